Source: an optimization exercise on an open RTL-to-GDS flow (aim: small area and few clock cycles). Production flows keep margins and buffers that such runs may drop.
At most, simulation tests tie the RTL to the original design; equivalence was not proved.
Order is by start time. A run may have started before the one above it ended, and the first run may already hold edits.
Some runs may be left out. An edit can pass the tests and still lose a function that they never use.
Function not checked in runs 3 to 6: the RTL went through the layout flow alone.

--- flow/run.sh ---
#!/bin/bash
# synth_recipe.tcl (not shown) runs the flow's synth.tcl, then flattens the netlist and writes it again
# the make line also repeats each setting of config.mk as NAME=value (left out here)
make -C /OpenROAD-flow-scripts/flow DESIGN_CONFIG=/design/flow/config.mk WORK_HOME=/design/flow/orfs CLKGATE_MAP_FILE= SYNTH_SCRIPT=/design/flow/synth_recipe.tcl finish
--- flow/config.mk ---
export PLATFORM = sky130hd
export DESIGN_NAME = huffman
export DESIGN_NICKNAME = huffman
export VERILOG_FILES = /design/flow/design.v
export SDC_FILE = /design/flow/constraint.sdc
export NUM_CORES = 4
export LEC_CHECK = 0
export CAP_MARGIN = 20
export CORE_MARGIN = 2
export CORE_UTILIZATION = 40
export SLEW_MARGIN = 20
--- flow/constraint.sdc ---
create_clock -name core_clock -period 12.0 [get_ports {clk}]
set_input_delay 2.4000 -clock core_clock [delete_from_list [all_inputs] [get_ports {clk}]]
set_output_delay 2.4000 -clock core_clock [all_outputs]
set_load 0.01 [all_outputs]
--- flow/design.v ---
module huffman(
  clk, 
  rst_n, 
  in_valid, 
  gray_data, 
  CNT_valid, 
  CNT1, 
  CNT2, 
  CNT3, 
  CNT4, 
  CNT5, 
  CNT6,
  code_valid, 
  HC1, 
  HC2, 
  HC3, 
  HC4, 
  HC5, 
  HC6, 
  M1, 
  M2, 
  M3, 
  M4, 
  M5, 
  M6
);
input clk;
input rst_n;
input in_valid;
input [7:0] gray_data;
output logic CNT_valid;
output logic [7:0] CNT1, CNT2, CNT3, CNT4, CNT5, CNT6;
output logic code_valid;
output logic [7:0] HC1, HC2, HC3, HC4, HC5, HC6;
output logic [7:0] M1, M2, M3, M4, M5, M6;
logic [14:0] Huf1,Huf2,Huf3,Huf4,Huf5,Huf6;
logic [14:0] Huf1_sort,Huf2_sort,Huf3_sort,Huf4_sort,Huf5_sort,Huf6_sort;
logic [14:0] Huf1_ns,Huf2_ns,Huf3_ns,Huf4_ns,Huf5_ns,Huf6_ns;
logic [6:0] CNT1_temp,CNT2_temp,CNT3_temp,CNT4_temp,CNT5_temp,CNT6_temp;
logic [6:0] CNT1_temp_ns,CNT2_temp_ns,CNT3_temp_ns,CNT4_temp_ns,CNT5_temp_ns,CNT6_temp_ns;
logic [4:0] HC1_temp, HC2_temp, HC3_temp, HC4_temp, HC5_temp, HC6_temp;
logic [4:0] HC1_temp_ns, HC2_temp_ns, HC3_temp_ns, HC4_temp_ns, HC5_temp_ns, HC6_temp_ns;
logic [4:0] M1_temp, M2_temp, M3_temp, M4_temp, M5_temp, M6_temp;
logic [4:0] M1_temp_ns, M2_temp_ns, M3_temp_ns, M4_temp_ns, M5_temp_ns, M6_temp_ns;
logic [1:0] current_state,next;
logic round1,round1_ns,round2,round2_ns;
parameter
IDLE      = 2'b00,
COUNT_PRO = 2'b01,
HUFFMAN   = 2'b11;
parameter
C0 = 2'b00,
C1 = 2'b01,
C2 = 2'b10,
C3 = 2'b11;
CN SORT (Huf6_sort,Huf5_sort,Huf4_sort,Huf3_sort,Huf2_sort,Huf1_sort,Huf6_ns,Huf5_ns,Huf4_ns,Huf3_ns,Huf2_ns,Huf1_ns);
always_comb begin
  CNT_valid = 0;
  code_valid = 0;
  CNT1 = 0; 
  CNT2 = 0;
  CNT3 = 0;
  CNT4 = 0;
  CNT5 = 0;
  CNT6 = 0;
  HC1 = 0;
  HC2 = 0;
  HC3 = 0;
  HC4 = 0;
  HC5 = 0;
  HC6 = 0;
  M1 = 0;
  M2 = 0;
  M3 = 0;
  M4 = 0;
  M5 = 0;
  M6 = 0;
  CNT1_temp_ns = CNT1_temp;
  CNT2_temp_ns = CNT2_temp;
  CNT3_temp_ns = CNT3_temp;
  CNT4_temp_ns = CNT4_temp;
  CNT5_temp_ns = CNT5_temp;
  CNT6_temp_ns = CNT6_temp;
  HC1_temp_ns = HC1_temp;
  HC2_temp_ns = HC2_temp;
  HC3_temp_ns = HC3_temp;
  HC4_temp_ns = HC4_temp;
  HC5_temp_ns = HC5_temp;
  HC6_temp_ns = HC6_temp;
  M1_temp_ns = M1_temp;
  M2_temp_ns = M2_temp;
  M3_temp_ns = M3_temp;
  M4_temp_ns = M4_temp;
  M5_temp_ns = M5_temp;
  M6_temp_ns = M6_temp;
  Huf1_sort = {CNT1_temp,C3,6'b10_0000};
  Huf2_sort = {CNT2_temp,C3,6'b01_0000};
  Huf3_sort = {CNT3_temp,C3,6'b00_1000};
  Huf4_sort = {CNT4_temp,C3,6'b00_0100};
  Huf5_sort = {CNT5_temp,C3,6'b00_0010};
  Huf6_sort = {CNT6_temp,C3,6'b00_0001};
  round1_ns = 0;
  round2_ns = 0;
  next = IDLE;
  if (gray_data[2]) begin
    if (gray_data[1]) begin 
      CNT6_temp_ns = CNT6_temp + 1;
    end
    else begin
      if (gray_data[0]) begin 
        CNT5_temp_ns = CNT5_temp + 1; 
      end
      else begin 
        CNT4_temp_ns = CNT4_temp + 1;
      end
    end
  end
  else begin
    if (gray_data[1]) begin
      if (gray_data[0]) begin 
        CNT3_temp_ns = CNT3_temp + 1; 
      end
      else begin 
        CNT2_temp_ns = CNT2_temp + 1;
      end
    end
    else begin
      if (gray_data[0]) begin 
        CNT1_temp_ns = CNT1_temp + 1; 
      end
    end
  end
  case (current_state)
    IDLE : begin 
      HC1_temp_ns = 0;
      HC2_temp_ns = 0;
      HC3_temp_ns = 0;
      HC4_temp_ns = 0;
      HC5_temp_ns = 0;
      HC6_temp_ns = 0;
      M1_temp_ns = 0;
      M2_temp_ns = 0;
      M3_temp_ns = 0;
      M4_temp_ns = 0;
      M5_temp_ns = 0;
      M6_temp_ns = 0;
      if (in_valid) next = COUNT_PRO;
      else begin
        CNT1_temp_ns = 0;
        CNT2_temp_ns = 0;
        CNT3_temp_ns = 0;
        CNT4_temp_ns = 0;
        CNT5_temp_ns = 0;
        CNT6_temp_ns = 0;
      end
    end
    COUNT_PRO : begin
      next = current_state;
      if (!in_valid) next = HUFFMAN;
    end
    HUFFMAN : begin
      next = current_state;
      round1_ns = 1;
      round2_ns = round1;
      Huf6_sort = ~(Huf6 & 0);
      Huf5_sort = Huf6;
      Huf4_sort = Huf5;
      Huf3_sort = Huf4;
      Huf2_sort = Huf3;
      Huf1_sort[14:8] = Huf1[14:8] + Huf2[14:8];
      Huf1_sort[5:0] = Huf1[5:0] + Huf2[5:0];
      Huf1_sort[7:6] = C2;
      if (round1) Huf1_sort[7:6] = C1;
      else begin
        CNT_valid = 1;
        CNT1 = {1'b0,CNT1_temp};
        CNT2 = {1'b0,CNT2_temp};
        CNT3 = {1'b0,CNT3_temp};
        CNT4 = {1'b0,CNT4_temp};
        CNT5 = {1'b0,CNT5_temp};
        CNT6 = {1'b0,CNT6_temp};
      end
      if (round2) Huf1_sort[7:6] = C0;
      if (Huf1[5]) begin 
        if (M1_temp[3]) HC1_temp_ns[4] = 1;
        else if (M1_temp[2]) HC1_temp_ns[3] = 1;
        else if (M1_temp[1]) HC1_temp_ns[2] = 1;
        else if (M1_temp[0]) HC1_temp_ns[1] = 1;
        else HC1_temp_ns[0] = 1;
      end
      if (Huf1[4]) begin 
        if (M2_temp[3]) HC2_temp_ns[4] = 1;
        else if (M2_temp[2]) HC2_temp_ns[3] = 1;
        else if (M2_temp[1]) HC2_temp_ns[2] = 1;
        else if (M2_temp[0]) HC2_temp_ns[1] = 1;
        else HC2_temp_ns[0] = 1; 
      end      
      if (Huf1[3]) begin 
        if (M3_temp[3]) HC3_temp_ns[4] = 1;
        else if (M3_temp[2]) HC3_temp_ns[3] = 1;
        else if (M3_temp[1]) HC3_temp_ns[2] = 1;
        else if (M3_temp[0]) HC3_temp_ns[1] = 1;
        else HC3_temp_ns[0] = 1; 
      end
      if (Huf1[2]) begin 
        if (M4_temp[3]) HC4_temp_ns[4] = 1;
        else if (M4_temp[2]) HC4_temp_ns[3] = 1;
        else if (M4_temp[1]) HC4_temp_ns[2] = 1;
        else if (M4_temp[0]) HC4_temp_ns[1] = 1;
        else HC4_temp_ns[0] = 1;  
      end
      if (Huf1[1]) begin 
        if (M5_temp[3]) HC5_temp_ns[4] = 1;
        else if (M5_temp[2]) HC5_temp_ns[3] = 1;
        else if (M5_temp[1]) HC5_temp_ns[2] = 1;
        else if (M5_temp[0]) HC5_temp_ns[1] = 1;
        else HC5_temp_ns[0] = 1;  
      end
      if (Huf1[0]) begin 
        if (M6_temp[3]) HC6_temp_ns[4] = 1;
        else if (M6_temp[2]) HC6_temp_ns[3] = 1;
        else if (M6_temp[1]) HC6_temp_ns[2] = 1;
        else if (M6_temp[0]) HC6_temp_ns[1] = 1;
        else HC6_temp_ns[0] = 1;  
      end
      if (Huf1[5] | Huf2[5]) begin 
        if (M1_temp[3]) M1_temp_ns[4] = 1;
        else if (M1_temp[2]) M1_temp_ns[3] = 1;
        else if (M1_temp[1]) M1_temp_ns[2] = 1;
        else if (M1_temp[0]) M1_temp_ns[1] = 1;
        else M1_temp_ns[0] = 1;
      end
      if (Huf1[4] | Huf2[4]) begin 
        if (M2_temp[3]) M2_temp_ns[4] = 1;
        else if (M2_temp[2]) M2_temp_ns[3] = 1;
        else if (M2_temp[1]) M2_temp_ns[2] = 1;
        else if (M2_temp[0]) M2_temp_ns[1] = 1;
        else M2_temp_ns[0] = 1; 
      end      
      if (Huf1[3] | Huf2[3]) begin 
        if (M3_temp[3]) M3_temp_ns[4] = 1;
        else if (M3_temp[2]) M3_temp_ns[3] = 1;
        else if (M3_temp[1]) M3_temp_ns[2] = 1;
        else if (M3_temp[0]) M3_temp_ns[1] = 1;
        else M3_temp_ns[0] = 1; 
      end
      if (Huf1[2] | Huf2[2]) begin 
        if (M4_temp[3]) M4_temp_ns[4] = 1;
        else if (M4_temp[2]) M4_temp_ns[3] = 1;
        else if (M4_temp[1]) M4_temp_ns[2] = 1;
        else if (M4_temp[0]) M4_temp_ns[1] = 1;
        else M4_temp_ns[0] = 1;  
      end
      if (Huf1[1] | Huf2[1]) begin 
        if (M5_temp[3]) M5_temp_ns[4] = 1;
        else if (M5_temp[2]) M5_temp_ns[3] = 1;
        else if (M5_temp[1]) M5_temp_ns[2] = 1;
        else if (M5_temp[0]) M5_temp_ns[1] = 1;
        else M5_temp_ns[0] = 1;  
      end
      if (Huf1[0] | Huf2[0]) begin 
        if (M6_temp[3]) M6_temp_ns[4] = 1;
        else if (M6_temp[2]) M6_temp_ns[3] = 1;
        else if (M6_temp[1]) M6_temp_ns[2] = 1;
        else if (M6_temp[0]) M6_temp_ns[1] = 1;
        else M6_temp_ns[0] = 1;  
      end
      if (Huf1_sort[14] & Huf1_sort[13] & Huf1_sort[10]) begin
      next = IDLE;
      code_valid = 1;
      M1[4:0] = M1_temp_ns;
      M2[4:0] = M2_temp_ns;
      M3[4:0] = M3_temp_ns;
      M4[4:0] = M4_temp_ns;
      M5[4:0] = M5_temp_ns;
      M6[4:0] = M6_temp_ns;
      HC1[4:0] = HC1_temp_ns;
      HC2[4:0] = HC2_temp_ns;
      HC3[4:0] = HC3_temp_ns;
      HC4[4:0] = HC4_temp_ns;
      HC5[4:0] = HC5_temp_ns;
      HC6[4:0] = HC6_temp_ns;
      end
    end
  endcase 
end
always_ff @(posedge clk) begin
    Huf6 <= Huf6_ns;
    Huf5 <= Huf5_ns;
    Huf4 <= Huf4_ns;
    Huf3 <= Huf3_ns;
    Huf2 <= Huf2_ns;
    Huf1 <= Huf1_ns;
end
always_ff @(posedge clk) begin
    round1 <= round1_ns;
    round2 <= round2_ns;
end
always_ff @(posedge clk) begin
    CNT1_temp <= CNT1_temp_ns;
    CNT2_temp <= CNT2_temp_ns;
    CNT3_temp <= CNT3_temp_ns;
    CNT4_temp <= CNT4_temp_ns;
    CNT5_temp <= CNT5_temp_ns;
    CNT6_temp <= CNT6_temp_ns;
end
always_ff @(posedge clk) begin
    HC1_temp <= HC1_temp_ns;
    HC2_temp <= HC2_temp_ns;
    HC3_temp <= HC3_temp_ns;
    HC4_temp <= HC4_temp_ns;
    HC5_temp <= HC5_temp_ns;
    HC6_temp <= HC6_temp_ns;
end
always_ff @(posedge clk) begin
    M1_temp <= M1_temp_ns;
    M2_temp <= M2_temp_ns;
    M3_temp <= M3_temp_ns;
    M4_temp <= M4_temp_ns;
    M5_temp <= M5_temp_ns;
    M6_temp <= M6_temp_ns;
end
always_ff @(posedge clk,negedge rst_n) begin
  if (!rst_n) current_state <= IDLE;
  else current_state <= next;
end
endmodule
module CN(number1,number2,number3,number4,number5,number6,s_number6,s_number5,s_number4,s_number3,s_number2,s_number1);
	input [14:0] number1, number2, number3, number4, number5, number6;
	output logic [14:0] s_number1, s_number2, s_number3, s_number4, s_number5, s_number6;
	logic [14:0] w1,w2,w3,w4,w5,w6,w7,w8,w9,w10;
	always_comb begin
		if(number1 > number2) begin
            w1 = (number2 > number3) ? number3 : number2;
            w2 = (number2 > number3) ? number2 : number3;
            w3 = number1;
		end 
        else begin
            w1 = (number1 > number3) ? number3 : number1;
            w2 = (number1 > number3) ? number1 : number3;
            w3 = number2;
		end
	end
	always_comb begin
		if(number5 > number6) begin
            w4 = (number4 > number6) ? number6 : number4;
            w5 = (number4 > number6) ? number4 : number6;
            w6 = number5;
		end 
        else begin
            w4 = (number4 > number5) ? number5 : number4;
            w5 = (number4 > number5) ? number4 : number5;
            w6 = number6;
		end
	end
    assign s_number3 = (w2 > w3) ? w2 : w3;
    assign w7 = (w2 > w3) ? w3 : w2;
    assign s_number4 = (w5 > w6) ? w5 : w6;
    assign w8 = (w5 > w6) ? w6 : w5;
    assign w9 = (w1 > w4) ? w1 : w4;
    assign s_number1 = (w1 > w4) ? w4 : w1;
    assign s_number5 = (w7 > w8) ? w7 : w8;
    assign w10 = (w7 > w8) ? w8 : w7;
    assign s_number6 = (w9 > w10) ? w9 : w10;
    assign s_number2 = (w9 > w10) ? w10 : w9;
endmodule
==> impl_metrics.tcl, run 1 <==
set metrics [dict create \
    status "timing/DRC/antenna clean" \
    synth_ff_type "dfxtp_1" \
    syn-cell-area_sq_um 15700 \
    drive_gt1_frac 0.0892 \
    hp-start "CNT6_temp[1]$_DFF_P_" \
    portBuffers 109 \
    end_kind "flip-flop" \
    slowest_stage "or4_1" \
    htreeDepth 4 \
    clock_skew_ps 12.3 \
    holdWs_ps 516 \
    syn_inst 1944 \
    fin_crit_sh 0.960 \
    synth_edf_count 60 \
    synth_top_family_by_area "simple AND/OR/NAND/NOR gates" \
    critPathMaxStageDelay_ps 530 \
    synth_warnings 2 \
    synth_compound_area_frac 0.181 \
    ctsLongestPathBuffers 2 \
    hp-class "reg2reg" \
    cp_num_buf_inv 6 \
    avgViaCountPerCell 5.48 \
    hold_violations 0 \
    cp_top_family "compound AO/OA/AOI/OAI gates" \
    rsz0062_at_grt "false" \
    drc 0 \
    die_height_microns 202 \
    clock-sinks 192 \
    ant_nets 0 \
    synth.distinct_cells 84 \
    die_x_microns 202 \
    arrival_ps 11880 \
    fin_nets 2231 \
    dr.pass1.iters 6 \
    syn_avg_cell_area_sq_um 8.07 \
    critPathKind "reg2reg" \
    io_pins 157 \
    synth_top_area_frac 0.166 \
    clkTransAtPathRegs_ps 80 \
    dieArea_sq_um 40800 \
    drv_cap 0 \
    crit_required_ps 12350 \
    wl_per_cell_microns 17.7 \
    grt_overflow 0 \
    clk_latency_ps 460 \
    root_buffer "clkbuf_16" \
    synth_fa_ha_area_frac 0.137 \
    drt-initial-drc-count 1321 \
    muxShareOfSynthArea 0.104 \
    clock.fmax_ghz 0.0868 \
    fp.coreArea_sq_um 38600 \
    place_inst 2542 \
    dpl.hpwl_microns 35900 \
    area_delta_synth_final_pct 15.4 \
    synth_area_leader_cell "dfxtp_1" \
    antenna_found_initial 1 \
    relSlewSlack 0.455 \
    antennaDiodeCount 0 \
    reg2reg_from "Huf1[8]$_DFF_P_" \
    synth-xor-area-share 0.0257 \
    grtUsageTotal 0.221 \
    vias 14100 \
    netlist_top_cells_area "dfxtp_1 (17%), ha_1 (13%), edfxtp_1 (11%), mux2i_1 (7.6%), nor2_1 (7.2%)" \
    rows 72 \
    tightest_slew_ps 815 \
    cts_tree "built" \
    wl_microns 45800 \
    first_global_vias 13500 \
    initial_core_util 0.406 \
    setup_tns_ps 0 \
    grt_max_degree 65 \
    crit_fanout 30 \
    maxSlewViolCount 0 \
    crit_top_cell "a21o_1" \
    cts_made_buffers 17 \
    async_flop_share 0.0104 \
    layout_min_cycle_time_ps 11520 \
    yosys-top-cells-count "nor2_1 (302), ha_1 (168), a21oi_1 (146)" \
    synth_seq_cells 192 \
    crit_start "Huf1[8]$_DFF_P_" \
    yosysMostFrequentCell "nor2_1" \
    yosysSeqAreaShare 0.284 \
    finalSetupViolCount 0 \
    fin_cells 2581 \
    cp-start-kind "flip-flop" \
    gp_congestion 0.909 \
    yosys.area_share.simple 0.189 \
    grt_pass1_wl_microns 72000 \
]
[sequential cells by signal, summed over array words and instances (netlist names), 13 cells and up]
register and flops:
Huf1 13, Huf2 13, Huf3 15, Huf4 15, Huf5 15, Huf6 15
[timing repair]
item / CTS / global route
endpoints found under the setup margin: 0 / 26
hold buffers: 0 / 0
buffers inserted: 0 / 7
resized for setup: 0 / 12
[layout by cell type, fill, tap and decap left out, types with 21 or more instances in the layout]
cell type	n
a211oi_1	21
edfxtp_1	60
a21oi_1	144
clkdlybuf4s50_1	109
inv_1	144
dfxtp_1	130
nand4_1	21
a31oi_1	22
mux2_2	36
nor3_1	23
nor2_1	299
nand3_1	29
and3_1	50
xnor2_1	27
mux2i_1	118
ha_1	167
conb_1	42
nand2_1	142
o21ai_0	109
a21o_1	45
buf_4	68
[path summary, 6_finish.rpt]
check / endpoint / slack [ps] / depth (start not counted)
min in group asynchronous: current_state[0]$_DFFE_PN0P_ / 2100 / 1
min: CNT6_temp[1]$_DFF_P_ / 520 / 2
max reg2reg: Huf6[0]$_DFF_P_ / 480 / 51
max in group asynchronous: current_state[1]$_DFFE_PN0P_ / 9780 / 1
min reg2reg: CNT6_temp[1]$_DFF_P_ / 520 / 2
max: Huf6[0]$_DFF_P_ / 480 / 51
[layer usage]
metal | up-vias | wire [microns] | global-route usage
met1 | 6722 | 21600 | 0.306
met4 | 0 | 1130 | 0.0704
met2 | 380 | 20900 | 0.355
li1 | 6969 | - | -
met5 | - | 0 | 0
met3 | 62 | 2220 | 0.0335
[final cells by class]
cell class / count / area, sq um
Timing Repair Buffer: 180 / 1650
Fill cell: 3849 / 20500
Clock buffer: 17 / 425
Clock inverter: 15 / 133
Multi-Input combinational cell: 1514 / 10200
Sequential cell: 192 / 4450
Inverter: 145 / 544
Tap cell: 518 / 648
[cells by family after synthesis]
kind of cell,Yosys count
adder cells (fa/ha/maj),170
other,1
AND/OR/NAND/NOR,648
buffers and inverters,279
XOR/XNOR,46
flip-flops,192
multiplexers,158
AO/OA/AOI/OAI,450
[stage by stage]
step                worst slack (ps)  cell area (sq um)   util
finish                           476              18100  0.468
global route                    50.8              18100  0.468
CTS                              319              18000  0.466
detailed placement               476              17400  0.451
global placement                 540              17400  0.451
floorplan                        855              15800      -
[worst register-to-register path: cells and delay by family (launching register included)]
kind                     cells  cell delay [ps]
AND/OR/NAND/NOR              6             1330
flip-flops                   1              310
XOR/XNOR                     1              220
multiplexers                 4             1130
AO/OA/AOI/OAI               28             5680
adder cells (fa/ha/maj)      6             1750
buffers and inverters        6             1010
Testbench counts, summed over its fixed seeds: cycles 20,536.
Power of run 1 is not shown: default switching activity piles up to over one toggle a cycle in this logic, so the estimate is an artifact.
==> run 2, diff against run 1 <==
==> flow/design.v (replaced) <==
module huffman(
  input  logic       clk,
  input  logic       rst_n,
  input  logic       in_valid,
  input  logic [7:0] gray_data,
  output logic       CNT_valid,
  output logic [7:0] CNT1, CNT2, CNT3, CNT4, CNT5, CNT6,
  output logic       code_valid,
  output logic [7:0] HC1, HC2, HC3, HC4, HC5, HC6,
  output logic [7:0] M1, M2, M3, M4, M5, M6
);
  logic [1:0] st;
  logic [6:0] cnt [6];
  logic [1:0] tag [6];
  logic [2:0] ptr [6];
  logic [4:0] val [6];
  logic counting, merge1, merging, clr;
  assign counting = in_valid;
  assign merge1   = (st == 2'b01) & ~in_valid;
  assign merging  = merge1 | st[1];
  assign clr      = (st == 2'b00) & ~in_valid;
  logic [5:0] pix;
  always_comb begin
    pix[5] = in_valid &  gray_data[2] &  gray_data[1];
    pix[4] = in_valid &  gray_data[2] & ~gray_data[1] &  gray_data[0];
    pix[3] = in_valid &  gray_data[2] & ~gray_data[1] & ~gray_data[0];
    pix[2] = in_valid & ~gray_data[2] &  gray_data[1] &  gray_data[0];
    pix[1] = in_valid & ~gray_data[2] &  gray_data[1] & ~gray_data[0];
    pix[0] = in_valid & ~gray_data[2] & ~gray_data[1] &  gray_data[0];
  end
  logic jb [6][6];
  always_comb begin
    for (int i = 0; i < 6; i++)
      for (int j = 0; j < 6; j++)
        jb[i][j] = 1'b0;
    for (int i = 0; i < 6; i++)
      for (int j = i + 1; j < 6; j++)
        jb[i][j] = {cnt[j], tag[j]} <= {cnt[i], tag[i]};
  end
  logic [5:0] a, b, sa, sb, r, d;
  always_comb begin
    for (int x = 0; x < 6; x++) begin
      a[x] = 1'b1;
      for (int y = 0; y < 6; y++)
        if (y < x) a[x] = a[x] & jb[y][x];
        else if (y > x) a[x] = a[x] & ~jb[x][y];
    end
    for (int x = 0; x < 6; x++) begin
      b[x] = ~a[x];
      for (int y = 0; y < 6; y++)
        if (y < x) b[x] = b[x] & (jb[y][x] | a[y]);
        else if (y > x) b[x] = b[x] & (~jb[x][y] | a[y]);
    end
    sa = merging ? a : pix;
    sb = merging ? b : 6'b0;
    for (int x = 0; x < 6; x++) begin
      r[x] = sa[x] | sb[x];
      for (int y = 0; y < x; y++) r[x] = r[x] & ~(sa[y] | sb[y]);
    end
    d = merging ? ((a | b) & ~r) : 6'b0;
  end
  logic [6:0] ca, cb, sum;
  always_comb begin
    ca = '0;
    cb = '0;
    for (int x = 0; x < 6; x++) begin
      ca = ca | (cnt[x] & {7{sa[x]}});
      cb = cb | (cnt[x] & {7{sb[x]}});
    end
    sum = ca + cb + {6'b0, ~merging};
  end
  logic last;
  assign last = merging & sum[6] & sum[5] & sum[2];
  logic [1:0] newtag;
  assign newtag = merge1 ? 2'b10 : (st == 2'b10) ? 2'b01 : 2'b00;
  logic [2:0] ridx;
  always_comb begin
    ridx = 3'd0;
    for (int x = 0; x < 6; x++) if (r[x]) ridx = ridx | 3'(x);
  end
  logic [5:0] ina, inb;
  always_comb begin
    for (int s = 0; s < 6; s++) begin
      ina[s] = a[ptr[s]];
      inb[s] = b[ptr[s]];
    end
  end
  logic [4:0] above [6];
  logic [4:0] lead [6];
  logic [4:0] vnext [6];
  always_comb begin
    for (int s = 0; s < 6; s++) begin
      above[s][4] = 1'b0;
      for (int j = 3; j >= 0; j--) above[s][j] = above[s][j + 1] | val[s][j + 1];
      lead[s] = val[s] & ~above[s];
      vnext[s] = (val[s] & ~lead[s]) | (lead[s] & {5{ina[s]}}) | {lead[s][3:0], 1'b0};
    end
  end
  always_ff @(posedge clk) begin
    for (int x = 0; x < 6; x++) begin
      if (clr) cnt[x] <= 7'd0;
      else if (d[x]) cnt[x] <= 7'd127;
      else if (r[x]) cnt[x] <= sum;
    end
    for (int x = 0; x < 6; x++) begin
      if (!merging) tag[x] <= 2'b11;
      else if (r[x]) tag[x] <= newtag;
    end
    for (int s = 0; s < 6; s++) begin
      if (!merging) begin
        ptr[s] <= 3'(s);
        val[s] <= 5'b00001;
      end else if (ina[s] | inb[s]) begin
        ptr[s] <= ridx;
        val[s] <= vnext[s];
      end
    end
  end
  always_ff @(posedge clk or negedge rst_n) begin
    if (!rst_n) st <= 2'b00;
    else begin
      case (st)
        2'b00: st <= in_valid ? 2'b01 : 2'b00;
        2'b01: st <= in_valid ? 2'b01 : 2'b10;
        2'b10: st <= 2'b11;
        default: st <= last ? 2'b00 : 2'b11;
      endcase
    end
  end
  logic [4:0] hc [6];
  logic [4:0] mk [6];
  always_comb begin
    for (int s = 0; s < 6; s++) begin
      hc[s] = {5{last}} & val[s] & (above[s] | {5{ina[s]}});
      mk[s] = {5{last}} & (above[s] | val[s]);
    end
  end
  assign CNT_valid  = merge1;
  assign code_valid = last;
  assign CNT1 = {1'b0, cnt[0] & {7{merge1}}};
  assign CNT2 = {1'b0, cnt[1] & {7{merge1}}};
  assign CNT3 = {1'b0, cnt[2] & {7{merge1}}};
  assign CNT4 = {1'b0, cnt[3] & {7{merge1}}};
  assign CNT5 = {1'b0, cnt[4] & {7{merge1}}};
  assign CNT6 = {1'b0, cnt[5] & {7{merge1}}};
  assign HC1 = {3'b0, hc[0]};
  assign HC2 = {3'b0, hc[1]};
  assign HC3 = {3'b0, hc[2]};
  assign HC4 = {3'b0, hc[3]};
  assign HC5 = {3'b0, hc[4]};
  assign HC6 = {3'b0, hc[5]};
  assign M1 = {3'b0, mk[0]};
  assign M2 = {3'b0, mk[1]};
  assign M3 = {3'b0, mk[2]};
  assign M4 = {3'b0, mk[3]};
  assign M5 = {3'b0, mk[4]};
  assign M6 = {3'b0, mk[5]};
endmodule
==> impl_metrics.tcl, run 2 <==
set metrics [dict create \
    grt_max_degree 43 \
    synth_seq_cells 104 \
    rsz0062_at_grt "false" \
    dr.pass1.iters 6 \
    regMostFlops "cnt" \
    grt_overflow 0 \
    die_height_microns 167 \
    worstRegToRegCells 22 \
    fin_nets 1577 \
    cp_top_family "simple AND/OR/NAND/NOR gates" \
    syn_inst 1352 \
    post-route-cell-area_sq_um 12100 \
    synth_warnings 11 \
    relSlewSlack 0.335 \
    yosysSeqAreaShare 0.197 \
    clkTransAtPathRegs_ps 70 \
    first_global_vias 10300 \
    hp-class "reg2reg" \
    rows 59 \
    cp.depth 21 \
    hold_violations 0 \
    mostFrequentLayoutCell "nor2_1" \
    syn-cell-area_sq_um 10600 \
    yosysMostFrequentCell "nor2_1" \
    avgViaCountPerCell 6.28 \
    area_delta_synth_final_pct 14.4 \
    htreeDepth 3 \
    cp_num_buf_inv 5 \
    crit_required_ps 9600 \
    wl_per_cell_microns 21.6 \
    grtUsageTotal 0.267 \
    synth.distinct_cells 96 \
    largest_registers "cnt: 42 flops, val: 24 flops, ptr: 18 flops" \
    finalSetupViolCount 0 \
    clock.fmax_ghz 0.0881 \
    crit_top_cell "clkdlybuf4s50_1" \
    synth_ff_type "dfxtp_1" \
    drc 0 \
    cp-start-kind "input pin" \
    netlist_top_cells_area "dfxtp_1 (19%), ha_1 (17%), nor2_1 (5.3%), a21oi_1 (3.7%), o21ai_0 (3.6%)" \
    end_kind "output pin" \
    post_cts_resized 0 \
    clock_skew_ps 11.4 \
    cts_made_buffers 9 \
    worstHoldPathCells 2 \
    drive_gt1_frac 0.0623 \
    status "timing/DRC/antenna clean" \
    gp_congestion 0.964 \
    wl_microns 38200 \
    critPathMaxStageDelay_ps 860 \
    synth_top_area_frac 0.192 \
    maxSlewViolCount 0 \
    fp.coreArea_sq_um 26100 \
    grt_pass1_wl_microns 58800 \
    ctsLongestPathBuffers 2 \
    tightest_slew_ps 994 \
    io_pins 157 \
    synth_edf_count 0 \
    n_fill_cell 2619 \
    drt-initial-drc-count 1184 \
    clk_latency_ps 360 \
    largest_reg_flops 42 \
    yosys-top-cells-count "nor2_1 (150), ha_1 (140), dfxtp_1 (102)" \
    final_cell_mix "nor2_1 (149), ha_1 (140), clkdlybuf4s50_1 (109)" \
    worstPathCellList "clkdlybuf4s50_1 > nor2_1 > nand2_1 > inv_1 > nor2_4 > buf_4 > nor4_1 > a22oi_1 > o211a_1 > fa_1 > nor2b_1 > o21ai_0 > nand2b_1 > a21o_1 > a21oi_1 > xnor2_1 > and3_1 > o21ai_4 > inv_2 > o311a_1 > clkdlybuf4s50_1" \
    layout_min_cycle_time_ps 11350 \
    vias 11100 \
    fin_crit_sh 0.946 \
    portBuffers 109 \
    slowest_stage "nor4_1" \
    dpl.hpwl_microns 28300 \
    initial_core_util 0.407 \
    clock-sinks 104 \
    crit_fanout 29 \
    die_x_microns 167 \
    async_flop_share 0.0192 \
    root_buffer "clkbuf_16" \
    cts_tree "built" \
    synth_area_leader_cell "dfxtp_1" \
    dieArea_sq_um 27900 \
    hold_buffers 0 \
    syn_avg_cell_area_sq_um 7.85 \
    antenna_found_initial 1 \
    cts_setup_buffers 0 \
    setup_tns_ps 0 \
    arrival_ps 8950 \
    critPathKind "in2out" \
    ant_nets 0 \
    drv_cap 0 \
    dpl_cell_area_sq_um 11800 \
]
run 2: changes by cell type after synthesis, sizes merged, moves of 26 or more:
cell / delta
dfxtp: -28
and3: -34
o21ai: -27
a21o: -26
edfxtp: -60
inv: -73
a21oi: -69
mux2i: -89
mux2: -39
nor2: -152
ha: -28
nand2: -43
run 2: stage by stage:
| step | util | hold WS (ps) | setup slack, ps | cells |
|---|---|---|---|---|
| 2_1_floorplan | - | 439 | 2800 | 1393 |
| 3_3_place_gp | 0.455 | 451 | 937 | 1748 |
| 3_5_place_dp | 0.455 | 487 | 818 | 1748 |
| 4_1_cts | 0.466 | 502 | 860 | 1764 |
| 5_1_grt | 0.466 | 539 | 379 | 1765 |
| 6_report | 0.466 | 497 | 651 | 1765 |
run 2: path summary, 6_finish.rpt:
kind                                         from                      to  slack (ps)
min in group asynchronous                   rst_n         st[0]$_DFF_PN0_        2190
max in group asynchronous                   rst_n         st[0]$_DFF_PN0_        9700
min                        tag[0][1]$_SDFFE_PP1P_  tag[0][1]$_SDFFE_PP1P_         500
max                                      in_valid                  HC4[0]         650
max reg2reg                cnt[4][5]$_SDFFE_PP0P_         st[1]$_DFF_PN0_        4260
min reg2reg                tag[0][1]$_SDFFE_PP1P_  tag[0][1]$_SDFFE_PP1P_         500
run 2: cells by family (layout without fill, tap and decap cells):
logic type,count (synthesis),after routing,synth area share
AOI/OAI and AO/OA,404,404,0.281
adders and majority gates,142,142,0.169
muxes,36,36,0.0410
DFF,104,104,0.197
xor gates and xnor gates,8,8,0.00660
other,1,43,0.000353
buffers and inverters,179,215,0.0816
and+or+nand+nor,478,478,0.224
run 2: final cells by class:
type                    count  area, sq um  share of cell area
flip-flops and latches    104         2090               0.172
inverters                  72          270              0.0222
repair buffers            127         1230               0.101
clock buffers               9          225              0.0185
well taps                 335          419              0.0345
clock inverters             7         72.6             0.00597
diodes                      1         2.50            0.000206
multi-input cells        1110         7840               0.645
run 2: worst min-delay path, cell delays in order (launching register included):
cell	delay, ps
dfxtp_1	340
a21oi_1	60
o21ai_0	70
run 2: routing by layer:
metal / part of all wire / global-route usage
met2: 0.42 / 0.396
met5: 0 / 0
met1: 0.44 / 0.378
met3: 0.10 / 0.0520
met4: 0.040 / 0.109
Testbench counts for the RTL of run 2, summed over its fixed seeds: cycles 20,344.
Power of run 2 is left out for the same reason.
==> run 3, diff against run 2 <==
--- a/flow/design.v
+++ b/flow/design.v
@@ -11,12 +11,16 @@
 );
-  logic [1:0] st;
+  localparam logic [2:0] IDLE = 3'd0, COUNT = 3'd1, MG2 = 3'd2, MG3 = 3'd3,
+                         MG4 = 3'd4, MG5 = 3'd5;
+  logic [2:0] st;
   logic [6:0] cnt [6];
-  logic [1:0] tag [6];
+  logic [5:0] z;           
+  assign z[5] = 1'b0;      
+  logic       rel [6][6];  
   logic [2:0] ptr [6];
   logic [4:0] val [6];
-  logic counting, merge1, merging, clr;
-  assign counting = in_valid;
-  assign merge1   = (st == 2'b01) & ~in_valid;
-  assign merging  = merge1 | st[1];
-  assign clr      = (st == 2'b00) & ~in_valid;
+  logic merge1, merging, late, clr;
+  assign merge1  = (st == COUNT) & ~in_valid;
+  assign merging = merge1 | (st >= MG2);
+  assign late    = (st >= MG3);
+  assign clr     = (st == IDLE) & ~in_valid;
   logic [5:0] pix;
@@ -30,12 +34,3 @@
   end
-  logic jb [6][6];
-  always_comb begin
-    for (int i = 0; i < 6; i++)
-      for (int j = 0; j < 6; j++)
-        jb[i][j] = 1'b0;
-    for (int i = 0; i < 6; i++)
-      for (int j = i + 1; j < 6; j++)
-        jb[i][j] = {cnt[j], tag[j]} <= {cnt[i], tag[i]};
-  end
-  logic [5:0] a, b, sa, sb, r, d;
+  logic [5:0] a, b, sa, sb, r, d, gt;
   always_comb begin
@@ -43,5 +38,6 @@
       a[x] = 1'b1;
+      b[x] = 1'b1;
       for (int y = 0; y < 6; y++)
-        if (y < x) a[x] = a[x] & jb[y][x];
-        else if (y > x) a[x] = a[x] & ~jb[x][y];
+        if (y < x) a[x] = a[x] & rel[y][x];
+        else if (y > x) a[x] = a[x] & ~rel[x][y];
     end
@@ -50,4 +46,4 @@
       for (int y = 0; y < 6; y++)
-        if (y < x) b[x] = b[x] & (jb[y][x] | a[y]);
-        else if (y > x) b[x] = b[x] & (~jb[x][y] | a[y]);
+        if (y < x) b[x] = b[x] & (rel[y][x] | a[y]);
+        else if (y > x) b[x] = b[x] & (~rel[x][y] | a[y]);
     end
@@ -59,3 +55,7 @@
     end
-    d = merging ? ((a | b) & ~r) : 6'b0;
+    d = (sa | sb) & ~r;
+    for (int j = 0; j < 6; j++) begin
+      gt[j] = 1'b0;
+      for (int x = j + 1; x < 6; x++) gt[j] = gt[j] | r[x];
+    end
   end
@@ -69,14 +69,16 @@
     end
-    sum = ca + cb + {6'b0, ~merging};
+    sum = ca + cb + {6'b0, in_valid};
   end
-  logic last;
-  assign last = merging & sum[6] & sum[5] & sum[2];
-  logic [1:0] newtag;
-  assign newtag = merge1 ? 2'b10 : (st == 2'b10) ? 2'b01 : 2'b00;
-  logic [2:0] ridx;
+  logic [5:0] xb;
   always_comb begin
-    ridx = 3'd0;
-    for (int x = 0; x < 6; x++) if (r[x]) ridx = ridx | 3'(x);
+    for (int j = 0; j < 6; j++) begin
+      logic t;
+      t = merging & ~(late & z[j]) | gt[j];
+      for (int k = 0; k < 7; k++)
+        t = (~sum[k] & cnt[j][k]) | (~(sum[k] ^ cnt[j][k]) & t);
+      xb[j] = t;
+    end
   end
   logic [5:0] ina, inb;
+  logic [2:0] ridx;
   always_comb begin
@@ -86,2 +88,4 @@
     end
+    ridx = 3'd0;
+    for (int x = 0; x < 6; x++) if (r[x]) ridx = ridx | 3'(x);
   end
@@ -100,10 +104,17 @@
     for (int x = 0; x < 6; x++) begin
-      if (clr) cnt[x] <= 7'd0;
-      else if (d[x]) cnt[x] <= 7'd127;
-      else if (r[x]) cnt[x] <= sum;
+      if (r[x] | clr) cnt[x] <= sum;
+      else if (d[x]) cnt[x] <= cnt[x] | 7'b1110000;
     end
-    for (int x = 0; x < 6; x++) begin
-      if (!merging) tag[x] <= 2'b11;
-      else if (r[x]) tag[x] <= newtag;
+    for (int x = 0; x < 5; x++) begin
+      if (clr) z[x] <= 1'b0;
+      else if (r[x] & late) z[x] <= 1'b1;
     end
+    for (int i = 0; i < 6; i++)
+      for (int j = i + 1; j < 6; j++) begin
+        if (clr) rel[i][j] <= 1'b1;
+        else if (d[j]) rel[i][j] <= 1'b0;
+        else if (d[i]) rel[i][j] <= 1'b1;
+        else if (r[i]) rel[i][j] <= ~xb[j];
+        else if (r[j]) rel[i][j] <= xb[i];
+      end
     for (int s = 0; s < 6; s++) begin
@@ -119,9 +130,11 @@
   always_ff @(posedge clk or negedge rst_n) begin
-    if (!rst_n) st <= 2'b00;
+    if (!rst_n) st <= IDLE;
     else begin
       case (st)
-        2'b00: st <= in_valid ? 2'b01 : 2'b00;
-        2'b01: st <= in_valid ? 2'b01 : 2'b10;
-        2'b10: st <= 2'b11;
-        default: st <= last ? 2'b00 : 2'b11;
+        IDLE:    st <= in_valid ? COUNT : IDLE;
+        COUNT:   st <= in_valid ? COUNT : MG2;
+        MG2:     st <= MG3;
+        MG3:     st <= MG4;
+        MG4:     st <= MG5;
+        default: st <= IDLE;
       endcase
@@ -129,2 +142,4 @@
   end
+  logic last;
+  assign last = (st == MG5);
   logic [4:0] hc [6];
--- a/flow/config.mk
+++ b/flow/config.mk
@@ -7,5 +7,7 @@
 export LEC_CHECK = 0
+export ABC_AREA = 1
+export ABC_CLOCK_PERIOD_IN_PS = 12000
 export CAP_MARGIN = 20
 export CORE_MARGIN = 2
-export CORE_UTILIZATION = 40
+export CORE_UTILIZATION = 65
 export SLEW_MARGIN = 20
==> impl_metrics.tcl, run 3 <==
set metrics [dict create \
    synth-xor-area-share 0.00409 \
    synth_ff_type "dfxtp_1" \
    yosys-top-cells-count "nand2_1 (306), inv_1 (237), nor2_1 (164)" \
    ctsLongestPathBuffers 2 \
    critPathKind "in2reg" \
    hp-start "z[4]$_SDFFE_PP0P_" \
    io_pins 157 \
    cts_made_buffers 17 \
    hp-class "reg2reg" \
    synth_edf_count 42 \
    layout_min_cycle_time_ps 8710 \
    yosysMostFrequentCell "nand2_1" \
    grt_overflow 0 \
    netlist_top_cells_area "dfxtp_1 (16%), edfxtp_1 (15%), nand2_1 (13%), inv_1 (10%), nor2_1 (7.2%)" \
    clock-sinks 113 \
    ant_nets 0 \
    relSlewSlack 0.308 \
    dpl.hpwl_microns 18100 \
    drive_gt1_frac 0.0548 \
    yosysSeqAreaShare 0.315 \
    antenna_found_initial 0 \
    r2r_slack_ps 5500 \
    crit_start "in_valid" \
    grt_max_degree 46 \
    avgViaCountPerCell 5.81 \
    synth_area_leader_cell "dfxtp_1" \
    hold_violations 0 \
    fp.coreArea_sq_um 12700 \
    largest_reg_flops 42 \
    htreeDepth 4 \
    critPathMaxStageDelay_ps 820 \
    dr.pass1.iters 7 \
    clock_skew_ps 8.78 \
    mostFrequentLayoutCell "nand2_1" \
    crit_required_ps 12370 \
    cp-endpoint "rel[17]$_SDFFE_PP1P_" \
    muxShareOfSynthArea 0 \
    post_cts_resized 0 \
    fin_crit_sh 0.726 \
    drc 0 \
    end_kind "flip-flop" \
    gp_congestion 0.966 \
    reg2reg_from "st[2]$_DFF_PN0_" \
    die_x_microns 119 \
    crit_top_cell "nand2_1" \
    root_buffer "clkbuf_16" \
    finalSetupViolCount 0 \
    worstPathCellList "clkdlybuf4s50_1 > nor2_8 > nand2_8 > nand2_8 > inv_2 > nor3_1 > inv_1 > o22ai_1 > a2111oi_0 > fa_1 > inv_1 > fa_1 > a21oi_1 > o21ai_0 > a21o_1 > a21oi_1 > xnor2_1 > xnor2_1 > ha_1 > nand2_1 > nand2_1 > a211oi_1 > nand2_1 > nand2_1" \
    synth_seq_cells 113 \
    worstRegToRegCells 25 \
    syn-cell-area_sq_um 8560 \
    status "timing/DRC/antenna clean" \
    first_global_vias 8270 \
    wl_per_cell_microns 16.0 \
    yosys.area_share.simple 0.289 \
    clk_latency_ps 430 \
    synth.distinct_cells 47 \
    async_flop_share 0.0265 \
    antennaDiodeCount 0 \
    synth_warnings 10 \
    r2r_end "rel[17]$_SDFFE_PP1P_" \
    setup_tns_ps 0 \
    drt-initial-drc-count 965 \
    clkTransAtPathRegs_ps 50 \
    die_height_microns 119 \
    wl_microns 25500 \
    synth_compound_area_frac 0.186 \
    grt_pass1_wl_microns 40200 \
    cts_setup_buffers 0 \
    n_fill_cell 959 \
    synth_top_area_frac 0.159 \
    crit_fanout 45 \
    hold_buffers 0 \
    cts_tree "built" \
    fin_nets 1453 \
    dieArea_sq_um 14100 \
    area_delta_synth_final_pct 19.5 \
    syn_inst 1304 \
    tightest_slew_ps 1030 \
    synth_top_family_by_area "simple AND/OR/NAND/NOR gates" \
    syn_avg_cell_area_sq_um 6.56 \
    portBuffers 109 \
    arrival_ps 9080 \
    initial_core_util 0.673 \
    cp-start-kind "input pin" \
    synth_fa_ha_area_frac 0.0471 \
    clock.fmax_ghz 0.115 \
    final_cell_mix "nand2_1 (306), inv_1 (237), nor2_1 (164)" \
    ff_latch_area_sq_um 2700 \
    rows 41 \
    maxSlewViolCount 0 \
    slowest_stage "xnor2_1" \
    multi_input_comb_area_sq_um 4660 \
    rsz0062_at_grt "false" \
    regMostFlops "cnt" \
    drv_cap 0 \
    grtUsageTotal 0.355 \
    largest_registers "cnt: 42 flops, val: 24 flops, ptr: 18 flops" \
    vias 9272 \
]
## run 3: changes by cell type in the layout (fill, tap and decap cells not counted), sizes merged, moves of 32 or more
cell	delta
inv	+170
nor3	-32
ha	-111
edfxtp	+42
nand3	+52
dfxtp	-34
nand2	+221
## run 3: worst max-delay path, delay by kind of cell
kind | cells | cell delay, ps
adders and majority gates | 3 | 1140
AOI/OAI and AO/OA | 7 | 1740
and+or+nand+nor | 8 | 1150
xor gates and xnor gates | 2 | 960
buffers and inverters | 4 | 1680
## run 3: cells by family after synthesis
group	after synthesis
xor+xnor	4
simple gates	580
other cells	1
flops	113
fa+ha+maj	31
buf+inv	315
compound gates	260
## run 3: layer usage
metal / up-vias / global-route usage / share of wire
met4: 0 / 0.183 / 0.045
met1: 4180 / 0.448 / 0.38
met5: - / 0 / 0
li1: 4359 / - / -
met2: 603 / 0.584 / 0.47
met3: 130 / 0.0594 / 0.10
## run 3: cell type report
type | count | share of cell area
Clock buffer | 23 | 0.0488
Tap cell | 172 | 0.0210
Sequential cell | 113 | 0.264
Inverter | 249 | 0.0914
Timing Repair Buffer | 113 | 0.110
Multi-Input combinational cell | 917 | 0.455
Clock inverter | 9 | 0.00991
## run 3: stage by stage
step	setup slack (ps)	utilization	std cells	area [sq um]	hold slack (ps)
after floorplan	5620	-	1345	8710	430
after global placement	3230	0.757	1564	9630	439
after detailed placement	3150	0.757	1564	9630	446
after CTS	3510	0.804	1596	10200	453
after global routing	2950	0.804	1596	10200	482
final	3290	0.804	1596	10200	452
## run 3: how the worst min path moves through the flow
stage | end | slack [ps] | depth (start not counted)
floorplan | z[2]$_SDFFE_PP0P_ | 430 | 2
global placement | z[4]$_SDFFE_PP0P_ | 440 | 2
detailed placement | z[1]$_SDFFE_PP0P_ | 450 | 2
CTS | z[4]$_SDFFE_PP0P_ | 450 | 2
global route | z[0]$_SDFFE_PP0P_ | 480 | 2
finish | z[4]$_SDFFE_PP0P_ | 450 | 2
Power of run 3 is left out for the same reason.
==> run 4, diff against run 3 <==
--- a/flow/config.mk
+++ b/flow/config.mk
@@ -11,3 +11,3 @@
 export CORE_MARGIN = 2
-export CORE_UTILIZATION = 65
+export CORE_UTILIZATION = 40
 export SLEW_MARGIN = 20
==> impl_metrics.tcl, run 4 <==
set metrics [dict create \
    drt-initial-drc-count 643 \
    worst_slack_ps 3580 \
    largest_registers "cnt: 42 flops, val: 24 flops, ptr: 18 flops" \
    yosysSeqAreaShare 0.315 \
    clock_skew_ps 11.4 \
    die_x_microns 150 \
    dpl_cell_area_sq_um 9750 \
    hp-start "z[1]$_SDFFE_PP0P_" \
    rsz0062_at_grt "false" \
    relSlewSlack 0.379 \
    final_cell_mix "nand2_1 (306), inv_1 (237), nor2_1 (164)" \
    dieArea_sq_um 22600 \
    synth.distinct_cells 47 \
    crit_required_ps 12370 \
    vias 8657 \
    clk_latency_ps 430 \
    die_height_microns 150 \
    post-route-cell-area_sq_um 10400 \
    synth_fa_ha_area_frac 0.0471 \
    muxShareOfSynthArea 0 \
    portBuffers 109 \
    r2r_slack_ps 5770 \
    hp-class "reg2reg" \
    first_global_vias 7852 \
    worstRegToRegCells 25 \
    dpl.hpwl_microns 19200 \
    regMostFlops "cnt" \
    layout_min_cycle_time_ps 8420 \
    critPathKind "in2reg" \
    end_kind "flip-flop" \
    hold_violations 0 \
    pre_cts_slack_ps 2900 \
    wl_per_cell_microns 15.5 \
    synth_area_leader_cell "dfxtp_1" \
    drive_gt1_frac 0.0555 \
    clock.fmax_ghz 0.119 \
    drv_cap 0 \
    synth_warnings 10 \
    dr.pass1.iters 5 \
    worstHoldPathCells 2 \
    netlist_top_cells_area "dfxtp_1 (16%), edfxtp_1 (15%), nand2_1 (13%), inv_1 (10%), nor2_1 (7.2%)" \
    finalSetupViolCount 0 \
    synth_top_area_frac 0.159 \
    arrival_ps 8790 \
    drc 0 \
    synth_seq_cells 113 \
    root_buffer "clkbuf_16" \
    synth_edf_count 42 \
    fin_crit_sh 0.702 \
    syn_avg_cell_area_sq_um 6.56 \
    async_flop_share 0.0265 \
    r2r_end "rel[17]$_SDFFE_PP1P_" \
    synth_ff_type "dfxtp_1" \
    setup_tns_ps 0 \
    synth_compound_area_frac 0.186 \
    syn-cell-area_sq_um 8560 \
    area_delta_synth_final_pct 21.2 \
    clkTransAtPathRegs_ps 60 \
    synth_top_family_by_area "simple AND/OR/NAND/NOR gates" \
    cts_setup_buffers 0 \
    largest_reg_flops 42 \
    cts_tree "built" \
    yosys-top-cells-count "nand2_1 (306), inv_1 (237), nor2_1 (164)" \
    clock-sinks 113 \
    antennaDiodeCount 0 \
    grt_overflow 0 \
    crit_fanout 45 \
    yosys.area_share.simple 0.289 \
    io_pins 157 \
    grtUsageTotal 0.237 \
    maxSlewViolCount 0 \
    htreeDepth 4 \
    yosysMostFrequentCell "nand2_1" \
    holdPathEnd "z[1]$_SDFFE_PP0P_" \
    ant_nets 0 \
    status "timing/DRC/antenna clean" \
    antenna_found_initial 0 \
    fp.coreArea_sq_um 21000 \
    ctsLongestPathBuffers 2 \
    synth-xor-area-share 0.00409 \
    cts_made_buffers 17 \
    wl_microns 26300 \
    rows 53 \
    hold_buffers 0 \
    initial_core_util 0.407 \
    tightest_slew_ps 930 \
    reg2reg_from "st[2]$_DFF_PN0_" \
    cp-start-kind "input pin" \
    fin_nets 1452 \
    grt_pass1_wl_microns 41500 \
    grt_max_degree 46 \
    mostFrequentLayoutCell "nand2_1" \
    avgViaCountPerCell 5.10 \
    post_cts_resized 0 \
    gp_congestion 0.920 \
    syn_inst 1304 \
]
-- run 4: per-layer routing --
metal,part of all wire,vias to the layer above,GRT usage
met1,0.45,3961,0.315
li1,-,4361,-
met4,0.028,0,0.0967
met5,0,-,0
met2,0.47,284,0.389
met3,0.057,51,0.0355
-- run 4: critical path, cell delays in order --
cell,delay [ps]
clkdlybuf4s50_1,750
nor2_8,90
nand2_8,240
nand2_8,260
inv_2,560
nor3_1,140
inv_1,310
o22ai_1,120
a2111oi_0,610
fa_1,310
inv_1,70
fa_1,460
a21oi_1,140
o21ai_0,200
a21o_1,220
a21oi_1,260
xnor2_1,170
xnor2_2,500
ha_1,340
nand2_1,80
nand2_1,130
a211oi_1,240
nand2_1,90
nand2_1,70
-- run 4: stage by stage --
| stage | hold WS (ps) | utilization | instances |
|---|---|---|---|
| global route | 462 | 0.493 | 1698 |
| global placement | 440 | 0.464 | 1666 |
| detailed placement | 445 | 0.464 | 1666 |
| CTS | 453 | 0.493 | 1698 |
| floorplan | 430 | - | 1345 |
| finish | 455 | 0.493 | 1698 |
-- run 4: cell type report --
| class | count | area [sq um] |
|---|---|---|
| Clock buffer | 18 | 450 |
| Tap cell | 275 | 344 |
| Multi-Input combinational cell | 917 | 4670 |
| Fill cell | 2162 | 10600 |
| Inverter | 249 | 935 |
| Clock inverter | 14 | 160 |
| Timing Repair Buffer | 112 | 1110 |
| Sequential cell | 113 | 2700 |
-- run 4: how the worst max path moves through the flow --
stage / from / slack (ps) / to
CTS: in_valid / 3320 / rel[17]$_SDFFE_PP1P_
detailed placement: in_valid / 2900 / rel[29]$_SDFFE_PP1P_
floorplan: in_valid / 5620 / rel[29]$_SDFFE_PP1P_
global route: in_valid / 3120 / rel[29]$_SDFFE_PP1P_
global placement: in_valid / 2940 / rel[29]$_SDFFE_PP1P_
finish: in_valid / 3580 / rel[17]$_SDFFE_PP1P_
-- run 4: kinds of logic after synthesis --
logic type / count (synthesis)
AND/OR/NAND/NOR: 580
other: 1
flip-flops: 113
XOR/XNOR: 4
buffers and inverters: 315
AO/OA/AOI/OAI: 260
adder cells (fa/ha/maj): 31
Power of run 4 is left out for the same reason.
==> run 5, diff against run 4 <==
--- a/flow/design.v
+++ b/flow/design.v
@@ -19,2 +19,3 @@
   logic [2:0] ptr [6];
+  localparam logic [17:0] PMASK = {3'b111, 3'b111, 3'b011, 3'b011, 3'b001, 3'b000};
   logic [4:0] val [6];
@@ -124,3 +125,3 @@
       end else if (ina[s] | inb[s]) begin
-        ptr[s] <= ridx;
+        ptr[s] <= ridx & PMASK[3*s +: 3];   
         val[s] <= vnext[s];
==> flow/flow/run.sh (new file) <==
#!/bin/bash
# Own layout flow: the standard synthesis, then its combinational logic
# re-mapped for area (every flip-flop kept as the standard synthesis made
# it, same instance name and cell), then the standard layout steps with
# small port buffers. Each tool's output goes to a log file here.
set -euo pipefail
here=$(pwd)
res=$here/orfs/results/$FLOW_PLATFORM/huffman/base
lib=$FLOW_HOME/platforms/$FLOW_PLATFORM/lib/sky130_fd_sc_hd__tt_025C_1v80.lib
yosys_bin=${YOSYS_EXE:-$FLOW_HOME/../tools/install/yosys/bin/yosys}

# 1. standard synthesis, netlist only
bash standard.sh "$res/1_2_yosys.v" > "$here/flow_synth.log" 2>&1
cp "$res/1_2_yosys.v" "$here/standard_synth.v"

# 2. re-map the combinational logic for area
grep -o 'cell *( *"\?sky130_fd_sc_hd__[a-z0-9_]*' "$lib" | sed 's/.*(\s*"\?//' \
  | grep -E "__(df|edf|sdf|sedf|dl|conb|lpflow|probe)" | tr '\n' ' ' > "$here/keep_cells.txt"
REOPT_LIB=$lib REOPT_KEEP=$here/keep_cells.txt REOPT_IN=$here/standard_synth.v \
  REOPT_OUT=$here/reopt.v REOPT_SCRIPT=$here/flow/area.abc \
  "$yosys_bin" -c "$here/flow/reopt.tcl" > "$here/flow_reopt.log" 2>&1
cp "$here/reopt.v" "$res/1_2_yosys.v"
rm -f "$res/1_synth.odb" "$res/1_synth.sdc"

# 3. the standard layout from there, ports buffered with the smallest buffer
bash standard.sh "BUFFER_PORTS_ARGS=-buffer_cell sky130_fd_sc_hd__buf_1" finish \
  > "$here/flow_layout.log" 2>&1
==> flow/flow/area.abc (new file) <==
strash; dch; map -a; topo
==> flow/flow/reopt.tcl (new file) <==
yosys -import
# Re-map the combinational logic of a mapped netlist for area, keeping
# every flip-flop (and its instance name) as it is.
set lib $::env(REOPT_LIB)
set keep [read [open $::env(REOPT_KEEP)]]
read_liberty -ignore_miss_func $lib
foreach c $keep { catch { blackbox $c } }
read_verilog $::env(REOPT_IN)
hierarchy -top huffman
flatten
opt_clean -purge
set du {}
foreach c $keep { if {[string match *lpflow* $c] || [string match *probe* $c]} { lappend du -dont_use $c } }
abc -liberty $lib {*}$du -script $::env(REOPT_SCRIPT)
opt_clean -purge
hilomap -singleton -hicell sky130_fd_sc_hd__conb_1 HI -locell sky130_fd_sc_hd__conb_1 LO
splitnets
opt_clean -purge
stat -liberty $lib
write_verilog -noattr -nohex -nodec $::env(REOPT_OUT)
==> flow/standard.sh (new file) <==
#!/bin/bash
# synth_recipe.tcl (not shown) runs the flow's synth.tcl, then flattens the netlist and writes it again
# the make line also repeats each setting of config.mk as NAME=value (left out here)
make -C /OpenROAD-flow-scripts/flow DESIGN_CONFIG=/design/flow/config.mk WORK_HOME=/design/flow/orfs CLKGATE_MAP_FILE= SYNTH_SCRIPT=/design/flow/synth_recipe.tcl "${@:-finish}"
--- a/flow/config.mk
+++ b/flow/config.mk
@@ -11,3 +11,3 @@
 export CORE_MARGIN = 2
-export CORE_UTILIZATION = 40
+export CORE_UTILIZATION = 50
 export SLEW_MARGIN = 20
removed: flow/run.sh
==> impl_metrics.tcl, run 5 <==
set metrics [dict create \
    status "timing/DRC/antenna clean" \
    fin_nets 1191 \
    cts_setup_buffers 0 \
    regMostFlops "cnt" \
    worst_slack_ps 3830 \
    antenna_found_initial 0 \
    syn_avg_cell_area_sq_um 6.72 \
    die_x_microns 120 \
    mostFrequentLayoutCell "nor2_1" \
    wl_microns 21700 \
    clock-sinks 106 \
    cts_made_buffers 9 \
    vias 7685 \
    rows 42 \
    synth_warnings 10 \
    drc 0 \
    worstRegToRegCells 23 \
    arrival_ps 8420 \
    area_delta_synth_final_pct 17.4 \
    hold_buffers 0 \
    relSlewSlack 0.407 \
    fp.coreArea_sq_um 13200 \
    antennaDiodeCount 0 \
    end_kind "flip-flop" \
    multi_input_comb_area_sq_um 3700 \
    grtUsageTotal 0.298 \
    tightest_slew_ps 883 \
    cp_top_family "compound AO/OA/AOI/OAI gates" \
    largest_reg_flops 42 \
    dpl.hpwl_microns 16500 \
    cp.depth 27 \
    critPathKind "in2reg" \
    hp-class "reg2reg" \
    maxSlewViolCount 0 \
    root_buffer "clkbuf_16" \
    portBuffers 109 \
    final_cell_mix "nor2_1 (232), clkinv_1 (177), nand2_1 (118)" \
    drv_cap 0 \
    cp_num_buf_inv 5 \
    worstHoldPathCells 2 \
    gp_congestion 0.960 \
    drive_gt1_frac 0.0312 \
    ctsLongestPathBuffers 2 \
    setup_tns_ps 0 \
    dr.pass1.iters 6 \
    holdWs_ps 447 \
    clock.fmax_ghz 0.122 \
    avgViaCountPerCell 5.65 \
    clock_skew_ps 11.7 \
    critPathMaxStageDelay_ps 640 \
    pre_cts_slack_ps 3580 \
    fin_crit_sh 0.681 \
    post_cts_resized 0 \
    holdPathEnd "z[2]$_SDFFE_PP0P_" \
    die_height_microns 120 \
    io_pins 157 \
    crit_top_cell "nand2_1" \
    r2r_slack_ps 5220 \
    first_global_vias 6515 \
    clk_latency_ps 360 \
    clkTransAtPathRegs_ps 80 \
    htreeDepth 3 \
    cts_tree "built" \
    finalSetupViolCount 0 \
    grt_max_degree 51 \
    ant_nets 0 \
    slowest_stage "clkinv_1" \
    syn_inst 1006 \
    rsz0062_at_grt "false" \
    cp-start-kind "input pin" \
    fin_cells 1361 \
    reg2reg_from "rel[8]$_SDFFE_PP1P_" \
    place_inst 1345 \
    syn-cell-area_sq_um 6770 \
    crit_fanout 50 \
    hp-start "z[2]$_SDFFE_PP0P_" \
    grt_overflow 0 \
    largest_registers "cnt: 42 flops, val: 24 flops, rel: 15 flops" \
    r2r_end "rel[1]$_SDFFE_PP1P_" \
    drt-initial-drc-count 762 \
    grt_pass1_wl_microns 34000 \
    dieArea_sq_um 14500 \
    layout_min_cycle_time_ps 8170 \
    wl_per_cell_microns 16.0 \
    initial_core_util 0.511 \
    ff_latch_area_sq_um 2560 \
    crit_required_ps 12240 \
    hold_violations 0 \
    n_fill_cell 1369 \
]
==> run 5: worst max path at each step <==
stage          startpoint              endpoint
2_1_floorplan    in_valid   rel[1]$_SDFFE_PP1P_
3_3_place_gp     in_valid  rel[17]$_SDFFE_PP1P_
3_5_place_dp     in_valid  rel[17]$_SDFFE_PP1P_
4_1_cts          in_valid  rel[17]$_SDFFE_PP1P_
5_1_grt          in_valid  rel[23]$_SDFFE_PP1P_
6_report         in_valid  rel[17]$_SDFFE_PP1P_
==> run 5: area by class of cell <==
type / count / share of cell area
tap: 176 / 0.0277
timing repair buffer: 122 / 0.0638
multi-input combinational: 763 / 0.466
clock inverter: 5 / 0.00441
inverter: 178 / 0.0841
clock buffer: 11 / 0.0320
sequential: 106 / 0.322
==> run 5: per-layer routing <==
metal | global-route usage | wire length, microns
met4 | 0.0945 | 418
met1 | 0.454 | 9940
met5 | 0 | 0
met2 | 0.428 | 8960
met3 | 0.0514 | 2400
==> run 5: through the flow <==
stage / area (sq um) / utilization
after floorplan: 6920 / -
after global routing: 7940 / 0.600
after global placement: 7650 / 0.578
after CTS: 7940 / 0.600
after detailed placement: 7650 / 0.578
final: 7940 / 0.600
==> run 5: tightest hold or removal path, cell delays in order (launching register included) <==
cell and delay, ps:
dfxtp_1 300, clkinv_1 50, a21oi_1 50
Power of run 5 is not shown: the default activity estimate is doubtful for this run.
==> run 6, diff against run 5 <==
==> flow/run.sh (new file) <==
#!/bin/bash
# synth_recipe.tcl (not shown) runs the flow's synth.tcl, then flattens the netlist and writes it again
# the make line also repeats each setting of config.mk as NAME=value (left out here)
make -C /OpenROAD-flow-scripts/flow DESIGN_CONFIG=/design/flow/config.mk WORK_HOME=/design/flow/orfs CLKGATE_MAP_FILE= SYNTH_SCRIPT=/design/flow/synth_recipe.tcl finish
--- a/flow/config.mk
+++ b/flow/config.mk
@@ -12,2 +12,3 @@
 export CORE_UTILIZATION = 50
+export CTS_BUF_LIST = sky130_fd_sc_hd__clkbuf_8
 export SLEW_MARGIN = 20
removed: flow/flow/run.sh
removed: flow/flow/area.abc
removed: flow/flow/reopt.tcl
removed: flow/standard.sh
==> impl_metrics.tcl, run 6 <==
set metrics [dict create \
    status "timing/DRC/antenna clean" \
    root_buffer "clkbuf_8" \
    rows 46 \
    fin_nets 1340 \
    dieArea_sq_um 17400 \
    crit_fanout 33 \
    cp-start-kind "input pin" \
    wl_microns 23800 \
    worstPathCellList "clkdlybuf4s50_1 > o21ai_4 > buf_4 > nand2_1 > nand2_2 > o22ai_1 > nor3_1 > fa_1 > inv_1 > fa_1 > a21oi_1 > o21ai_0 > a21o_1 > a21oi_1 > xnor2_1 > xnor2_1 > ha_1 > nand2_1 > nand2_1 > o21ai_0 > inv_1 > nand2_1 > nand2_1 > nand2_1" \
    wl_per_cell_microns 15.7 \
    synth_ff_type "dfxtp_1" \
    syn_inst 1196 \
    die_height_microns 132 \
    async_flop_share 0.0283 \
    fp.coreArea_sq_um 15900 \
    grt_pass1_wl_microns 37500 \
    end_kind "flip-flop" \
    drc 0 \
    initial_core_util 0.513 \
    synth_warnings 10 \
    cp_top_family "compound AO/OA/AOI/OAI gates" \
    fin_crit_sh 0.632 \
    antenna_found_initial 0 \
    crit_top_cell "nand2_1" \
    synth_seq_cells 106 \
    yosysMostFrequentCell "nand2_1" \
    yosys-top-cells-count "nand2_1 (248), inv_1 (212), nor2_1 (159)" \
    largest_registers "cnt: 42 flops, val: 24 flops, rel: 15 flops" \
    synth_area_leader_cell "edfxtp_1" \
    worstHoldPathCells 2 \
    grtUsageTotal 0.269 \
    cts_tree "built" \
    final_cell_mix "nand2_1 (248), inv_1 (213), nor2_1 (159)" \
    dr.pass1.iters 5 \
    rsz0062_at_grt "false" \
    relSlewSlack 0.300 \
    holdWs_ps 461 \
    portBuffers 109 \
    worstRegToRegCells 28 \
    grt_max_degree 44 \
    hp-class "reg2reg" \
    clock.fmax_ghz 0.132 \
    first_global_vias 7155 \
    synth_edf_count 42 \
    mostFrequentLayoutCell "nand2_1" \
    dpl.hpwl_microns 17800 \
    synth.distinct_cells 50 \
    die_x_microns 132 \
    crit_required_ps 12350 \
    tightest_slew_ps 1040 \
    drt-initial-drc-count 629 \
    clk_latency_ps 400 \
    htreeDepth 3 \
    critPathKind "in2reg" \
    antennaDiodeCount 0 \
    hold_buffers 0 \
    setup_tns_ps 0 \
    layout_min_cycle_time_ps 7590 \
    hp-start "z[2]$_SDFFE_PP0P_" \
    syn-cell-area_sq_um 8180 \
    r2r_slack_ps 6530 \
    post_cts_resized 0 \
    ctsLongestPathBuffers 2 \
    clkTransAtPathRegs_ps 110 \
    syn_avg_cell_area_sq_um 6.84 \
    clock-sinks 106 \
    cts_made_buffers 9 \
    maxSlewViolCount 0 \
    io_pins 157 \
    gp_congestion 0.868 \
    finalSetupViolCount 0 \
    arrival_ps 7940 \
    cp_num_buf_inv 4 \
    pre_cts_slack_ps 4070 \
    avgViaCountPerCell 5.26 \
    cts_setup_buffers 0 \
    netlist_top_cells_area "edfxtp_1 (15%), dfxtp_1 (15%), nand2_1 (11%), inv_1 (9.7%), nor2_1 (7.3%)" \
    ant_nets 0 \
    regMostFlops "cnt" \
    worst_slack_ps 4410 \
    area_delta_synth_final_pct 16.7 \
    r2r_end "rel[23]$_SDFFE_PP1P_" \
    hold_violations 0 \
    largest_reg_flops 42 \
    holdPathEnd "z[2]$_SDFFE_PP0P_" \
    grt_overflow 0 \
    vias 7997 \
    reg2reg_from "rel[4]$_SDFFE_PP1P_" \
    synth_top_area_frac 0.154 \
    critPathMaxStageDelay_ps 820 \
    drive_gt1_frac 0.0752 \
    clock_skew_ps 12.8 \
    yosysSeqAreaShare 0.313 \
    drv_cap 0 \
    slowest_stage "xnor2_1" \
]
[run 6: metal layers]
metal | GRT usage | vias up | share of wire
met1 | 0.356 | 3682 | 0.44
met3 | 0.0334 | 30 | 0.060
met5 | 0 | - | 0
met4 | 0.0773 | 0 | 0.019
li1 | - | 4009 | -
met2 | 0.463 | 276 | 0.49
[run 6: cell type report]
type	count	area (sq um)
Clock buffer	11	151
Clock inverter	5	77.6
Fill cell	1594	6390
Inverter	226	851
Multi-Input combinational cell	840	4510
Sequential cell	106	2560
Tap cell	216	270
Timing Repair Buffer	115	1140
[run 6: logic make-up after synthesis]
family	synth area share
other	0.000458
AOI/OAI and AO/OA	0.184
and+or+nand+nor	0.293
buffers and inverters	0.156
adders and majority gates	0.0492
xor gates and xnor gates	0.00428
DFF	0.313
[run 6: how the worst max path moves through the flow]
stage	cells past startpoint	end	from
3_5_place_dp	24	rel[23]$_SDFFE_PP1P_	in_valid
2_1_floorplan	24	rel[23]$_SDFFE_PP1P_	in_valid
6_report	24	rel[23]$_SDFFE_PP1P_	in_valid
3_3_place_gp	24	rel[23]$_SDFFE_PP1P_	in_valid
5_1_grt	23	rel[23]$_SDFFE_PP1P_	in_valid
4_1_cts	24	rel[23]$_SDFFE_PP1P_	in_valid
[run 6: metrics by stage]
step | instance area, sq um | cells | util
after global routing | 9550 | 1519 | 0.599
final | 9550 | 1519 | 0.599
after detailed placement | 9320 | 1503 | 0.585
after floorplan | 8340 | 1237 | -
after CTS | 9550 | 1519 | 0.599
after global placement | 9320 | 1503 | 0.585
[run 6: worst min-delay path, cell delays in order, from the launching register on]
cell and delay [ps]:
dfxtp_1 320, inv_1 50, a21oi_1 50
Power of run 6 is not shown: default switching activity piles up to over one toggle a cycle in this logic, so the estimate is an artifact.
==> run 7, diff against run 6 <==
--- a/flow/design.v
+++ b/flow/design.v
@@ -93,3 +93,2 @@
   logic [4:0] above [6];
-  logic [4:0] lead [6];
   logic [4:0] vnext [6];
@@ -99,4 +98,6 @@
       for (int j = 3; j >= 0; j--) above[s][j] = above[s][j + 1] | val[s][j + 1];
-      lead[s] = val[s] & ~above[s];
-      vnext[s] = (val[s] & ~lead[s]) | (lead[s] & {5{ina[s]}}) | {lead[s][3:0], 1'b0};
+      for (int j = 0; j < 5; j++)
+        vnext[s][j] = above[s][j] ? val[s][j] :
+                      val[s][j]   ? ~inb[s] :
+                      (j > 0) & (ina[s] | inb[s]) & val[s][(j > 0) ? j - 1 : 0];
     end
@@ -124,4 +125,4 @@
         val[s] <= 5'b00001;
-      end else if (ina[s] | inb[s]) begin
-        ptr[s] <= ridx & PMASK[3*s +: 3];   
+      end else begin
+        if (ina[s] | inb[s]) ptr[s] <= ridx & PMASK[3*s +: 3];   
         val[s] <= vnext[s];
@@ -150,3 +151,3 @@
       hc[s] = {5{last}} & val[s] & (above[s] | {5{ina[s]}});
-      mk[s] = {5{last}} & (above[s] | val[s]);
+      mk[s] = {{4{last}} & (above[s][4:1] | val[s][4:1]), last};
     end
==> flow/flow/run.sh (new file) <==
#!/bin/bash
# Own layout flow: the standard synthesis, then its combinational logic
# re-mapped for area (every flip-flop kept as the standard synthesis made
# it, same instance name and cell), then the standard layout steps with
# small port buffers. Each tool's output goes to a log file here.
set -euo pipefail
here=$(pwd)
res=$here/orfs/results/$FLOW_PLATFORM/huffman/base
lib=$FLOW_HOME/platforms/$FLOW_PLATFORM/lib/sky130_fd_sc_hd__tt_025C_1v80.lib
yosys_bin=${YOSYS_EXE:-$FLOW_HOME/../tools/install/yosys/bin/yosys}

# 1. standard synthesis, netlist only
bash standard.sh "$res/1_2_yosys.v" > "$here/flow_synth.log" 2>&1
cp "$res/1_2_yosys.v" "$here/standard_synth.v"

# 2. re-map the combinational logic for area
grep -o 'cell *( *"\?sky130_fd_sc_hd__[a-z0-9_]*' "$lib" | sed 's/.*(\s*"\?//' \
  | grep -E "__(df|edf|sdf|sedf|dl|conb|lpflow|probe)" | tr '\n' ' ' > "$here/keep_cells.txt"
REOPT_LIB=$lib REOPT_KEEP=$here/keep_cells.txt REOPT_IN=$here/standard_synth.v \
  REOPT_OUT=$here/reopt.v REOPT_SCRIPT=$here/flow/area.abc \
  "$yosys_bin" -c "$here/flow/reopt.tcl" > "$here/flow_reopt.log" 2>&1
cp "$here/reopt.v" "$res/1_2_yosys.v"
rm -f "$res/1_synth.odb" "$res/1_synth.sdc"

# 3. the standard layout from there, ports buffered with the smallest buffer
bash standard.sh "BUFFER_PORTS_ARGS=-buffer_cell sky130_fd_sc_hd__buf_1" finish \
  > "$here/flow_layout.log" 2>&1
==> flow/flow/area.abc (new file) <==
strash; dch; map -a; topo
==> flow/flow/reopt.tcl (new file) <==
yosys -import
# Re-map the combinational logic of a mapped netlist for area, keeping
# every flip-flop (and its instance name) as it is.
set lib $::env(REOPT_LIB)
set keep [read [open $::env(REOPT_KEEP)]]
read_liberty -ignore_miss_func $lib
foreach c $keep { catch { blackbox $c } }
read_verilog $::env(REOPT_IN)
hierarchy -top huffman
flatten
opt_clean -purge
set du {}
foreach c $keep { if {[string match *lpflow* $c] || [string match *probe* $c]} { lappend du -dont_use $c } }
abc -liberty $lib {*}$du -script $::env(REOPT_SCRIPT)
opt_clean -purge
hilomap -singleton -hicell sky130_fd_sc_hd__conb_1 HI -locell sky130_fd_sc_hd__conb_1 LO
splitnets
opt_clean -purge
stat -liberty $lib
write_verilog -noattr -nohex -nodec $::env(REOPT_OUT)
==> flow/standard.sh (new file) <==
#!/bin/bash
# synth_recipe.tcl (not shown) runs the flow's synth.tcl, then flattens the netlist and writes it again
# the make line also repeats each setting of config.mk as NAME=value (left out here)
make -C /OpenROAD-flow-scripts/flow DESIGN_CONFIG=/design/flow/config.mk WORK_HOME=/design/flow/orfs CLKGATE_MAP_FILE= SYNTH_SCRIPT=/design/flow/synth_recipe.tcl "${@:-finish}"
--- a/flow/config.mk
+++ b/flow/config.mk
@@ -12,3 +12,2 @@
 export CORE_UTILIZATION = 50
-export CTS_BUF_LIST = sky130_fd_sc_hd__clkbuf_8
 export SLEW_MARGIN = 20
removed: flow/run.sh
==> impl_metrics.tcl, run 7 <==
set metrics [dict create \
    status "timing/DRC/antenna clean" \
    dr.pass1.iters 5 \
    clock-sinks 106 \
    crit_top_cell "nor2_1" \
    fp.coreArea_sq_um 13100 \
    final_cell_mix "nor2_1 (236), clkinv_1 (170), nand2_1 (121)" \
    clock_skew_ps 9.30 \
    grt_pass1_wl_microns 33500 \
    area_delta_synth_final_pct 16.9 \
    cts_tree "built" \
    rows 42 \
    drv_cap 0 \
    fin_crit_sh 0.719 \
    rsz0062_at_grt "false" \
    hp-class "reg2reg" \
    die_height_microns 120 \
    fin_nets 1173 \
    root_buffer "clkbuf_16" \
    tightest_slew_ps 1030 \
    clock.fmax_ghz 0.116 \
    wl_per_cell_microns 15.8 \
    clk_latency_ps 360 \
    cts_made_buffers 9 \
    syn-cell-area_sq_um 6680 \
    dpl.hpwl_microns 16200 \
    regMostFlops "cnt" \
    end_kind "flip-flop" \
    grt_overflow 0 \
    die_x_microns 120 \
    hold_buffers 0 \
    initial_core_util 0.508 \
    avgViaCountPerCell 5.64 \
    cp-start-kind "input pin" \
    vias 7573 \
    post-route-util 0.594 \
    arrival_ps 8910 \
    wl_microns 21200 \
    ant_nets 0 \
    relSlewSlack 0.304 \
    antenna_found_initial 0 \
    dieArea_sq_um 14300 \
    drt-initial-drc-count 683 \
    place_inst 1327 \
    syn_inst 992 \
    largest_reg_flops 42 \
    drc 0 \
    io_pins 157 \
    slowest_stage "o21ai_0" \
    n_fill_cell 1334 \
    clkTransAtPathRegs_ps 70 \
    crit_fanout 50 \
    setup_tns_ps 0 \
    htreeDepth 3 \
    finalSetupViolCount 0 \
    syn_avg_cell_area_sq_um 6.73 \
    post_cts_resized 0 \
    critPathKind "in2reg" \
    mostFrequentLayoutCell "nor2_1" \
    portBuffers 109 \
    largest_registers "cnt: 42 flops, val: 30 flops, rel: 15 flops" \
    critPathMaxStageDelay_ps 760 \
    synth_warnings 9 \
    grt_max_degree 51 \
    fin_cells 1343 \
    first_global_vias 6358 \
    drive_gt1_frac 0.0291 \
    gp_congestion 0.935 \
    ctsLongestPathBuffers 2 \
    crit_required_ps 12280 \
    antennaDiodeCount 0 \
    maxSlewViolCount 0 \
    layout_min_cycle_time_ps 8630 \
    cts_setup_buffers 0 \
    grtUsageTotal 0.296 \
    hold_violations 0 \
]
[run 7: changes by cell type in the layout (fill, tap and decap cells not counted), moves of 12 or more]
| cell | before | now |
|---|---|---|
| buf_1 | 0 | 109 |
| nand2_2 | 12 | 0 |
| nand2_1 | 248 | 121 |
| clkdlybuf4s50_1 | 109 | 0 |
| a22oi_1 | 8 | 20 |
| clkinv_1 | 3 | 170 |
| nor2_1 | 159 | 236 |
| nand3_1 | 43 | 26 |
| ha_1 | 29 | 0 |
| o211ai_1 | 18 | 4 |
| o21ai_0 | 57 | 99 |
| o22ai_1 | 23 | 37 |
| inv_1 | 213 | 0 |
[run 7: layout make-up]
class	count	area [sq um]	area share
well taps	176	220	0.0282
inverters	171	642	0.0823
multi-input cells	756	3640	0.467
clock buffers	11	233	0.0298
clock inverters	5	31.3	0.00401
repair buffers	118	477	0.0611
flip-flops and latches	106	2560	0.328
[run 7: critical path: cells and delay by family]
family | cells | cell delay, ps
AOI/OAI and AO/OA | 9 | 2760
buffers and inverters | 8 | 2240
and+or+nand+nor | 12 | 1470
[run 7: per-stage QoR]
| stage | hold WS, ps | cell area (sq um) | setup WS (ps) |
|---|---|---|---|
| floorplan | 425 | 6830 | 3590 |
| global placement | 431 | 7540 | 3180 |
| detailed placement | 441 | 7540 | 3220 |
| CTS | 451 | 7800 | 3500 |
| global route | 486 | 7800 | 2760 |
| finish | 451 | 7800 | 3370 |
[run 7: layer usage]
layer | track usage | wire [microns]
met1 | 0.464 | 9960
met2 | 0.409 | 8540
met3 | 0.0585 | 2280
met4 | 0.0816 | 450
met5 | 0 | 0
[run 7: path summary, 6_finish.rpt]
path	endpoint	start	slack, ps	depth (start not counted)
setup / recovery	rel[22]$_SDFFE_PP1P_	in_valid	3370	29
hold / removal	z[2]$_SDFFE_PP0P_	z[2]$_SDFFE_PP0P_	450	2
setup reg to reg	rel[22]$_SDFFE_PP1P_	st[1]$_DFF_PN0_	5190	29
hold reg to reg	z[2]$_SDFFE_PP0P_	z[2]$_SDFFE_PP0P_	450	2
max in group asynchronous	st[2]$_DFF_PN0_	rst_n	10020	1
min in group asynchronous	st[1]$_DFF_PN0_	rst_n	1830	1
Testbench counts for the RTL of run 7, summed over its fixed seeds: cycles 20,344.
Power of run 7 is left out for the same reason.
==> run 8, diff against run 7 <==
--- a/flow/flow/run.sh
+++ b/flow/flow/run.sh
@@ -25,3 +25,3 @@
 # 3. the standard layout from there, ports buffered with the smallest buffer
-bash standard.sh "BUFFER_PORTS_ARGS=-buffer_cell sky130_fd_sc_hd__buf_1" finish \
+bash standard.sh "BUFFER_PORTS_ARGS=-buffer_cell sky130_fd_sc_hd__buf_1" SKIP_REPAIR_TIE_FANOUT=1 finish \
   > "$here/flow_layout.log" 2>&1
--- a/flow/config.mk
+++ b/flow/config.mk
@@ -12,2 +12,5 @@
 export CORE_UTILIZATION = 50
+export CTS_BUF_LIST = sky130_fd_sc_hd__clkbuf_8
+export CTS_CLUSTER_DIAMETER = 100
+export CTS_CLUSTER_SIZE = 40
 export SLEW_MARGIN = 20
==> impl_metrics.tcl, run 8 <==
set metrics [dict create \
    n_fill_cell 1384 \
    crit_required_ps 12300 \
    mostFrequentLayoutCell "nor2_1" \
    end_kind "flip-flop" \
    cts_tree "built" \
    worstHoldPathCells 2 \
    area_delta_synth_final_pct 14.0 \
    cp_top_family "compound AO/OA/AOI/OAI gates" \
    ant_nets 0 \
    slowest_stage "o21ai_0" \
    drv_cap 0 \
    synth_warnings 9 \
    clk_latency_ps 400 \
    drt-initial-drc-count 562 \
    root_buffer "clkbuf_8" \
    largest_reg_flops 42 \
    critPathMaxStageDelay_ps 900 \
    crit_fanout 50 \
    cp-start-kind "input pin" \
    arrival_ps 8770 \
    clock.fmax_ghz 0.118 \
    final_cell_mix "nor2_1 (236), clkinv_1 (170), nand2_1 (121)" \
    fin_crit_sh 0.706 \
    portBuffers 109 \
    wl_microns 21900 \
    grt_overflow 0 \
    layout_min_cycle_time_ps 8470 \
    regMostFlops "cnt" \
    ctsLongestPathBuffers 2 \
    multi_input_comb_area_sq_um 3490 \
    finalSetupViolCount 0 \
    ff_latch_area_sq_um 2560 \
    antennaDiodeCount 0 \
    worstRegToRegCells 30 \
    vias 7462 \
    grt_max_degree 51 \
    antenna_found_initial 0 \
    wl_per_cell_microns 16.8 \
    hold_violations 0 \
    gp_congestion 0.971 \
    drive_gt1_frac 0.0319 \
    initial_core_util 0.508 \
    die_x_microns 120 \
    avgViaCountPerCell 5.73 \
    dpl_cell_area_sq_um 7380 \
    clock_skew_ps 12.8 \
    io_pins 157 \
    relSlewSlack 0.222 \
    syn-cell-area_sq_um 6680 \
    critPathKind "in2reg" \
    rsz0062_at_grt "false" \
    post_cts_resized 0 \
    grtUsageTotal 0.306 \
    first_global_vias 6705 \
    syn_inst 992 \
    die_height_microns 120 \
    cts_setup_buffers 0 \
    grt_pass1_wl_microns 34400 \
    tightest_slew_ps 1160 \
    cp_num_buf_inv 6 \
    hold_buffers 0 \
    dr.pass1.iters 7 \
    post-route-cell-area_sq_um 7610 \
    crit_top_cell "nor2_1" \
    clkTransAtPathRegs_ps 110 \
    status "timing/DRC/antenna clean" \
    dpl.hpwl_microns 16500 \
    htreeDepth 3 \
    rows 42 \
    hp-class "reg2reg" \
    dieArea_sq_um 14300 \
    setup_tns_ps 0 \
    cp.depth 29 \
    clock-sinks 106 \
    syn_avg_cell_area_sq_um 6.73 \
    largest_registers "cnt: 42 flops, val: 30 flops, rel: 15 flops" \
    fp.coreArea_sq_um 13100 \
    maxSlewViolCount 0 \
    drc 0 \
    cts_made_buffers 9 \
    fin_nets 1133 \
]
[run 8: cell types whose count changed in the layout (fill, tap and decap cells not counted), sizes merged]
| cell | before | now |
|---|---|---|
| conb | 42 | 1 |
| inv | 2 | 4 |
| bufinv | 0 | 1 |
| clkbuf | 11 | 10 |
| clkinv | 172 | 171 |
[run 8: area by class of cell]
cell class,instances,area share
clock inverter,7,0.0102
sequential,106,0.336
inverter,171,0.0844
multi-input combinational,715,0.458
clock buffer,9,0.0163
tap,176,0.0289
timing repair buffer,119,0.0656
[run 8: tightest hold or removal path, cell delays in order, from the launching register on]
cell and delay (ps):
dfxtp_1 320, clkinv_1 50, a21oi_1 50
[run 8: per-stage QoR]
step	hold slack (ps)	setup WS, ps	instances	util
finish	455	3530	1303	0.579
global route	476	3020	1303	0.579
CTS	459	3590	1301	0.577
detailed placement	442	3170	1285	0.562
global placement	435	3230	1285	0.562
floorplan	425	3590	992	-
[run 8: metal layers]
| layer | GRT usage | vias to the layer above | wire length, microns |
|---|---|---|---|
| met5 | 0 | - | 0 |
| met4 | 0.179 | 0 | 1150 |
| met3 | 0.0418 | 73 | 1460 |
| met2 | 0.510 | 332 | 10300 |
| met1 | 0.378 | 3370 | 9080 |
| li1 | - | 3687 | - |
[run 8: final timing paths]
path	from	endpoint	slack, ps
hold / removal	z[2]$_SDFFE_PP0P_	z[2]$_SDFFE_PP0P_	450
max in group asynchronous	rst_n	st[2]$_DFF_PN0_	10060
min in group asynchronous	rst_n	st[1]$_DFF_PN0_	1780
setup / recovery	in_valid	rel[23]$_SDFFE_PP1P_	3530
hold reg to reg	z[2]$_SDFFE_PP0P_	z[2]$_SDFFE_PP0P_	450
setup reg to reg	st[1]$_DFF_PN0_	rel[23]$_SDFFE_PP1P_	5090
Power of run 8 is left out for the same reason.
==> run 9, diff against run 8 <==
--- a/flow/design.v
+++ b/flow/design.v
@@ -18,4 +18,4 @@
   logic       rel [6][6];  
-  logic [2:0] ptr [6];
-  localparam logic [17:0] PMASK = {3'b111, 3'b111, 3'b011, 3'b011, 3'b001, 3'b000};
+  logic [2:0] par [6];     
+  localparam logic [17:0] PMASK = {3'b111, 3'b011, 3'b011, 3'b001, 3'b000, 3'b000};
   logic [4:0] val [6];
@@ -82,8 +82,19 @@
   end
-  logic [5:0] ina, inb;
+  logic [5:0] dead, ina, inb;
   logic [2:0] ridx;
   always_comb begin
-    for (int s = 0; s < 6; s++) begin
-      ina[s] = a[ptr[s]];
-      inb[s] = b[ptr[s]];
+    for (int x = 0; x < 6; x++) dead[x] = &cnt[x][6:4];
+    ina[0] = a[0];
+    inb[0] = b[0];
+    for (int s = 1; s < 6; s++) begin
+      logic pa, pb;
+      pa = ina[0];
+      pb = inb[0];
+      for (int q = 1; q < s; q++)
+        if (par[s] == 3'(q)) begin
+          pa = ina[q];
+          pb = inb[q];
+        end
+      ina[s] = dead[s] ? pa : a[s];
+      inb[s] = dead[s] ? pb : b[s];
     end
@@ -122,9 +133,5 @@
     for (int s = 0; s < 6; s++) begin
-      if (!merging) begin
-        ptr[s] <= 3'(s);
-        val[s] <= 5'b00001;
-      end else begin
-        if (ina[s] | inb[s]) ptr[s] <= ridx & PMASK[3*s +: 3];   
-        val[s] <= vnext[s];
-      end
+      if (!merging) val[s] <= 5'b00001;
+      else val[s] <= vnext[s];
+      if (d[s]) par[s] <= ridx & PMASK[3*s +: 3];
     end
==> impl_metrics.tcl, run 9 <==
set metrics [dict create \
    dieArea_sq_um 14100 \
    grt_pass1_wl_microns 33600 \
    crit_fanout 40 \
    first_global_vias 6422 \
    hold_buffers 0 \
    ctsLongestPathBuffers 2 \
    largest_reg_flops 42 \
    synth_warnings 9 \
    relSlewSlack 0.442 \
    drt-initial-drc-count 724 \
    arrival_ps 8740 \
    initial_core_util 0.517 \
    drive_gt1_frac 0.0299 \
    clock-sinks 103 \
    cts_setup_buffers 0 \
    vias 7381 \
    syn_avg_cell_area_sq_um 6.80 \
    avgViaCountPerCell 5.79 \
    final_cell_mix "nor2_1 (217), clkinv_1 (161), nand2_1 (144)" \
    cts_tree "built" \
    antennaDiodeCount 0 \
    clk_latency_ps 380 \
    syn-cell-area_sq_um 6570 \
    hold_violations 0 \
    rows 41 \
    htreeDepth 3 \
    post_cts_resized 0 \
    critPathKind "in2reg" \
    grt_max_degree 43 \
    finalSetupViolCount 0 \
    hp-start "z[2]$_SDFFE_PP0P_" \
    crit_required_ps 12280 \
    setup_tns_ps 0 \
    end_kind "flip-flop" \
    die_x_microns 119 \
    root_buffer "clkbuf_8" \
    reg2reg_from "rel[10]$_SDFFE_PP1P_" \
    mostFrequentLayoutCell "nor2_1" \
    dpl.hpwl_microns 16600 \
    tightest_slew_ps 832 \
    drc 0 \
    hp-class "reg2reg" \
    drv_cap 0 \
    gp_congestion 0.972 \
    portBuffers 109 \
    antenna_found_initial 0 \
    holdPathEnd "z[2]$_SDFFE_PP0P_" \
    dr.pass1.iters 5 \
    regMostFlops "cnt" \
    layout_min_cycle_time_ps 8470 \
    wl_microns 21700 \
    io_pins 157 \
    clock_skew_ps 22.4 \
    status "timing/DRC/antenna clean" \
    worstHoldPathCells 2 \
    met1Wirelength_microns 9420 \
    cp-start-kind "input pin" \
    met2_length_microns 10000 \
    met3_length_microns 1740 \
    clkTransAtPathRegs_ps 100 \
    r2r_slack_ps 5120 \
    grt_overflow 0 \
    ant_nets 0 \
    rsz0062_at_grt "false" \
    fin_nets 1109 \
    area_delta_synth_final_pct 14.0 \
    clock.fmax_ghz 0.118 \
    syn_inst 967 \
    worstRegToRegCells 29 \
    wl_per_cell_microns 17.0 \
    top_layer "met4" \
    largest_registers "cnt: 42 flops, val: 30 flops, rel: 15 flops" \
    r2r_end "rel[9]$_SDFFE_PP1P_" \
    cts_made_buffers 9 \
    fp.coreArea_sq_um 12700 \
    die_height_microns 119 \
    grtUsageTotal 0.301 \
    fin_crit_sh 0.705 \
    maxSlewViolCount 0 \
]
-- run 9: area by class of cell --
class                      count  area, sq um
clock buffer                  11          151
clock inverter                 5         51.3
fill                        1322         5230
inverter                     161          604
multi-input combinational    703         3400
sequential                   103         2580
tap                          172          215
timing repair buffer         120          492
-- run 9: per-stage QoR --
step | std cells | util | setup WS (ps) | instance area (sq um) | hold WS [ps]
finish | 1275 | 0.589 | 3530 | 7490 | 452
global route | 1275 | 0.589 | 3090 | 7490 | 472
floorplan | 967 | - | 3470 | 6570 | 425
global placement | 1259 | 0.573 | 3320 | 7290 | 443
detailed placement | 1259 | 0.573 | 3310 | 7290 | 441
CTS | 1275 | 0.589 | 3690 | 7490 | 455
-- run 9: worst max path at each step --
stage | from | endpoint | cells after the start
CTS | in_valid | rel[9]$_SDFFE_PP1P_ | 25
global placement | in_valid | rel[9]$_SDFFE_PP1P_ | 25
floorplan | in_valid | rel[9]$_SDFFE_PP1P_ | 23
global route | in_valid | rel[9]$_SDFFE_PP1P_ | 25
finish | in_valid | rel[9]$_SDFFE_PP1P_ | 25
detailed placement | in_valid | rel[9]$_SDFFE_PP1P_ | 25
-- run 9: routing by layer --
metal	up-vias	track usage
met5	-	0
met4	0	0.100
met3	40	0.0265
met2	382	0.495
met1	3370	0.418
li1	3589	-
-- run 9: critical path, cell delays in order --
cell and delay [ps]:
buf_1 220, nor2_1 220, clkinv_1 120, nor2_1 300, nor2_4 50, buf_4 280
o21ai_0 680, clkinv_1 340, a2111oi_0 760, nand2_1 150, nand2_1 110, nand2_1 90
a21oi_1 160, or2_2 140, a21boi_0 210, nor2_1 80, nor2_1 520, clkinv_1 500
o221ai_1 280, o221ai_1 160, o221ai_1 130, o211ai_1 170, nand2_1 170, o21ai_0 120
a221o_2 350
Testbench counts for the RTL of run 9, summed over its fixed seeds: cycles 20,344.
Power of run 9 is left out for the same reason.
==> run 10, diff against run 9 <==
--- a/flow/flow/run.sh
+++ b/flow/flow/run.sh
@@ -4,3 +4,4 @@
 # it, same instance name and cell), then the standard layout steps with
-# small port buffers. Each tool's output goes to a log file here.
+# small port buffers, one tie cell for the constant outputs and a clock
+# tree of small buffers without dummy loads. Each tool's output goes to a log file here.
 set -euo pipefail
@@ -25,3 +26,7 @@
 # 3. the standard layout from there, ports buffered with the smallest buffer
-bash standard.sh "BUFFER_PORTS_ARGS=-buffer_cell sky130_fd_sc_hd__buf_1" SKIP_REPAIR_TIE_FANOUT=1 finish \
+cts="-sink_clustering_enable -repair_clock_nets -dont_use_dummy_load"
+cts="$cts -buf_list sky130_fd_sc_hd__clkbuf_8 -root_buf sky130_fd_sc_hd__clkbuf_8"
+cts="$cts -sink_clustering_size 30 -sink_clustering_max_diameter 100"
+bash standard.sh "BUFFER_PORTS_ARGS=-buffer_cell sky130_fd_sc_hd__buf_1" \
+  SKIP_REPAIR_TIE_FANOUT=1 "CTS_ARGS=$cts" finish \
   > "$here/flow_layout.log" 2>&1
--- a/flow/config.mk
+++ b/flow/config.mk
@@ -12,5 +12,3 @@
 export CORE_UTILIZATION = 50
-export CTS_BUF_LIST = sky130_fd_sc_hd__clkbuf_8
-export CTS_CLUSTER_DIAMETER = 100
-export CTS_CLUSTER_SIZE = 40
+export GPL_TIMING_DRIVEN = 0
 export SLEW_MARGIN = 20
==> impl_metrics.tcl, run 10 <==
set metrics [dict create \
    clock.fmax_ghz 0.108 \
    vias 7357 \
    drc 0 \
    n_fill_cell 1311 \
    area_delta_synth_final_pct 12.4 \
    clkTransAtPathRegs_ps 100 \
    cts_setup_buffers 0 \
    antenna_found_initial 0 \
    setup_tns_ps 0 \
    dr.pass1.iters 5 \
    dpl.hpwl_microns 16600 \
    drv_cap 0 \
    cp_top_family "compound AO/OA/AOI/OAI gates" \
    crit_required_ps 12270 \
    cts_tree "built" \
    finalSetupViolCount 0 \
    fin_crit_sh 0.769 \
    layout_min_cycle_time_ps 9220 \
    worst_slack_ps 2780 \
    crit_start "in_valid" \
    status "timing/DRC/antenna clean" \
    relSlewSlack 0.204 \
    first_global_vias 6404 \
    crit_fanout 32 \
    maxSlewViolCount 0 \
    synth_warnings 9 \
    cp_num_buf_inv 5 \
    hp-start "z[2]$_SDFFE_PP0P_" \
    antennaDiodeCount 0 \
    largest_registers "cnt: 42 flops, val: 30 flops, rel: 15 flops" \
    mostFrequentLayoutCell "nor2_1" \
    grt_max_degree 43 \
    hp-class "reg2reg" \
    gp_congestion 0.974 \
    pre_cts_slack_ps 2400 \
    arrival_ps 9500 \
    drive_gt1_frac 0.0220 \
    initial_core_util 0.517 \
    regMostFlops "cnt" \
    final_cell_mix "nor2_1 (216), clkinv_1 (160), nand2_1 (144)" \
    wl_microns 21600 \
    io_pins 157 \
    fin_nets 1102 \
    post_cts_resized 0 \
    syn_inst 967 \
    critPathMaxStageDelay_ps 860 \
    cp-start-kind "input pin" \
    clock-sinks 103 \
    dieArea_sq_um 14100 \
    rows 41 \
    die_height_microns 119 \
    grtUsageTotal 0.303 \
    end_kind "flip-flop" \
    slowest_stage "o21ai_1" \
    largest_reg_flops 42 \
    root_buffer "clkbuf_8" \
    critPathKind "in2reg" \
    die_x_microns 119 \
    fp.coreArea_sq_um 12700 \
    place_inst 1252 \
    clock_skew_ps 24.4 \
    cts_made_buffers 9 \
    clk_latency_ps 380 \
    ant_nets 0 \
    grt_overflow 0 \
    syn_avg_cell_area_sq_um 6.80 \
    hold_violations 0 \
    syn-cell-area_sq_um 6570 \
    grt_pass1_wl_microns 33700 \
    htreeDepth 3 \
    portBuffers 109 \
    avgViaCountPerCell 5.83 \
    rsz0062_at_grt "false" \
    ctsLongestPathBuffers 2 \
    reg2reg_from "st[1]$_DFF_PN0_" \
    wl_per_cell_microns 17.2 \
    drt-initial-drc-count 767 \
    hold_buffers 0 \
    tightest_slew_ps 1180 \
    fin_cells 1261 \
]
run 10: cell count changes in the layout (fill, tap and decap cells not counted), sizes merged:
cell and change:
bufinv -1, clkbuf -2, inv -1, buf -7
clkinv -3
run 10: layer usage:
metal,share of wire,GRT usage,wire length (microns),vias up
met5,0,0,0,-
met4,0.027,0.106,575,0
met3,0.088,0.0444,1910,48
met2,0.45,0.491,9830,392
met1,0.43,0.414,9330,3332
li1,-,-,-,3585
run 10: layout make-up:
| type | count | area, sq um | area share |
|---|---|---|---|
| timing repair buffer | 113 | 459 | 0.0621 |
| multi-input combinational | 703 | 3410 | 0.461 |
| tap | 172 | 215 | 0.0291 |
| inverter | 161 | 604 | 0.0818 |
| sequential | 103 | 2580 | 0.349 |
| clock buffer | 9 | 124 | 0.0168 |
run 10: final timing paths:
check | endpoint | cells after the start | slack, ps
worst max-delay path | rel[9]$_SDFFE_PP1P_ | 26 | 2780
worst min-delay path | z[2]$_SDFFE_PP0P_ | 2 | 450
worst max register to register | rel[9]$_SDFFE_PP1P_ | 27 | 4690
worst min register to register | z[2]$_SDFFE_PP0P_ | 2 | 450
max in group asynchronous | st[2]$_DFF_PN0_ | 1 | 10050
min in group asynchronous | st[0]$_DFF_PN0_ | 1 | 1800
run 10: worst register-to-register path, delay by kind of cell, from the launching register on:
kind | cells | cell delay, ps
flops | 1 | 410
buf+inv | 5 | 1520
simple gates | 11 | 1850
compound gates | 11 | 3390
run 10: through the flow:
stage                     hold WS (ps)  area (sq um)  utilization
after floorplan                    425          6570            -
after global placement             437          7200        0.566
after detailed placement           440          7270        0.571
after CTS                          455          7390        0.581
after global routing               487          7390        0.581
final                              454          7390        0.581
Power of run 10 is left out for the same reason.
==> run 11, diff against run 10 <==
--- a/flow/design.v
+++ b/flow/design.v
@@ -118,3 +118,3 @@
       if (r[x] | clr) cnt[x] <= sum;
-      else if (d[x]) cnt[x] <= cnt[x] | 7'b1110000;
+      else if (d[x]) cnt[x] <= sum | 7'b1110000;
     end
==> impl_metrics.tcl, run 11 <==
set metrics [dict create \
    critPathKind "in2reg" \
    end_kind "flip-flop" \
    clock_skew_ps 25.2 \
    die_height_microns 118 \
    mostFrequentLayoutCell "nor2_1" \
    multi_input_comb_area_sq_um 3280 \
    slowest_stage "o21ai_0" \
    rows 41 \
    cts_tree "built" \
    cts_setup_buffers 0 \
    die_x_microns 118 \
    dr.pass1.iters 5 \
    relSlewSlack 0.202 \
    area_delta_synth_final_pct 12.5 \
    ant_nets 0 \
    synth_warnings 9 \
    largest_reg_flops 42 \
    crit_fanout 28 \
    rsz0062_at_grt "false" \
    ctsLongestPathBuffers 2 \
    regMostFlops "cnt" \
    fp.coreArea_sq_um 12600 \
    portBuffers 109 \
    post_cts_resized 0 \
    crit_top_cell "clkinv_1" \
    hold_buffers 0 \
    finalSetupViolCount 0 \
    use_met3 0.0451 \
    drt-initial-drc-count 693 \
    largest_registers "cnt: 42 flops, val: 30 flops, rel: 15 flops" \
    clock.fmax_ghz 0.106 \
    cts_made_buffers 9 \
    final_cell_mix "nor2_1 (190), clkinv_1 (166), nand2_1 (131)" \
    grtUsageTotal 0.307 \
    antennaDiodeCount 0 \
    grt_overflow 0 \
    dieArea_sq_um 13900 \
    hold_violations 0 \
    n_fill_cell 1339 \
    grt_max_degree 44 \
    wl_per_cell_microns 17.4 \
    first_global_vias 6361 \
    status "timing/DRC/antenna clean" \
    clock-sinks 103 \
    dpl.hpwl_microns 16400 \
    fin_crit_sh 0.783 \
    antenna_found_initial 0 \
    cp-start-kind "input pin" \
    met2_usage 0.486 \
    post-route-util 0.576 \
    hp-class "reg2reg" \
    avgViaCountPerCell 5.83 \
    crit_required_ps 12280 \
    syn_inst 937 \
    tightest_slew_ps 1180 \
    critPathMaxStageDelay_ps 1110 \
    ff_latch_area_sq_um 2580 \
    maxSlewViolCount 0 \
    arrival_ps 9680 \
    htreeDepth 3 \
    clk_latency_ps 390 \
    initial_core_util 0.513 \
    clkTransAtPathRegs_ps 90 \
    syn_avg_cell_area_sq_um 6.90 \
    io_pins 157 \
    layout_min_cycle_time_ps 9400 \
    drv_cap 0 \
    gp_congestion 0.994 \
    grt_pass1_wl_microns 33700 \
    drc 0 \
    wl_microns 21400 \
    top_usage_layer "met2" \
    vias 7175 \
    root_buffer "clkbuf_8" \
    drive_gt1_frac 0.0246 \
    grt_use_met1 0.421 \
    fin_nets 1071 \
    syn-cell-area_sq_um 6470 \
]
run 11: critical path: cells and delay by family:
kind,cells,cell delay (ps)
AOI/OAI and AO/OA,12,2890
adders and majority gates,1,190
buffers and inverters,9,2150
and+or+nand+nor,7,2000
run 11: worst paths after layout:
path                       cells past startpoint                   end  slack [ps]         startpoint
max in group asynchronous                      1       st[2]$_DFF_PN0_       10050              rst_n
setup reg to reg                              30  rel[10]$_SDFFE_PP1P_        4450    st[2]$_DFF_PN0_
min in group asynchronous                      1       st[1]$_DFF_PN0_        1800              rst_n
hold / removal                                 2     z[2]$_SDFFE_PP0P_         450  z[2]$_SDFFE_PP0P_
hold reg to reg                                2     z[2]$_SDFFE_PP0P_         450  z[2]$_SDFFE_PP0P_
setup / recovery                              29  rel[10]$_SDFFE_PP1P_        2600           in_valid
run 11: area by class of cell:
type / count / area share
clock buffer: 9 / 0.0170
inverter: 167 / 0.0862
timing repair buffer: 112 / 0.0621
sequential: 103 / 0.354
tap: 172 / 0.0296
multi-input combinational: 667 / 0.451
run 11: stage by stage:
stage                     worst slack (ps)  std cells  TNS [ps]  hold WS, ps  area, sq um
after floorplan                       3690        937         0          421         6470
after CTS                             2860       1230         0          451         7270
after global placement                -284       1218      -534          436         7090
after global routing                  2110       1230         0          468         7270
final                                 2600       1230         0          447         7270
after detailed placement              2490       1221         0          438         7150
run 11: routing by layer:
layer	up-vias	share of wire
li1	3505	-
met1	3223	0.44
met2	382	0.44
met3	65	0.083
met4	0	0.037
met5	-	0
Testbench counts for the RTL of run 11, summed over its fixed seeds: cycles 20,344.
Power of run 11 is left out for the same reason.
==> run 12, diff against run 11 <==
--- a/flow/design.v
+++ b/flow/design.v
@@ -14,3 +14,5 @@
   logic [2:0] st;
+  logic [6:0] ncnt [6];    
   logic [6:0] cnt [6];
+  always_comb for (int x = 0; x < 6; x++) cnt[x] = ~ncnt[x];
   logic [5:0] z;           
@@ -117,4 +119,4 @@
     for (int x = 0; x < 6; x++) begin
-      if (r[x] | clr) cnt[x] <= sum;
-      else if (d[x]) cnt[x] <= sum | 7'b1110000;
+      if (r[x] | clr) ncnt[x] <= ~sum;
+      else if (d[x]) ncnt[x] <= ~(sum | 7'b1110000);
     end
==> impl_metrics.tcl, run 12 <==
set metrics [dict create \
    status "timing/DRC/antenna clean" \
    layout_min_cycle_time_ps 9910 \
    die_x_microns 117 \
    fin_crit_sh 0.826 \
    cts_setup_buffers 0 \
    drc 0 \
    ant_nets 0 \
    fin_nets 1067 \
    hold_violations 0 \
    io_pins 157 \
    grt_max_degree 43 \
    clock.fmax_ghz 0.101 \
    largest_registers "ncnt: 42 flops, val: 30 flops, rel: 15 flops" \
    syn_inst 933 \
    ff_latch_area_sq_um 2580 \
    clock_skew_ps 13.8 \
    rsz0062_at_grt "false" \
    fin_cells 1226 \
    grt_overflow 0 \
    crit_fanout 38 \
    wl_microns 21200 \
    htreeDepth 3 \
    drive_gt1_frac 0.0218 \
    root_buffer "clkbuf_8" \
    slowest_stage "o21ai_1" \
    final_cell_mix "nor2_1 (211), nand2_1 (145), clkinv_1 (128)" \
    largest_reg_flops 42 \
    regMostFlops "ncnt" \
    post-route-cell-area_sq_um 7230 \
    avgViaCountPerCell 5.82 \
    n_fill_cell 1331 \
    syn-cell-area_sq_um 6430 \
    portBuffers 109 \
    hp-class "reg2reg" \
    tightest_slew_ps 1140 \
    synth_warnings 10 \
    pre_cts_slack_ps 1920 \
    die_height_microns 117 \
    hold_buffers 0 \
    setup_tns_ps 0 \
    fp.coreArea_sq_um 12600 \
    drv_cap 0 \
    clock-sinks 103 \
    clkTransAtPathRegs_ps 90 \
    worst_slack_ps 2090 \
    gp_congestion 0.945 \
    end_kind "flip-flop" \
    dieArea_sq_um 13800 \
    place_inst 1217 \
    grtUsageTotal 0.308 \
    initial_core_util 0.511 \
    cts_tree "built" \
    mostFrequentLayoutCell "nor2_1" \
    rows 41 \
    syn_avg_cell_area_sq_um 6.89 \
    maxSlewViolCount 0 \
    multi_input_comb_area_sq_um 3360 \
    finalSetupViolCount 0 \
    post_cts_resized 0 \
    cts_made_buffers 9 \
    critPathKind "in2reg" \
    grt_pass1_wl_microns 33700 \
    dr.pass1.iters 5 \
    wl_per_cell_microns 17.3 \
    clk_latency_ps 390 \
    antennaDiodeCount 0 \
    drt-initial-drc-count 685 \
    dpl.hpwl_microns 15800 \
    arrival_ps 10190 \
    dpl_cell_area_sq_um 7100 \
    cp-start-kind "input pin" \
    first_global_vias 6457 \
    antenna_found_initial 0 \
    ctsLongestPathBuffers 2 \
    crit_required_ps 12280 \
    critPathMaxStageDelay_ps 900 \
    vias 7137 \
    area_delta_synth_final_pct 12.4 \
    relSlewSlack 0.229 \
]
-- run 12: per-stage QoR --
step	hold slack, ps	utilization
floorplan	421	-
global placement	433	0.561
detailed placement	435	0.565
CTS	449	0.575
global route	461	0.575
finish	444	0.575
-- run 12: layout make-up --
class,count,share of cell area
inverter,129,0.0672
timing repair buffer,112,0.0625
sequential,103,0.357
clock buffer,9,0.0171
tap,172,0.0298
multi-input combinational,698,0.465
buffer,3,0.00156
-- run 12: final timing paths --
path,startpoint,end,slack (ps),cells past startpoint
min in group asynchronous,rst_n,st[2]$_DFF_PN0_,1800,1
min,z[1]$_SDFFE_PP0P_,z[1]$_SDFFE_PP0P_,440,2
max reg2reg,st[2]$_DFF_PN0_,rel[29]$_SDFFE_PP1P_,3830,28
max in group asynchronous,rst_n,st[0]$_DFF_PN0_,10060,1
max,in_valid,rel[29]$_SDFFE_PP1P_,2090,29
min reg2reg,z[1]$_SDFFE_PP0P_,z[1]$_SDFFE_PP0P_,440,2
-- run 12: critical path, delay by kind of cell --
family,cells,cell delay [ps]
AOI/OAI and AO/OA,10,2220
adders and majority gates,1,370
buffers and inverters,9,2620
and+or+nand+nor,9,2530
-- run 12: routing by layer --
layer  wire length [microns]  global-route usage  vias to the layer above
li1                        -                   -                     3484
met1                    8840               0.393                     3222
met2                    9860               0.504                      359
met3                    1700              0.0676                       72
met4                     816               0.133                        0
met5                       0                   0                        -
Testbench counts for the RTL of run 12, summed over its fixed seeds: cycles 20,344.
Power of run 12 is left out for the same reason.
==> run 13, diff against run 12 <==
--- a/flow/design.v
+++ b/flow/design.v
@@ -80,3 +80,3 @@
       for (int k = 0; k < 7; k++)
-        t = (~sum[k] & cnt[j][k]) | (~(sum[k] ^ cnt[j][k]) & t);
+        t = (~sum[k] & cnt[j][k]) | (~sum[k] & t) | (cnt[j][k] & t);
       xb[j] = t;
--- a/flow/flow/run.sh
+++ b/flow/flow/run.sh
@@ -28,3 +28,3 @@
 cts="$cts -buf_list sky130_fd_sc_hd__clkbuf_8 -root_buf sky130_fd_sc_hd__clkbuf_8"
-cts="$cts -sink_clustering_size 30 -sink_clustering_max_diameter 100"
+cts="$cts -sink_clustering_size 60 -sink_clustering_max_diameter 200"
 bash standard.sh "BUFFER_PORTS_ARGS=-buffer_cell sky130_fd_sc_hd__buf_1" \
==> impl_metrics.tcl, run 13 <==
set metrics [dict create \
    ant_nets 0 \
    finalSetupViolCount 0 \
    initial_core_util 0.508 \
    final_cell_mix "nor2_1 (217), clkinv_1 (128), nand2_1 (127)" \
    grt_max_degree 43 \
    critPathKind "in2reg" \
    largest_reg_flops 42 \
    area_delta_synth_final_pct 12.7 \
    syn_avg_cell_area_sq_um 7.00 \
    cts_tree "built" \
    io_pins 157 \
    pre_cts_slack_ps 3050 \
    synth_warnings 10 \
    met1Wirelength_microns 9310 \
    relSlewSlack 0.255 \
    grtUsageTotal 0.314 \
    top_layer "met4" \
    maxSlewViolCount 0 \
    regMostFlops "ncnt" \
    fp.coreArea_sq_um 12600 \
    portBuffers 109 \
    dpl_cell_area_sq_um 7070 \
    met2_length_microns 9660 \
    cts_setup_buffers 0 \
    dpl.hpwl_microns 16000 \
    crit_fanout 26 \
    wl_per_cell_microns 17.7 \
    clock.fmax_ghz 0.114 \
    hold_buffers 0 \
    end_kind "flip-flop" \
    dr.pass1.iters 6 \
    gp_congestion 0.972 \
    grt_pass1_wl_microns 32700 \
    fin_nets 1045 \
    clock-sinks 103 \
    fin_cells 1204 \
    wl_microns 21300 \
    drv_cap 0 \
    multi_input_comb_area_sq_um 3330 \
    met3_length_microns 1830 \
    syn_inst 912 \
    mostFrequentLayoutCell "nor2_1" \
    die_x_microns 117 \
    drive_gt1_frac 0.0242 \
    ff_latch_area_sq_um 2580 \
    ctsLongestPathBuffers 2 \
    crit_required_ps 12270 \
    vias 7139 \
    die_height_microns 117 \
    hp-class "reg2reg" \
    drt-initial-drc-count 636 \
    drc 0 \
    post_cts_resized 0 \
    clock_skew_ps 17.2 \
    rows 41 \
    layout_min_cycle_time_ps 8770 \
    clkTransAtPathRegs_ps 100 \
    antennaDiodeCount 0 \
    status "timing/DRC/antenna clean" \
    place_inst 1195 \
    cp-start-kind "input pin" \
    arrival_ps 9040 \
    n_fill_cell 1269 \
    largest_registers "ncnt: 42 flops, val: 30 flops, rel: 15 flops" \
    rsz0062_at_grt "false" \
    worst_slack_ps 3230 \
    clk_latency_ps 380 \
    tightest_slew_ps 1110 \
    avgViaCountPerCell 5.93 \
    root_buffer "clkbuf_8" \
    hold_violations 0 \
    grt_overflow 0 \
    htreeDepth 3 \
    dieArea_sq_um 13700 \
    post-route-cell-area_sq_um 7190 \
    syn-cell-area_sq_um 6390 \
    fin_crit_sh 0.731 \
    antenna_found_initial 0 \
    first_global_vias 6090 \
    cts_made_buffers 9 \
]
## run 13: worst max-delay path, cell delays in order
cell       delay [ps]
buf_1             330
clkinv_1          310
a21oi_4           540
buf_16            240
clkinv_1          490
nand2_1           480
clkinv_1          150
nor2_1            570
clkinv_1          320
nor2_1            260
clkinv_1          250
nor2_1            230
clkinv_1          150
nor3_1            540
clkinv_1          280
o211ai_1          160
o221ai_1          150
o221ai_1          110
nand2_1            80
o221ai_1          100
a31oi_1           130
nor2_1            290
clkinv_1          150
o2111ai_1         190
o21ai_0           110
## run 13: path summary, 6_finish.rpt
kind                       depth (start not counted)                   to               from  slack [ps]
setup / recovery                                  25  rel[4]$_SDFFE_PP1P_           in_valid        3230
hold / removal                                     2    z[4]$_SDFFE_PP0P_  z[4]$_SDFFE_PP0P_         440
setup reg to reg                                  25  rel[4]$_SDFFE_PP1P_    st[1]$_DFF_PN0_        5310
hold reg to reg                                    2    z[4]$_SDFFE_PP0P_  z[4]$_SDFFE_PP0P_         440
max in group asynchronous                          1      st[0]$_DFF_PN0_              rst_n       10060
min in group asynchronous                          1      st[2]$_DFF_PN0_              rst_n        1790
## run 13: metal layers
layer | global-route usage | vias up
met5 | 0 | -
met4 | 0.122 | 0
met3 | 0.0474 | 42
met2 | 0.516 | 418
met1 | 0.420 | 3226
li1 | - | 3453
## run 13: per-stage QoR
step                      utilization  setup TNS (ps)  hold WS [ps]
final                           0.572               0           445
after global routing            0.572               0           480
after CTS                       0.572               0           446
after detailed placement        0.562               0           433
after global placement          0.558            -622           432
after floorplan                     -               0           421
## run 13: final cells by class
cell class / instances / area share
Tap cell: 172 / 0.0299
Sequential cell: 103 / 0.358
Inverter: 129 / 0.0673
Buffer: 3 / 0.00157
Multi-Input combinational cell: 677 / 0.463
Timing Repair Buffer: 111 / 0.0623
Clock buffer: 9 / 0.0172
Testbench counts for the RTL of run 13, summed over its fixed seeds: cycles 20,344.
Power of run 13 is not shown: the default activity estimate is doubtful for this run.
==> run 14, diff against run 13 <==
--- a/flow/flow/run.sh
+++ b/flow/flow/run.sh
@@ -28,3 +28,3 @@
 cts="$cts -buf_list sky130_fd_sc_hd__clkbuf_8 -root_buf sky130_fd_sc_hd__clkbuf_8"
-cts="$cts -sink_clustering_size 60 -sink_clustering_max_diameter 200"
+cts="$cts -sink_clustering_size 30 -sink_clustering_max_diameter 100"
 bash standard.sh "BUFFER_PORTS_ARGS=-buffer_cell sky130_fd_sc_hd__buf_1" \
==> impl_metrics.tcl, run 14 <==
set metrics [dict create \
    status "timing/DRC/antenna clean" \
    grt_overflow 0 \
    antennaDiodeCount 0 \
    grtUsageTotal 0.314 \
    die_height_microns 117 \
    crit_fanout 26 \
    wl_microns 21300 \
    grt_max_degree 43 \
    syn_avg_cell_area_sq_um 7.00 \
    htreeDepth 3 \
    tightest_slew_ps 1110 \
    drc 0 \
    mostFrequentLayoutCell "nor2_1" \
    clock-sinks 103 \
    crit_top_cell "clkinv_1" \
    hold_buffers 0 \
    hp-class "reg2reg" \
    layout_min_cycle_time_ps 8770 \
    drt-initial-drc-count 636 \
    cts_setup_buffers 0 \
    drv_cap 0 \
    clk_latency_ps 380 \
    io_pins 157 \
    cts_tree "built" \
    syn-cell-area_sq_um 6390 \
    syn_inst 912 \
    vias 7139 \
    ff_latch_area_sq_um 2580 \
    antenna_found_initial 0 \
    gp_congestion 0.972 \
    ctsLongestPathBuffers 2 \
    relSlewSlack 0.255 \
    fin_nets 1045 \
    largest_reg_flops 42 \
    cp_num_buf_inv 10 \
    clock.fmax_ghz 0.114 \
    fin_cells 1204 \
    first_global_vias 6090 \
    area_delta_synth_final_pct 12.7 \
    arrival_ps 9040 \
    final_cell_mix "nor2_1 (217), clkinv_1 (128), nand2_1 (127)" \
    rsz0062_at_grt "false" \
    synth_warnings 10 \
    fin_crit_sh 0.731 \
    avgViaCountPerCell 5.93 \
    critPathMaxStageDelay_ps 570 \
    drive_gt1_frac 0.0242 \
    finalSetupViolCount 0 \
    multi_input_comb_area_sq_um 3330 \
    n_fill_cell 1269 \
    dieArea_sq_um 13700 \
    pre_cts_slack_ps 3050 \
    dr.pass1.iters 6 \
    slowest_stage "nor2_1" \
    critPathKind "in2reg" \
    cp-start-kind "input pin" \
    post-route-util 0.572 \
    cts_made_buffers 9 \
    cp_top_family "buffers and inverters" \
    wl_per_cell_microns 17.7 \
    root_buffer "clkbuf_8" \
    largest_registers "ncnt: 42 flops, val: 30 flops, rel: 15 flops" \
    crit_required_ps 12270 \
    fp.coreArea_sq_um 12600 \
    post_cts_resized 0 \
    end_kind "flip-flop" \
    grt_pass1_wl_microns 32700 \
    regMostFlops "ncnt" \
    hold_violations 0 \
    dpl.hpwl_microns 16000 \
    clock_skew_ps 17.2 \
    die_x_microns 117 \
    initial_core_util 0.508 \
    worst_slack_ps 3230 \
    maxSlewViolCount 0 \
    clkTransAtPathRegs_ps 100 \
    portBuffers 109 \
    place_inst 1195 \
    ant_nets 0 \
    rows 41 \
]
[run 14: cell type report]
cell class,instances,share of cell area
well taps,172,0.0299
clock buffers,9,0.0172
repair buffers,111,0.0623
inverters,129,0.0673
multi-input cells,677,0.463
flip-flops and latches,103,0.358
plain buffers,3,0.00157
[run 14: per-stage QoR]
step | area [sq um] | TNS [ps] | hold WS (ps)
6_report | 7190 | 0 | 445
5_1_grt | 7190 | 0 | 480
4_1_cts | 7190 | 0 | 446
3_5_place_dp | 7070 | 0 | 433
3_3_place_gp | 7010 | -622 | 432
2_1_floorplan | 6390 | 0 | 421
[run 14: tightest hold or removal path: cells and delay by family (launching register included)]
kind / cells / cell delay (ps)
buffers and inverters: 1 / 40
flip-flops: 1 / 310
AO/OA/AOI/OAI: 1 / 50
[run 14: path summary, 6_finish.rpt]
kind / startpoint / endpoint / slack [ps] / cells past startpoint
worst max-delay path: in_valid / rel[4]$_SDFFE_PP1P_ / 3230 / 25
worst min-delay path: z[4]$_SDFFE_PP0P_ / z[4]$_SDFFE_PP0P_ / 440 / 2
worst max register to register: st[1]$_DFF_PN0_ / rel[4]$_SDFFE_PP1P_ / 5310 / 25
worst min register to register: z[4]$_SDFFE_PP0P_ / z[4]$_SDFFE_PP0P_ / 440 / 2
max in group asynchronous: rst_n / st[0]$_DFF_PN0_ / 10060 / 1
min in group asynchronous: rst_n / st[2]$_DFF_PN0_ / 1790 / 1
[run 14: metal layers]
| metal | vias to the layer above | routed length, microns | global-route usage |
|---|---|---|---|
| met3 | 42 | 1830 | 0.0474 |
| met4 | 0 | 547 | 0.122 |
| met5 | - | 0 | 0 |
| met1 | 3226 | 9310 | 0.420 |
| li1 | 3453 | - | - |
| met2 | 418 | 9660 | 0.516 |
Power of run 14 is not shown: the default activity estimate is doubtful for this run.
==> run 15, diff against run 14 <==
--- a/flow/flow/run.sh
+++ b/flow/flow/run.sh
@@ -27,3 +27,3 @@
 cts="-sink_clustering_enable -repair_clock_nets -dont_use_dummy_load"
-cts="$cts -buf_list sky130_fd_sc_hd__clkbuf_8 -root_buf sky130_fd_sc_hd__clkbuf_8"
+cts="$cts -buf_list \"sky130_fd_sc_hd__clkbuf_4 sky130_fd_sc_hd__clkbuf_8\" -root_buf sky130_fd_sc_hd__clkbuf_8"
 cts="$cts -sink_clustering_size 30 -sink_clustering_max_diameter 100"
--- a/flow/config.mk
+++ b/flow/config.mk
@@ -9,3 +9,3 @@
 export ABC_CLOCK_PERIOD_IN_PS = 12000
-export CAP_MARGIN = 20
+export CAP_MARGIN = 0
 export CORE_MARGIN = 2
@@ -13,2 +13,2 @@
 export GPL_TIMING_DRIVEN = 0
-export SLEW_MARGIN = 20
+export SLEW_MARGIN = 0
==> impl_metrics.tcl, run 15 <==
set metrics [dict create \
    gp_congestion 0.972 \
    die_x_microns 117 \
    stop_stage "clock tree synthesis (4_1_cts)" \
    io_pins 157 \
    error_line "[ERROR STA-0564] clock_tree_synthesis positional arguments not supported." \
    synth_warnings 10 \
    initial_core_util 0.508 \
    syn_inst 912 \
    syn-cell-area_sq_um 6390 \
    status "stopped before the end" \
    portBuffers 109 \
    pre_cts_slack_ps 2990 \
    die_height_microns 117 \
    rows 41 \
    syn_avg_cell_area_sq_um 7.00 \
    dpl.hpwl_microns 15900 \
]
-- run 15: worst max-delay path by stage --
stage               slack (ps)                   end     start
floorplan                 3670  rel[15]$_SDFFE_PP1P_  in_valid
global placement          -180   rel[4]$_SDFFE_PP1P_  in_valid
detailed placement        2990  rel[15]$_SDFFE_PP1P_  in_valid
-- run 15: per-stage QoR --
step	area, sq um	instances
2_1_floorplan	6390	912
3_3_place_gp	7010	1193
3_5_place_dp	7050	1194
==> run 16, diff against run 15 <==
--- a/flow/flow/run.sh
+++ b/flow/flow/run.sh
@@ -27,3 +27,3 @@
 cts="-sink_clustering_enable -repair_clock_nets -dont_use_dummy_load"
-cts="$cts -buf_list \"sky130_fd_sc_hd__clkbuf_4 sky130_fd_sc_hd__clkbuf_8\" -root_buf sky130_fd_sc_hd__clkbuf_8"
+cts="$cts -buf_list sky130_fd_sc_hd__clkbuf_4 -root_buf sky130_fd_sc_hd__clkbuf_8"
 cts="$cts -sink_clustering_size 30 -sink_clustering_max_diameter 100"
==> impl_metrics.tcl, run 16 <==
set metrics [dict create \
    status "timing/DRC/antenna clean" \
    cp_num_buf_inv 10 \
    avgViaCountPerCell 5.89 \
    top_usage_layer "met2" \
    drive_gt1_frac 0.0194 \
    cts_tree "built" \
    cp-start-kind "input pin" \
    grt_overflow 0 \
    ctsLongestPathBuffers 2 \
    grt_pass1_wl_microns 32200 \
    clkTransAtPathRegs_ps 90 \
    clock-sinks 103 \
    fp.coreArea_sq_um 12600 \
    vias 7084 \
    grt_use_met1 0.415 \
    largest_registers "ncnt: 42 flops, val: 30 flops, rel: 15 flops" \
    relSlewSlack 0.0719 \
    maxSlewViolCount 0 \
    rows 41 \
    slowest_stage "nor2_1" \
    grtUsageTotal 0.311 \
    critPathKind "in2reg" \
    cts_setup_buffers 0 \
    finalSetupViolCount 0 \
    syn_inst 912 \
    critPathMaxStageDelay_ps 570 \
    post_cts_resized 0 \
    dpl.hpwl_microns 15900 \
    drc 0 \
    clk_latency_ps 390 \
    die_height_microns 117 \
    dieArea_sq_um 13700 \
    area_delta_synth_final_pct 12.4 \
    dr.pass1.iters 6 \
    portBuffers 109 \
    htreeDepth 3 \
    mostFrequentLayoutCell "nor2_1" \
    initial_core_util 0.508 \
    first_global_vias 5935 \
    rsz0062_at_grt "false" \
    crit_fanout 26 \
    n_fill_cell 1302 \
    drv_cap 0 \
    clock.fmax_ghz 0.112 \
    crit_top_cell "clkinv_1" \
    post-route-util 0.571 \
    wl_microns 21400 \
    tightest_slew_ps 1390 \
    final_cell_mix "nor2_1 (219), clkinv_1 (129), nand2_1 (128)" \
    layout_min_cycle_time_ps 8900 \
    root_buffer "clkbuf_8" \
    antenna_found_initial 0 \
    use_met3 0.0438 \
    gp_congestion 0.972 \
    fin_nets 1044 \
    grt_max_degree 43 \
    syn-cell-area_sq_um 6390 \
    syn_avg_cell_area_sq_um 7.00 \
    met2_usage 0.517 \
    wl_per_cell_microns 17.8 \
    crit_required_ps 12280 \
    arrival_ps 9180 \
    end_kind "flip-flop" \
    drt-initial-drc-count 707 \
    hold_buffers 0 \
    hp-class "reg2reg" \
    hold_violations 0 \
    synth_warnings 10 \
    clock_skew_ps 19.1 \
    cts_made_buffers 9 \
    io_pins 157 \
    largest_reg_flops 42 \
    fin_crit_sh 0.741 \
    antennaDiodeCount 0 \
    die_x_microns 117 \
    cp_top_family "buffers and inverters" \
    ant_nets 0 \
    regMostFlops "ncnt" \
]
run 16: final cells by class:
type / count / area (sq um) / area share
inverter: 129 / 484 / 0.0675
timing repair buffer: 110 / 437 / 0.0609
sequential: 103 / 2580 / 0.359
tap: 172 / 215 / 0.0300
clock buffer: 9 / 124 / 0.0173
buffer: 3 / 11.3 / 0.00157
multi-input combinational: 677 / 3330 / 0.464
run 16: stage by stage:
| step | hold slack, ps | TNS, ps | instance area (sq um) | setup WS [ps] | cells |
|---|---|---|---|---|---|
| floorplan | 421 | 0 | 6390 | 3670 | 912 |
| detailed placement | 433 | 0 | 7050 | 2990 | 1194 |
| global route | 481 | 0 | 7180 | 2810 | 1203 |
| global placement | 432 | -622 | 7010 | -175 | 1193 |
| finish | 445 | 0 | 7180 | 3100 | 1203 |
| CTS | 446 | 0 | 7180 | 3410 | 1203 |
run 16: final timing paths:
check / start / endpoint / slack (ps) / depth (start not counted)
setup / recovery: in_valid / rel[4]$_SDFFE_PP1P_ / 3100 / 25
hold / removal: z[4]$_SDFFE_PP0P_ / z[4]$_SDFFE_PP0P_ / 450 / 2
setup reg to reg: rel[3]$_SDFFE_PP1P_ / rel[15]$_SDFFE_PP1P_ / 5140 / 26
hold reg to reg: z[4]$_SDFFE_PP0P_ / z[4]$_SDFFE_PP0P_ / 450 / 2
max in group asynchronous: rst_n / st[0]$_DFF_PN0_ / 10060 / 1
min in group asynchronous: rst_n / st[2]$_DFF_PN0_ / 1790 / 1
run 16: worst reg2reg max path: cells and delay by family, from the launching register on:
family | cells | cell delay (ps)
AND/OR/NAND/NOR | 15 | 3770
buffers and inverters | 2 | 190
flip-flops | 1 | 390
AO/OA/AOI/OAI | 9 | 2420
run 16: per-layer routing:
| layer | wire, microns | share of wire |
|---|---|---|
| met4 | 446 | 0.021 |
| met1 | 9170 | 0.43 |
| met2 | 9890 | 0.46 |
| met5 | 0 | 0 |
| met3 | 1910 | 0.089 |
Power of run 16 is not shown: the default activity estimate is doubtful for this run.
==> run 17, diff against run 16 <==
--- a/flow/design.v
+++ b/flow/design.v
@@ -20,4 +20,4 @@
   logic       rel [6][6];  
-  logic [2:0] par [6];     
-  localparam logic [17:0] PMASK = {3'b111, 3'b011, 3'b011, 3'b001, 3'b000, 3'b000};
+  logic [2:0] par [6];
+  always_comb for (int x = 0; x < 6; x++) par[x] = cnt[x][2:0];
   logic [4:0] val [6];
@@ -120,3 +120,3 @@
       if (r[x] | clr) ncnt[x] <= ~sum;
-      else if (d[x]) ncnt[x] <= ~(sum | 7'b1110000);
+      else if (d[x]) ncnt[x] <= ~{4'b1110, ridx};
     end
@@ -137,3 +137,2 @@
       else val[s] <= vnext[s];
-      if (d[s]) par[s] <= ridx & PMASK[3*s +: 3];
     end
--- a/flow/flow/run.sh
+++ b/flow/flow/run.sh
@@ -27,3 +27,3 @@
 cts="-sink_clustering_enable -repair_clock_nets -dont_use_dummy_load"
-cts="$cts -buf_list sky130_fd_sc_hd__clkbuf_4 -root_buf sky130_fd_sc_hd__clkbuf_8"
+cts="$cts -buf_list sky130_fd_sc_hd__clkbuf_8 -root_buf sky130_fd_sc_hd__clkbuf_8"
 cts="$cts -sink_clustering_size 30 -sink_clustering_max_diameter 100"
--- a/flow/config.mk
+++ b/flow/config.mk
@@ -9,3 +9,3 @@
 export ABC_CLOCK_PERIOD_IN_PS = 12000
-export CAP_MARGIN = 0
+export CAP_MARGIN = 20
 export CORE_MARGIN = 2
@@ -13,2 +13,2 @@
 export GPL_TIMING_DRIVEN = 0
-export SLEW_MARGIN = 0
+export SLEW_MARGIN = 20
==> impl_metrics.tcl, run 17 <==
set metrics [dict create \
    synth_warnings 10 \
    grt_max_degree 43 \
    dpl_cell_area_sq_um 7120 \
    root_buffer "clkbuf_8" \
    htreeDepth 3 \
    fin_crit_sh 0.798 \
    slowest_stage "o21ai_1" \
    layout_min_cycle_time_ps 9580 \
    final_cell_mix "nor2_1 (198), clkinv_1 (167), nand2_1 (119)" \
    avgViaCountPerCell 6.01 \
    ant_nets 0 \
    fin_nets 1082 \
    maxSlewViolCount 0 \
    antennaDiodeCount 0 \
    die_height_microns 117 \
    finalSetupViolCount 0 \
    mostFrequentLayoutCell "nor2_1" \
    hold_violations 0 \
    initial_core_util 0.510 \
    clock-sinks 95 \
    ctsLongestPathBuffers 2 \
    syn_avg_cell_area_sq_um 6.77 \
    syn-cell-area_sq_um 6410 \
    cp-start-kind "input pin" \
    status "timing/DRC/antenna clean" \
    tightest_slew_ps 1230 \
    wl_microns 23000 \
    clk_latency_ps 390 \
    post_cts_resized 0 \
    arrival_ps 9870 \
    wl_per_cell_microns 18.5 \
    drive_gt1_frac 0.0234 \
    drt-initial-drc-count 915 \
    cp_num_buf_inv 8 \
    critPathMaxStageDelay_ps 950 \
    syn_inst 947 \
    end_kind "flip-flop" \
    grt_pass1_wl_microns 35300 \
    rows 41 \
    portBuffers 109 \
    drv_cap 0 \
    crit_fanout 20 \
    post-route-cell-area_sq_um 7240 \
    fp.coreArea_sq_um 12600 \
    hold_buffers 0 \
    drc 0 \
    cts_made_buffers 9 \
    grtUsageTotal 0.340 \
    clock.fmax_ghz 0.104 \
    cts_setup_buffers 0 \
    crit_required_ps 12300 \
    relSlewSlack 0.175 \
    clkTransAtPathRegs_ps 100 \
    vias 7456 \
    cts_tree "built" \
    grt_overflow 0 \
    largest_registers "ncnt: 42 flops, val: 30 flops, rel: 15 flops" \
    cp_top_family "compound AO/OA/AOI/OAI gates" \
    setup_tns_ps 0 \
    antenna_found_initial 0 \
    holdWs_ps 446 \
    critPathKind "in2reg" \
    first_global_vias 6386 \
    die_x_microns 117 \
    regMostFlops "ncnt" \
    area_delta_synth_final_pct 13.0 \
    largest_reg_flops 42 \
    rsz0062_at_grt "false" \
    dieArea_sq_um 13700 \
    hp-class "reg2reg" \
    dr.pass1.iters 5 \
    clock_skew_ps 20.5 \
    dpl.hpwl_microns 17600 \
    io_pins 157 \
    gp_congestion 1.00 \
]
run 17: worst paths after layout:
path | startpoint | to | slack (ps) | cells after the start
min in group asynchronous | rst_n | st[0]$_DFF_PN0_ | 1790 | 1
min reg2reg | z[0]$_SDFFE_PP0P_ | z[0]$_SDFFE_PP0P_ | 450 | 2
min | z[0]$_SDFFE_PP0P_ | z[0]$_SDFFE_PP0P_ | 450 | 2
max in group asynchronous | rst_n | st[2]$_DFF_PN0_ | 10060 | 1
max | in_valid | rel[3]$_SDFFE_PP1P_ | 2420 | 30
max reg2reg | st[1]$_DFF_PN0_ | rel[3]$_SDFFE_PP1P_ | 4270 | 31
run 17: layer usage:
layer,routed length [microns],global-route usage,up-vias,share of wire
met3,2130,0.0561,84,0.093
met1,9520,0.444,3321,0.41
met5,0,0,-,0
li1,-,-,3601,-
met4,1340,0.187,0,0.058
met2,10000,0.538,450,0.44
run 17: final cells by class:
cell class | count | area (sq um)
inverter | 167 | 627
multi-input combinational | 685 | 3460
tap | 172 | 215
timing repair buffer | 113 | 479
fill | 1282 | 5330
sequential | 95 | 2340
clock buffer | 9 | 124
run 17: worst min-delay path, stage by stage, from the launching register on:
cell      delay [ps]
dfxtp_1          310
clkinv_1          40
a21oi_1           50
run 17: stage by stage:
stage          setup WS [ps]   util  std cells
4_1_cts                 2650  0.576       1241
2_1_floorplan           3740      -        947
3_3_place_gp            -661  0.560       1228
3_5_place_dp            2240  0.566       1232
5_1_grt                 1780  0.576       1241
6_report                2420  0.576       1241
Testbench counts for the RTL of run 17, summed over its fixed seeds: cycles 20,344.
Power of run 17 is not shown: default switching activity piles up to over one toggle a cycle in this logic, so the estimate is an artifact.
==> run 18, diff against run 17 <==
--- a/flow/flow/run.sh
+++ b/flow/flow/run.sh
@@ -27,3 +27,3 @@
 cts="-sink_clustering_enable -repair_clock_nets -dont_use_dummy_load"
-cts="$cts -buf_list sky130_fd_sc_hd__clkbuf_8 -root_buf sky130_fd_sc_hd__clkbuf_8"
+cts="$cts -buf_list sky130_fd_sc_hd__clkbuf_4 -root_buf sky130_fd_sc_hd__clkbuf_8"
 cts="$cts -sink_clustering_size 30 -sink_clustering_max_diameter 100"
--- a/flow/config.mk
+++ b/flow/config.mk
@@ -9,3 +9,3 @@
 export ABC_CLOCK_PERIOD_IN_PS = 12000
-export CAP_MARGIN = 20
+export CAP_MARGIN = 0
 export CORE_MARGIN = 2
@@ -13,2 +13,2 @@
 export GPL_TIMING_DRIVEN = 0
-export SLEW_MARGIN = 20
+export SLEW_MARGIN = 0
==> impl_metrics.tcl, run 18 <==
set metrics [dict create \
    ant_nets 0 \
    crit_start "in_valid" \
    clock_skew_ps 23.9 \
    grtUsageTotal 0.342 \
    place_inst 1229 \
    fin_nets 1079 \
    first_global_vias 6372 \
    cp_num_buf_inv 7 \
    final_cell_mix "nor2_1 (198), clkinv_1 (167), nand2_1 (119)" \
    ff_latch_area_sq_um 2340 \
    root_buffer "clkbuf_8" \
    finalSetupViolCount 0 \
    slowest_stage "o21ai_0" \
    drive_gt1_frac 0.0206 \
    worstHoldPathCells 2 \
    drt-initial-drc-count 921 \
    cp.depth 29 \
    avgViaCountPerCell 6.04 \
    fin_cells 1238 \
    tightest_slew_ps 1300 \
    fin_crit_sh 0.864 \
    wl_microns 23300 \
    arrival_ps 10680 \
    cts_made_buffers 9 \
    multi_input_comb_area_sq_um 3460 \
    grt_max_degree 44 \
    dpl_cell_area_sq_um 7060 \
    hold_violations 0 \
    gp_congestion 1.00 \
    clk_latency_ps 390 \
    cp_top_family "compound AO/OA/AOI/OAI gates" \
    pre_cts_slack_ps 1510 \
    clock-sinks 95 \
    wl_per_cell_microns 18.8 \
    ctsLongestPathBuffers 2 \
    rsz0062_at_grt "false" \
    clkTransAtPathRegs_ps 90 \
    syn-cell-area_sq_um 6410 \
    initial_core_util 0.510 \
    critPathKind "in2reg" \
    cp-start-kind "input pin" \
    drv_cap 0 \
    reg2reg_from "st[1]$_DFF_PN0_" \
    dpl.hpwl_microns 17700 \
    r2r_slack_ps 3490 \
    dr.pass1.iters 5 \
    setup_tns_ps 0 \
    worst_slack_ps 1630 \
    cp-endpoint "rel[3]$_SDFFE_PP1P_" \
    mostFrequentLayoutCell "nor2_1" \
    largest_reg_flops 42 \
    vias 7482 \
    hp-class "reg2reg" \
    r2r_end "rel[3]$_SDFFE_PP1P_" \
    worstRegToRegCells 30 \
    portBuffers 109 \
    dieArea_sq_um 13700 \
    die_x_microns 117 \
    status "timing/DRC/antenna clean" \
    post_cts_resized 0 \
    drc 0 \
    area_delta_synth_final_pct 12.0 \
    clock.fmax_ghz 0.0964 \
    grt_pass1_wl_microns 35500 \
    n_fill_cell 1314 \
    layout_min_cycle_time_ps 10370 \
    relSlewSlack 0.127 \
    antenna_found_initial 0 \
    critPathMaxStageDelay_ps 1240 \
    grt_overflow 0 \
    crit_fanout 38 \
    hold_buffers 0 \
    end_kind "flip-flop" \
    fp.coreArea_sq_um 12600 \
    rows 41 \
    htreeDepth 3 \
    post-route-cell-area_sq_um 7180 \
    cts_tree "built" \
    synth_warnings 10 \
    crit_required_ps 12310 \
    syn_inst 947 \
    maxSlewViolCount 0 \
    largest_registers "ncnt: 42 flops, val: 30 flops, rel: 15 flops" \
    io_pins 157 \
    syn_avg_cell_area_sq_um 6.77 \
    die_height_microns 117 \
    regMostFlops "ncnt" \
    antennaDiodeCount 0 \
    cts_setup_buffers 0 \
]
[run 18: stage by stage]
step / hold slack, ps / util
after CTS: 448 / 0.572
after floorplan: 421 / -
after global routing: 471 / 0.572
after global placement: 436 / 0.560
after detailed placement: 436 / 0.562
final: 444 / 0.572
[run 18: final cells by class]
class	count	area share
tap	172	0.0300
multi-input combinational	685	0.482
clock buffer	9	0.0172
sequential	95	0.325
timing repair buffer	110	0.0585
inverter	167	0.0873
[run 18: worst min path at each step]
stage / start / to
after global placement: z[0]$_SDFFE_PP0P_ / z[0]$_SDFFE_PP0P_
after detailed placement: z[0]$_SDFFE_PP0P_ / z[0]$_SDFFE_PP0P_
after CTS: z[0]$_SDFFE_PP0P_ / z[0]$_SDFFE_PP0P_
final: z[0]$_SDFFE_PP0P_ / z[0]$_SDFFE_PP0P_
after floorplan: z[0]$_SDFFE_PP0P_ / z[0]$_SDFFE_PP0P_
after global routing: z[0]$_SDFFE_PP0P_ / z[0]$_SDFFE_PP0P_
[run 18: layer usage]
layer,global-route usage,wire (microns)
met5,0,0
met4,0.168,1140
met3,0.0633,2150
met2,0.543,10200
met1,0.451,9770
[run 18: worst register-to-register path: cells and delay by family, from the launching register on]
kind                   cells  cell delay [ps]
AO/OA/AOI/OAI             13             3110
buffers and inverters      7             2030
flip-flops                 1              410
AND/OR/NAND/NOR           10             2860
Power of run 18 is left out for the same reason.
==> run 19, diff against run 18 <==
--- a/flow/flow/run.sh
+++ b/flow/flow/run.sh
@@ -19,5 +19,20 @@
   | grep -E "__(df|edf|sdf|sedf|dl|conb|lpflow|probe)" | tr '\n' ' ' > "$here/keep_cells.txt"
-REOPT_LIB=$lib REOPT_KEEP=$here/keep_cells.txt REOPT_IN=$here/standard_synth.v \
-  REOPT_OUT=$here/reopt.v REOPT_SCRIPT=$here/flow/area.abc \
-  "$yosys_bin" -c "$here/flow/reopt.tcl" > "$here/flow_reopt.log" 2>&1
+# several ABC scripts; keep the smallest netlist
+best=""; best_area=""
+n=0
+while IFS= read -r script; do
+  [[ -z "$script" ]] && continue
+  n=$((n + 1))
+  echo "$script" > "$here/reopt_$n.abc"
+  if REOPT_LIB=$lib REOPT_KEEP=$here/keep_cells.txt REOPT_IN=$here/standard_synth.v \
+      REOPT_OUT=$here/reopt_$n.v REOPT_SCRIPT=$here/reopt_$n.abc \
+      "$yosys_bin" -c "$here/flow/reopt.tcl" > "$here/flow_reopt_$n.log" 2>&1; then
+    area=$(grep "Chip area" "$here/flow_reopt_$n.log" | tail -1 | awk '{print $NF}')
+    if [[ -n "$area" ]] && { [[ -z "$best_area" ]] || awk -v a="$area" -v b="$best_area" 'BEGIN{exit !(a < b)}'; }; then
+      best=$n; best_area=$area
+    fi
+  fi
+done < "$here/flow/scripts.abc"
+echo "best: script $best, area $best_area" > "$here/flow_reopt_choice.log"
+cp "$here/reopt_$best.v" "$here/reopt.v"
 cp "$here/reopt.v" "$res/1_2_yosys.v"
==> flow/flow/scripts.abc (new file) <==
strash; dch; map -a; topo
strash; ifraig; dc2; dch -f; map -a; topo
strash; dch -f; amap; topo
strash; dc2; dch -f; map -a; topo
strash; dch -f; map -a; topo; strash; dch -f; map -a; topo
strash; balance; dch -f; map -a; topo
removed: flow/flow/area.abc
==> impl_metrics.tcl, run 19 <==
set metrics [dict create \
    clock-sinks 95 \
    worstPathCellList "buf_1 > nor2_1 > clkinv_1 > nor2_1 > nor2_4 > clkinv_1 > o32ai_1 > clkinv_1 > o22ai_1 > nor3_1 > nor2_1 > a21oi_1 > nand2_1 > o21ai_0 > o21ai_0 > clkinv_1 > o221a_1 > a221oi_1 > nor3_1 > a221oi_1 > nor2_1 > o32ai_1 > a21oi_1 > o311ai_0" \
    htreeDepth 3 \
    use_met3 0.0497 \
    drv_cap 0 \
    rsz0062_at_grt "false" \
    ant_nets 0 \
    dieArea_sq_um 13400 \
    top_usage_layer "met2" \
    cp_top_family "compound AO/OA/AOI/OAI gates" \
    area_delta_synth_final_pct 13.4 \
    maxSlewViolCount 0 \
    portBuffers 109 \
    syn_inst 908 \
    cts_setup_buffers 0 \
    clk_latency_ps 380 \
    met2_usage 0.504 \
    dpl.hpwl_microns 16400 \
    drc 0 \
    regMostFlops "ncnt" \
    worstRegToRegCells 25 \
    die_height_microns 116 \
    relSlewSlack 0.0358 \
    crit_fanout 39 \
    post_cts_resized 0 \
    critPathMaxStageDelay_ps 1140 \
    final_cell_mix "nor2_1 (300), clkinv_1 (127), buf_1 (109)" \
    largest_reg_flops 42 \
    first_global_vias 6230 \
    grt_pass1_wl_microns 33900 \
    pre_cts_slack_ps 1770 \
    antennaDiodeCount 0 \
    cts_tree "built" \
    ctsLongestPathBuffers 2 \
    place_inst 1188 \
    fp.coreArea_sq_um 12100 \
    clkTransAtPathRegs_ps 80 \
    grt_max_degree 53 \
    status "timing/DRC/antenna clean" \
    clock.fmax_ghz 0.0963 \
    clock_skew_ps 35.6 \
    tightest_slew_ps 1430 \
    wl_microns 22300 \
    fin_crit_sh 0.866 \
    cp-start-kind "input pin" \
    synth_warnings 10 \
    hold_violations 0 \
    cp.depth 24 \
    gp_congestion 1.04 \
    antenna_found_initial 0 \
    dr.pass1.iters 5 \
    cts_made_buffers 9 \
    reg2reg_from "st[2]$_DFF_PN0_" \
    drive_gt1_frac 0.0184 \
    avgViaCountPerCell 6.14 \
    crit_required_ps 12260 \
    initial_core_util 0.515 \
    arrival_ps 10650 \
    worst_slack_ps 1610 \
    wl_per_cell_microns 18.5 \
    largest_registers "ncnt: 42 flops, val: 30 flops, rel: 15 flops" \
    grt_use_met1 0.458 \
    cp_num_buf_inv 5 \
    grtUsageTotal 0.334 \
    syn-cell-area_sq_um 6230 \
    root_buffer "clkbuf_8" \
    syn_avg_cell_area_sq_um 6.87 \
    grt_overflow 0 \
    vias 7366 \
    die_x_microns 116 \
    hold_buffers 0 \
    critPathKind "in2reg" \
    post-route-util 0.584 \
    fin_nets 1045 \
    hp-class "reg2reg" \
    r2r_slack_ps 3410 \
    rows 40 \
    fin_cells 1200 \
    r2r_end "rel[10]$_SDFFE_PP1P_" \
    mostFrequentLayoutCell "nor2_1" \
    io_pins 157 \
    end_kind "flip-flop" \
    drt-initial-drc-count 841 \
    layout_min_cycle_time_ps 10390 \
    crit_start "in_valid" \
    finalSetupViolCount 0 \
    cp-endpoint "rel[10]$_SDFFE_PP1P_" \
    slowest_stage "o21ai_0" \
]
## run 19: layer usage
metal / vias to the layer above / part of all wire
met5: - / 0
met4: 0 / 0.053
met3: 89 / 0.090
met2: 447 / 0.44
met1: 3319 / 0.42
li1: 3511 / -
## run 19: cell type report
class	count	area (sq um)
fillers	1256	5040
multi-input cells	685	3430
flip-flops and latches	95	2340
repair buffers	115	485
inverters	128	480
well taps	168	210
clock buffers	9	124
## run 19: worst min path at each step
stage / from / endpoint / slack (ps) / depth (start not counted)
after global placement: z[4]$_SDFFE_PP0P_ / z[4]$_SDFFE_PP0P_ / 450 / 2
after detailed placement: z[4]$_SDFFE_PP0P_ / z[4]$_SDFFE_PP0P_ / 450 / 2
final: z[3]$_SDFFE_PP0P_ / z[3]$_SDFFE_PP0P_ / 460 / 2
after floorplan: z[4]$_SDFFE_PP0P_ / z[4]$_SDFFE_PP0P_ / 430 / 2
after CTS: z[4]$_SDFFE_PP0P_ / z[4]$_SDFFE_PP0P_ / 470 / 2
after global routing: z[4]$_SDFFE_PP0P_ / z[4]$_SDFFE_PP0P_ / 490 / 2
## run 19: through the flow
step	hold slack [ps]	setup TNS, ps	area (sq um)
2_1_floorplan	435	0	6230
3_3_place_gp	449	-7720	6850
3_5_place_dp	454	0	6900
4_1_cts	467	0	7030
5_1_grt	490	0	7070
6_report	460	0	7070
## run 19: worst reg2reg max path, stage by stage, from the launching register on
cell and delay [ps]:
dfrtp_1 380, clkinv_1 110, nand2_1 140, nor2_1 80, clkinv_1 90, nor2_1 80, nor2_4 730, clkinv_1 830
o32ai_1 780, clkinv_1 440, o22ai_1 260, nor3_1 100, nor2_1 110, a21oi_1 60, nand2_1 100, o21ai_0 130
o21ai_0 1140, clkinv_1 790, o221a_1 420, a221oi_1 210, nor3_1 80, a221oi_1 260, nor2_1 140, o32ai_1 610
a21oi_1 90, o311ai_0 300
Power of run 19 is not shown: the default activity estimate is doubtful for this run.
==> run 20, diff against run 19 <==
--- a/flow/design.v
+++ b/flow/design.v
@@ -22,3 +22,5 @@
   always_comb for (int x = 0; x < 6; x++) par[x] = cnt[x][2:0];
+  logic [4:0] nval [6];   
   logic [4:0] val [6];
+  always_comb for (int x = 0; x < 6; x++) val[x] = ~nval[x];
   logic merge1, merging, late, clr;
@@ -135,4 +137,4 @@
     for (int s = 0; s < 6; s++) begin
-      if (!merging) val[s] <= 5'b00001;
-      else val[s] <= vnext[s];
+      if (!merging) nval[s] <= ~5'b00001;
+      else if (ina[s] | inb[s]) nval[s] <= ~vnext[s];
     end
==> flow/flow/scripts.abc (replaced) <==
strash; dch; map -a; topo
strash; dch -f; map -a; topo
strash; ifraig; dc2; dch -f; map -a; topo
strash; dch -f; map -a; topo; strash; dch -f; amap; topo
strash; dch; amap; topo
strash; dch -f; amap; topo
strash; dch -f; amap -m; topo
strash; &get -n; &dch -f; &put; amap; topo
strash; &get -n; &dch -f; &put; amap -m; topo
strash; ifraig; dch -f; amap; topo
strash; balance; dch -f; amap; topo
strash; dc2; dch -f; map -a; topo
==> impl_metrics.tcl, run 20 <==
set metrics [dict create \
    r2r_end "rel[16]$_SDFFE_PP1P_" \
    grt_use_met1 0.428 \
    dieArea_sq_um 13000 \
    critPathKind "in2reg" \
    dr.pass1.iters 6 \
    fp.coreArea_sq_um 11900 \
    grtUsageTotal 0.315 \
    clkTransAtPathRegs_ps 90 \
    layout_min_cycle_time_ps 9480 \
    antenna_found_initial 0 \
    fin_crit_sh 0.790 \
    relSlewSlack 0.107 \
    worstHoldPathCells 2 \
    antennaDiodeCount 0 \
    vias 7106 \
    met2_usage 0.505 \
    grt_pass1_wl_microns 32000 \
    portBuffers 109 \
    clk_latency_ps 390 \
    cp_num_buf_inv 7 \
    clock-sinks 95 \
    top_usage_layer "met2" \
    holdPathEnd "z[3]$_SDFFE_PP0P_" \
    crit_fanout 29 \
    cts_setup_buffers 0 \
    grt_max_degree 55 \
    hp-start "z[3]$_SDFFE_PP0P_" \
    gp_congestion 0.995 \
    cts_made_buffers 9 \
    syn-cell-area_sq_um 6050 \
    mostFrequentLayoutCell "nor2_1" \
    first_global_vias 6102 \
    synth_warnings 11 \
    clock_skew_ps 20.2 \
    htreeDepth 3 \
    fin_nets 977 \
    hold_violations 0 \
    status "timing/DRC/antenna clean" \
    cp-start-kind "input pin" \
    final_cell_mix "nor2_1 (214), buf_1 (109), clkinv_1 (97)" \
    reg2reg_from "st[1]$_DFF_PN0_" \
    drt-initial-drc-count 940 \
    ant_nets 0 \
    rows 40 \
    ctsLongestPathBuffers 2 \
    die_x_microns 114 \
    use_met3 0.0441 \
    syn_inst 842 \
    avgViaCountPerCell 6.40 \
    finalSetupViolCount 0 \
    root_buffer "clkbuf_8" \
    rsz0062_at_grt "false" \
    tightest_slew_ps 1340 \
    slowest_stage "o22ai_1" \
    cts_tree "built" \
    hold_buffers 0 \
    crit_required_ps 12320 \
    maxSlewViolCount 0 \
    setup_tns_ps 0 \
    area_delta_synth_final_pct 12.9 \
    crit_top_cell "nor2_1" \
    critPathMaxStageDelay_ps 900 \
    end_kind "flip-flop" \
    r2r_slack_ps 4210 \
    dpl.hpwl_microns 15600 \
    hp-class "reg2reg" \
    cp_top_family "simple AND/OR/NAND/NOR gates" \
    drc 0 \
    arrival_ps 9800 \
    drv_cap 0 \
    wl_microns 20700 \
    grt_overflow 0 \
    syn_avg_cell_area_sq_um 7.18 \
    wl_per_cell_microns 18.6 \
    drive_gt1_frac 0.0176 \
    worstRegToRegCells 31 \
    io_pins 157 \
    post_cts_resized 0 \
    clock.fmax_ghz 0.105 \
    die_height_microns 114 \
    initial_core_util 0.508 \
    n_fill_cell 1175 \
]
[run 20: final cells by class]
cell class | instances | area (sq um) | area share
repair buffers | 113 | 463 | 0.0678
well taps | 147 | 184 | 0.0269
clock buffers | 9 | 124 | 0.0181
multi-input cells | 650 | 3360 | 0.492
flip-flops and latches | 95 | 2340 | 0.342
inverters | 97 | 364 | 0.0533
[run 20: worst reg2reg max path, delay by kind of cell, from the launching register on]
| kind | cells | cell delay (ps) |
|---|---|---|
| flops | 1 | 360 |
| compound gates | 10 | 2680 |
| simple gates | 14 | 3030 |
| buf+inv | 7 | 1660 |
[run 20: metal layers]
layer | share of wire | wire length (microns) | vias up
met3 | 0.093 | 1920 | 45
met2 | 0.45 | 9330 | 423
li1 | - | - | 3350
met5 | 0 | 0 | -
met4 | 0.032 | 665 | 0
met1 | 0.43 | 8810 | 3288
[run 20: per-stage QoR]
step | hold slack, ps | cell area (sq um) | util | instances | setup WS (ps)
floorplan | 425 | 6050 | - | 842 | 3580
global placement | 447 | 6640 | 0.558 | 1098 | 323
detailed placement | 458 | 6670 | 0.560 | 1100 | 2400
CTS | 476 | 6800 | 0.571 | 1109 | 2790
global route | 518 | 6830 | 0.574 | 1111 | 2220
finish | 476 | 6830 | 0.574 | 1111 | 2520
[run 20: how the worst max path moves through the flow]
| stage | startpoint | to | slack, ps | cells after the start |
|---|---|---|---|---|
| finish | in_valid | rel[16]$_SDFFE_PP1P_ | 2520 | 30 |
| detailed placement | in_valid | rel[16]$_SDFFE_PP1P_ | 2400 | 30 |
| global route | in_valid | rel[29]$_SDFFE_PP1P_ | 2220 | 30 |
| global placement | in_valid | rel[5]$_SDFFE_PP1P_ | 320 | 27 |
| CTS | in_valid | rel[16]$_SDFFE_PP1P_ | 2790 | 30 |
| floorplan | in_valid | rel[15]$_SDFFE_PP1P_ | 3580 | 28 |
Testbench counts for the RTL of run 20, summed over its fixed seeds: cycles 20,344.
Power of run 20 is not shown: the default activity estimate is doubtful for this run.
==> run 21, diff against run 20 <==
--- a/flow/config.mk
+++ b/flow/config.mk
@@ -11,3 +11,3 @@
 export CORE_MARGIN = 2
-export CORE_UTILIZATION = 50
+export CORE_UTILIZATION = 70
 export GPL_TIMING_DRIVEN = 0
==> impl_metrics.tcl, run 21 <==
set metrics [dict create \
    arrival_ps 10460 \
    grt_pass1_wl_microns 31900 \
    initial_core_util 0.729 \
    htreeDepth 3 \
    critPathKind "in2reg" \
    synth_warnings 11 \
    hold_buffers 0 \
    final_cell_mix "nor2_1 (214), buf_1 (109), clkinv_1 (97)" \
    crit_fanout 29 \
    syn-cell-area_sq_um 6050 \
    post_cts_resized 0 \
    fp.coreArea_sq_um 8300 \
    grt_overflow 0 \
    io_pins 157 \
    first_global_vias 6513 \
    die_height_microns 97.0 \
    clock-sinks 95 \
    grtUsageTotal 0.416 \
    cts_tree "built" \
    cts_setup_buffers 0 \
    finalSetupViolCount 0 \
    clkTransAtPathRegs_ps 100 \
    clock_skew_ps 32.2 \
    root_buffer "clkbuf_8" \
    vias 7505 \
    drive_gt1_frac 0.0176 \
    layout_min_cycle_time_ps 10140 \
    antennaDiodeCount 0 \
    syn_avg_cell_area_sq_um 7.18 \
    setup_tns_ps 0 \
    dpl.hpwl_microns 15300 \
    slowest_stage "o22ai_1" \
    clock.fmax_ghz 0.0987 \
    wl_microns 20500 \
    rows 33 \
    portBuffers 109 \
    hold_violations 0 \
    ant_nets 0 \
    clk_latency_ps 380 \
    worstHoldPathCells 2 \
    die_x_microns 97.0 \
    dr.pass1.iters 15 \
    status "timing/DRC/antenna clean" \
    n_fill_cell 565 \
    mostFrequentLayoutCell "nor2_1" \
    tightest_slew_ps 1330 \
    area_delta_synth_final_pct 12.2 \
    syn_inst 842 \
    worstRegToRegCells 31 \
    critPathMaxStageDelay_ps 940 \
    maxSlewViolCount 0 \
    antenna_found_initial 0 \
    end_kind "flip-flop" \
    dieArea_sq_um 9400 \
    drt-initial-drc-count 1459 \
    fin_nets 979 \
    fin_crit_sh 0.845 \
    gp_congestion 1.19 \
    crit_required_ps 12320 \
    rsz0062_at_grt "false" \
    avgViaCountPerCell 7.01 \
    ctsLongestPathBuffers 2 \
    crit_top_cell "nor2_1" \
    drv_cap 0 \
    grt_max_degree 55 \
    relSlewSlack 0.111 \
    wl_per_cell_microns 19.1 \
    drc 0 \
    cts_made_buffers 9 \
    hp-class "reg2reg" \
    cp-start-kind "input pin" \
]
run 21: cell count changes in the layout (fill, tap and decap cells not counted):
cell     before  now
buf_6         1    2
buf_12        1    0
buf_2         0    1
buf_16        0    1
buf_8         1    0
a21oi_1      61   63
a21oi_2       2    0
buf_4         1    2
run 21: layer usage:
| metal | up-vias | share of wire | global-route usage |
|---|---|---|---|
| met5 | - | 0 | 0 |
| met3 | 165 | 0.14 | 0.0831 |
| li1 | 3347 | - | - |
| met1 | 3297 | 0.35 | 0.537 |
| met2 | 696 | 0.44 | 0.656 |
| met4 | 0 | 0.063 | 0.230 |
run 21: layout make-up:
cell class	count	area, sq um	area share
Multi-Input combinational cell	650	3350	0.494
Tap cell	105	131	0.0194
Sequential cell	95	2340	0.344
Clock buffer	9	124	0.0182
Timing Repair Buffer	115	479	0.0706
Inverter	97	364	0.0536
run 21: critical path: cells and delay by family:
kind	cells	cell delay, ps
AND/OR/NAND/NOR	13	3390
AO/OA/AOI/OAI	10	2810
buffers and inverters	7	1840
run 21: per-stage QoR:
step / hold slack [ps] / utilization / std cells / instance area [sq um] / setup slack [ps]
floorplan: 425 / - / 842 / 6050 / 3580
finish: 467 / 0.818 / 1071 / 6790 / 1860
detailed placement: 445 / 0.797 / 1058 / 6620 / 2190
CTS: 465 / 0.812 / 1067 / 6740 / 2540
global route: 517 / 0.818 / 1071 / 6790 / 1610
global placement: 436 / 0.794 / 1056 / 6590 / 990
run 21: worst paths after layout:
check | start | to | slack [ps]
worst max-delay path | in_valid | rel[16]$_SDFFE_PP1P_ | 1860
worst min-delay path | z[3]$_SDFFE_PP0P_ | z[3]$_SDFFE_PP0P_ | 470
worst max register to register | st[1]$_DFF_PN0_ | rel[16]$_SDFFE_PP1P_ | 3590
worst min register to register | z[3]$_SDFFE_PP0P_ | z[3]$_SDFFE_PP0P_ | 470
max in group asynchronous | rst_n | st[2]$_DFF_PN0_ | 10000
min in group asynchronous | rst_n | st[1]$_DFF_PN0_ | 1830
Power of run 21 is not shown: the default activity estimate is doubtful for this run.
==> run 22, diff against run 21 <==
--- a/flow/flow/run.sh
+++ b/flow/flow/run.sh
@@ -42,3 +42,3 @@
 cts="-sink_clustering_enable -repair_clock_nets -dont_use_dummy_load"
-cts="$cts -buf_list sky130_fd_sc_hd__clkbuf_4 -root_buf sky130_fd_sc_hd__clkbuf_8"
+cts="$cts -buf_list sky130_fd_sc_hd__clkbuf_16 -root_buf sky130_fd_sc_hd__clkbuf_16"
 cts="$cts -sink_clustering_size 30 -sink_clustering_max_diameter 100"
--- a/flow/config.mk
+++ b/flow/config.mk
@@ -11,3 +11,3 @@
 export CORE_MARGIN = 2
-export CORE_UTILIZATION = 70
+export CORE_UTILIZATION = 50
 export GPL_TIMING_DRIVEN = 0
==> impl_metrics.tcl, run 22 <==
set metrics [dict create \
    hold_buffers 0 \
    met3_length_microns 1980 \
    met1Wirelength_microns 8760 \
    area_delta_synth_final_pct 14.6 \
    ctsLongestPathBuffers 2 \
    maxSlewViolCount 0 \
    rsz0062_at_grt "false" \
    dr.pass1.iters 6 \
    vias 7089 \
    worstHoldPathCells 2 \
    slowest_stage "o22ai_1" \
    ff_latch_area_sq_um 2340 \
    layout_min_cycle_time_ps 9540 \
    clock-sinks 95 \
    grt_max_degree 55 \
    io_pins 157 \
    mostFrequentLayoutCell "nor2_1" \
    antenna_found_initial 0 \
    final_cell_mix "nor2_1 (214), buf_1 (109), clkinv_1 (97)" \
    synth_warnings 11 \
    clock.fmax_ghz 0.105 \
    syn_avg_cell_area_sq_um 7.18 \
    crit_required_ps 12280 \
    relSlewSlack 0.101 \
    grt_overflow 0 \
    worstRegToRegCells 31 \
    avgViaCountPerCell 6.38 \
    grt_pass1_wl_microns 32000 \
    gp_congestion 0.995 \
    met2_length_microns 9290 \
    drv_cap 0 \
    hp-class "reg2reg" \
    initial_core_util 0.508 \
    clk_latency_ps 350 \
    clkTransAtPathRegs_ps 70 \
    wl_per_cell_microns 18.7 \
    hold_violations 0 \
    grtUsageTotal 0.317 \
    cts_setup_buffers 0 \
    drive_gt1_frac 0.0176 \
    end_kind "flip-flop" \
    crit_top_cell "nor2_1" \
    die_height_microns 114 \
    root_buffer "clkbuf_16" \
    cts_made_buffers 9 \
    die_x_microns 114 \
    syn_inst 842 \
    setup_tns_ps 0 \
    wl_microns 20800 \
    antennaDiodeCount 0 \
    cts_tree "built" \
    first_global_vias 6089 \
    n_fill_cell 1152 \
    post_cts_resized 0 \
    status "timing/DRC/antenna clean" \
    drc 0 \
    cp-start-kind "input pin" \
    portBuffers 109 \
    htreeDepth 3 \
    syn-cell-area_sq_um 6050 \
    finalSetupViolCount 0 \
    arrival_ps 9830 \
    critPathKind "in2reg" \
    critPathMaxStageDelay_ps 910 \
    multi_input_comb_area_sq_um 3360 \
    drt-initial-drc-count 916 \
    fp.coreArea_sq_um 11900 \
    tightest_slew_ps 1350 \
    fin_crit_sh 0.795 \
    dieArea_sq_um 13000 \
    top_layer "met4" \
    rows 40 \
    ant_nets 0 \
    dpl.hpwl_microns 15600 \
    crit_fanout 29 \
    fin_nets 977 \
    clock_skew_ps 15.2 \
]
==> run 22: cell count changes in the layout (fill, tap and decap cells not counted) <==
cell,delta
clkbuf_16,+9
clkbuf_8,-9
buf_8,+1
buf_2,-1
a21oi_1,-2
buf_4,-1
a21oi_2,+2
buf_12,+1
buf_16,-1
buf_6,-1
==> run 22: path summary, 6_finish.rpt <==
kind | startpoint | end | slack, ps
worst max-delay path | in_valid | rel[16]$_SDFFE_PP1P_ | 2460
worst min-delay path | z[4]$_SDFFE_PP0P_ | z[4]$_SDFFE_PP0P_ | 470
worst max register to register | st[1]$_DFF_PN0_ | rel[16]$_SDFFE_PP1P_ | 4180
worst min register to register | z[4]$_SDFFE_PP0P_ | z[4]$_SDFFE_PP0P_ | 470
max in group asynchronous | rst_n | st[2]$_DFF_PN0_ | 10020
min in group asynchronous | rst_n | st[1]$_DFF_PN0_ | 1830
==> run 22: critical path, delay by kind of cell <==
| family | cells | cell delay (ps) |
|---|---|---|
| AND/OR/NAND/NOR | 13 | 2940 |
| AO/OA/AOI/OAI | 10 | 2680 |
| buffers and inverters | 7 | 1770 |
==> run 22: cell type report <==
| type | count | area share |
|---|---|---|
| Multi-Input combinational cell | 650 | 0.485 |
| Sequential cell | 95 | 0.337 |
| Timing Repair Buffer | 113 | 0.0668 |
| Inverter | 97 | 0.0525 |
| Clock buffer | 9 | 0.0325 |
| Tap cell | 147 | 0.0265 |
==> run 22: through the flow <==
stage               instance area [sq um]   util  worst slack, ps  cells  hold WS, ps
floorplan                            6050      -             3580    842          425
global placement                     6640  0.558              323   1098          447
detailed placement                   6670  0.560             2400   1100          458
CTS                                  6900  0.579             2740   1109          472
global route                         6930  0.582             2200   1111          513
finish                               6930  0.582             2460   1111          470
==> run 22: layer usage <==
layer,GRT usage,vias up
met2,0.507,443
met5,0,-
li1,-,3343
met4,0.146,0
met3,0.0457,56
met1,0.426,3247
Power of run 22 is not shown: the default activity estimate is doubtful for this run.
==> run 23, diff against run 22 <==
--- a/flow/flow/run.sh
+++ b/flow/flow/run.sh
@@ -5,3 +5,5 @@
 # small port buffers, one tie cell for the constant outputs and a clock
-# tree of small buffers without dummy loads. Each tool's output goes to a log file here.
+# tree of small buffers without dummy loads. Each tool's output goes to a
+# log file here. Step 2 tries several ABC scripts (flow/scripts.abc) and
+# keeps the smallest netlist.
 set -euo pipefail
@@ -42,3 +44,3 @@
 cts="-sink_clustering_enable -repair_clock_nets -dont_use_dummy_load"
-cts="$cts -buf_list sky130_fd_sc_hd__clkbuf_16 -root_buf sky130_fd_sc_hd__clkbuf_16"
+cts="$cts -buf_list sky130_fd_sc_hd__clkbuf_4 -root_buf sky130_fd_sc_hd__clkbuf_8"
 cts="$cts -sink_clustering_size 30 -sink_clustering_max_diameter 100"
==> impl_metrics.tcl, run 23 <==
set metrics [dict create \
    layout_min_cycle_time_ps 9480 \
    syn_inst 842 \
    fin_nets 977 \
    slowest_stage "o22ai_1" \
    drv_cap 0 \
    portBuffers 109 \
    rows 40 \
    maxSlewViolCount 0 \
    antennaDiodeCount 0 \
    clock-sinks 95 \
    antenna_found_initial 0 \
    end_kind "flip-flop" \
    synth_warnings 11 \
    root_buffer "clkbuf_8" \
    drc 0 \
    drive_gt1_frac 0.0176 \
    hold_violations 0 \
    hold_buffers 0 \
    crit_top_cell "nor2_1" \
    status "timing/DRC/antenna clean" \
    first_global_vias 6102 \
    crit_required_ps 12320 \
    clkTransAtPathRegs_ps 90 \
    htreeDepth 3 \
    fin_crit_sh 0.790 \
    ant_nets 0 \
    syn-cell-area_sq_um 6050 \
    dpl_cell_area_sq_um 6670 \
    crit_fanout 29 \
    cp-start-kind "input pin" \
    hp-class "reg2reg" \
    clock.fmax_ghz 0.105 \
    mostFrequentLayoutCell "nor2_1" \
    dieArea_sq_um 13000 \
    tightest_slew_ps 1340 \
    grt_pass1_wl_microns 32000 \
    syn_avg_cell_area_sq_um 7.18 \
    r2r_slack_ps 4210 \
    cts_made_buffers 9 \
    grtUsageTotal 0.315 \
    ctsLongestPathBuffers 2 \
    grt_max_degree 55 \
    final_cell_mix "nor2_1 (214), buf_1 (109), clkinv_1 (97)" \
    setup_tns_ps 0 \
    clock_skew_ps 20.2 \
    dpl.hpwl_microns 15600 \
    rsz0062_at_grt "false" \
    post-route-cell-area_sq_um 6830 \
    finalSetupViolCount 0 \
    vias 7106 \
    die_x_microns 114 \
    drt-initial-drc-count 940 \
    io_pins 157 \
    critPathMaxStageDelay_ps 900 \
    post_cts_resized 0 \
    relSlewSlack 0.107 \
    critPathKind "in2reg" \
    area_delta_synth_final_pct 12.9 \
    cts_setup_buffers 0 \
    grt_overflow 0 \
    avgViaCountPerCell 6.40 \
    cts_tree "built" \
    wl_per_cell_microns 18.6 \
    dr.pass1.iters 6 \
    clk_latency_ps 390 \
    gp_congestion 0.995 \
    arrival_ps 9800 \
    initial_core_util 0.508 \
    fp.coreArea_sq_um 11900 \
    wl_microns 20700 \
    die_height_microns 114 \
]
==> run 23: cell types whose count changed in the layout (fill, tap and decap cells not counted) <==
cell,delta
clkbuf_8,+9
clkbuf_16,-9
==> run 23: cell type report <==
type,count,area (sq um)
clock buffer,9,124
fill,1175,5080
sequential,95,2340
multi-input combinational,650,3360
tap,147,184
timing repair buffer,113,463
inverter,97,364
==> run 23: worst max-delay path, delay by kind of cell <==
family / cells / cell delay [ps]
AO/OA/AOI/OAI: 10 / 2670
buffers and inverters: 7 / 1760
AND/OR/NAND/NOR: 13 / 2930
==> run 23: routing by layer <==
metal | vias up | track usage | wire length, microns
met5 | - | 0 | 0
met4 | 0 | 0.135 | 665
met2 | 423 | 0.505 | 9330
li1 | 3350 | - | -
met1 | 3288 | 0.428 | 8810
met3 | 45 | 0.0441 | 1920
==> run 23: stage by stage <==
step                utilization  instances  hold WS, ps  worst slack (ps)
floorplan                     -        842          425              3580
global placement          0.558       1098          447               323
detailed placement        0.560       1100          458              2400
CTS                       0.571       1109          476              2790
global route              0.574       1111          518              2220
finish                    0.574       1111          476              2520
==> run 23: path summary, 6_finish.rpt <==
path / from / end / cells past startpoint
max in group asynchronous: rst_n / st[0]$_DFF_PN0_ / 1
min in group asynchronous: rst_n / st[1]$_DFF_PN0_ / 1
worst max register to register: st[1]$_DFF_PN0_ / rel[16]$_SDFFE_PP1P_ / 31
worst max-delay path: in_valid / rel[16]$_SDFFE_PP1P_ / 30
worst min register to register: z[3]$_SDFFE_PP0P_ / z[3]$_SDFFE_PP0P_ / 2
worst min-delay path: z[3]$_SDFFE_PP0P_ / z[3]$_SDFFE_PP0P_ / 2
Power of run 23 is not shown: the default activity estimate is doubtful for this run.

[static timing again, ports no longer ideal]
How much do the figures lean on ideal ports? The routed layouts below were timed once more, with nothing changed but the port constraints. Step 1: set_driving_cell puts a clkbuf_16 on clk and a buf_2 on each other input, an assumption about the parent block. Step 2 adds t to the input delays and takes it off the output delays; t is the mean of the earliest and latest rising clock arrival at the registers after step 1. Input paths then give back, and output paths get back, about the clock's delay inside the block. Three values: ideal, step 1, step 2; two values: the first two.
run | t, ns | setup WS [ns] | worst setup path at the end | worst slew at a driven data input, ns | cell pins on the clock port's net
run 1 | 0.505 | 0.476 / 0.476 / 0.476 | register to register | 0.03 | 1
run 2 | 0.404 | 0.651 / 0.627 / 0.627 | input to output | 0.09 | 1
run 3 | 0.471 | 3.289 / 3.302 / 2.832 | input to register | 0.04 | 1
run 4 | 0.471 | 3.581 / 3.605 / 3.135 | input to register | 0.05 | 1
run 5 | 0.393 | 3.825 / 3.841 / 3.448 | input to register | 0.05 | 1
run 6 | 0.434 | 4.410 / 4.429 / 3.995 | input to register | 0.03 | 1
run 7 | 0.394 | 3.371 / 3.390 / 2.996 | input to register | 0.05 | 1
run 8 | 0.433 | 3.526 / 3.546 / 3.112 | input to register | 0.06 | 1
run 9 | 0.408 | 3.534 / 3.546 / 3.137 | input to register | 0.03 | 1
run 10 | 0.409 | 2.776 / 2.789 / 2.380 | input to register | 0.03 | 1
run 11 | 0.411 | 2.600 / 2.616 / 2.205 | input to register | 0.03 | 1
run 12 | 0.423 | 2.087 / 2.101 / 1.678 | input to register | 0.03 | 1
run 13 | 0.414 | 3.232 / 3.244 / 2.830 | input to register | 0.03 | 1
run 14 | 0.414 | 3.232 / 3.244 / 2.830 | input to register | 0.03 | 1
run 16 | 0.418 | 3.104 / 3.117 / 2.698 | input to register | 0.03 | 1
run 17 | 0.415 | 2.423 / 2.442 / 2.026 | input to register | 0.03 | 1
run 18 | 0.414 | 1.626 / 1.642 / 1.228 | input to register | 0.03 | 1
run 19 | 0.403 | 1.611 / 1.625 / 1.222 | input to register | 0.05 | 1
run 20 | 0.413 | 2.520 / 2.529 / 2.116 | input to register | 0.03 | 1
run 21 | 0.399 | 1.864 / 1.873 / 1.474 | input to register | 0.03 | 1
run 22 | 0.388 | 2.458 / 2.470 / 2.083 | input to register | 0.03 | 1
run 23 | 0.413 | 2.520 / 2.529 / 2.116 | input to register | 0.03 | 1
After both steps setup and hold are still met in every run listed. For run 3, which loses most, drivers alone change the setup slack by +0.013 ns; drivers and shift together by -0.457 ns.
